Source: an optimization exercise on an open RTL-to-GDS flow (aim: small area and a short achievable clock period). Production flows keep margins and buffers that such runs may drop. At most, simulation tests tie the RTL to the original design; equivalence was not proved. Runs are listed by start time; runs that overlapped did not see each other's results, and the first one shown may already differ from the original design. Some runs may be left out. An edit can pass the tests and still lose a function that they never use. For runs 2 to 5, 7, 24 and 25, only the layout was checked, not whether the RTL still works. Power figures rest on the tool's default switching activity, not on a simulated workload.

==> flow/design.v <==
module clock_generator(f_clk,rst,f_adc_clock,f_dac_clock,f_sw,f_sw_rise);
input f_clk,rst;
output reg f_adc_clock,f_dac_clock,f_sw;
output f_sw_rise;                                   
parameter N_sw=499;                                 
parameter N_adc=3;                                  
reg [9:0]counter1,counter2;
wire f_sw_next;
assign f_sw_next=(counter1<=10)||(counter1==N_sw);
assign f_sw_rise=f_sw_next&~f_sw;
always@(posedge f_clk)
begin
if(rst)
begin
f_sw<=0;
counter1<=0;
end
else if(counter1<=10)
begin
f_sw<=1;
counter1<=counter1+1;
end
else if (counter1==N_sw)
begin
f_sw<=1;
counter1<=0;
end
else
begin
f_sw<=0;
counter1<=counter1+1;
end
end
always@(posedge f_clk)
begin
if(rst)
begin
f_adc_clock<=0;
f_dac_clock<=0;
counter2<=0;
end
else if(counter2<=0)
begin
f_adc_clock<=0;
f_dac_clock<=0;
counter2<=counter2+1;
end
else if(counter2==N_adc)
begin
f_adc_clock<=1;
f_dac_clock<=1;
counter2<=0;
end
else 
begin
f_adc_clock<=0;
f_dac_clock<=0;
counter2<=counter2+1;
end
end
endmodule
module digital_PID_controller(clk,rst,f_pwm,N_er,N_con,K_p,K_i,K_d);
input signed[9:0]N_er,K_p,K_i,K_d;
input clk,rst;
input f_pwm;                              
output signed [18:0]N_con;
wire signed [19:0]N_prop_temp,N_int_temp1;
reg signed [19:0]N_der_temp;
wire signed [18:0]N_prop,N_int_temp2,N_int_inst,N_der;  
reg signed [18:0]N_int,N_int_temp3,N_int_temp4;
reg signed [9:0]N_er_prev;
parameter u_int_max=19'sb0_111111111111111110;
assign N_prop_temp=K_p*N_er;
assign N_int_temp1=K_i*N_er;
always@(posedge clk)
begin
if(rst)
begin
N_der_temp<=0;
N_er_prev<=0;
end
else if(f_pwm)
begin
N_der_temp<=K_d*(N_er-N_er_prev);
N_er_prev<=N_er;
end
end
assign N_prop={N_prop_temp[18:0]};        
assign N_int_temp2={N_int_temp1[18:0]};
assign N_der={N_der_temp[18:0]};
always@(posedge clk)
begin
if(rst)
begin
N_int_temp4<=0;
N_int_temp3<=0;
end
else if(f_pwm)
begin
N_int_temp4<=N_int_temp2+N_int_temp3;
N_int_temp3<=N_int_temp2+N_int_temp3;
end
end
assign N_int_inst={N_int_temp4[18],N_int_temp4[18],N_int_temp4[18],{N_int_temp4[18:3]}};
always@(posedge clk)
begin
if(rst)
N_int<=0;
else if(f_pwm)
begin
if(N_int_inst>u_int_max)
N_int<=u_int_max;
else
N_int<=N_int_inst;
end
end
assign N_con=N_prop+N_int+N_der;
endmodule
module DPWM_dead_time_circuit(clk,rst,f_pwm,cont_out,Q_H,Q_L);
input clk,rst,f_pwm;
input signed [18:0]cont_out;     
output Q_H,Q_L;
reg q_pwm;
reg[7:0]shift;
reg pwm_delay;
wire signed [11:0]controller_output;
reg signed [11:0]counter;        
assign controller_output={cont_out[18:7]};
always@(posedge clk)
begin
if(rst)
begin
q_pwm<=0;
counter<=0;
end
else if(counter<=1)
begin
q_pwm<=1;
counter<=counter+1;
end
else if(counter<=controller_output)
begin
q_pwm<=1;
counter<=counter+1;
end
else if(counter==499)
begin
q_pwm<=0;
counter<=0;
end
else 
begin
q_pwm<=0;
counter<=counter+1;
end
end
always@(posedge clk)
begin
if(rst)
begin
shift<=0;
pwm_delay<=0;
end
else
begin
shift[0]<=q_pwm;
shift[1]<=shift[0];
shift[2]<=shift[1];
shift[3]<=shift[2];
shift[4]<=shift[3];
pwm_delay<=shift[4];
end
end
assign Q_H=q_pwm & pwm_delay;
assign Q_L=~(q_pwm | pwm_delay);
endmodule
  module PID_CONTROLLER(clk,rst,clk_adc,clk_dac,pwm_high,pwm_low,adc_data,dac_data,Q_load,Q_L_R_tran);
input clk,rst,Q_L_R_tran;                             
output clk_adc,clk_dac,pwm_high,pwm_low,Q_load;       
input signed [9:0]adc_data;                           
output [11:0]dac_data;                                
reg signed [9:0]N_out;
wire signed [9:0] N_e;
wire signed [18:0] N_con;
wire f_sw;                                            
wire f_pwm;                                           
parameter K_p=10'sb0001_010000;                       
parameter K_i=10'sb0_001100011;                       
parameter K_d=10'sb0111_111111;                       
parameter N_ref_nom=10'sb0_010001010;                 
parameter delta_N_ref=10'sb0_000001110;               
wire signed [9:0]N_ref;
reg signed [9:0]N_ref_temp;
always@(posedge clk)
begin                                                 
if(rst)
N_out<=0;
else if(f_pwm)
N_out<={adc_data[9:1],1'b0};                          
end
assign N_e=N_ref-N_out;
clock_generator u1(.f_clk(clk),.rst(rst),.f_adc_clock(clk_adc),.f_dac_clock(clk_dac),.f_sw(f_sw),.f_sw_rise(f_pwm));
digital_PID_controller u2(.clk(clk),.rst(rst),.f_pwm(f_pwm),.N_er(N_e),.N_con(N_con),.K_p(K_p),.K_i(K_i),.K_d(K_d));
DPWM_dead_time_circuit u6(.clk(clk),.rst(rst),.f_pwm(f_pwm),.cont_out(N_con),.Q_H(pwm_high),.Q_L(pwm_low));
parameter N_tran=100;
reg[9:0]counter1;
reg Q_tran;
wire Q_tran_type;
assign Q_tran_type=Q_L_R_tran;                       
always@(posedge clk)
begin
if(rst)
begin
Q_tran<=0;
N_ref_temp<=0;
counter1<=0;
end
else if(f_pwm)
begin
if(counter1<=N_tran/2)
begin
Q_tran<=0;
N_ref_temp<=N_ref_nom;
counter1<=counter1+1;
end
else if(counter1==N_tran)
begin
Q_tran<=0;
N_ref_temp<=N_ref_nom;
counter1<=0;
end
else 
begin
Q_tran<=1;
N_ref_temp<=N_ref_nom+delta_N_ref;
counter1<=counter1+1;
end
end
end
assign Q_load=Q_tran_type?0:Q_tran;
assign N_ref=Q_tran_type?N_ref_temp:N_ref_nom;
assign dac_data=12'b0;
endmodule
==> flow/run.sh <==
#!/bin/bash
# synth_recipe.tcl (not shown) runs the flow's synth.tcl, then flattens the netlist and writes it again
# the make line also repeats each setting of config.mk as NAME=value (left out here)
make -C /OpenROAD-flow-scripts/flow DESIGN_CONFIG=/design/flow/config.mk WORK_HOME=/design/flow/orfs CLKGATE_MAP_FILE= SYNTH_SCRIPT=/design/flow/synth_recipe.tcl finish
==> flow/config.mk <==
export PLATFORM = sky130hd
export DESIGN_NAME = PID_CONTROLLER
export DESIGN_NICKNAME = PID_CONTROLLER
export VERILOG_FILES = /design/flow/design.v
export SDC_FILE = /design/flow/constraint.sdc
export NUM_CORES = 4
export LEC_CHECK = 0
export CAP_MARGIN = 20
export CORE_MARGIN = 2
export CORE_UTILIZATION = 40
export SLEW_MARGIN = 20
==> flow/constraint.sdc <==
create_clock -name core_clock -period 10.0 [get_ports {clk}]
set_input_delay 2.0000 -clock core_clock [delete_from_list [all_inputs] [get_ports {clk}]]
set_output_delay 2.0000 -clock core_clock [all_outputs]
set_load 0.01 [all_outputs]
==> results of run 1 <==
-- cells by family after synthesis --
family,after synthesis,share of synthesized area
other,1,0.000334
adder cells (fa/ha/maj),254,0.346
buffers and inverters,267,0.0964
AND/OR/NAND/NOR,362,0.146
multiplexers,1,0.000891
flip-flops,124,0.221
AO/OA/AOI/OAI,208,0.114
XOR/XNOR,95,0.0747
-- flip-flops by register name (all words and copies together), names as in the netlist --
| signal | flops |
|---|---|
| u1.counter1 | 10 |
| u2.N_int_temp3 | 18 |
| u1.f_adc_clock | 1 |
| counter1 | 10 |
| u6.counter | 12 |
| u2.N_der_temp | 18 |
| u6.shift | 5 |
| u1.f_sw | 1 |
| u6.pwm_delay | 1 |
| N_ref_temp | 3 |
| u2.N_er_prev | 9 |
| N_out | 9 |
| u2.N_int | 16 |
| u1.counter2 | 10 |
| u6.q_pwm | 1 |
-- metrics by stage --
stage          instance area, µm²  hold slack [ns]  setup TNS, ns  instances   util
2_1_floorplan               11300            0.414              0       1323      -
3_3_place_gp                11800            0.416              0       1695  0.427
3_5_place_dp                11800            0.424       -0.00918       1695  0.427
4_1_cts                     12400            0.439              0       1727  0.447
5_1_grt                     12400            0.453              0       1727  0.447
6_report                    12400            0.438              0       1727  0.447
-- layout by cell type (no fill, tap or decap), types with 8 or more instances in the layout --
cell / synthesis / routed
nand3_1: 26 / 26
o21bai_1: 8 / 8
inv_1: 223 / 223
conb_1: 1 / 12
clkbuf_16: 0 / 17
a21oi_1: 100 / 100
nand2_1: 151 / 151
a21o_1: 12 / 12
nand4_1: 15 / 15
nand2b_1: 8 / 8
or3_1: 9 / 9
a211oi_1: 11 / 11
nor2b_1: 18 / 16
o21ai_0: 28 / 26
ha_1: 159 / 159
buf_4: 13 / 22
clkdlybuf4s50_1: 0 / 15
dfxtp_1: 124 / 124
xor2_1: 39 / 39
fa_1: 95 / 95
nor2_1: 82 / 82
nor3_1: 18 / 18
xnor2_1: 55 / 55
-- worst min path at each step --
stage | startpoint | end | slack (ns) | cells past startpoint
floorplan | u6.shift[4] | u6.pwm_delay | 0.41 | 1
global placement | u6.shift[1] | u6.shift[2] | 0.42 | 1
detailed placement | u6.shift[0] | u6.shift[1] | 0.42 | 1
CTS | u6.shift[0] | u6.shift[1] | 0.44 | 1
finish | u6.shift[0] | u6.shift[1] | 0.44 | 1
global route | u6.shift[0] | u6.shift[1] | 0.45 | 1
-- repair_timing --
item | in CTS | in global routing
endpoints found under the setup margin | 0 | 1
gates resized for setup | 0 | 6
setup buffers | 0 | 0
-- layout make-up --
cell class	count	area, µm²	area share
multi-input cells	932	7740	0.624
flip-flops and latches	124	2480	0.200
inverters	224	841	0.0679
well taps	378	473	0.0382
clock buffers	17	425	0.0343
repair buffers	37	315	0.0254
clock inverters	15	118	0.00949
-- per-layer routing --
layer | up-vias | global-route usage | routed length (µm)
met2 | 90 | 0.287 | 10700
met3 | 22 | 0.0269 | 602
li1 | 4286 | - | -
met4 | 0 | 0.0405 | 289
met5 | - | 0 | 0
met1 | 3941 | 0.232 | 11400
==> run summary, run 1 <==
total CTS buffers - 17
Post-synth EDFFs - 0
reg2reg end - u2.N_der_temp[18]
IO Pins - 30
clk_skew - 0.0114 ns
Critical Path Slowest Stage Cell - fa_1
sequential-to-total area share from yosys stat - 0.221
post-synth top area cell - dfxtp_1
DR iter-0 viols - 340
Place WS - -0.00918 ns
Clk pin slew, worst setup/hold paths - 0.06 ns
clock root buffer - clkbuf_16
Final ANT Viol Nets - 0
Yosys warnings - 4
gpl congestion - 0.819
worst slew pin tran - 0.836 ns
RSZ-0062 raised after global routing - false
Synth top cells by count - inv_1 (223), ha_1 (159), nand2_1 (151)
cts hold-fix bufs - 0
# diodes - 0
htree depth - 4
DRT Wirelength - 23.0 mm
Worst EP arrival - 9.76 ns
Post-synth top flop - dfxtp_1
gr ovfl total - 0
Total GRT Usage - 0.171
later-pin clock latency in the skew report - 0.42 ns
Syn-to-layout area delta - 10.2%
Slew HR - 0.443
core area - 27700 µm²
outcome - finished clean
Die X - 172 µm
Setup WS post-layout - 0.553 ns
Avg Cell Area, Syn - 8.57 µm²
Starting Density - 0.406
crit path capture type - flip-flop
final hold violations - 0
max-slew violation count - 0
initial antenna violation count - 0
WP depth - 28
Detail Placement HPWL - 17.9 mm
vias in the first global route - 8449
crit-path leading delay family - adder cells
#FFs+latches synth - 124
top-count cell post-synth - inv_1
Synth area leaders - dfxtp_1 (22%), ha_1 (18%), fa_1 (17%), inv_1 (7.4%), nand2_1 (5.0%)
reg-to-reg startpoint - N_ref_temp[3]
mapped cell area - 11200 µm²
largest net degree at the start of global routing - 74
crit-path max FO - 6
first-pass GRT wire length - 40.5 mm
Cell variety after synth - 67
CP endpoint - u2.N_der_temp[18]
post-synth top area share - 0.221
die area - 29500 µm²
slowest cell delay on critical path - 0.56 ns
worst setup path class - input port to flip-flop
Startpoint Class - input port
min Tclk post-route - 9.45 ns
most frequent CP cell - fa_1
CTS tree - yes
Rows - 61
drc violations - 0
I/O Buffers - 16
Critical Path RT - 10.31 ns
total vias in the final route - 8339
max_cap viols - 0
critical path startpoint - Q_L_R_tran
routed vias/inst - 4.83
r2r setup slk - 2.33 ns
Setup Viol. Count Final - 0
CP Buf/Inv Count - 4
Final period util - 0.945
Clock Sink Count - 124
clk buf depth - 2
Reg2Reg Depth - 28
Die Ht - 172 µm
Gate Count Post-Synth - 1312
Fillers - 2716
share of layout cells above drive strength 1 - 0.0563
Pre-antenna DRT Iters - 5
f_max - 0.106 GHz
HP Class - flip-flop to flip-flop
final net count - 1603
ys async rst share - 0
drt wl/cell - 13.3 µm
Power of run 1 is left out: the tool's default activity adds up to more than one toggle a clock period on the data nets, which glitch-free logic cannot reach.
==> inputs of run 2 (changes only) <==
==> flow/design.v (replaced) <==
module clock_generator(f_clk,rst,f_adc_clock,f_dac_clock,f_sw,f_sw_rise);
input f_clk,rst;
output f_adc_clock,f_dac_clock,f_sw;
output f_sw_rise;
reg [8:0] t;
wire en = (&t[8:4]) & t[1] & t[0];       
assign f_sw_rise = en;
assign f_sw = en & t[2];                 
assign f_adc_clock = ~t[1] & ~t[0];
assign f_dac_clock = f_adc_clock;
always @(posedge f_clk)
  if (rst) t <= 9'd503;
  else if (en) t <= {8'd0, t[2]};
  else t <= t + 9'd1;
endmodule
module digital_PID_controller(clk,rst,en,sel,a,r1,y0,y1);
input clk,rst,en,sel;
input signed [8:0] a;           
input [6:0] r1;                 
output signed [11:0] y0,y1;     
reg signed [8:0] fp;
reg signed [17:0] acc;
reg [13:0] kh;
wire signed [8:0] f0 = 9'sd69 - a;
wire signed [8:0] f1 = $signed({2'b00, r1}) - a;
wire signed [8:0] fe = sel ? f1 : f0;
wire signed [18:0] ai = {{3{acc[17]}}, acc[17:2]};
wire signed [9:0] d = fe - fp;
wire [18:0] k = ai + ({{9{d[9]}}, d} <<< 10) - ({{9{d[9]}}, d} <<< 1);
wire [13:0] s0 = kh + {{3{f0[8]}}, f0, 2'b00} + {{5{f0[8]}}, f0};
wire [13:0] s1 = kh + {{3{f1[8]}}, f1, 2'b00} + {{5{f1[8]}}, f1};
assign y0 = s0[13:2];
assign y1 = s1[13:2];
always @(posedge clk)
  if (en) kh <= k[18:5];
always @(posedge clk)
  if (rst) begin
    fp <= 9'sd0;
    acc <= 18'sd0;
  end else if (en) begin
    fp <= fe;
    acc <= acc + fe * 18'sd99;
  end
endmodule
module DPWM_dead_time_circuit(clk,rst,sel,y0,y1,Q_H,Q_L);
input clk,rst,sel;
input signed [11:0] y0,y1;
output Q_H,Q_L;
reg q_pwm;
reg [5:0] shift;
reg signed [11:0] counter;
wire low = counter <= 12'sd1;
wire cmp0 = counter <= y0;
wire cmp1 = counter <= y1;
wire on = low | (sel ? cmp1 : cmp0);
wire wrap = (counter == 12'sd499) & ~on;
always @(posedge clk)
  if (rst) begin
    q_pwm <= 1'b0;
    counter <= 12'sd0;
    shift <= 6'd0;
  end else begin
    q_pwm <= on;
    counter <= wrap ? 12'sd0 : counter + 12'sd1;
    shift <= {shift[4:0], q_pwm};
  end
assign Q_H = q_pwm & shift[5];
assign Q_L = ~(q_pwm | shift[5]);
endmodule
module PID_CONTROLLER(clk,rst,clk_adc,clk_dac,pwm_high,pwm_low,adc_data,dac_data,Q_load,Q_L_R_tran);
input clk,rst,Q_L_R_tran;
output clk_adc,clk_dac,pwm_high,pwm_low,Q_load;
input signed [9:0] adc_data;
output [11:0] dac_data;
wire en, init;
reg signed [8:0] a;             
reg [6:0] s;                    
wire q_tran = s[6];             
wire [6:0] r1 = init ? 7'd0 : (q_tran ? 7'd76 : 7'd69);
wire signed [11:0] y0, y1;
clock_generator u1(.f_clk(clk),.rst(rst),.f_adc_clock(clk_adc),.f_dac_clock(clk_dac),.f_sw(init),.f_sw_rise(en));
always @(posedge clk)
  if (rst) begin
    a <= 9'sd0;
    s <= 7'd12;
  end else if (en) begin
    a <= adc_data[9:1];
    s <= (s == 7'd112) ? 7'd12 : s + 7'd1;
  end
digital_PID_controller u2(.clk(clk),.rst(rst),.en(en),.sel(Q_L_R_tran),.a(a),.r1(r1),.y0(y0),.y1(y1));
DPWM_dead_time_circuit u6(.clk(clk),.rst(rst),.sel(Q_L_R_tran),.y0(y0),.y1(y1),.Q_H(pwm_high),.Q_L(pwm_low));
assign Q_load = ~Q_L_R_tran & q_tran;
assign dac_data = 12'b0;
endmodule
==> run summary, run 2 <==
outcome - finished clean
Avg Cell Area, Syn - 8.53 µm²
Reg2Reg Depth - 31
DR iter-0 viols - 350
multi-input logic area - 6500 µm²
max reg flops - 18
gpl congestion - 0.832
initial antenna violation count - 0
sequential-to-total area share from yosys stat - 0.206
Total GRT Usage - 0.161
Cell variety after synth - 72
min Tclk post-route - 7.83 ns
slowest cell delay on critical path - 0.64 ns
Slew HR - 0.467
first-pass GRT wire length - 31.1 mm
Detail Placement HPWL - 14.6 mm
IO Pins - 30
total vias in the final route - 6771
Startpoint Class - input port
crit path cell chain - clkdlybuf4s50_1 > buf_4 > inv_1 > a21oi_1 > ha_1 > ha_1 > fa_1 > inv_1 > fa_1 > inv_1 > ha_1 > a21oi_1 > nor2b_1 > o21bai_1 > nand2_1 > xor2_1 > ha_1 > a21oi_1 > or4b_2 > a41oi_1 > xnor2_1 > nand2_1 > a21oi_1
Rows - 54
final hold violations - 0
Starting Density - 0.408
top-count cell post-synth - ha_1
# diodes - 0
hold depth - 1
largest net degree at the start of global routing - 68
Yosys warnings - 4
core area - 21900 µm²
gr ovfl total - 0
most frequent cells in the layout - ha_1 (152), inv_1 (113), nand2_1 (105)
Die X - 153 µm
most common cell after layout, fill and taps aside - ha_1
Final period util - 0.783
Final ANT Viol Nets - 0
#FFs+latches synth - 85
clk_skew - 0.00822 ns
Post-synth top flop - dfxtp_1
crit path capture type - flip-flop
Clk pin slew, worst setup/hold paths - 0.07 ns
Setup Viol. Count Final - 0
drc violations - 0
worst slew pin tran - 0.778 ns
FF+latch area - 1840 µm²
Synth area leaders - ha_1 (21%), dfxtp_1 (16%), fa_1 (8.1%), xnor2_1 (6.4%), inv_1 (4.7%)
final net count - 1259
later-pin clock latency in the skew report - 0.35 ns
htree depth - 3
post-synth top area cell - ha_1
I/O Buffers - 16
mapped cell area - 8930 µm²
Worst EP arrival - 8.10 ns
Placed Cells - 1327
Pre-antenna DRT Iters - 4
Fillers - 2207
Layout Cells excl Fill - 1343
HP Class - flip-flop to flip-flop
Largest Register - u2.acc
Critical Path RT - 10.28 ns
worst setup path class - input port to flip-flop
drt wl/cell - 13.6 µm
Syn-to-layout area delta - 7.95%
post-CTS sizing - 0
DRT Wirelength - 18.2 mm
routed vias/inst - 5.04
Gate Count Post-Synth - 1047
total CTS buffers - 9
Clock Sink Count - 85
Die Ht - 153 µm
ys async rst share - 0
die area - 23500 µm²
cts hold-fix bufs - 0
Critical Path Slowest Stage Cell - or4b_2
Post-synth EDFFs - 14
RSZ-0062 raised after global routing - false
share of layout cells above drive strength 1 - 0.0405
clock root buffer - clkbuf_16
vias in the first global route - 6652
max-slew violation count - 0
Synth top cells by count - ha_1 (152), inv_1 (113), nand2_1 (105)
clk buf depth - 2
setup tns final - 0 ns
post-synth top area share - 0.213
f_max - 0.128 GHz
crit-path max FO - 17
CTS tree - yes
top flop regs - u2.acc (18), u2.kh (14), u6.counter (12)
setup bufs post-CTS - 0
max_cap viols - 0
==> run 2: changes by cell type after synthesis, sizes merged, moves of 10 or more <==
cell    change
nand2      -46
xnor2      +10
fa         -59
nor2       -16
edfxtp     +14
dfxtp      -53
a21oi      -32
a21o       +14
inv       -110
==> run 2: cell families (layout without fill, tap and decap cells) <==
group | Yosys count | count (layout) | synth area share
buffers and inverters | 148 | 153 | 0.0707
AND/OR/NAND/NOR | 309 | 309 | 0.167
adder cells (fa/ha/maj) | 190 | 190 | 0.296
AO/OA/AOI/OAI | 206 | 206 | 0.151
XOR/XNOR | 104 | 104 | 0.103
flip-flops | 85 | 85 | 0.206
multiplexers | 4 | 4 | 0.00476
other | 1 | 12 | 0.000420
==> run 2: stage by stage <==
stage	setup slack, ns	cell area (µm²)	hold WS (ns)	util
2_1_floorplan	2.82	8980	0.414	-
3_3_place_gp	1.86	9330	0.418	0.426
3_5_place_dp	1.83	9330	0.427	0.426
4_1_cts	2.21	9650	0.444	0.441
5_1_grt	1.73	9650	0.456	0.441
6_report	2.17	9650	0.440	0.441
==> run 2: final timing paths <==
path / end / slack [ns] / from
worst min register to register: u6.shift[5] / 0.44 / u6.shift[4]
worst max-delay path: u2.acc[16] / 2.17 / Q_L_R_tran
worst max register to register: u2.acc[16] / 2.50 / u1.t[0]
worst min-delay path: u6.shift[5] / 0.44 / u6.shift[4]
==> run 2: cell type report <==
type / instances / area share
Multi-Input combinational cell: 825 / 0.674
Clock buffer: 10 / 0.0237
Clock inverter: 6 / 0.00895
Inverter: 114 / 0.0444
Sequential cell: 85 / 0.191
Tap cell: 280 / 0.0363
Timing Repair Buffer: 23 / 0.0215
==> run 2: routing by layer <==
layer	part of all wire	GRT usage	up-vias
met3	0.020	0.0250	19
met1	0.47	0.203	3096
li1	-	-	3595
met5	0	0	-
met4	0.019	0.0502	0
met2	0.49	0.283	61
==> run 2: critical path, delay by kind of cell <==
kind | cells | cell delay [ns]
AOI/OAI and AO/OA | 6 | 1.54
adders and majority gates | 6 | 2.35
xor gates and xnor gates | 2 | 0.30
buffers and inverters | 5 | 1.00
and+or+nand+nor | 4 | 0.89
Power of run 2 is left out for the same reason.
==> inputs of run 3 (changes only) <==
==> flow/design.v (replaced) <==
module clock_generator(f_clk,rst,f_adc_clock,f_dac_clock,f_sw,f_sw_rise,upd);
input f_clk,rst;
output f_adc_clock,f_dac_clock,f_sw;
output f_sw_rise;
output upd;
reg [8:0] t;
wire en = (&t[8:4]) & t[1] & t[0];       
assign f_sw_rise = en;
assign f_sw = en & t[2];                 
assign upd = (t == 9'd1);                
assign f_adc_clock = ~t[1] & ~t[0];
assign f_dac_clock = f_adc_clock;
always @(posedge f_clk)
  if (rst) t <= 9'd503;
  else if (en) t <= {8'd0, t[2]};
  else t <= t + 9'd1;
endmodule
module digital_PID_controller(clk,rst,en,upd,init,qt,sel,adc,y0,y1);
input clk,rst;
input en;                       
input upd;                      
input init;                     
input qt;                       
input sel;                      
input [8:0] adc;                
output [11:0] y0,y1;            
reg [8:0] f0;
reg [8:0] fp;
reg [17:0] acc;
reg [13:0] kh;
wire band = ~f0[8] & (&f0[7:3]) & (|f0[2:0]);    
wire [8:0] f76 = f0 + 9'd7;
wire hi = sel & qt;
wire zero = sel & init;
wire [8:0] fe = zero ? 9'd0 : hi ? f76 : f0;
wire [9:0] d = {f0[8], f0} - {fp[8], fp};
wire [18:0] k0 = {{3{acc[17]}}, acc[17:2]} + {d[8:0], 10'd0} - {{8{d[9]}}, d, 1'b0};
wire [13:0] k1 = k0[18:5] + (band ? 14'd255 : 14'd223) + (k0[4:0] >= 5'd14);
wire [13:0] s0 = kh + {{3{f0[8]}}, f0, 2'b00} + {{5{f0[8]}}, f0};
wire [13:0] s1 = s0 + (band ? 14'h3623 : 14'h0023);
assign y0 = s0[13:2];
assign y1 = s1[13:2];
always @(posedge clk)
  if (en) kh <= zero ? 14'd0 : hi ? k1 : k0[18:5];
always @(posedge clk)
  if (rst) begin
    f0 <= 9'd69;
    fp <= 9'd0;
    acc <= 18'd0;
  end else begin
    if (en) begin
      f0 <= 9'd69 - adc;
      fp <= fe;
    end
    if (upd) acc <= acc + {{9{fp[8]}}, fp} * 18'd99;
  end
endmodule
module DPWM_dead_time_circuit(clk,rst,sel,y0,y1,Q_H,Q_L);
input clk,rst,sel;
input signed [11:0] y0,y1;
output Q_H,Q_L;
reg q_pwm;
reg [5:0] shift;
reg signed [11:0] counter;
wire low = counter <= 12'sd1;
wire cmp0 = counter <= y0;
wire cmp1 = counter <= y1;
wire on = low | (sel ? cmp1 : cmp0);
wire wrap = (counter == 12'sd499) & ~on;
always @(posedge clk)
  if (rst) begin
    q_pwm <= 1'b0;
    counter <= 12'sd0;
    shift <= 6'd0;
  end else begin
    q_pwm <= on;
    counter <= wrap ? 12'sd0 : counter + 12'sd1;
    shift <= {shift[4:0], q_pwm};
  end
assign Q_H = q_pwm & shift[5];
assign Q_L = ~(q_pwm | shift[5]);
endmodule
module PID_CONTROLLER(clk,rst,clk_adc,clk_dac,pwm_high,pwm_low,adc_data,dac_data,Q_load,Q_L_R_tran);
input clk,rst,Q_L_R_tran;
output clk_adc,clk_dac,pwm_high,pwm_low,Q_load;
input signed [9:0] adc_data;
output [11:0] dac_data;
wire en, init, upd;
reg [6:0] s;                    
wire q_tran = s[6];             
wire [11:0] y0, y1;
clock_generator u1(.f_clk(clk),.rst(rst),.f_adc_clock(clk_adc),.f_dac_clock(clk_dac),.f_sw(init),.f_sw_rise(en),.upd(upd));
always @(posedge clk)
  if (rst) s <= 7'd12;
  else if (en) s <= (s == 7'd112) ? 7'd12 : s + 7'd1;
digital_PID_controller u2(.clk(clk),.rst(rst),.en(en),.upd(upd),.init(init),.qt(q_tran),.sel(Q_L_R_tran),
  .adc(adc_data[9:1]),.y0(y0),.y1(y1));
DPWM_dead_time_circuit u6(.clk(clk),.rst(rst),.sel(Q_L_R_tran & q_tran),.y0(y0),.y1(y1),.Q_H(pwm_high),.Q_L(pwm_low));
assign Q_load = ~Q_L_R_tran & q_tran;
assign dac_data = 12'b0;
endmodule
==> run summary, run 3 <==
initial antenna violation count - 0
Setup Viol. Count Final - 0
vias in the first global route - 6798
outcome - finished clean
Total GRT Usage - 0.173
Pre-antenna DRT Iters - 5
drt wl/cell - 14.2 µm
top flop regs - u2.acc (18), u2.kh (14), u6.counter (12)
Post-synth EDFFs - 14
later-pin clock latency in the skew report - 0.36 ns
setup bufs post-CTS - 0
#FFs+latches synth - 85
post-synth top area cell - ha_1
Rows - 54
post-synthesis adder-cell area fraction - 0.280
Die Ht - 153 µm
Gate Count Post-Synth - 1051
Clock Sink Count - 85
min Tclk post-route - 5.83 ns
placed inst area - 9340 µm²
share of layout cells above drive strength 1 - 0.0336
Finished Cell Area - 9640 µm²
Yosys warnings - 4
crit path cell chain - fa_1 > ha_1 > a21o_1 > a21oi_1 > nor2b_1 > o31a_1 > o311a_1 > o21a_1 > o21a_1 > nor2_1 > ha_1 > a21o_1 > a41o_1 > xnor2_1 > ha_1 > nand4_1 > nor3_1 > a311oi_1 > o311a_1 > o21ai_0 > a21oi_1 > a211oi_1
worst setup path class - flip-flop to flip-flop
Core Util, Final - 0.442
WL met3 - 347 µm
crit-path max FO - 9
slowest cell delay on critical path - 0.58 ns
Final ANT Viol Nets - 0
drc violations - 0
post-synth top area share - 0.208
htree depth - 3
die area - 23500 µm²
ys async rst share - 0
XOR/XNOR share of the synthesized area - 0.106
most common cell after layout, fill and taps aside - ha_1
mux share of post-synthesis cell area - 0.00562
RSZ-0062 raised after global routing - false
r2r setup slk - 4.17 ns
most frequent cells in the layout - ha_1 (148), nor2_1 (109), inv_1 (109)
post-CTS sizing - 0
Clk pin slew, worst setup/hold paths - 0.07 ns
gr ovfl total - 0
I/O Buffers - 16
DR iter-0 viols - 336
met2 WL post-DR - 8.66 mm
Largest Register - u2.acc
Avg Cell Area, Syn - 8.47 µm²
Startpoint Class - flip-flop
total vias in the final route - 7007
mapped cell area - 8900 µm²
IO Pins - 30
# diodes - 0
cts hold-fix bufs - 0
Die X - 153 µm
Synth top cells by count - ha_1 (148), inv_1 (109), nor2_1 (109)
DRT Wirelength - 19.1 mm
first-pass GRT wire length - 33.2 mm
Critical Path RT - 10.21 ns
Synth area leaders - ha_1 (21%), dfxtp_1 (16%), fa_1 (7.2%), xnor2_1 (6.8%), edfxtp_1 (4.7%)
HP Class - flip-flop to flip-flop
max layer used - met4
final net count - 1260
clk buf depth - 2
Syn-to-layout area delta - 8.22%
setup tns final - 0 ns
core area - 21800 µm²
Starting Density - 0.408
wl on met1 - 9.88 mm
Worst EP arrival - 6.04 ns
Cell variety after synth - 69
CTS tree - yes
max-slew violation count - 0
total CTS buffers - 9
gpl congestion - 0.829
Detail Placement HPWL - 15.4 mm
max_cap viols - 0
Final period util - 0.583
largest family of logic cells by synthesized area - adder cells
clk_skew - 0.00955 ns
compound-gate portion of the synthesized area - 0.183
top-count cell post-synth - ha_1
largest net degree at the start of global routing - 50
Critical Path Slowest Stage Cell - a21oi_1
most frequent CP cell - ha_1
crit path capture type - flip-flop
final hold violations - 0
worst slew pin tran - 0.853 ns
Post-synth top flop - dfxtp_1
max reg flops - 18
Slew HR - 0.424
f_max - 0.171 GHz
routed vias/inst - 5.18
sequential-to-total area share from yosys stat - 0.207
clock root buffer - clkbuf_16
post-synthesis simple-gate area fraction - 0.155
==> run 3: cell types whose count changed in the layout (fill, tap and decap cells not counted), sizes merged, moves of 9 or more <==
cell	previous run	this run
a21o	26	17
nand3	23	14
nand2	105	67
o21a	8	18
o21ai	36	53
a211oi	11	21
nor2	68	109
==> run 3: routing by layer <==
layer	up-vias	global-route usage
met2	52	0.283
li1	3682	-
met5	-	0
met4	0	0.0459
met3	14	0.0196
met1	3259	0.241
==> run 3: worst paths after layout <==
check	start	endpoint	cells after the start
max	u2.f0[2]	u6.counter[2]	22
min	u6.shift[1]	u6.shift[2]	1
max reg2reg	u2.f0[2]	u6.counter[2]	22
min reg2reg	u6.shift[1]	u6.shift[2]	1
==> run 3: cell families after synthesis <==
logic type | Yosys count
xor gates and xnor gates | 106
muxes | 5
buffers and inverters | 138
adders and majority gates | 180
and+or+nand+nor | 292
other | 1
DFF | 85
AOI/OAI and AO/OA | 244
==> run 3: worst max-delay path: cells and delay by family, from the launching register on <==
kind	cells	cell delay, ns
and+or+nand+nor	4	0.52
adders and majority gates	4	1.43
DFF	1	0.49
AOI/OAI and AO/OA	13	3.01
xor gates and xnor gates	1	0.22
==> run 3: cell type report <==
cell class,instances,area [µm²]
multi-input cells,839,6540
inverters,110,413
well taps,280,350
fillers,2170,12200
clock buffers,10,250
clock inverters,6,43.8
flip-flops and latches,85,1840
repair buffers,22,200
==> run 3: stage by stage <==
step	hold slack, ns	instances	setup slack (ns)
after floorplan	0.414	1062	4.71
after global placement	0.421	1336	4.21
after detailed placement	0.429	1336	4.18
after CTS	0.445	1352	4.16
after global routing	0.466	1352	3.65
final	0.441	1352	4.17
Power of run 3 is not shown: the default activity estimate is doubtful for this run.
==> inputs of run 4 (changes only) <==
--- a/flow/config.mk
+++ b/flow/config.mk
@@ -8,4 +8,5 @@
 export CAP_MARGIN = 20
 export CORE_MARGIN = 2
 export CORE_UTILIZATION = 40
+export SETUP_SLACK_MARGIN = 5
 export SLEW_MARGIN = 20
==> run summary, run 4 <==
core area - 21800 µm²
max_cap viols - 0
die area - 23500 µm²
final net count - 1283
#FFs+latches synth - 85
ys async rst share - 0
Detail Placement HPWL - 15.5 mm
top flop regs - u2.acc (18), u2.kh (14), u6.counter (12)
worst hold start - u6.shift[2]
final hold violations - 0
crit path capture type - flip-flop
largest net degree at the start of global routing - 50
most frequent cells in the layout - ha_1 (139), inv_1 (107), nor2_1 (104)
gpl congestion - 0.855
share of layout cells above drive strength 1 - 0.129
Die Ht - 153 µm
Critical Path Slowest Stage Cell - fa_1
Die X - 153 µm
CP Buf/Inv Count - 3
clk_skew - 0.0108 ns
top-count cell post-synth - ha_1
gr ovfl total - 0
slowest cell delay on critical path - 0.50 ns
Gate Count Post-Synth - 1051
outcome - finished clean
Clock Sink Count - 85
Worst EP arrival - 5.44 ns
Slew HR - 0.473
Yosys warnings - 4
total vias in the final route - 7081
most common cell after layout, fill and taps aside - ha_1
r2r setup slk - 4.83 ns
Cell variety after synth - 69
max-slew violation count - 0
DRT Wirelength - 20.1 mm
clock root buffer - clkbuf_16
Startpoint Class - flip-flop
later-pin clock latency in the skew report - 0.36 ns
vias in the first global route - 7031
post-synth top area cell - ha_1
Synth area leaders - ha_1 (21%), dfxtp_1 (16%), fa_1 (7.2%), xnor2_1 (6.8%), edfxtp_1 (4.7%)
htree depth - 3
CTS tree - yes
most frequent CP cell - ha_1
drc violations - 0
DR iter-0 viols - 249
Rows - 54
crit-path max FO - 8
routed vias/inst - 5.15
worst setup path class - flip-flop to flip-flop
Synth top cells by count - ha_1 (148), inv_1 (109), nor2_1 (109)
Post-synth top flop - dfxtp_1
hold path endpoint - u6.shift[3]
first-pass GRT wire length - 34.3 mm
cts hold-fix bufs - 0
Post-synth EDFFs - 14
initial antenna violation count - 0
min Tclk post-route - 5.17 ns
Largest Register - u2.acc
Final period util - 0.517
max reg flops - 18
Placed Cells - 1334
crit-path leading delay family - compound AO/OA/AOI/OAI gates
Final ANT Viol Nets - 0
RSZ-0062 raised after global routing - true
Critical Path RT - 10.27 ns
Syn-to-layout area delta - 15.6%
IO Pins - 30
worst slew pin tran - 0.788 ns
post-synth top area share - 0.208
Pre-antenna DRT Iters - 4
mapped cell area - 8900 µm²
Total GRT Usage - 0.176
Avg Cell Area, Syn - 8.47 µm²
setup tns final - 0 ns
HP Class - flip-flop to flip-flop
sequential-to-total area share from yosys stat - 0.207
Layout Cells excl Fill - 1375
Starting Density - 0.408
f_max - 0.193 GHz
hold depth - 1
# diodes - 0
reg2reg end - u6.counter[0]
Clk pin slew, worst setup/hold paths - 0.07 ns
I/O Buffers - 16
clk buf depth - 2
Reg2Reg Depth - 25
total CTS buffers - 9
drt wl/cell - 14.6 µm
reg-to-reg startpoint - u2.kh[2]
Setup Viol. Count Final - 0
Fillers - 2097
==> run 4: cell counts after synthesis <==
Identical to the previous run, type by type.
==> run 4: cells by family (layout without fill, tap and decap cells) <==
family,Yosys count,in the layout,synth area share
buf+inv,138,171,0.0636
other cells,1,12,0.000421
fa+ha+maj,180,180,0.280
compound gates,244,244,0.183
mux,5,5,0.00562
simple gates,292,292,0.155
xor+xnor,106,106,0.106
flops,85,85,0.207
==> run 4: through the flow <==
step / worst slack, ns / hold WS [ns] / util / instance area (µm²)
floorplan: 5.02 / 0.414 / - / 8960
global placement: 4.35 / 0.417 / 0.428 / 9340
detailed placement: 4.27 / 0.429 / 0.428 / 9340
CTS: 4.86 / 0.446 / 0.454 / 9920
global route: 4.53 / 0.464 / 0.472 / 10300
finish: 4.83 / 0.442 / 0.472 / 10300
==> run 4: layout make-up <==
cell class | count | area (µm²) | area share
clock buffers | 9 | 225 | 0.0219
flip-flops and latches | 85 | 1860 | 0.181
clock inverters | 7 | 55.1 | 0.00535
inverters | 110 | 417 | 0.0405
repair buffers | 45 | 388 | 0.0377
multi-input cells | 839 | 7000 | 0.680
well taps | 280 | 350 | 0.0340
==> run 4: worst max-delay path by stage <==
stage	cells past startpoint	to	start
2_1_floorplan	22	u6.counter[8]	u2.kh[2]
3_3_place_gp	19	u2.kh[13]	u2.f0[1]
3_5_place_dp	19	u2.kh[13]	u2.f0[1]
4_1_cts	23	u6.counter[6]	u2.kh[2]
5_1_grt	25	u6.counter[8]	u2.kh[2]
6_report	25	u6.counter[0]	u2.kh[2]
==> run 4: timing repair <==
action / 4_1_cts / 5_1_grt
resized for setup: 45 / 65
buffers inserted: 15 / 10
setup endpoints to repair: 20 / 19
pin swaps: 23 / 31
==> run 4: routing by layer <==
layer | track usage | routed length, µm | vias to the layer above
li1 | - | - | 3726
met1 | 0.245 | 10200 | 3298
met2 | 0.293 | 9360 | 44
met3 | 0.0204 | 264 | 13
met4 | 0.0437 | 232 | 0
met5 | 0 | 0 | -
Power of run 4 is left out: the tool's default activity adds up to more than one toggle a clock period on the data nets, which glitch-free logic cannot reach.
==> inputs of run 5 (changes only) <==
--- a/flow/design.v
+++ b/flow/design.v
@@ -33,13 +33,28 @@
 wire hi = sel & qt;
 wire zero = sel & init;
 wire [8:0] fe = zero ? 9'd0 : hi ? f76 : f0;
-wire [9:0] d = {f0[8], f0} - {fp[8], fp};
-wire [18:0] k0 = {{3{acc[17]}}, acc[17:2]} + {d[8:0], 10'd0} - {{8{d[9]}}, d, 1'b0};
-wire [13:0] k1 = k0[18:5] + (band ? 14'd255 : 14'd223) + (k0[4:0] >= 5'd14);
-wire [13:0] s0 = kh + {{3{f0[8]}}, f0, 2'b00} + {{5{f0[8]}}, f0};
-wire [13:0] s1 = s0 + (band ? 14'h3623 : 14'h0023);
+wire [9:0] d;
+rca #(10) ad(.a({f0[8], f0}), .b(~{fp[8], fp}), .ci(1'b1), .s(d), .co());
+wire [18:0] ka = {{3{acc[17]}}, acc[17:2]};
+wire [18:0] kb = {d[8:0], 10'd0};
+wire [18:0] kc = ~{{8{d[9]}}, d, 1'b0};
+wire [18:0] ks, kk;
+csa #(19) kcs(.a(ka), .b(kb), .c(kc), .s(ks), .k(kk));
+wire [18:0] k0;
+rca #(19) ka0(.a(ks), .b(kk), .ci(1'b1), .s(k0), .co());
+wire [13:0] k1;
+rca #(14) ka1(.a(k0[18:5]), .b(band ? 14'd255 : 14'd223), .ci(k0[4:0] >= 5'd14), .s(k1), .co());
+wire [13:0] ss, sk, s0, s1;
+csa #(14) scs(.a(kh), .b({{3{f0[8]}}, f0, 2'b00}), .c({{5{f0[8]}}, f0}), .s(ss), .k(sk));
+rca #(14) sa0(.a(ss), .b(sk), .ci(1'b0), .s(s0), .co());
+rca #(14) sa1(.a(s0), .b(band ? 14'h3623 : 14'h0023), .ci(1'b0), .s(s1), .co());
 assign y0 = s0[13:2];
 assign y1 = s1[13:2];
+wire [10:0] f3;
+rca #(11) af3(.a({{2{fp[8]}}, fp}), .b({fp[8], fp, 1'b0}), .ci(1'b0), .s(f3), .co());
+wire [17:0] as, ak, accn;
+csa #(18) acs(.a(acc), .b({{7{f3[10]}}, f3}), .c({{2{f3[10]}}, f3, 5'd0}), .s(as), .k(ak));
+rca #(18) aa(.a(as), .b(ak), .ci(1'b0), .s(accn), .co());
 always @(posedge clk)
   if (en) kh <= zero ? 14'd0 : hi ? k1 : k0[18:5];
 always @(posedge clk)
@@ -52,8 +67,22 @@
       f0 <= 9'd69 - adc;
       fp <= fe;
     end
-    if (upd) acc <= acc + {{9{fp[8]}}, fp} * 18'd99;
+    if (upd) acc <= accn;
   end
+endmodule
+module rca #(parameter N = 8) (input [N-1:0] a, input [N-1:0] b, input ci, output [N-1:0] s, output co);
+wire [N:0] c;
+assign c[0] = ci;
+genvar i;
+generate for (i = 0; i < N; i = i + 1) begin : g
+  assign s[i] = a[i] ^ b[i] ^ c[i];
+  assign c[i+1] = (a[i] & b[i]) | (c[i] & (a[i] ^ b[i]));
+end endgenerate
+assign co = c[N];
+endmodule
+module csa #(parameter N = 8) (input [N-1:0] a, input [N-1:0] b, input [N-1:0] c, output [N-1:0] s, output [N-1:0] k);
+assign s = a ^ b ^ c;
+assign k = {(a[N-2:0] & b[N-2:0]) | (c[N-2:0] & (a[N-2:0] ^ b[N-2:0])), 1'b0};
 endmodule
 module DPWM_dead_time_circuit(clk,rst,sel,y0,y1,Q_H,Q_L);
 input clk,rst,sel;
==> run summary, run 5 <==
vias in the first global route - 5174
drt wl/cell - 15.4 µm
ys async rst share - 0
Synth area leaders - fa_1 (24%), dfxtp_1 (19%), ha_1 (14%), inv_1 (7.1%), edfxtp_1 (5.7%)
Pre-antenna DRT Iters - 4
clk buf depth - 2
r2r setup slk - 1.78 ns
Synth top cells by count - inv_1 (139), fa_1 (87), ha_1 (81)
Reg2Reg Depth - 27
Gate Count Post-Synth - 743
worst slew pin tran - 1.02 ns
#FFs+latches synth - 85
max_cap viols - 0
final net count - 948
Setup Viol. Count Final - 0
hold depth - 1
Cell variety after synth - 53
top flop regs - u2.acc (18), u2.kh (14), u6.counter (12)
total vias in the final route - 5002
top-count cell post-synth - inv_1
largest net degree at the start of global routing - 60
Die X - 139 µm
clock root buffer - clkbuf_16
post-synth top area share - 0.238
sequential-to-total area share from yosys stat - 0.251
Post-synth top flop - dfxtp_1
routed vias/inst - 5.00
cts hold-fix bufs - 0
Yosys warnings - 4
Worst EP arrival - 8.30 ns
RSZ-0062 raised after global routing - true
worst hold start - u6.shift[0]
first-pass GRT wire length - 25.5 mm
core area - 18000 µm²
Detail Placement HPWL - 12.0 mm
min Tclk post-route - 8.22 ns
Die Ht - 139 µm
Avg Cell Area, Syn - 9.87 µm²
Slew HR - 0.315
gr ovfl total - 0
htree depth - 3
reg-to-reg startpoint - u2.f0[0]
crit-path max FO - 2
drc violations - 0
HP Class - flip-flop to flip-flop
outcome - finished clean
Syn-to-layout area delta - 15.1%
critical path startpoint - u2.f0[0]
max-slew violation count - 0
initial antenna violation count - 0
hold path endpoint - u6.shift[1]
f_max - 0.122 GHz
CTS tree - yes
Total GRT Usage - 0.165
die area - 19400 µm²
Final period util - 0.822
setup tns final - 0 ns
later-pin clock latency in the skew report - 0.36 ns
Rows - 49
clk_skew - 0.00924 ns
most common cell after layout, fill and taps aside - inv_1
DR iter-0 viols - 142
worst setup path class - flip-flop to flip-flop
Starting Density - 0.408
IO Pins - 30
I/O Buffers - 16
reg2reg end - u2.kh[13]
final hold violations - 0
Final ANT Viol Nets - 0
mapped cell area - 7330 µm²
max reg flops - 18
share of layout cells above drive strength 1 - 0.185
Clk pin slew, worst setup/hold paths - 0.07 ns
# diodes - 0
gpl congestion - 0.848
total CTS buffers - 9
crit path capture type - flip-flop
DRT Wirelength - 15.4 mm
Critical Path RT - 10.08 ns
Startpoint Class - flip-flop
Largest Register - u2.acc
Clock Sink Count - 85
post-synth top area cell - fa_1
most frequent cells in the layout - inv_1 (123), ha_1 (72), dfxtp_1 (65)
Post-synth EDFFs - 14
==> run 5: cell count changes after synthesis, sizes merged, moves of 10 or more <==
cell   delta
o21a     -18
ha       -67
o21ai    -38
xnor2    -39
xor2     -21
inv      +30
fa       +55
nor3     -17
a21oi    -48
nor2     -55
nand2    -24
mux2i    +10
==> run 5: area by class of cell <==
| class | instances | area (µm²) |
|---|---|---|
| clock buffers | 10 | 250 |
| clock inverters | 6 | 58.8 |
| fillers | 1649 | 9530 |
| inverters | 139 | 524 |
| multi-input cells | 498 | 5160 |
| flip-flops and latches | 85 | 1850 |
| well taps | 229 | 287 |
| repair buffers | 34 | 299 |
==> run 5: how the worst max path moves through the flow <==
| stage | end | slack, ns | cells past startpoint |
|---|---|---|---|
| floorplan | u2.kh[13] | 2.06 | 27 |
| global placement | u2.kh[13] | 1.75 | 27 |
| detailed placement | u2.kh[13] | 1.70 | 27 |
| CTS | u2.kh[13] | 1.82 | 27 |
| global route | u2.kh[13] | 1.57 | 27 |
| finish | u2.kh[13] | 1.78 | 27 |
==> run 5: cells by family after synthesis <==
group | count (synthesis) | share of synthesized area
AND/OR/NAND/NOR | 177 | 0.122
buffers and inverters | 171 | 0.0942
adder cells (fa/ha/maj) | 168 | 0.376
flip-flops | 85 | 0.251
AO/OA/AOI/OAI | 81 | 0.0826
XOR/XNOR | 45 | 0.0538
multiplexers | 15 | 0.0205
other | 1 | 0.000511
==> run 5: per-stage QoR <==
stage | hold slack [ns] | util | worst slack [ns] | std cells | instance area (µm²)
floorplan | 0.414 | - | 2.06 | 754 | 7610
global placement | 0.419 | 0.440 | 1.75 | 970 | 7900
detailed placement | 0.428 | 0.440 | 1.70 | 970 | 7900
CTS | 0.446 | 0.463 | 1.82 | 994 | 8320
global route | 0.465 | 0.470 | 1.57 | 1001 | 8440
finish | 0.440 | 0.470 | 1.78 | 1001 | 8440
==> run 5: layer usage <==
| layer | vias to the layer above | track usage | part of all wire |
|---|---|---|---|
| met3 | 23 | 0.0323 | 0.026 |
| li1 | 2435 | - | - |
| met5 | - | 0 | 0 |
| met1 | 2482 | 0.212 | 0.46 |
| met4 | 0 | 0.0420 | 0.017 |
| met2 | 62 | 0.285 | 0.50 |
==> run 5: repair_timing <==
action / CTS / global route
resized for setup: 12 / 20
setup endpoints to repair: 30 / 30
setup buffers: 8 / 7
pin swaps: 7 / 34
==> run 5: critical path, stage by stage, from the launching register on <==
cell and delay (ns):
dfxtp_4 0.36, inv_4 0.06, ha_4 0.12, inv_2 0.03
fa_2 0.39, fa_2 0.40, fa_2 0.36, fa_2 0.38
fa_2 0.59, inv_2 0.05, ha_4 0.21, fa_2 0.38
fa_2 0.36, fa_2 0.36, fa_2 0.35, fa_2 0.35
fa_2 0.35, fa_2 0.35, fa_2 0.34, fa_2 0.35
fa_2 0.35, fa_2 0.34, fa_1 0.51, ha_1 0.15
nand2_1 0.08, xnor2_2 0.14, xnor2_1 0.17, nor2_1 0.06
Power of run 5 is not shown: the default activity estimate is doubtful for this run.
==> inputs of run 6 (changes only) <==
==> flow/design.v (replaced) <==
module clock_generator(f_clk,rst,f_adc_clock,f_dac_clock,f_sw,f_sw_rise,t);
input f_clk,rst;
output f_adc_clock,f_dac_clock,f_sw;
output f_sw_rise;
output reg [8:0] t;
wire en = (&t[8:4]) & t[1] & t[0];       
assign f_sw_rise = en;
assign f_sw = en & t[2];                 
assign f_adc_clock = ~t[1] & ~t[0];
assign f_dac_clock = f_adc_clock;
always @(posedge f_clk)
  if (rst) t <= 9'd503;
  else if (en) t <= {8'd0, t[2]};
  else t <= t + 9'd1;
endmodule
module digital_PID_controller(clk,rst,en,init,qt,sel,adc,t,y0,y1);
input clk,rst;
input en;                       
input init;                     
input qt;                       
input sel;                      
input [8:0] adc;                
input [8:0] t;                  
output [11:0] y0,y1;            
reg [8:0] f0;
reg [8:0] fp;                   
reg fs;                         
reg [17:0] acc;                 
reg [13:0] k0;                  
reg kap;                        
reg [13:0] kh;
reg c1, c2, ca, cb, cx, cy, ck1, ck2;
wire band = ~f0[8] & (&f0[7:3]) & (|f0[2:0]);    
wire hi = sel & qt;
wire pass = (t[8:5] == 4'd1);
wire [4:0] s = t[4:0];
wire tp0 = (s <= 5'd8) ? fp[0] : fs;                                  
wire tp8 = (s == 5'd0) ? 1'b0 : (s <= 5'd9) ? fp[8] : fs;             
wire tp4 = (s < 5'd5) ? 1'b0 : (s <= 5'd13) ? fp[4] : fs;             
wire tp3 = (s < 5'd6) ? 1'b0 : (s <= 5'd14) ? fp[3] : fs;             
wire tpx = (s <= 5'd11) ? fp[6] : fs;                                 
wire tpy = (s < 5'd12) ? 1'b0 : fp[6];                                
reg f0m;                                                              
always @(*)
  case (s)
    5'd3,  5'd12: f0m = f0[0];
    5'd4,  5'd13: f0m = f0[1];
    5'd5,  5'd14: f0m = f0[2];
    5'd6,  5'd15: f0m = f0[3];
    5'd7,  5'd16: f0m = f0[4];
    5'd8,  5'd17: f0m = f0[5];
    5'd9,  5'd18: f0m = f0[6];
    5'd10, 5'd19: f0m = f0[7];
    default:      f0m = f0[8];
  endcase
wire f0x = (s <= 5'd11) ? f0m : f0[8];
wire f0y = (s < 5'd12) ? 1'b0 : f0m;
wire h1 = tp0 ^ tp8 ^ c1;
wire h1c = (tp0 & tp8) | (c1 & (tp0 ^ tp8));
wire h2 = tp4 ^ tp3 ^ c2;
wire h2c = (tp4 & tp3) | (c2 & (tp4 ^ tp3));
wire sa = acc[0] ^ h1 ^ ca;
wire sac = (acc[0] & h1) | (ca & (acc[0] ^ h1));
wire ab = sa ^ h2 ^ cb;                                               
wire abc = (sa & h2) | (cb & (sa ^ h2));
wire x = f0x ^ ~tpx ^ cx;
wire xc = (f0x & ~tpx) | (cx & (f0x ^ ~tpx));
wire y = f0y ^ ~tpy ^ cy;
wire yc = (f0y & ~tpy) | (cy & (f0y ^ ~tpy));
wire dy = (s < 5'd12) ? 1'b0 : y;                                     
wire nx = (s < 5'd3) ? 1'b1 : ~x;                                     
wire ak = (s <= 5'd17) ? ab : acc[17];
wire sk = ak ^ dy ^ ck1;
wire skc = (ak & dy) | (ck1 & (ak ^ dy));
wire kb = sk ^ nx ^ ck2;
wire kbc = (sk & nx) | (ck2 & (sk ^ nx));
always @(posedge clk) begin
  c1 <= pass & h1c;
  c2 <= pass & h2c;
  ca <= pass & sac;
  cb <= pass & abc;
  cx <= ~(pass & (s >= 5'd3)) | xc;
  cy <= ~(pass & (s >= 5'd12)) | yc;
  ck1 <= pass & (s >= 5'd2) & skc;
  ck2 <= ~(pass & (s >= 5'd2)) | kbc;
  if (pass & (s >= 5'd7) & (s <= 5'd20)) k0 <= {kb, k0[13:1]};
  if (pass & (s == 5'd3)) kap <= kb;
  if (pass & ((s == 5'd4) | (s == 5'd5))) kap <= kap & kb;
  if (pass & (s == 5'd6)) kap <= kap | kb;
end
wire [13:0] k1 = k0 + (band ? 14'd255 : 14'd223) + kap;
wire [8:0] fe = init ? (sel ? 9'd0 : 9'd69) : hi ? f0 + 9'd7 : f0;
always @(posedge clk) begin
  if (en) begin
    kh <= init ? (sel ? 14'd0 : 14'd2203) : hi ? k1 : k0;
    f0 <= 9'd69 - adc;
  end
  if (en) begin
    fp <= fe;
    fs <= fe[8];
  end else if (pass & (s <= 5'd20))
    fp <= {fp[0], fp[8:1]};
end
always @(posedge clk)
  if (rst) acc <= 18'd0;
  else if (pass & (s <= 5'd17)) acc <= {ab, acc[17:1]};
wire [13:0] s0 = kh + {{3{f0[8]}}, f0, 2'b00} + {{5{f0[8]}}, f0};
wire [13:0] s1 = kh + {{3{f0[8]}}, f0, 2'b00} + {{5{f0[8]}}, f0} + (band ? 14'h3623 : 14'h0023);
assign y0 = s0[13:2];
assign y1 = s1[13:2];
endmodule
module DPWM_dead_time_circuit(clk,rst,sel,y0,y1,Q_H,Q_L);
input clk,rst,sel;
input signed [11:0] y0,y1;
output Q_H,Q_L;
reg q_pwm;
reg [5:0] shift;
reg signed [11:0] counter;
wire low = counter <= 12'sd1;
wire cmp0 = counter <= y0;
wire cmp1 = counter <= y1;
wire on = low | (sel ? cmp1 : cmp0);
wire wrap = (counter == 12'sd499) & ~on;
always @(posedge clk)
  if (rst) begin
    q_pwm <= 1'b0;
    counter <= 12'sd0;
    shift <= 6'd0;
  end else begin
    q_pwm <= on;
    counter <= wrap ? 12'sd0 : counter + 12'sd1;
    shift <= {shift[4:0], q_pwm};
  end
assign Q_H = q_pwm & shift[5];
assign Q_L = ~(q_pwm | shift[5]);
endmodule
module PID_CONTROLLER(clk,rst,clk_adc,clk_dac,pwm_high,pwm_low,adc_data,dac_data,Q_load,Q_L_R_tran);
input clk,rst,Q_L_R_tran;
output clk_adc,clk_dac,pwm_high,pwm_low,Q_load;
input signed [9:0] adc_data;
output [11:0] dac_data;
wire en, init;
wire [8:0] t;
reg [6:0] s;                    
wire q_tran = s[6];             
wire [11:0] y0, y1;
clock_generator u1(.f_clk(clk),.rst(rst),.f_adc_clock(clk_adc),.f_dac_clock(clk_dac),.f_sw(init),.f_sw_rise(en),.t(t));
always @(posedge clk)
  if (rst) s <= 7'd12;
  else if (en) s <= (s == 7'd112) ? 7'd12 : s + 7'd1;
digital_PID_controller u2(.clk(clk),.rst(rst),.en(en),.init(init),.qt(q_tran),.sel(Q_L_R_tran),
  .adc(adc_data[9:1]),.t(t),.y0(y0),.y1(y1));
DPWM_dead_time_circuit u6(.clk(clk),.rst(rst),.sel(Q_L_R_tran & q_tran),.y0(y0),.y1(y1),.Q_H(pwm_high),.Q_L(pwm_low));
assign Q_load = ~Q_L_R_tran & q_tran;
assign dac_data = 12'b0;
endmodule
==> run summary, run 6 <==
Cell variety after synth - 73
final net count - 867
HP Class - flip-flop to flip-flop
Clk pin slew, worst setup/hold paths - 0.07 ns
Synth top cells by count - nand2_1 (85), dfxtp_1 (61), ha_1 (59)
Die X - 137 µm
vias in the first global route - 5047
total CTS buffers - 9
DRT Wirelength - 15.4 mm
Synth area leaders - edfxtp_1 (20%), dfxtp_1 (17%), ha_1 (10%), fa_1 (4.8%), nand2_1 (4.5%)
Setup Viol. Count Final - 0
mapped cell area - 7040 µm²
IO Pins - 30
total vias in the final route - 5368
max-slew violation count - 0
Gate Count Post-Synth - 745
#FFs+latches synth - 109
gpl congestion - 0.863
Die Ht - 137 µm
worst setup path class - flip-flop to flip-flop
Starting Density - 0.409
Largest Register - u2.acc
# diodes - 0
core area - 17200 µm²
outcome - finished clean
Total GRT Usage - 0.168
Worst EP arrival - 5.14 ns
die area - 18700 µm²
later-pin clock latency in the skew report - 0.36 ns
Startpoint Class - flip-flop
Post-synth top flop - dfxtp_1
Final period util - 0.491
htree depth - 3
Rows - 48
max_cap viols - 0
drt wl/cell - 15.2 µm
Yosys warnings - 4
most frequent cells in the layout - nand2_1 (85), dfxtp_1 (56), ha_1 (54)
most common cell after layout, fill and taps aside - nand2_1
min Tclk post-route - 4.91 ns
post-synth top area cell - edfxtp_1
share of layout cells above drive strength 1 - 0.124
routed vias/inst - 5.33
crit path capture type - flip-flop
initial antenna violation count - 0
I/O Buffers - 16
f_max - 0.204 GHz
cts hold-fix bufs - 0
DR iter-0 viols - 300
max reg flops - 18
clock root buffer - clkbuf_16
Syn-to-layout area delta - 14.3%
worst slew pin tran - 0.861 ns
final hold violations - 0
Critical Path RT - 10.23 ns
Final ANT Viol Nets - 0
clk_skew - 0.0105 ns
gr ovfl total - 0
Post-synth EDFFs - 48
crit-path max FO - 8
RSZ-0062 raised after global routing - true
CTS tree - yes
setup tns final - 0 ns
Avg Cell Area, Syn - 9.45 µm²
first-pass GRT wire length - 24.5 mm
Detail Placement HPWL - 11.1 mm
Slew HR - 0.420
top-count cell post-synth - nand2_1
largest net degree at the start of global routing - 42
Clock Sink Count - 109
post-synth top area share - 0.205
sequential-to-total area share from yosys stat - 0.378
ys async rst share - 0
clk buf depth - 2
top flop regs - u2.acc (18), u2.k0 (14), u2.kh (14)
drc violations - 0
Pre-antenna DRT Iters - 5
## run 6: cell types whose count changed after synthesis, sizes merged, moves of 13 or more
cell,before,now
fa,87,17
ha,81,59
o21ai,15,32
nor3,6,19
nand2,43,86
xor2,15,29
edfxtp,14,48
inv,139,44
a21oi,21,56
## run 6: through the flow
step / setup WS, ns / area (µm²) / hold WS, ns / instances / utilization
final: 5.09 / 8050 / 0.447 / 1008 / 0.467
after global routing: 4.87 / 8050 / 0.461 / 1008 / 0.467
after CTS: 5.01 / 7810 / 0.453 / 992 / 0.453
after detailed placement: 4.39 / 7370 / 0.431 / 966 / 0.428
after global placement: 4.59 / 7370 / 0.421 / 966 / 0.428
after floorplan: 5.07 / 7080 / 0.414 / 756 / -
## run 6: logic make-up after synthesis
| family | after synthesis | share of synthesized area |
|---|---|---|
| adders and majority gates | 76 | 0.153 |
| and+or+nand+nor | 242 | 0.163 |
| other | 1 | 0.000532 |
| xor gates and xnor gates | 65 | 0.0849 |
| muxes | 8 | 0.0121 |
| AOI/OAI and AO/OA | 165 | 0.159 |
| DFF | 109 | 0.378 |
| buffers and inverters | 79 | 0.0496 |
## run 6: final timing paths
kind / start / end / slack [ns] / cells after the start
worst max register to register: u2.f0[2] / u6.counter[2] / 5.09 / 24
worst max-delay path: u2.f0[2] / u6.counter[2] / 5.09 / 24
worst min-delay path: u6.shift[3] / u6.shift[4] / 0.45 / 1
worst min register to register: u6.shift[3] / u6.shift[4] / 0.45 / 1
## run 6: layout make-up
type                       count  area, µm²
tap                          225        282
multi-input combinational    568       4250
clock inverter                 7       48.8
timing repair buffer          46        399
inverter                      44        168
sequential                   109       2680
clock buffer                   9        225
fill                        1595       9190
## run 6: what timing repair did
item                       4_1_cts  5_1_grt
pin swaps                       11       26
buffers inserted                10       16
setup endpoints to repair       12       11
resized for setup               24       20
cloned                           0        0
## run 6: worst max-delay path: stages, from the launching register on
cell      delay, ns
edfxtp_1       0.49
buf_6          0.17
fa_1           0.51
ha_4           0.32
nand2_4        0.06
o31ai_4        0.29
a21oi_2        0.11
nor2b_2        0.15
o21a_1         0.18
nor2_4         0.06
xnor2_2        0.18
ha_1           0.29
a21oi_2        0.20
o31ai_4        0.10
a31oi_2        0.21
xnor2_1        0.10
ha_1           0.31
nand4_1        0.08
nor2_1         0.11
nand2_1        0.07
o21bai_4       0.17
a31o_4         0.25
a31oi_4        0.15
buf_12         0.15
nor3_2         0.05
## run 6: routing by layer
metal / up-vias / global-route usage / share of wire
li1: 2655 / - / -
met2: 111 / 0.285 / 0.49
met3: 26 / 0.0341 / 0.038
met1: 2576 / 0.213 / 0.45
met5: - / 0 / 0
met4: 0 / 0.0550 / 0.015
Power of run 6 is left out: the tool's default activity adds up to more than one toggle a clock period on the data nets, which glitch-free logic cannot reach.
==> inputs of run 7 (changes only) <==
--- a/flow/design.v
+++ b/flow/design.v
@@ -25,21 +25,22 @@
 reg [8:0] f0;
 reg [8:0] fp;                   
 reg fs;                         
-reg [17:0] acc;                 
+reg [19:0] acc;                 
 reg [13:0] k0;                  
 reg kap;                        
-reg [13:0] kh;
+reg [11:0] y0r;                 
+reg y0e;                        
 reg c1, c2, ca, cb, cx, cy, ck1, ck2;
 wire band = ~f0[8] & (&f0[7:3]) & (|f0[2:0]);    
 wire hi = sel & qt;
 wire pass = (t[8:5] == 4'd1);
 wire [4:0] s = t[4:0];
-wire tp0 = (s <= 5'd8) ? fp[0] : fs;                                  
-wire tp8 = (s == 5'd0) ? 1'b0 : (s <= 5'd9) ? fp[8] : fs;             
-wire tp4 = (s < 5'd5) ? 1'b0 : (s <= 5'd13) ? fp[4] : fs;             
-wire tp3 = (s < 5'd6) ? 1'b0 : (s <= 5'd14) ? fp[3] : fs;             
-wire tpx = (s <= 5'd11) ? fp[6] : fs;                                 
-wire tpy = (s < 5'd12) ? 1'b0 : fp[6];                                
+wire tp0 = (s <= 5'd8) ? fp[4] : fs;                                  
+wire tp8 = (s == 5'd0) ? 1'b0 : (s <= 5'd9) ? fp[3] : fs;             
+wire tp4 = (s < 5'd5) ? 1'b0 : (s <= 5'd13) ? fp[8] : fs;             
+wire tp3 = (s < 5'd6) ? 1'b0 : (s <= 5'd14) ? fp[7] : fs;             
+wire tpx = (s <= 5'd11) ? fp[1] : fs;                                 
+wire tpy = (s < 5'd12) ? 1'b0 : fp[1];                                
 reg f0m;                                                              
 always @(*)
   case (s)
@@ -69,7 +70,7 @@
 wire yc = (f0y & ~tpy) | (cy & (f0y ^ ~tpy));
 wire dy = (s < 5'd12) ? 1'b0 : y;                                     
 wire nx = (s < 5'd3) ? 1'b1 : ~x;                                     
-wire ak = (s <= 5'd17) ? ab : acc[17];
+wire ak = (s <= 5'd17) ? ab : acc[19];
 wire sk = ak ^ dy ^ ck1;
 wire skc = (ak & dy) | (ck1 & (ak ^ dy));
 wire kb = sk ^ nx ^ ck2;
@@ -83,52 +84,83 @@
   cy <= ~(pass & (s >= 5'd12)) | yc;
   ck1 <= pass & (s >= 5'd2) & skc;
   ck2 <= ~(pass & (s >= 5'd2)) | kbc;
-  if (pass & (s >= 5'd7) & (s <= 5'd20)) k0 <= {kb, k0[13:1]};
+  k0 <= {(pass & (s >= 5'd7) & (s <= 5'd20)) ? kb : k0[0], k0[13:1]};
   if (pass & (s == 5'd3)) kap <= kb;
   if (pass & ((s == 5'd4) | (s == 5'd5))) kap <= kap & kb;
   if (pass & (s == 5'd6)) kap <= kap | kb;
 end
-wire [13:0] k1 = k0 + (band ? 14'd255 : 14'd223) + kap;
-wire [8:0] fe = init ? (sel ? 9'd0 : 9'd69) : hi ? f0 + 9'd7 : f0;
+wire [8:0] na = ~adc;
+wire w = ~na[8] & (na[7:0] >= 8'd186);
+wire hn = hi & ~init;
+wire [13:0] kbase = init ? (sel ? 14'd0 : 14'd2203) : {k0[1:0], k0[13:2]};
+wire [8:0] ko = hn ? (band ? 9'd255 : 9'd223) + {8'd0, kap} : 9'd0;
+wire [13:0] kc = (w ? 14'd350 - 14'd2560 : 14'd350) + {5'd0, ko};
+wire [13:0] o2 = {{3{na[8]}}, na, 2'b00};
+wire [13:0] o3 = {{5{na[8]}}, na};
+wire [13:0] p1 = kbase ^ o2 ^ o3;
+wire [13:0] g1 = {(kbase[12:0] & o2[12:0]) | (kbase[12:0] & o3[12:0]) | (o2[12:0] & o3[12:0]), 1'b0};
+wire [13:0] p2 = p1 ^ g1 ^ kc;
+wire [13:0] g2 = {(p1[12:0] & g1[12:0]) | (p1[12:0] & kc[12:0]) | (g1[12:0] & kc[12:0]), 1'b0};
+wire [13:0] y0n = p2 + g2;
+wire [8:0] fe = init ? (sel ? 9'd0 : 9'b100100010) : hi ? f0 + 9'd7 : f0;
 always @(posedge clk) begin
   if (en) begin
-    kh <= init ? (sel ? 14'd0 : 14'd2203) : hi ? k1 : k0;
+    y0r <= y0n[13:2];
+    y0e <= y0n[1] | y0n[0];
     f0 <= 9'd69 - adc;
   end
-  if (en) begin
-    fp <= fe;
-    fs <= fe[8];
-  end else if (pass & (s <= 5'd20))
-    fp <= {fp[0], fp[8:1]};
+  fp <= en ? fe : {fp[0], fp[8:1]};
+  if (en) fs <= ~init & fe[8];
 end
 always @(posedge clk)
-  if (rst) acc <= 18'd0;
-  else if (pass & (s <= 5'd17)) acc <= {ab, acc[17:1]};
-wire [13:0] s0 = kh + {{3{f0[8]}}, f0, 2'b00} + {{5{f0[8]}}, f0};
-wire [13:0] s1 = kh + {{3{f0[8]}}, f0, 2'b00} + {{5{f0[8]}}, f0} + (band ? 14'h3623 : 14'h0023);
-assign y0 = s0[13:2];
-assign y1 = s1[13:2];
+  if (rst) acc <= 20'd0;
+  else acc <= {(pass & (s <= 5'd17)) ? ab : (pass & (s <= 5'd19) & s[4]) ? acc[19] : acc[0], acc[19:1]};
+wire [11:0] d0 = y0r;
+wire [11:0] ad = {band, band, 1'b0, band, band, 3'b000, 1'b1, 2'b00, y0e};
+wire [12:0] rc;
+assign rc[0] = 1'b0;
+genvar i;
+generate for (i = 0; i < 12; i = i + 1) begin : r1
+  assign rc[i+1] = (d0[i] & ad[i]) | (rc[i] & (d0[i] ^ ad[i]));
+end endgenerate
+assign y0 = d0;
+assign y1 = d0 ^ ad ^ rc[11:0];
 endmodule
 module DPWM_dead_time_circuit(clk,rst,sel,y0,y1,Q_H,Q_L);
 input clk,rst,sel;
-input signed [11:0] y0,y1;
+input [11:0] y0,y1;
 output Q_H,Q_L;
 reg q_pwm;
 reg [5:0] shift;
-reg signed [11:0] counter;
-wire low = counter <= 12'sd1;
-wire cmp0 = counter <= y0;
-wire cmp1 = counter <= y1;
-wire on = low | (sel ? cmp1 : cmp0);
-wire wrap = (counter == 12'sd499) & ~on;
+reg [11:0] counter;
+function le12;
+  input [11:0] a, b;
+  reg [11:0] g, p;
+  reg [2:0] gg, pp;
+  integer k;
+  begin
+    g = b & ~a;                          
+    p = ~(a ^ b);
+    g[11] = a[11] & ~b[11];              
+    for (k = 0; k < 3; k = k + 1) begin
+      gg[k] = g[4*k+3] | (p[4*k+3] & g[4*k+2]) | (p[4*k+3] & p[4*k+2] & g[4*k+1]) |
+              (p[4*k+3] & p[4*k+2] & p[4*k+1] & g[4*k]);
+      pp[k] = &p[4*k +: 4];
+    end
+    le12 = gg[2] | (pp[2] & (gg[1] | (pp[1] & (gg[0] | pp[0]))));
+  end
+endfunction
+wire low = counter[11] | (counter[10:1] == 10'd0);    
+wire on = low | le12(counter, sel ? y1 : y0);
+wire wrap = (counter == 12'd499) & ~on;
 always @(posedge clk)
   if (rst) begin
     q_pwm <= 1'b0;
-    counter <= 12'sd0;
+    counter <= 12'd0;
     shift <= 6'd0;
   end else begin
     q_pwm <= on;
-    counter <= wrap ? 12'sd0 : counter + 12'sd1;
+    counter <= wrap ? 12'd0 : counter + 12'd1;
     shift <= {shift[4:0], q_pwm};
   end
 assign Q_H = q_pwm & shift[5];
==> run summary, run 7 <==
outcome - finished clean
IO Pins - 30
CTS tree - yes
crit-path leading delay family - compound AO/OA/AOI/OAI gates
Critical Path RT - 10.09 ns
reg-to-reg startpoint - u2.y0r[0]
Synth area leaders - dfxtp_1 (25%), edfxtp_1 (10%), ha_1 (10%), fa_1 (8.0%), inv_1 (4.5%)
Worst EP arrival - 4.97 ns
#FFs+latches synth - 110
clk buf depth - 2
gr ovfl total - 0
Post-synth EDFFs - 24
FF+latch area - 2450 µm²
Final ANT Viol Nets - 0
most frequent cells in the layout - dfxtp_1 (84), inv_1 (81), nand2_1 (76)
final net count - 878
Setup Viol. Count Final - 0
CP endpoint - u2.y0r[11]
setup tns final - 0 ns
wl on met1 - 7.28 mm
Final period util - 0.487
htree depth - 3
initial antenna violation count - 0
mapped cell area - 6970 µm²
# diodes - 0
post-synth top area share - 0.247
crit-path max FO - 6
total CTS buffers - 9
Starting Density - 0.406
min Tclk post-route - 4.87 ns
WL met3 - 440 µm
core area - 17200 µm²
Clk pin slew, worst setup/hold paths - 0.07 ns
RSZ-0062 raised after global routing - false
Yosys warnings - 4
Largest Register - u2.acc
worst setup path class - input port to flip-flop
die area - 18500 µm²
WP depth - 11
Critical Path Slowest Stage Cell - fa_1
Cell variety after synth - 64
post-synth top area cell - dfxtp_1
critical path startpoint - adc_data[3]
final hold violations - 0
share of layout cells above drive strength 1 - 0.115
max_cap viols - 0
HP Class - flip-flop to flip-flop
Reg2Reg Depth - 23
drt wl/cell - 14.3 µm
routed vias/inst - 5.04
met2 WL post-DR - 6.57 mm
Die X - 136 µm
first-pass GRT wire length - 24.1 mm
max reg flops - 20
total vias in the final route - 5091
Slew HR - 0.522
Startpoint Class - input port
reg2reg end - u6.counter[5]
slowest cell delay on critical path - 0.56 ns
I/O Buffers - 16
ys async rst share - 0
Post-synth top flop - dfxtp_1
Detail Placement HPWL - 10.4 mm
Syn-to-layout area delta - 12.4%
most common cell after layout, fill and taps aside - dfxtp_1
gpl congestion - 0.811
worst slew pin tran - 0.709 ns
DRT Wirelength - 14.5 mm
CP Buf/Inv Count - 1
vias in the first global route - 4757
crit path cell chain - dlygate4sd2_1 > a2111o_1 > a211oi_4 > ha_4 > fa_1 > ha_4 > a21o_1 > a31o_2 > a21oi_1 > o31ai_1 > xor2_1
Synth top cells by count - dfxtp_1 (86), inv_1 (83), nand2_1 (77)
clk_skew - 0.0143 ns
Total GRT Usage - 0.166
Rows - 48
sequential-to-total area share from yosys stat - 0.350
multi-input logic area - 4190 µm²
most frequent CP cell - ha_4
later-pin clock latency in the skew report - 0.36 ns
top-count cell post-synth - dfxtp_1
clock root buffer - clkbuf_16
Avg Cell Area, Syn - 9.11 µm²
max layer used - met4
crit path capture type - flip-flop
top flop regs - u2.acc (20), u2.k0 (14)
Gate Count Post-Synth - 765
Die Ht - 136 µm
DR iter-0 viols - 278
drc violations - 0
Fillers - 1706
max-slew violation count - 0
largest net degree at the start of global routing - 43
Clock Sink Count - 110
r2r setup slk - 5.20 ns
f_max - 0.205 GHz
cts hold-fix bufs - 0
Pre-antenna DRT Iters - 5
## run 7: area by class of cell
cell class,instances,area share
Clock buffer,9,0.0288
Timing Repair Buffer,34,0.0343
Tap cell,225,0.0359
Multi-Input combinational cell,539,0.535
Clock inverter,7,0.0115
Sequential cell,110,0.313
Inverter,86,0.0422
## run 7: through the flow
step                std cells   util  cell area, µm²  hold WS [ns]  worst slack (ns)
floorplan                 776      -            7010         0.323              5.01
global route             1010  0.456            7830         0.357              5.00
global placement          981  0.423            7270         0.327              4.03
finish                   1010  0.456            7830         0.353              5.13
detailed placement        981  0.423            7270         0.329              4.06
CTS                      1000  0.446            7670         0.354              5.01
## run 7: kinds of logic (layout without fill, tap and decap cells)
kind of cell / after synthesis / after routing / share of synthesized area
AOI/OAI and AO/OA: 131 / 132 / 0.123
xor gates and xnor gates: 49 / 49 / 0.0636
adders and majority gates: 85 / 85 / 0.183
buffers and inverters: 128 / 136 / 0.0790
DFF: 110 / 110 / 0.350
muxes: 9 / 9 / 0.0135
other: 1 / 12 / 0.000538
and+or+nand+nor: 252 / 252 / 0.187
## run 7: worst min path at each step
stage	start	endpoint	slack, ns	cells past startpoint
after floorplan	u2.k0[11]	u2.k0[10]	0.32	0
after global routing	u2.k0[2]	u2.k0[1]	0.36	0
after global placement	u2.k0[7]	u2.k0[6]	0.33	0
after CTS	u2.k0[2]	u2.k0[1]	0.35	0
after detailed placement	u2.k0[4]	u2.k0[3]	0.33	0
final	u2.k0[11]	u2.k0[10]	0.35	0
## run 7: what timing repair did
| item | CTS | global route |
|---|---|---|
| resized for setup | 24 | 42 |
| setup endpoints to repair | 20 | 14 |
| gates cloned | 0 | 1 |
| pin swaps | 2 | 16 |
| buffers inserted | 3 | 9 |
## run 7: per-layer routing
metal  track usage  vias to the layer above
met5             0                        -
met4        0.0527                        0
met3        0.0321                       10
met2         0.261                       70
met1         0.232                     2416
li1              -                     2595
Power of run 7 is not shown: the default activity estimate is doubtful for this run.
==> inputs of run 8 (changes only) <==
--- a/flow/design.v
+++ b/flow/design.v
@@ -93,8 +93,20 @@
 wire w = ~na[8] & (na[7:0] >= 8'd186);
 wire hn = hi & ~init;
 wire [13:0] kbase = init ? (sel ? 14'd0 : 14'd2203) : {k0[1:0], k0[13:2]};
-wire [8:0] ko = hn ? (band ? 9'd255 : 9'd223) + {8'd0, kap} : 9'd0;
-wire [13:0] kc = (w ? 14'd350 - 14'd2560 : 14'd350) + {5'd0, ko};
+wire [13:0] kc0 = w ? 14'd350 - 14'd2560 : 14'd350;
+reg [13:0] kc1;
+always @(*)
+  case ({band, kap, w})
+    3'b000: kc1 = 14'd350 + 14'd223;
+    3'b001: kc1 = 14'd350 + 14'd223 - 14'd2560;
+    3'b010: kc1 = 14'd350 + 14'd224;
+    3'b011: kc1 = 14'd350 + 14'd224 - 14'd2560;
+    3'b100: kc1 = 14'd350 + 14'd255;
+    3'b101: kc1 = 14'd350 + 14'd255 - 14'd2560;
+    3'b110: kc1 = 14'd350 + 14'd256;
+    default: kc1 = 14'd350 + 14'd256 - 14'd2560;
+  endcase
+wire [13:0] kc = hn ? kc1 : kc0;
 wire [13:0] o2 = {{3{na[8]}}, na, 2'b00};
 wire [13:0] o3 = {{5{na[8]}}, na};
 wire [13:0] p1 = kbase ^ o2 ^ o3;
@@ -135,23 +147,17 @@
 reg [11:0] counter;
 function le12;
   input [11:0] a, b;
-  reg [11:0] g, p;
-  reg [2:0] gg, pp;
+  reg c;
   integer k;
   begin
-    g = b & ~a;                          
-    p = ~(a ^ b);
-    g[11] = a[11] & ~b[11];              
-    for (k = 0; k < 3; k = k + 1) begin
-      gg[k] = g[4*k+3] | (p[4*k+3] & g[4*k+2]) | (p[4*k+3] & p[4*k+2] & g[4*k+1]) |
-              (p[4*k+3] & p[4*k+2] & p[4*k+1] & g[4*k]);
-      pp[k] = &p[4*k +: 4];
-    end
-    le12 = gg[2] | (pp[2] & (gg[1] | (pp[1] & (gg[0] | pp[0]))));
+    c = 1'b1;
+    for (k = 0; k < 11; k = k + 1)
+      c = (b[k] & ~a[k]) | (b[k] & c) | (~a[k] & c);
+    le12 = (~b[11] & a[11]) | (~b[11] & c) | (a[11] & c);
   end
 endfunction
 wire low = counter[11] | (counter[10:1] == 10'd0);    
-wire on = low | le12(counter, sel ? y1 : y0);
+wire on = low | (sel ? le12(counter, y1) : le12(counter, y0));
 wire wrap = (counter == 12'd499) & ~on;
 always @(posedge clk)
   if (rst) begin
==> run summary, run 8 <==
Starting Density - 0.410
Total GRT Usage - 0.156
top flop regs - u2.acc (20), u2.k0 (14)
CTS tree - yes
Synth top cells by count - dfxtp_1 (86), inv_1 (75), nand2_1 (53)
crit path capture type - flip-flop
Critical Path RT - 10.10 ns
most common cell after layout, fill and taps aside - dfxtp_1
drc violations - 0
ys async rst share - 0
final net count - 799
worst slew pin tran - 0.910 ns
cts hold-fix bufs - 0
Max VDD drop - 0.119 mV
clock root buffer - clkbuf_16
slowest cell delay on critical path - 0.50 ns
Cell variety after synth - 66
Largest Register - u2.acc
Rows - 46
drt wl/cell - 14.0 µm
Pre-antenna DRT Iters - 5
max-slew violation count - 0
Clock Sink Count - 110
die area - 17300 µm²
placed inst area - 6830 µm²
post-synth top area share - 0.264
routed vias/inst - 5.07
Synth area leaders - dfxtp_1 (26%), edfxtp_1 (11%), fa_1 (8.6%), ha_1 (7.9%), inv_1 (4.3%)
DR iter-0 viols - 273
Final period util - 0.486
Avg Cell Area, Syn - 9.36 µm²
f_max - 0.206 GHz
P_leak - 3.10 nW
Fillers - 1540
max reg flops - 20
clk_skew - 0.00660 ns
multi-input logic area - 3790 µm²
Critical Path Slowest Stage Cell - fa_1
core area - 15900 µm²
first-pass GRT wire length - 22.3 mm
initial antenna violation count - 0
Yosys warnings - 4
final hold violations - 0
share of layout cells above drive strength 1 - 0.118
most frequent cells in the layout - dfxtp_1 (83), inv_1 (70), nand2_1 (52)
r2r setup slk - 5.23 ns
setup tns final - 0 ns
RSZ-0062 raised after global routing - false
Power Dens Cells - 267 nW/µm²
Place WS - 3.84 ns
sequential-to-total area share from yosys stat - 0.375
vias in the first global route - 4610
Finished Cell Area - 7350 µm²
Die X - 132 µm
total CTS buffers - 9
Post-synth top flop - dfxtp_1
clk buf depth - 2
Gate Count Post-Synth - 696
Clk pin slew, worst setup/hold paths - 0.07 ns
# diodes - 0
worst setup path class - input port to flip-flop
htree depth - 3
DRT Wirelength - 13.1 mm
Die Ht - 132 µm
post-synth top area cell - dfxtp_1
Worst EP arrival - 4.96 ns
total vias in the final route - 4760
largest net degree at the start of global routing - 36
max_cap viols - 0
mapped cell area - 6520 µm²
Detail Placement HPWL - 9.71 mm
Setup Viol. Count Final - 0
HP Class - flip-flop to flip-flop
Setup WS post-layout - 5.14 ns
Slew HR - 0.388
gpl congestion - 0.884
I/O Buffers - 16
gr ovfl total - 0
later-pin clock latency in the skew report - 0.35 ns
min Tclk post-route - 4.86 ns
outcome - finished clean
#FFs+latches synth - 110
top-count cell post-synth - dfxtp_1
crit-path max FO - 5
IO Pins - 30
Syn-to-layout area delta - 12.9%
Final ANT Viol Nets - 0
crit path cell chain - clkdlybuf4s50_1 > inv_2 > fa_1 > inv_1 > fa_1 > inv_1 > ha_1 > or2_2 > a21oi_1 > a21oi_2 > a21o_1 > a21oi_2 > xnor2_1
Startpoint Class - input port
FF+latch area - 2450 µm²
Post-synth EDFFs - 24
==> run 8: logic make-up (layout without fill, tap and decap cells) <==
logic type      count (synthesis)  in the layout  share of synthesized area
simple gates                  220            220                      0.173
fa+ha+maj                      73             73                      0.172
mux                             7              7                     0.0111
buf+inv                       108            123                     0.0714
xor+xnor                       49             49                     0.0659
compound gates                128            128                      0.132
other cells                     1             12                   0.000575
flops                         110            110                      0.375
==> run 8: critical path, delay by kind of cell <==
family,cells,cell delay [ns]
AO/OA/AOI/OAI,4,0.71
buffers and inverters,4,0.67
AND/OR/NAND/NOR,1,0.33
XOR/XNOR,1,0.08
adder cells (fa/ha/maj),3,1.16
==> run 8: worst paths after layout <==
check,startpoint,endpoint,depth (start not counted)
max,adc_data[7],u2.y0r[9],13
min,u2.k0[4],u2.k0[3],0
max reg2reg,u1.t[2],u2.y0r[8],17
min reg2reg,u2.k0[4],u2.k0[3],0
==> run 8: per-stage QoR <==
| stage | power, mW | hold slack, ns | util | instances |
|---|---|---|---|---|
| 2_1_floorplan | 1.33 | 0.323 | - | 707 |
| 3_3_place_gp | 1.51 | 0.330 | 0.430 | 910 |
| 3_5_place_dp | 1.54 | 0.333 | 0.430 | 910 |
| 4_1_cts | 1.92 | 0.350 | 0.452 | 927 |
| 5_1_grt | 2.14 | 0.358 | 0.463 | 938 |
| 6_report | 1.96 | 0.349 | 0.463 | 938 |
==> run 8: repair_timing <==
| item | CTS | global route |
|---|---|---|
| endpoints found under the setup margin | 9 | 6 |
| pin swaps | 2 | 13 |
| setup buffers | 1 | 11 |
| resized for setup | 26 | 34 |
==> run 8: report_power, final <==
| part | switching, mW | total (mW) | internal [mW] | leakage, nW |
|---|---|---|---|---|
| Clock | 0.155 | 0.353 | 0.198 | 0.145 |
| Combinational | 0.546 | 0.947 | 0.401 | 2.03 |
| Sequential | 0.0836 | 0.663 | 0.579 | 0.922 |
==> run 8: metal layers <==
layer | GRT usage | vias to the layer above | routed length, µm
li1 | - | 2363 | -
met5 | 0 | - | 0
met3 | 0.0285 | 19 | 574
met2 | 0.253 | 98 | 6120
met4 | 0.0525 | 0 | 242
met1 | 0.211 | 2280 | 6190
==> run 8: area by class of cell <==
type                       count  area share
tap                          216      0.0367
sequential                   110       0.334
timing repair buffer          32      0.0367
clock inverter                 6     0.00698
multi-input combinational    489       0.515
clock buffer                  10      0.0325
inverter                      75      0.0383
==> inputs of run 9 (changes only) <==
--- a/flow/design.v
+++ b/flow/design.v
@@ -31,6 +31,7 @@
 reg [11:0] y0r;                 
 reg y0e;                        
 reg c1, c2, ca, cb, cx, cy, ck1, ck2;
+reg fw;                         
 wire band = ~f0[8] & (&f0[7:3]) & (|f0[2:0]);    
 wire hi = sel & qt;
 wire pass = (t[8:5] == 4'd1);
@@ -60,8 +61,9 @@
 wire h1c = (tp0 & tp8) | (c1 & (tp0 ^ tp8));
 wire h2 = tp4 ^ tp3 ^ c2;
 wire h2c = (tp4 & tp3) | (c2 & (tp4 ^ tp3));
-wire sa = acc[0] ^ h1 ^ ca;
-wire sac = (acc[0] & h1) | (ca & (acc[0] ^ h1));
+wire a0 = acc[0] & ~fw;
+wire sa = a0 ^ h1 ^ ca;
+wire sac = (a0 & h1) | (ca & (a0 ^ h1));
 wire ab = sa ^ h2 ^ cb;                                               
 wire abc = (sa & h2) | (cb & (sa ^ h2));
 wire x = f0x ^ ~tpx ^ cx;
@@ -93,22 +95,22 @@
 wire w = ~na[8] & (na[7:0] >= 8'd186);
 wire hn = hi & ~init;
 wire [13:0] kbase = init ? (sel ? 14'd0 : 14'd2203) : {k0[1:0], k0[13:2]};
-wire [13:0] kc0 = w ? 14'd350 - 14'd2560 : 14'd350;
+wire [13:0] kc0 = w ? 14'd350 - 14'd1280 - 14'd2560 : 14'd350 - 14'd1280;
 reg [13:0] kc1;
 always @(*)
   case ({band, kap, w})
-    3'b000: kc1 = 14'd350 + 14'd223;
-    3'b001: kc1 = 14'd350 + 14'd223 - 14'd2560;
-    3'b010: kc1 = 14'd350 + 14'd224;
-    3'b011: kc1 = 14'd350 + 14'd224 - 14'd2560;
-    3'b100: kc1 = 14'd350 + 14'd255;
-    3'b101: kc1 = 14'd350 + 14'd255 - 14'd2560;
-    3'b110: kc1 = 14'd350 + 14'd256;
-    default: kc1 = 14'd350 + 14'd256 - 14'd2560;
+    3'b000: kc1 = 14'd350 - 14'd1280 + 14'd223;
+    3'b001: kc1 = 14'd350 - 14'd1280 + 14'd223 - 14'd2560;
+    3'b010: kc1 = 14'd350 - 14'd1280 + 14'd224;
+    3'b011: kc1 = 14'd350 - 14'd1280 + 14'd224 - 14'd2560;
+    3'b100: kc1 = 14'd350 - 14'd1280 + 14'd255;
+    3'b101: kc1 = 14'd350 - 14'd1280 + 14'd255 - 14'd2560;
+    3'b110: kc1 = 14'd350 - 14'd1280 + 14'd256;
+    default: kc1 = 14'd350 - 14'd1280 + 14'd256 - 14'd2560;
   endcase
 wire [13:0] kc = hn ? kc1 : kc0;
-wire [13:0] o2 = {{3{na[8]}}, na, 2'b00};
-wire [13:0] o3 = {{5{na[8]}}, na};
+wire [13:0] o2 = {3'b000, adc[8], na[7:0], 2'b00};
+wire [13:0] o3 = {5'b00000, adc[8], na[7:0]};
 wire [13:0] p1 = kbase ^ o2 ^ o3;
 wire [13:0] g1 = {(kbase[12:0] & o2[12:0]) | (kbase[12:0] & o3[12:0]) | (o2[12:0] & o3[12:0]), 1'b0};
 wire [13:0] p2 = p1 ^ g1 ^ kc;
@@ -125,8 +127,10 @@
   if (en) fs <= ~init & fe[8];
 end
 always @(posedge clk)
-  if (rst) acc <= 20'd0;
-  else acc <= {(pass & (s <= 5'd17)) ? ab : (pass & (s <= 5'd19) & s[4]) ? acc[19] : acc[0], acc[19:1]};
+  if (rst) fw <= 1'b1;
+  else if (en & ~init) fw <= 1'b0;
+always @(posedge clk)
+  acc <= {(pass & (s <= 5'd17)) ? ab : (pass & (s <= 5'd19) & s[4]) ? acc[19] : acc[0], acc[19:1]};
 wire [11:0] d0 = y0r;
 wire [11:0] ad = {band, band, 1'b0, band, band, 3'b000, 1'b1, 2'b00, y0e};
 wire [12:0] rc;
==> run summary, run 9 <==
worst slew pin tran - 0.696 ns
clk_skew - 0.00971 ns
top-count cell post-synth - dfxtp_1
clk buf depth - 2
Synth area leaders - dfxtp_1 (27%), edfxtp_1 (12%), fa_1 (8.1%), ha_1 (7.8%), inv_1 (4.4%)
hold depth - 0
Syn-to-layout area delta - 11.3%
worst setup path class - input port to flip-flop
Finished Cell Area - 7180 µm²
slowest cell delay on critical path - 0.58 ns
largest net degree at the start of global routing - 36
Gate Count Post-Synth - 685
M3 GR Usage - 0.0366
met2 usage - 0.252
CTS tree - yes
vias in the first global route - 4537
Power Dens Cells - 267 nW/µm²
Final period util - 0.486
Worst EP arrival - 4.97 ns
mapped cell area - 6450 µm²
#FFs+latches synth - 111
Avg Cell Area, Syn - 9.42 µm²
hold path endpoint - u2.acc[4]
gr ovfl total - 0
Startpoint Class - input port
max-slew violation count - 0
crit-path max FO - 4
HP Class - flip-flop to flip-flop
P_leak - 2.96 nW
drc violations - 0
multi-input logic area - 3610 µm²
sequential-to-total area share from yosys stat - 0.383
Yosys warnings - 4
DR iter-0 viols - 298
htree depth - 3
Fillers - 1488
Synth top cells by count - dfxtp_1 (86), inv_1 (76), nand2_1 (47)
Critical Path Slowest Stage Cell - clkdlybuf4s50_1
gpl congestion - 0.847
reg-to-reg startpoint - u1.t[1]
top flop regs - u2.acc (20), u2.k0 (14)
Clk pin slew, worst setup/hold paths - 0.07 ns
Die Ht - 131 µm
Setup Viol. Count Final - 0
final net count - 775
first-pass GRT wire length - 21.6 mm
Starting Density - 0.408
# diodes - 0
GR peak layer - met2
FF+latch area - 2480 µm²
crit path cell chain - clkdlybuf4s50_1 > inv_1 > fa_1 > inv_1 > fa_1 > ha_1 > a21oi_1 > o21ai_0 > a211o_1 > a21oi_1 > xnor2_1
most common cell after layout, fill and taps aside - dfxtp_1
cts hold-fix bufs - 0
critical path startpoint - adc_data[9]
most frequent cells in the layout - dfxtp_1 (82), inv_1 (75), nand2_1 (46)
total vias in the final route - 4745
post-synth top area cell - dfxtp_1
die area - 17200 µm²
Total GRT Usage - 0.160
outcome - finished clean
routed vias/inst - 5.17
clock root buffer - clkbuf_16
Pre-antenna DRT Iters - 8
Critical Path RT - 10.11 ns
crit path capture type - flip-flop
later-pin clock latency in the skew report - 0.36 ns
Detail Placement HPWL - 9.74 mm
met1 usage - 0.215
max_cap viols - 0
f_max - 0.206 GHz
Max VDD drop - 0.112 mV
Rows - 46
placed inst area - 6750 µm²
reg2reg end - u2.kap
Slew HR - 0.535
max reg flops - 20
share of layout cells above drive strength 1 - 0.0827
IO Pins - 30
Final ANT Viol Nets - 0
Post-synth EDFFs - 25
Cell variety after synth - 74
post-synth top area share - 0.267
initial antenna violation count - 0
Reg2Reg Depth - 18
Clock Sink Count - 111
DRT Wirelength - 13.1 mm
I/O Buffers - 16
total CTS buffers - 9
r2r setup slk - 5.22 ns
drt wl/cell - 14.3 µm
Die X - 131 µm
min Tclk post-route - 4.86 ns
ys async rst share - 0
worst hold start - u2.acc[5]
setup tns final - 0 ns
final hold violations - 0
RSZ-0062 raised after global routing - false
Post-synth top flop - dfxtp_1
Largest Register - u2.acc
core area - 15800 µm²
## run 9: cell types whose count changed after synthesis, moves of 4 or more
cell	delta
nand2_1	-6
nor3_1	+10
clkbuf_1	-4
a21o_1	+5
nor2b_1	-11
nor2_1	-6
o21ai_0	-4
buf_2	+6
nand4_1	+9
xor2_1	-4
## run 9: logic make-up (layout without fill, tap and decap cells)
| kind of cell | Yosys count | count (layout) | share of synthesized area |
|---|---|---|---|
| compound gates | 129 | 129 | 0.136 |
| buf+inv | 114 | 119 | 0.0774 |
| fa+ha+maj | 69 | 69 | 0.163 |
| simple gates | 212 | 212 | 0.172 |
| mux | 5 | 5 | 0.00834 |
| flops | 111 | 111 | 0.383 |
| xor+xnor | 44 | 44 | 0.0597 |
| other cells | 1 | 12 | 0.000581 |
## run 9: per-stage QoR
stage	std cells	utilization	power [mW]	setup slack, ns	hold WS [ns]
finish	917	0.454	1.92	5.14	0.329
global route	917	0.454	2.08	5.00	0.335
CTS	911	0.447	1.89	4.99	0.332
detailed placement	895	0.426	1.52	4.13	0.314
global placement	895	0.426	1.50	4.15	0.315
floorplan	696	-	1.33	5.03	0.310
## run 9: worst max path at each step
stage	end	slack, ns	depth (start not counted)
after global routing	u2.kap	5.00	18
after floorplan	u2.kap	5.03	20
final	u2.y0r[11]	5.14	11
after detailed placement	u2.y0r[11]	4.13	12
after global placement	u2.y0r[11]	4.15	12
after CTS	u2.kap	4.99	18
## run 9: per-layer routing
metal / up-vias / routed length (µm) / share of wire
met5: - / 0 / 0
met4: 0 / 253 / 0.019
met3: 21 / 470 / 0.036
met2: 94 / 6060 / 0.46
met1: 2282 / 6320 / 0.48
li1: 2348 / - / -
## run 9: area by class of cell
type,count,share of cell area
Inverter,78,0.0408
Timing Repair Buffer,25,0.0336
Clock buffer,10,0.0319
Clock inverter,6,0.00766
Sequential cell,111,0.346
Tap cell,216,0.0376
Multi-Input combinational cell,471,0.503
## run 9: worst max-delay path: cells and delay by family
family / cells / cell delay [ns]
xor gates and xnor gates: 1 / 0.07
adders and majority gates: 3 / 1.27
AOI/OAI and AO/OA: 4 / 0.87
buffers and inverters: 3 / 0.75
## run 9: timing repair
action | in CTS | in global routing
gates resized for setup | 19 | 22
setup endpoints to repair | 10 | 6
pin swaps | 0 | 2
setup buffers | 0 | 6
## run 9: power by group
part / leakage, nW / internal (mW) / switching, mW / total [mW]
Combinational: 1.88 / 0.391 / 0.497 / 0.888
Sequential: 0.934 / 0.585 / 0.0960 / 0.681
Clock: 0.139 / 0.174 / 0.173 / 0.347
Total: 2.96 / 1.15 / 0.766 / 1.92
==> inputs of run 10 (changes only) <==
--- a/flow/config.mk
+++ b/flow/config.mk
@@ -7,6 +7,6 @@
 export LEC_CHECK = 0
 export CAP_MARGIN = 20
 export CORE_MARGIN = 2
-export CORE_UTILIZATION = 40
+export CORE_UTILIZATION = 60
 export SETUP_SLACK_MARGIN = 5
 export SLEW_MARGIN = 20
==> run summary, run 10 <==
sw power - 0.777 mW
mapped cell area - 6450 µm²
core area - 10400 µm²
Critical Path Slowest Stage Cell - fa_1
Gate Count Post-Synth - 685
Core Util, Final - 0.671
share of layout cells above drive strength 1 - 0.0801
Sw Ratio - 0.421
Tot Pwr - 1.85 mW
gpl congestion - 0.892
min Tclk post-route - 4.89 ns
clk_skew - 0.0134 ns
HP Class - flip-flop to flip-flop
drt wl/cell - 15.4 µm
Pre-antenna DRT Iters - 5
Rows - 37
Synth area leaders - dfxtp_1 (27%), edfxtp_1 (12%), fa_1 (8.1%), ha_1 (7.8%), inv_1 (4.4%)
worst hold start - u2.acc[9]
# diodes - 0
DRT Wirelength - 12.9 mm
power share of the sequential group - 0.367
Synth top cells by count - dfxtp_1 (86), inv_1 (76), nand2_1 (47)
crit path capture type - flip-flop
sequential-to-total area share from yosys stat - 0.383
worst slew pin tran - 0.701 ns
Avg Cell Area, Syn - 9.42 µm²
Comb power frac - 0.488
clock power share - 0.145
final net count - 773
worst setup path class - input port to flip-flop
post-synth top area cell - dfxtp_1
CTS tree - yes
Total GRT Usage - 0.240
most frequent cells in the layout - dfxtp_1 (82), inv_1 (75), nand2_1 (46)
outcome - finished clean
Pint - 1.07 mW
#FFs+latches synth - 111
Final ANT Viol Nets - 0
routed vias/inst - 5.66
slowest cell delay on critical path - 0.48 ns
htree depth - 3
top flop regs - u2.acc (20), u2.k0 (14)
post-synth top area share - 0.267
Power Dens Cells - 266 nW/µm²
r2r setup slk - 5.13 ns
f_max - 0.204 GHz
Die X - 108 µm
Startpoint Class - input port
first-pass GRT wire length - 21.7 mm
reg2reg end - u2.kap
most common cell after layout, fill and taps aside - dfxtp_1
DR iter-0 viols - 262
Post-synth top flop - dfxtp_1
later-pin clock latency in the skew report - 0.40 ns
Setup Viol. Count Final - 0
final hold violations - 0
die area - 11600 µm²
gr ovfl total - 0
cts hold-fix bufs - 0
max-slew violation count - 0
Largest Register - u2.acc
Setup WS post-layout - 5.11 ns
Die Ht - 108 µm
Yosys warnings - 4
crit-path max FO - 7
hold depth - 0
Starting Density - 0.622
Clock Sink Count - 111
vias in the first global route - 4579
Detail Placement HPWL - 9.72 mm
hold path endpoint - u2.acc[8]
ys async rst share - 0
Reg2Reg Depth - 18
max_cap viols - 0
Final period util - 0.489
total CTS buffers - 9
max reg flops - 20
Syn-to-layout area delta - 7.85%
Final Hold Slack - 0.337 ns
RSZ-0062 raised after global routing - true
initial antenna violation count - 0
I/O Buffers - 16
clock root buffer - clkbuf_8
Post-synth EDFFs - 25
Clk pin slew, worst setup/hold paths - 0.11 ns
clk buf depth - 2
reg-to-reg startpoint - u1.t[1]
P_leak - 2.90 nW
Critical Path RT - 10.17 ns
IO Pins - 30
Place WS - 4.13 ns
total vias in the final route - 4724
drc violations - 0
largest net degree at the start of global routing - 36
crit path cell chain - clkdlybuf4s18_2 > nor2_4 > a21o_1 > ha_1 > fa_1 > ha_1 > fa_1 > a211oi_2 > o21a_1 > nor2_1 > a211o_1 > a21oi_2 > xnor2_1
top-count cell post-synth - dfxtp_1
setup tns final - 0 ns
Worst EP arrival - 5.06 ns
Max VDD drop - 0.165 mV
Fillers - 869
Cell variety after synth - 74
Slew HR - 0.531
## run 10: cell counts after synthesis
Identical to the previous run, type by type.
## run 10: metal layers
layer | GRT usage | vias up | routed length (µm)
li1 | - | 2337 | -
met1 | 0.317 | 2259 | 5870
met2 | 0.398 | 110 | 6200
met3 | 0.0593 | 18 | 628
met4 | 0.0586 | 0 | 153
met5 | 0 | - | 0
## run 10: timing repair
item | 4_1_cts | 5_1_grt
pin swaps | 0 | 2
endpoints found under the setup margin | 8 | 5
resized for setup | 17 | 20
setup buffers | 2 | 0
## run 10: worst max-delay path: cells and delay by family
| kind | cells | cell delay (ns) |
|---|---|---|
| AOI/OAI and AO/OA | 5 | 1.09 |
| buffers and inverters | 1 | 0.30 |
| and+or+nand+nor | 2 | 0.15 |
| adders and majority gates | 4 | 1.45 |
| xor gates and xnor gates | 1 | 0.08 |
## run 10: final cells by class
type | count | area (µm²) | area share
Sequential cell | 111 | 2480 | 0.357
Inverter | 78 | 297 | 0.0426
Tap cell | 136 | 170 | 0.0245
Timing Repair Buffer | 23 | 220 | 0.0316
Clock inverter | 7 | 71.3 | 0.0102
Multi-Input combinational cell | 471 | 3590 | 0.516
Clock buffer | 9 | 124 | 0.0178
## run 10: power groups by stage
stage / Combinational (mW) / Clock [mW] / Sequential [mW]
after CTS: 0.884 / 0.278 / 0.672
final: 0.903 / 0.268 / 0.678
after floorplan: 0.690 / 0 / 0.637
after global placement: 0.828 / 0 / 0.681
after global routing: 1.02 / 0.294 / 0.692
after detailed placement: 0.859 / 0 / 0.684
## run 10: cell families after synthesis
logic type                 after synthesis  synth area share
buffers and inverters                  114            0.0774
AOI/OAI and AO/OA                      129             0.136
xor gates and xnor gates                44            0.0597
DFF                                    111             0.383
and+or+nand+nor                        212             0.172
other                                    1          0.000581
adders and majority gates               69             0.163
muxes                                    5           0.00834
## run 10: per-stage QoR
stage                     cell area (µm²)  std cells
after floorplan                      6490        696
after global placement               6660        817
after detailed placement             6660        817
after CTS                            6900        835
after global routing                 6960        835
final                                6960        835
## run 10: worst max path at each step
stage                      end  slack, ns  depth (start not counted)  startpoint
floorplan               u2.kap       5.03                         20     u1.t[1]
global placement    u2.y0r[11]       4.16                         12  Q_L_R_tran
detailed placement  u2.y0r[11]       4.13                         12  Q_L_R_tran
CTS                     u2.kap       4.99                         18     u1.t[1]
global route            u2.kap       4.95                         18     u1.t[1]
finish              u2.y0r[11]       5.11                         13  Q_L_R_tran
==> inputs of run 11 (changes only) <==
==> flow/flow/run.sh (new file) <==
#!/bin/bash
set -euo pipefail
export SETUP_SLACK_MARGIN=5.5
bash standard.sh > standard.log 2>&1
==> flow/standard.sh (new file) <==
#!/bin/bash
# synth_recipe.tcl (not shown) runs the flow's synth.tcl, then flattens the netlist and writes it again
# the make line also repeats each setting of config.mk as NAME=value (left out here)
make -C /OpenROAD-flow-scripts/flow DESIGN_CONFIG=/design/flow/config.mk WORK_HOME=/design/flow/orfs CLKGATE_MAP_FILE= SYNTH_SCRIPT=/design/flow/synth_recipe.tcl "${@:-finish}"
--- a/flow/config.mk
+++ b/flow/config.mk
@@ -7,6 +7,5 @@
 export LEC_CHECK = 0
 export CAP_MARGIN = 20
 export CORE_MARGIN = 2
-export CORE_UTILIZATION = 60
-export SETUP_SLACK_MARGIN = 5
+export CORE_UTILIZATION = 40
 export SLEW_MARGIN = 20
removed: flow/run.sh
==> run summary, run 11 <==
sequential-to-total area share from yosys stat - 0.383
DRT Wirelength - 13.6 mm
initial antenna violation count - 0
largest net degree at the start of global routing - 36
Yosys warnings - 4
post-synth top area share - 0.267
clk buf depth - 2
max reg flops - 20
Critical Path Slowest Stage Cell - fa_1
Setup Viol. Count Final - 0
max_cap viols - 0
Synth area leaders - dfxtp_1 (27%), edfxtp_1 (12%), fa_1 (8.1%), ha_1 (7.8%), inv_1 (4.4%)
Post-synth EDFFs - 25
clock root buffer - clkbuf_16
RSZ-0062 raised after global routing - true
gr ovfl total - 0
slowest cell delay on critical path - 0.49 ns
Clk pin slew, worst setup/hold paths - 0.07 ns
Rows - 46
Syn-to-layout area delta - 14.6%
top flop regs - u2.acc (20), u2.k0 (14)
hold depth - 0
Pre-antenna DRT Iters - 4
Largest Register - u2.acc
crit-path max FO - 7
worst slew pin tran - 0.747 ns
Post-synth top flop - dfxtp_1
first-pass GRT wire length - 23.0 mm
htree depth - 3
# diodes - 0
max-slew violation count - 0
Startpoint Class - input port
cts hold-fix bufs - 0
min Tclk post-route - 4.55 ns
outcome - finished clean
Gate Count Post-Synth - 685
vias in the first global route - 4776
most common cell after layout, fill and taps aside - dfxtp_1
Layout Cells excl Fill - 925
HP Class - flip-flop to flip-flop
die area - 17200 µm²
Max VDD drop - 0.140 mV
worst setup path class - input port to flip-flop
Synth top cells by count - dfxtp_1 (86), inv_1 (76), nand2_1 (47)
Cell variety after synth - 74
Reg2Reg Depth - 17
clk_skew - 0.0102 ns
#FFs+latches synth - 111
crit path capture type - flip-flop
setup tns final - 0 ns
Final period util - 0.455
I/O Buffers - 16
post-synth top area cell - dfxtp_1
crit path cell chain - buf_12 > nand2_8 > or3_4 > fa_1 > ha_2 > fa_2 > a211oi_2 > o21a_1 > nor2_2 > a211o_1 > a21oi_2 > xnor2_1
f_max - 0.220 GHz
Worst EP arrival - 4.65 ns
gpl congestion - 0.858
core area - 15800 µm²
later-pin clock latency in the skew report - 0.36 ns
IO Pins - 30
Core Util, Final - 0.467
Avg Cell Area, Syn - 9.42 µm²
share of layout cells above drive strength 1 - 0.140
total CTS buffers - 9
P_leak - 2.96 nW
Slew HR - 0.501
final net count - 783
total vias in the final route - 4770
mapped cell area - 6450 µm²
ys async rst share - 0
routed vias/inst - 5.16
top-count cell post-synth - dfxtp_1
Total GRT Usage - 0.171
Starting Density - 0.408
final hold violations - 0
Clock Sink Count - 111
most frequent cells in the layout - dfxtp_1 (81), inv_1 (70), nand2_1 (45)
CTS tree - yes
drt wl/cell - 14.7 µm
Die X - 131 µm
Power Dens Cells - 278 nW/µm²
drc violations - 0
Die Ht - 131 µm
Critical Path RT - 10.11 ns
Detail Placement HPWL - 10.1 mm
DR iter-0 viols - 285
Final ANT Viol Nets - 0
Placed Cells - 894
-- run 11: timing repair --
| item | 4_1_cts | 5_1_grt |
|---|---|---|
| gates cloned | 0 | 0 |
| endpoints found under the setup margin | 15 | 11 |
| gates resized for setup | 70 | 13 |
| buffers inserted | 13 | 2 |
| pin swaps | 25 | 14 |
-- run 11: metrics by stage --
step	total power [mW]	instance area (µm²)	setup WS (ns)	hold slack, ns
after global placement	1.54	6810	4.45	0.315
after CTS	2.04	7350	5.43	0.335
after global routing	2.22	7390	5.35	0.336
after floorplan	1.35	6590	5.42	0.310
final	2.05	7390	5.45	0.331
after detailed placement	1.57	6810	4.43	0.312
-- run 11: logic make-up after synthesis --
kind of cell | count (synthesis) | share of synthesized area
adders and majority gates | 69 | 0.163
buffers and inverters | 114 | 0.0774
muxes | 5 | 0.00834
and+or+nand+nor | 212 | 0.172
xor gates and xnor gates | 44 | 0.0597
DFF | 111 | 0.383
other | 1 | 0.000581
AOI/OAI and AO/OA | 129 | 0.136
-- run 11: cell type report --
cell class | instances | area [µm²]
clock inverter | 6 | 62.6
inverter | 78 | 297
multi-input combinational | 471 | 3760
fill | 1499 | 8440
sequential | 111 | 2490
timing repair buffer | 33 | 282
tap | 216 | 270
clock buffer | 10 | 229
-- run 11: critical path, delay by kind of cell --
family,cells,cell delay (ns)
XOR/XNOR,1,0.08
AO/OA/AOI/OAI,4,0.91
buffers and inverters,1,0.11
adder cells (fa/ha/maj),3,1.04
AND/OR/NAND/NOR,3,0.52
-- run 11: worst paths after layout --
kind | from | endpoint | slack (ns)
setup reg to reg | u1.t[0] | u2.kap | 5.55
hold / removal | u2.acc[9] | u2.acc[8] | 0.33
hold reg to reg | u2.acc[9] | u2.acc[8] | 0.33
setup / recovery | Q_L_R_tran | u2.y0r[11] | 5.45
-- run 11: layer usage --
metal | wire (µm) | up-vias | global-route usage
li1 | - | 2362 | -
met1 | 6280 | 2334 | 0.222
met2 | 6710 | 65 | 0.287
met3 | 401 | 9 | 0.0309
met4 | 180 | 0 | 0.0601
met5 | 0 | - | 0
-- run 11: where the power goes --
part	switching, mW	internal (mW)
Sequential	0.107	0.586
Clock	0.175	0.176
Combinational	0.540	0.468
==> inputs of run 12 (changes only) <==
==> flow/run.sh (new file) <==
#!/bin/bash
# synth_recipe.tcl (not shown) runs the flow's synth.tcl, then flattens the netlist and writes it again
# the make line also repeats each setting of config.mk as NAME=value (left out here)
make -C /OpenROAD-flow-scripts/flow DESIGN_CONFIG=/design/flow/config.mk WORK_HOME=/design/flow/orfs CLKGATE_MAP_FILE= SYNTH_SCRIPT=/design/flow/synth_recipe.tcl finish
--- a/flow/config.mk
+++ b/flow/config.mk
@@ -8,4 +8,6 @@
 export CAP_MARGIN = 20
 export CORE_MARGIN = 2
 export CORE_UTILIZATION = 40
+export CTS_BUF_LIST = sky130_fd_sc_hd__clkbuf_8
+export SETUP_SLACK_MARGIN = 5
 export SLEW_MARGIN = 20
removed: flow/flow/run.sh
removed: flow/standard.sh
==> run summary, run 12 <==
outcome - finished clean
Slew HR - 0.544
gpl congestion - 0.847
Comb power frac - 0.485
worst slew pin tran - 0.682 ns
Die X - 131 µm
post-synth top area cell - dfxtp_1
routed vias/inst - 5.16
Clk pin slew, worst setup/hold paths - 0.10 ns
RSZ-0062 raised after global routing - false
Pre-antenna DRT Iters - 8
# diodes - 0
Synth top cells by count - dfxtp_1 (86), inv_1 (76), nand2_1 (47)
worst setup path class - input port to flip-flop
Post-synth top flop - dfxtp_1
Cell variety after synth - 74
clk buf depth - 2
Critical Path RT - 10.15 ns
mapped cell area - 6450 µm²
later-pin clock latency in the skew report - 0.39 ns
Total GRT Usage - 0.159
Largest Register - u2.acc
die area - 17200 µm²
Rows - 46
gr ovfl total - 0
Critical Path Slowest Stage Cell - clkdlybuf4s50_1
Post-synth EDFFs - 25
vias in the first global route - 4537
clock root buffer - clkbuf_8
Tot Pwr - 1.82 mW
clk_skew - 0.0125 ns
max_cap viols - 0
drt wl/cell - 14.3 µm
crit path capture type - flip-flop
initial antenna violation count - 0
Power Dens Cells - 258 nW/µm²
Max VDD drop - 0.0813 mV
clock power share - 0.143
P_leak - 2.89 nW
CTS tree - yes
Final ANT Viol Nets - 0
HP Class - flip-flop to flip-flop
htree depth - 3
Sw Ratio - 0.415
Starting Density - 0.408
DRT Wirelength - 13.1 mm
CP Buf/Inv Count - 2
cts hold-fix bufs - 0
Setup Viol. Count Final - 0
Die Ht - 131 µm
first-pass GRT wire length - 21.5 mm
Clock Sink Count - 111
top-count cell post-synth - dfxtp_1
core area - 15800 µm²
Worst EP arrival - 5.04 ns
final net count - 774
power share of the sequential group - 0.372
ys async rst share - 0
I/O Buffers - 16
#FFs+latches synth - 111
Pint - 1.06 mW
Layout Cells excl Fill - 916
Detail Placement HPWL - 9.74 mm
drc violations - 0
Placed Cells - 895
total CTS buffers - 9
total vias in the final route - 4729
IO Pins - 30
Synth area leaders - dfxtp_1 (27%), edfxtp_1 (12%), fa_1 (8.1%), ha_1 (7.8%), inv_1 (4.4%)
largest net degree at the start of global routing - 36
max-slew violation count - 0
sw power - 0.755 mW
Startpoint Class - input port
top flop regs - u2.acc (20), u2.k0 (14)
Yosys warnings - 4
most frequent cells in the layout - dfxtp_1 (82), inv_1 (76), nand2_1 (46)
crit-path max FO - 5
setup tns final - 0 ns
f_max - 0.205 GHz
final hold violations - 0
DR iter-0 viols - 288
sequential-to-total area share from yosys stat - 0.383
crit path cell chain - clkdlybuf4s50_1 > inv_1 > fa_1 > fa_1 > ha_1 > and3_1 > a221o_1 > nand4_1 > nand4_1 > o211ai_1 > xnor2_1
Avg Cell Area, Syn - 9.42 µm²
max reg flops - 20
min Tclk post-route - 4.89 ns
slowest cell delay on critical path - 0.58 ns
post-synth top area share - 0.267
share of layout cells above drive strength 1 - 0.0800
Syn-to-layout area delta - 9.33%
Final period util - 0.489
crit-path leading delay family - adder cells
Gate Count Post-Synth - 685
most common cell after layout, fill and taps aside - dfxtp_1
-- run 12: cell counts after synthesis --
Identical to the previous run, type by type.
-- run 12: logic make-up (layout without fill, tap and decap cells) --
kind of cell,after synthesis,after routing,synth area share
other cells,1,12,0.000581
mux,5,5,0.00834
fa+ha+maj,69,69,0.163
xor+xnor,44,44,0.0597
simple gates,212,212,0.172
buf+inv,114,118,0.0774
compound gates,129,129,0.136
flops,111,111,0.383
-- run 12: timing repair --
item,4_1_cts,5_1_grt
hold endpoints to repair,0,0
gates resized for setup,18,16
buffers inserted,2,3
pin swaps,0,2
setup endpoints to repair,10,6
-- run 12: cell type report --
type,instances,area [µm²]
multi-input cells,471,3600
clock buffers,9,124
flip-flops and latches,111,2480
well taps,216,270
fillers,1502,8770
inverters,78,293
clock inverters,7,58.8
repair buffers,24,226
-- run 12: power groups by stage --
stage / clock, mW / combinational (mW) / sequential, mW
global route: 0.287 / 1.00 / 0.689
global placement: 0 / 0.824 / 0.680
CTS: 0.268 / 0.869 / 0.673
finish: 0.259 / 0.882 / 0.677
floorplan: 0 / 0.690 / 0.637
detailed placement: 0 / 0.838 / 0.684
-- run 12: worst register-to-register path: stages (launching register included) --
cell     delay (ns)
dfxtp_4        0.46
ha_4           0.21
nor2_4         0.06
o21ai_1        0.15
mux2i_1        0.20
a21oi_1        0.07
a21oi_2        0.13
fa_1           0.46
fa_1           0.52
inv_1          0.05
fa_1           0.48
mux2_2         0.29
fa_1           0.53
inv_1          0.06
fa_2           0.62
a41oi_1        0.06
nor2_1         0.14
a21oi_1        0.04
-- run 12: worst paths after layout --
path          startpoint  slack [ns]          to  cells after the start
min reg2reg   u2.acc[11]        0.34  u2.acc[10]                      0
max reg2reg      u1.t[0]        5.24      u2.kap                     17
min           u2.acc[11]        0.34  u2.acc[10]                      0
max          adc_data[6]        5.11  u2.y0r[10]                     11
-- run 12: metal layers --
| metal | vias up | track usage | routed length (µm) | share of wire |
|---|---|---|---|---|
| met4 | 0 | 0.0426 | 174 | 0.013 |
| met5 | - | 0 | 0 | 0 |
| met2 | 104 | 0.252 | 5950 | 0.46 |
| met1 | 2267 | 0.215 | 6350 | 0.49 |
| li1 | 2342 | - | - | - |
| met3 | 16 | 0.0464 | 576 | 0.044 |
-- run 12: stage by stage --
| stage | util | instance area [µm²] | hold WS (ns) | worst slack (ns) |
|---|---|---|---|---|
| floorplan | - | 6490 | 0.310 | 5.03 |
| global placement | 0.426 | 6740 | 0.315 | 4.15 |
| detailed placement | 0.426 | 6750 | 0.314 | 4.13 |
| CTS | 0.441 | 6990 | 0.339 | 5.00 |
| global route | 0.446 | 7050 | 0.344 | 5.00 |
| finish | 0.446 | 7050 | 0.336 | 5.11 |
==> inputs of run 13 (changes only) <==
--- a/flow/config.mk
+++ b/flow/config.mk
@@ -8,6 +8,6 @@
 export CAP_MARGIN = 20
 export CORE_MARGIN = 2
 export CORE_UTILIZATION = 40
-export CTS_BUF_LIST = sky130_fd_sc_hd__clkbuf_8
+export CTS_BUF_LIST = sky130_fd_sc_hd__clkbuf_4 sky130_fd_sc_hd__clkbuf_8
 export SETUP_SLACK_MARGIN = 5
 export SLEW_MARGIN = 20
==> run summary, run 13 <==
Final ANT Viol Nets - 0
htree depth - 3
Reg2Reg Depth - 17
Gate Count Post-Synth - 685
Slew HR - 0.544
Syn-to-layout area delta - 9.39%
critical path startpoint - adc_data[6]
share of layout cells above drive strength 1 - 0.0814
top flop regs - u2.acc (20), u2.k0 (14)
most common cell after layout, fill and taps aside - dfxtp_1
sw power - 0.755 mW
post-synth top area share - 0.267
CTS tree - yes
IO Pins - 30
Finished Cell Area - 7060 µm²
DR iter-0 viols - 288
clock power share - 0.144
#FFs+latches synth - 111
reg-to-reg startpoint - u1.t[0]
Pint - 1.07 mW
Clk pin slew, worst setup/hold paths - 0.10 ns
vias in the first global route - 4537
crit-path max FO - 5
min Tclk post-route - 4.89 ns
clock root buffer - clkbuf_8
mapped cell area - 6450 µm²
max reg flops - 20
ys async rst share - 0
sequential-to-total area share from yosys stat - 0.383
Yosys warnings - 4
max-slew violation count - 0
Worst EP arrival - 5.04 ns
top-count cell post-synth - dfxtp_1
Placed Cells - 895
final hold violations - 0
Detail Placement HPWL - 9.74 mm
Layout Cells excl Fill - 916
Synth top cells by count - dfxtp_1 (86), inv_1 (76), nand2_1 (47)
total CTS buffers - 9
Core Util, Final - 0.446
Rows - 46
Post-synth top flop - dfxtp_1
power share of the sequential group - 0.372
# diodes - 0
gr ovfl total - 0
Clock Sink Count - 111
final net count - 774
clk buf depth - 2
Cell variety after synth - 74
Comb power frac - 0.484
Avg Cell Area, Syn - 9.42 µm²
Sw Ratio - 0.414
f_max - 0.205 GHz
initial antenna violation count - 0
core area - 15800 µm²
Power Dens Cells - 258 nW/µm²
post-synth top area cell - dfxtp_1
Pre-antenna DRT Iters - 8
Starting Density - 0.408
largest net degree at the start of global routing - 36
worst setup path class - input port to flip-flop
placed inst area - 6750 µm²
Setup Viol. Count Final - 0
Tot Pwr - 1.82 mW
Synth area leaders - dfxtp_1 (27%), edfxtp_1 (12%), fa_1 (8.1%), ha_1 (7.8%), inv_1 (4.4%)
worst slew pin tran - 0.682 ns
setup tns final - 0 ns
outcome - finished clean
later-pin clock latency in the skew report - 0.39 ns
max_cap viols - 0
CP endpoint - u2.y0r[10]
Critical Path RT - 10.15 ns
drt wl/cell - 14.2 µm
die area - 17200 µm²
Startpoint Class - input port
most frequent cells in the layout - dfxtp_1 (82), inv_1 (75), nand2_1 (46)
I/O Buffers - 16
HP Class - flip-flop to flip-flop
Largest Register - u2.acc
gpl congestion - 0.847
Max VDD drop - 0.0813 mV
P_leak - 2.89 nW
Post-synth EDFFs - 25
Total GRT Usage - 0.159
routed vias/inst - 5.16
Die X - 131 µm
first-pass GRT wire length - 21.5 mm
total vias in the final route - 4724
clk_skew - 0.0125 ns
r2r setup slk - 5.24 ns
Final period util - 0.489
crit path capture type - flip-flop
Die Ht - 131 µm
reg2reg end - u2.kap
drc violations - 0
Fillers - 1501
DRT Wirelength - 13.0 mm
RSZ-0062 raised after global routing - false
-- run 13: how the worst min path moves through the flow --
stage,endpoint,depth (start not counted),from,slack [ns]
detailed placement,u2.acc[12],0,u2.acc[13],0.31
global placement,u2.acc[10],0,u2.acc[11],0.31
finish,u2.acc[10],0,u2.acc[11],0.34
global route,u2.acc[4],0,u2.acc[5],0.34
floorplan,u2.acc[0],0,u2.acc[1],0.31
CTS,u2.acc[10],0,u2.acc[11],0.34
-- run 13: area by class of cell --
cell class	count	area, µm²	share of cell area
Multi-Input combinational cell	471	3600	0.510
Sequential cell	111	2480	0.352
Inverter	78	293	0.0415
Tap cell	216	270	0.0383
Timing Repair Buffer	24	226	0.0321
Clock buffer	10	131	0.0186
Clock inverter	6	55.1	0.00780
-- run 13: repair_timing --
action / in CTS / in global routing
gates resized for setup: 18 / 16
endpoints found under the setup margin: 10 / 6
setup buffers: 2 / 3
hold buffers: 0 / 0
pin swaps: 0 / 2
-- run 13: routing by layer --
metal / GRT usage / part of all wire / routed length (µm)
met1: 0.215 / 0.48 / 6330
met2: 0.252 / 0.46 / 5950
met3: 0.0464 / 0.045 / 591
met4: 0.0426 / 0.013 / 174
met5: 0 / 0 / 0
-- run 13: cells by family (layout without fill, tap and decap cells) --
group | Yosys count | in the layout | synth area share
buffers and inverters | 114 | 118 | 0.0774
adders and majority gates | 69 | 69 | 0.163
and+or+nand+nor | 212 | 212 | 0.172
xor gates and xnor gates | 44 | 44 | 0.0597
AOI/OAI and AO/OA | 129 | 129 | 0.136
other | 1 | 12 | 0.000581
DFF | 111 | 111 | 0.383
muxes | 5 | 5 | 0.00834
-- run 13: stage by stage --
stage / hold WS, ns / setup WS, ns
floorplan: 0.310 / 5.03
global placement: 0.315 / 4.15
detailed placement: 0.314 / 4.13
CTS: 0.339 / 5.00
global route: 0.344 / 5.00
finish: 0.336 / 5.11
-- run 13: power by group through the flow --
stage / clock network [mW] / registers, mW / logic, mW
5_1_grt: 0.290 / 0.689 / 1.00
4_1_cts: 0.271 / 0.673 / 0.869
3_5_place_dp: 0 / 0.684 / 0.838
6_report: 0.263 / 0.677 / 0.882
2_1_floorplan: 0 / 0.637 / 0.690
3_3_place_gp: 0 / 0.680 / 0.824
-- run 13: worst max-delay path: stages --
cell and delay [ns]:
clkdlybuf4s50_1 0.58, inv_1 0.13, fa_1 0.50, fa_1 0.49
ha_1 0.35, and3_1 0.16, a221o_1 0.35, nand4_1 0.13
nand4_1 0.11, o211ai_1 0.13, xnor2_1 0.09
==> inputs of run 14 (changes only) <==
==> flow/flow/run.sh (new file) <==
#!/bin/bash
set -euo pipefail
export SETUP_SLACK_MARGIN=5.5
bash standard.sh > standard.log 2>&1
==> flow/standard.sh (new file) <==
#!/bin/bash
# synth_recipe.tcl (not shown) runs the flow's synth.tcl, then flattens the netlist and writes it again
# the make line also repeats each setting of config.mk as NAME=value (left out here)
make -C /OpenROAD-flow-scripts/flow DESIGN_CONFIG=/design/flow/config.mk WORK_HOME=/design/flow/orfs CLKGATE_MAP_FILE= SYNTH_SCRIPT=/design/flow/synth_recipe.tcl "${@:-finish}"
--- a/flow/config.mk
+++ b/flow/config.mk
@@ -8,6 +8,5 @@
 export CAP_MARGIN = 20
 export CORE_MARGIN = 2
 export CORE_UTILIZATION = 40
-export CTS_BUF_LIST = sky130_fd_sc_hd__clkbuf_4 sky130_fd_sc_hd__clkbuf_8
-export SETUP_SLACK_MARGIN = 5
+export CTS_BUF_LIST = sky130_fd_sc_hd__clkbuf_8
 export SLEW_MARGIN = 20
removed: flow/run.sh
==> run summary, run 14 <==
HP Class - flip-flop to flip-flop
post-synth top area cell - dfxtp_1
Max VDD drop - 0.139 mV
Syn-to-layout area delta - 13.5%
share of layout cells above drive strength 1 - 0.145
Clk pin slew, worst setup/hold paths - 0.10 ns
CTS tree - yes
top-count cell post-synth - dfxtp_1
final net count - 784
f_max - 0.223 GHz
Critical Path RT - 10.15 ns
most common cell after layout, fill and taps aside - dfxtp_1
max_cap viols - 0
drc violations - 0
Detail Placement HPWL - 10.1 mm
DR iter-0 viols - 259
routed vias/inst - 5.16
Synth area leaders - dfxtp_1 (27%), edfxtp_1 (12%), fa_1 (8.1%), ha_1 (7.8%), inv_1 (4.4%)
total vias in the final route - 4777
I/O Buffers - 16
ys async rst share - 0
mapped cell area - 6450 µm²
max-slew violation count - 0
sequential-to-total area share from yosys stat - 0.383
vias in the first global route - 4782
P_leak - 2.93 nW
later-pin clock latency in the skew report - 0.40 ns
crit path cell chain - inv_4 > ha_4 > nor2_4 > o21ai_2 > mux2i_1 > a21oi_1 > a21oi_2 > fa_1 > fa_1 > inv_1 > fa_1 > mux2_4 > fa_1 > inv_2 > fa_2 > a41oi_2 > nor2_1 > a21oi_1
Setup Viol. Count Final - 0
Gate Count Post-Synth - 685
Cell variety after synth - 74
Startpoint Class - flip-flop
max reg flops - 20
clk buf depth - 2
outcome - finished clean
cts hold-fix bufs - 0
#FFs+latches synth - 111
Slew HR - 0.469
# diodes - 0
Yosys warnings - 4
most frequent cells in the layout - dfxtp_1 (81), inv_1 (70), nand2_1 (45)
first-pass GRT wire length - 22.9 mm
Largest Register - u2.acc
Final period util - 0.448
most frequent CP cell - fa_1
clk_skew - 0.0154 ns
drt wl/cell - 14.9 µm
IO Pins - 30
setup tns final - 0 ns
worst slew pin tran - 0.795 ns
RSZ-0062 raised after global routing - true
Die X - 131 µm
Critical Path Slowest Stage Cell - fa_2
Starting Density - 0.408
worst setup path class - flip-flop to flip-flop
clock root buffer - clkbuf_8
htree depth - 3
Clock Sink Count - 111
core area - 15800 µm²
top flop regs - u2.acc (20), u2.k0 (14)
die area - 17200 µm²
final hold violations - 0
Tot Pwr - 1.99 mW
initial antenna violation count - 0
min Tclk post-route - 4.48 ns
Avg Cell Area, Syn - 9.42 µm²
Total GRT Usage - 0.169
Post-synth top flop - dfxtp_1
DRT Wirelength - 13.8 mm
total CTS buffers - 9
crit-path max FO - 6
Pre-antenna DRT Iters - 4
gr ovfl total - 0
Final ANT Viol Nets - 0
Worst EP arrival - 4.63 ns
Rows - 46
slowest cell delay on critical path - 0.56 ns
Power Dens Cells - 272 nW/µm²
Die Ht - 131 µm
largest net degree at the start of global routing - 36
Synth top cells by count - dfxtp_1 (86), inv_1 (76), nand2_1 (47)
post-synth top area share - 0.267
Post-synth EDFFs - 25
crit path capture type - flip-flop
gpl congestion - 0.858
## run 14: worst paths after layout
kind,startpoint,to,slack (ns),depth (start not counted)
setup / recovery,u1.t[1],u2.kap,5.52,18
hold / removal,u2.acc[9],u2.acc[8],0.34,0
setup reg to reg,u1.t[1],u2.kap,5.52,18
hold reg to reg,u2.acc[9],u2.acc[8],0.34,0
## run 14: kinds of logic after synthesis
| family | Yosys count | share of synthesized area |
|---|---|---|
| AO/OA/AOI/OAI | 129 | 0.136 |
| XOR/XNOR | 44 | 0.0597 |
| adder cells (fa/ha/maj) | 69 | 0.163 |
| buffers and inverters | 114 | 0.0774 |
| flip-flops | 111 | 0.383 |
| multiplexers | 5 | 0.00834 |
| other | 1 | 0.000581 |
| AND/OR/NAND/NOR | 212 | 0.172 |
## run 14: area by class of cell
class                   instances  area (µm²)
clock inverters                 7        66.3
multi-input cells             472        3800
clock buffers                   9         124
repair buffers                 33         270
inverters                      78         297
well taps                     216         270
fillers                      1518        8510
flip-flops and latches        111        2490
## run 14: routing by layer
layer	global-route usage	vias up	share of wire
met1	0.220	2315	0.46
met2	0.283	83	0.49
li1	-	2360	-
met4	0.0507	0	0.017
met3	0.0375	19	0.041
met5	0	-	0
## run 14: critical path, delay by kind of cell, from the launching register on
kind	cells	cell delay (ns)
AOI/OAI and AO/OA	5	0.36
adders and majority gates	6	2.64
buffers and inverters	3	0.14
DFF	1	0.42
muxes	2	0.41
and+or+nand+nor	2	0.27
## run 14: what timing repair did
| item | 4_1_cts | 5_1_grt |
|---|---|---|
| setup buffers | 12 | 3 |
| gates cloned | 0 | 1 |
| setup endpoints to repair | 15 | 12 |
| resized for setup | 65 | 27 |
| pin swaps | 21 | 24 |
## run 14: through the flow
stage	worst slack (ns)	instance area, µm²	std cells	util	hold slack, ns
floorplan	5.42	6590	696	-	0.310
global placement	4.45	6810	894	0.430	0.315
detailed placement	4.43	6810	894	0.431	0.312
CTS	5.44	7210	922	0.456	0.342
global route	5.34	7320	926	0.463	0.346
finish	5.52	7320	926	0.463	0.338
## run 14: where the power goes
group	switching (mW)	internal (mW)	total, mW
clock network	0.166	0.0964	0.263
logic	0.555	0.476	1.03
registers	0.109	0.586	0.695
total	0.830	1.16	1.99
==> inputs of run 15 (changes only) <==
--- a/flow/config.mk
+++ b/flow/config.mk
@@ -7,6 +7,6 @@
 export LEC_CHECK = 0
 export CAP_MARGIN = 20
 export CORE_MARGIN = 2
-export CORE_UTILIZATION = 40
+export CORE_UTILIZATION = 60
 export CTS_BUF_LIST = sky130_fd_sc_hd__clkbuf_8
 export SLEW_MARGIN = 20
==> run summary, run 15 <==
outcome - finished clean
Post-synth EDFFs - 25
met2 usage - 0.427
post-synth top area cell - dfxtp_1
Starting Density - 0.622
Rows - 37
share of layout cells above drive strength 1 - 0.156
die area - 11600 µm²
Clock Sink Count - 111
Final period util - 0.452
Sw Ratio - 0.418
Total GRT Usage - 0.255
most common cell after layout, fill and taps aside - dfxtp_1
Syn-to-layout area delta - 12.7%
most frequent cells in the layout - dfxtp_1 (82), inv_1 (69), nand2_1 (45)
HP Class - flip-flop to flip-flop
Synth area leaders - dfxtp_1 (27%), edfxtp_1 (12%), fa_1 (8.1%), ha_1 (7.8%), inv_1 (4.4%)
power share of the sequential group - 0.338
Power Dens Cells - 276 nW/µm²
max reg flops - 20
Critical Path RT - 10.16 ns
min Tclk post-route - 4.52 ns
Layout Cells excl Fill - 854
Placed Cells - 816
crit-path max FO - 8
initial antenna violation count - 0
drt wl/cell - 16.1 µm
Slew HR - 0.473
clock power share - 0.140
post-synth top area share - 0.267
sequential-to-total area share from yosys stat - 0.383
ys async rst share - 0
total CTS buffers - 9
total vias in the final route - 4910
Detail Placement HPWL - 9.88 mm
cts hold-fix bufs - 0
Fillers - 805
Gate Count Post-Synth - 685
largest net degree at the start of global routing - 36
Post-synth top flop - dfxtp_1
f_max - 0.221 GHz
drc violations - 0
worst setup path class - input port to flip-flop
max_cap viols - 0
placed inst area - 6720 µm²
Avg Cell Area, Syn - 9.42 µm²
sw power - 0.837 mW
# diodes - 0
clock root buffer - clkbuf_8
Pre-antenna DRT Iters - 5
final hold violations - 0
max-slew violation count - 0
Setup Viol. Count Final - 0
top flop regs - u2.acc (20), u2.k0 (14)
gr ovfl total - 0
Clk pin slew, worst setup/hold paths - 0.12 ns
Final ANT Viol Nets - 0
DR iter-0 viols - 426
P_leak - 2.98 nW
Cell variety after synth - 74
final net count - 792
DRT Wirelength - 13.7 mm
Core Util, Final - 0.701
#FFs+latches synth - 111
crit path capture type - flip-flop
later-pin clock latency in the skew report - 0.40 ns
Comb power frac - 0.522
core area - 10400 µm²
Startpoint Class - input port
Largest Register - u2.acc
IO Pins - 30
I/O Buffers - 16
gpl congestion - 0.940
clk buf depth - 2
top-count cell post-synth - dfxtp_1
Pint - 1.17 mW
htree depth - 3
met1 usage - 0.333
Max VDD drop - 0.148 mV
FF+latch area - 2480 µm²
first-pass GRT wire length - 23.1 mm
routed vias/inst - 5.75
RSZ-0062 raised after global routing - true
Finished Cell Area - 7270 µm²
CTS tree - yes
worst slew pin tran - 0.788 ns
Worst EP arrival - 4.68 ns
Synth top cells by count - dfxtp_1 (86), inv_1 (76), nand2_1 (47)
Die Ht - 108 µm
vias in the first global route - 4822
clk_skew - 0.0155 ns
Tot Pwr - 2.01 mW
setup tns final - 0 ns
Die X - 108 µm
mapped cell area - 6450 µm²
Yosys warnings - 4
GR peak layer - met2
multi-input logic area - 3770 µm²
M3 GR Usage - 0.0527
[run 15: cell counts after synthesis]
No cell type changed its count.
[run 15: power by group through the flow]
stage / logic [mW] / registers [mW] / clock network, mW
after floorplan: 0.716 / 0.638 / 0
after global placement: 0.854 / 0.680 / 0
after detailed placement: 0.882 / 0.683 / 0
after CTS: 1.00 / 0.674 / 0.288
after global routing: 1.16 / 0.690 / 0.305
final: 1.05 / 0.678 / 0.281
[run 15: metrics by stage]
step | worst slack [ns] | hold slack, ns
final | 5.48 | 0.340
after global routing | 5.36 | 0.347
after CTS | 5.43 | 0.341
after detailed placement | 4.42 | 0.312
after global placement | 4.46 | 0.313
after floorplan | 5.42 | 0.310
[run 15: logic make-up after synthesis]
group | count (synthesis) | synth area share
simple gates | 212 | 0.172
mux | 5 | 0.00834
other cells | 1 | 0.000581
buf+inv | 114 | 0.0774
fa+ha+maj | 69 | 0.163
flops | 111 | 0.383
xor+xnor | 44 | 0.0597
compound gates | 129 | 0.136
[run 15: final cells by class]
cell class	instances	share of cell area
repair buffers	42	0.0449
clock inverters	7	0.0139
clock buffers	9	0.0170
flip-flops and latches	111	0.342
multi-input cells	471	0.518
well taps	136	0.0234
inverters	78	0.0411
[run 15: what timing repair did]
| item | CTS | global route |
|---|---|---|
| pin swaps | 26 | 21 |
| setup buffers | 17 | 5 |
| gates cloned | 0 | 0 |
| gates resized for setup | 69 | 14 |
| endpoints found under the setup margin | 13 | 8 |
[run 15: routing by layer]
layer	share of wire	up-vias	wire length [µm]
met3	0.051	18	704
met2	0.49	148	6680
met4	0.014	0	199
met5	0	-	0
li1	-	2376	-
met1	0.45	2368	6170
[run 15: path summary, 6_finish.rpt]
path	startpoint	end	slack, ns	cells past startpoint
worst max-delay path	Q_L_R_tran	u2.y0r[11]	5.48	12
worst min register to register	u2.acc[14]	u2.acc[13]	0.34	0
worst min-delay path	u2.acc[14]	u2.acc[13]	0.34	0
worst max register to register	u1.t[1]	u2.kap	5.49	16
[run 15: critical path, stage by stage]
cell and delay [ns]:
buf_6 0.12, nand2_4 0.09, or3_4 0.43, fa_1 0.47, ha_2 0.20, fa_2 0.35
a211oi_2 0.23, o21a_1 0.19, nor2_2 0.05, a211o_1 0.31, a21oi_2 0.16, xnor2_1 0.08
==> inputs of run 16 (changes only) <==
==> flow/flow/run.sh (replaced) <==
#!/bin/bash
set -euo pipefail
export SETUP_SLACK_MARGIN=5.65
bash standard.sh > standard.log 2>&1
--- a/flow/config.mk
+++ b/flow/config.mk
@@ -7,6 +7,6 @@
 export LEC_CHECK = 0
 export CAP_MARGIN = 20
 export CORE_MARGIN = 2
-export CORE_UTILIZATION = 60
+export CORE_UTILIZATION = 40
 export CTS_BUF_LIST = sky130_fd_sc_hd__clkbuf_8
 export SLEW_MARGIN = 20
==> run summary, run 16 <==
outcome - finished clean
RSZ-0062 raised after global routing - true
clk_skew - 0.0228 ns
worst setup path class - input port to flip-flop
#FFs+latches synth - 111
Yosys warnings - 4
Setup WS post-layout - 5.47 ns
largest net degree at the start of global routing - 36
hold depth - 0
CTS tree - yes
Avg Cell Area, Syn - 9.42 µm²
DR iter-0 viols - 268
Finished Cell Area - 7420 µm²
max reg flops - 20
Cell variety after synth - 74
Total GRT Usage - 0.164
setup tns final - 0 ns
min Tclk post-route - 4.53 ns
Final period util - 0.453
most common cell after layout, fill and taps aside - dfxtp_1
power share of the sequential group - 0.346
cts hold-fix bufs - 0
max_cap viols - 0
final hold violations - 0
worst slew pin tran - 0.672 ns
crit path capture type - flip-flop
Post-synth EDFFs - 25
top flop regs - u2.acc (20), u2.k0 (14)
mapped cell area - 6450 µm²
I/O Buffers - 16
Sw Ratio - 0.416
Slew HR - 0.551
Post-synth top flop - dfxtp_1
Reg2Reg Depth - 18
DRT Wirelength - 13.8 mm
Layout Cells excl Fill - 930
vias in the first global route - 4591
Max VDD drop - 0.110 mV
Largest Register - u2.acc
WL met3 - 589 µm
clock power share - 0.130
post-synth top area share - 0.267
later-pin clock latency in the skew report - 0.40 ns
sw power - 0.834 mW
Fillers - 1471
ys async rst share - 0
die area - 17200 µm²
Rows - 46
HP Class - flip-flop to flip-flop
crit-path max FO - 6
gpl congestion - 0.859
reg2reg end - u2.kap
Pre-antenna DRT Iters - 5
first-pass GRT wire length - 22.2 mm
worst hold start - u2.acc[11]
wl on met1 - 6.34 mm
Pint - 1.17 mW
met2 WL post-DR - 6.64 mm
most frequent cells in the layout - dfxtp_1 (81), inv_1 (68), nand2_1 (45)
hold path endpoint - u2.acc[10]
Gate Count Post-Synth - 685
Synth area leaders - dfxtp_1 (27%), edfxtp_1 (12%), fa_1 (8.1%), ha_1 (7.8%), inv_1 (4.4%)
# diodes - 0
Setup Viol. Count Final - 0
max layer used - met4
Startpoint Class - input port
Clk pin slew, worst setup/hold paths - 0.10 ns
post-synth top area cell - dfxtp_1
share of layout cells above drive strength 1 - 0.168
drt wl/cell - 14.8 µm
Syn-to-layout area delta - 15.0%
core area - 15800 µm²
total CTS buffers - 9
sequential-to-total area share from yosys stat - 0.383
initial antenna violation count - 0
drc violations - 0
Synth top cells by count - dfxtp_1 (86), inv_1 (76), nand2_1 (47)
Placed Cells - 894
routed vias/inst - 5.15
reg-to-reg startpoint - u1.t[1]
top-count cell post-synth - dfxtp_1
Detail Placement HPWL - 10.0 mm
multi-input logic area - 3860 µm²
Clock Sink Count - 111
clock root buffer - clkbuf_8
IO Pins - 30
Power Dens Cells - 270 nW/µm²
htree depth - 3
Worst EP arrival - 4.68 ns
f_max - 0.221 GHz
Die X - 131 µm
Die Ht - 131 µm
max-slew violation count - 0
gr ovfl total - 0
Final ANT Viol Nets - 0
r2r setup slk - 5.57 ns
clk buf depth - 2
Place WS - 4.42 ns
Critical Path RT - 10.15 ns
P_leak - 2.96 nW
placed inst area - 6840 µm²
final net count - 788
FF+latch area - 2490 µm²
Starting Density - 0.408
total vias in the final route - 4787
Comb power frac - 0.524
## run 16: per-stage QoR
| step | power, mW | utilization | hold slack [ns] |
|---|---|---|---|
| 2_1_floorplan | 1.36 | - | 0.310 |
| 3_3_place_gp | 1.54 | 0.432 | 0.314 |
| 3_5_place_dp | 1.57 | 0.432 | 0.312 |
| 4_1_cts | 1.93 | 0.459 | 0.337 |
| 5_1_grt | 2.16 | 0.469 | 0.339 |
| 6_report | 2.00 | 0.469 | 0.336 |
## run 16: logic make-up after synthesis
logic type / share of synthesized area
buffers and inverters: 0.0774
xor gates and xnor gates: 0.0597
DFF: 0.383
other: 0.000581
muxes: 0.00834
AOI/OAI and AO/OA: 0.136
and+or+nand+nor: 0.172
adders and majority gates: 0.163
## run 16: power groups by stage
stage / Sequential, mW / Combinational (mW) / Clock [mW]
after floorplan: 0.638 / 0.724 / 0
after global placement: 0.695 / 0.849 / 0
after detailed placement: 0.696 / 0.875 / 0
after CTS: 0.689 / 0.975 / 0.269
after global routing: 0.709 / 1.17 / 0.284
final: 0.693 / 1.05 / 0.261
## run 16: what timing repair did
item | in CTS | in global routing
gates resized for setup | 73 | 29
pin swaps | 24 | 19
endpoints found under the setup margin | 16 | 19
gates cloned | 0 | 1
endpoints found under the hold margin | 0 | 0
setup buffers | 13 | 6
## run 16: worst max path at each step
stage,startpoint,end,slack [ns]
global route,adc_data[5],u2.y0r[11],5.39
floorplan,u1.t[1],u2.kap,5.42
detailed placement,Q_L_R_tran,u2.y0r[11],4.42
global placement,Q_L_R_tran,u2.y0r[11],4.45
CTS,Q_L_R_tran,u2.y0r[11],5.46
finish,adc_data[5],u2.y0r[11],5.47
## run 16: per-layer routing
metal	vias up	global-route usage
met1	2304	0.217
met2	100	0.271
met3	17	0.0371
li1	2366	-
met4	0	0.0482
met5	-	0
## run 16: worst max-delay path: stages
cell and delay, ns:
buf_2 0.14, inv_1 0.10, fa_1 0.54, inv_1 0.06, fa_1 0.53, inv_1 0.06, ha_4 0.26, o21a_1 0.18
nor2_2 0.16, nor2_2 0.07, a211o_1 0.31, a21oi_2 0.16, xnor2_1 0.08
## run 16: area by class of cell
| cell class | count | area share |
|---|---|---|
| clock buffers | 9 | 0.0167 |
| clock inverters | 7 | 0.00877 |
| inverters | 78 | 0.0410 |
| multi-input cells | 472 | 0.520 |
| flip-flops and latches | 111 | 0.335 |
| well taps | 216 | 0.0364 |
| repair buffers | 37 | 0.0415 |
==> inputs of run 17 (changes only) <==
==> flow/flow/run.sh (replaced) <==
#!/bin/bash
set -euo pipefail
export SETUP_SLACK_MARGIN=5.4
bash standard.sh > standard.log 2>&1
==> run summary, run 17 <==
Core Util, Final - 0.457
slowest cell delay on critical path - 0.44 ns
worst slew pin tran - 0.781 ns
RSZ-0062 raised after global routing - true
HP Class - flip-flop to flip-flop
Yosys warnings - 4
crit path cell chain - buf_4 > nand2_4 > or3_4 > fa_1 > ha_2 > fa_2 > a211oi_2 > o21a_1 > nor2_1 > a211o_1 > a21oi_2 > xnor2_1
max reg flops - 20
Final period util - 0.452
Synth top cells by count - dfxtp_1 (86), inv_1 (76), nand2_1 (47)
Clk pin slew, worst setup/hold paths - 0.10 ns
Gate Count Post-Synth - 685
Avg Cell Area, Syn - 9.42 µm²
Final ANT Viol Nets - 0
Die Ht - 131 µm
Critical Path RT - 10.15 ns
most frequent cells in the layout - dfxtp_1 (81), inv_1 (74), nand2_1 (45)
worst hold start - u2.acc[17]
Post-synth top flop - dfxtp_1
Rows - 46
drt wl/cell - 14.5 µm
clock root buffer - clkbuf_8
Slew HR - 0.478
top-count cell post-synth - dfxtp_1
drc violations - 0
final hold violations - 0
Tot Pwr - 1.92 mW
# diodes - 0
later-pin clock latency in the skew report - 0.40 ns
max_cap viols - 0
total CTS buffers - 9
vias in the first global route - 4466
worst setup path class - input port to flip-flop
I/O Buffers - 16
Pre-antenna DRT Iters - 5
Post-synth EDFFs - 25
largest net degree at the start of global routing - 36
post-synth top area share - 0.267
crit path capture type - flip-flop
DRT Wirelength - 13.3 mm
mapped cell area - 6450 µm²
post-synth top area cell - dfxtp_1
top flop regs - u2.acc (20), u2.k0 (14)
share of layout cells above drive strength 1 - 0.125
min Tclk post-route - 4.52 ns
Detail Placement HPWL - 9.94 mm
f_max - 0.221 GHz
sequential-to-total area share from yosys stat - 0.383
clk buf depth - 2
total vias in the final route - 4780
Worst EP arrival - 4.67 ns
Setup Viol. Count Final - 0
Max VDD drop - 0.111 mV
first-pass GRT wire length - 21.8 mm
CTS tree - yes
gr ovfl total - 0
ys async rst share - 0
core area - 15800 µm²
Synth area leaders - dfxtp_1 (27%), edfxtp_1 (12%), fa_1 (8.1%), ha_1 (7.8%), inv_1 (4.4%)
initial antenna violation count - 0
most common cell after layout, fill and taps aside - dfxtp_1
setup tns final - 0 ns
Total GRT Usage - 0.163
IO Pins - 30
die area - 17200 µm²
routed vias/inst - 5.19
Die X - 131 µm
Starting Density - 0.408
final net count - 779
P_leak - 2.93 nW
Final Hold Slack - 0.334 ns
gpl congestion - 0.864
DR iter-0 viols - 268
htree depth - 3
Power Dens Cells - 266 nW/µm²
max-slew violation count - 0
Cell variety after synth - 74
Clock Sink Count - 111
Largest Register - u2.acc
Finished Cell Area - 7230 µm²
#FFs+latches synth - 111
reg-to-reg startpoint - u1.t[1]
Syn-to-layout area delta - 12.0%
Critical Path Slowest Stage Cell - fa_1
Startpoint Class - input port
critical path startpoint - Q_L_R_tran
placed inst area - 6800 µm²
Fillers - 1484
outcome - finished clean
clk_skew - 0.0149 ns
crit-path max FO - 8
-- run 17: cell count changes in the layout (fill, tap and decap cells not counted), sizes merged --
cell,delta
bufinv,+1
nand3,-1
clkdlybuf4s18,+1
dlymetal6s2s,+1
clkdlybuf4s15,-1
clkinv,-1
buf,-10
clkbuf,+1
-- run 17: stage by stage --
stage	std cells	setup WS [ns]
final	921	5.48
after global routing	921	5.37
after CTS	921	5.41
after detailed placement	894	4.40
after global placement	894	4.42
after floorplan	696	5.41
-- run 17: path summary, 6_finish.rpt --
path,to,slack (ns),depth (start not counted)
max,u2.y0r[11],5.48,12
min,u2.acc[16],0.33,0
max reg2reg,u2.kap,5.55,16
min reg2reg,u2.acc[16],0.33,0
-- run 17: final cells by class --
class	instances	area (µm²)	area share
inverter	78	299	0.0414
timing repair buffer	29	235	0.0326
clock inverter	7	71.3	0.00987
clock buffer	9	124	0.0171
multi-input combinational	471	3740	0.517
sequential	111	2490	0.344
tap	216	270	0.0374
-- run 17: cells by family after synthesis --
kind of cell	Yosys count	synth area share
buffers and inverters	114	0.0774
adders and majority gates	69	0.163
AOI/OAI and AO/OA	129	0.136
xor gates and xnor gates	44	0.0597
other	1	0.000581
DFF	111	0.383
muxes	5	0.00834
and+or+nand+nor	212	0.172
-- run 17: routing by layer --
metal / up-vias / share of wire / wire length [µm] / track usage
met3: 21 / 0.042 / 557 / 0.0273
li1: 2350 / - / - / -
met4: 0 / 0.023 / 304 / 0.0763
met5: - / 0 / 0 / 0
met1: 2312 / 0.46 / 6130 / 0.217
met2: 97 / 0.48 / 6320 / 0.260
-- run 17: worst max-delay path: cells and delay by family --
| family | cells | cell delay [ns] |
|---|---|---|
| compound gates | 4 | 0.88 |
| xor+xnor | 1 | 0.07 |
| fa+ha+maj | 3 | 1.01 |
| buf+inv | 1 | 0.15 |
| simple gates | 3 | 0.57 |
-- run 17: where the power goes --
group	internal, mW	switching [mW]	leakage, nW
registers	0.586	0.107	0.934
clock network	0.116	0.152	0.103
logic	0.439	0.523	1.89
total	1.14	0.783	2.93
-- run 17: repair_timing --
| action | in CTS | in global routing |
|---|---|---|
| resized for setup | 56 | 19 |
| setup buffers | 11 | 0 |
| endpoints found under the hold margin | 0 | 0 |
| pin swaps | 15 | 12 |
| endpoints found under the setup margin | 12 | 8 |
| hold buffers | 0 | 0 |
==> inputs of run 18 (changes only) <==
==> flow/flow/run.sh (replaced) <==
#!/bin/bash
set -euo pipefail
export SETUP_SLACK_MARGIN=5.5
bash standard.sh > standard.log 2>&1
--- a/flow/config.mk
+++ b/flow/config.mk
@@ -9,4 +9,5 @@
 export CORE_MARGIN = 2
 export CORE_UTILIZATION = 40
 export CTS_BUF_LIST = sky130_fd_sc_hd__clkbuf_8
+export PLACE_DENSITY = 0.6
 export SLEW_MARGIN = 20
==> run summary, run 18 <==
outcome - finished clean
Rows - 46
top-count cell post-synth - dfxtp_1
Clk pin slew, worst setup/hold paths - 0.10 ns
core area - 15800 µm²
Startpoint Class - flip-flop
cts hold-fix bufs - 0
sequential-to-total area share from yosys stat - 0.383
Syn-to-layout area delta - 13.5%
crit path capture type - flip-flop
worst slew pin tran - 0.795 ns
mapped cell area - 6450 µm²
post-synth top area share - 0.267
largest net degree at the start of global routing - 36
mux share of post-synthesis cell area - 0.00834
crit-path max FO - 6
most common cell after layout, fill and taps aside - dfxtp_1
CTS tree - yes
Final period util - 0.448
Setup Viol. Count Final - 0
HP Class - flip-flop to flip-flop
Starting Density - 0.408
post-synthesis adder-cell area fraction - 0.163
Die Ht - 131 µm
IO Pins - 30
DR iter-0 viols - 259
Max VDD drop - 0.139 mV
Post-synth top flop - dfxtp_1
Fillers - 1518
compound-gate portion of the synthesized area - 0.136
clock root buffer - clkbuf_8
drt wl/cell - 14.9 µm
Pre-antenna DRT Iters - 4
multi-input logic area - 3800 µm²
max-slew violation count - 0
I/O Buffers - 16
Worst EP arrival - 4.63 ns
gpl congestion - 0.858
die area - 17200 µm²
setup tns final - 0 ns
vias in the first global route - 4782
min Tclk post-route - 4.48 ns
Largest Register - u2.acc
Power Dens Cells - 272 nW/µm²
RSZ-0062 raised after global routing - true
final hold violations - 0
Synth area leaders - dfxtp_1 (27%), edfxtp_1 (12%), fa_1 (8.1%), ha_1 (7.8%), inv_1 (4.4%)
drc violations - 0
Die X - 131 µm
most frequent cells in the layout - dfxtp_1 (81), inv_1 (70), nand2_1 (45)
initial antenna violation count - 0
Core Util, Final - 0.463
Final ANT Viol Nets - 0
DRT Wirelength - 13.8 mm
routed vias/inst - 5.16
Cell variety after synth - 74
Critical Path RT - 10.15 ns
clk_skew - 0.0154 ns
post-synthesis simple-gate area fraction - 0.172
top flop regs - u2.acc (20), u2.k0 (14)
gr ovfl total - 0
XOR/XNOR share of the synthesized area - 0.0597
# diodes - 0
Setup WS post-layout - 5.52 ns
total CTS buffers - 9
Slew HR - 0.469
post-synth top area cell - dfxtp_1
htree depth - 3
Avg Cell Area, Syn - 9.42 µm²
#FFs+latches synth - 111
Clock Sink Count - 111
final net count - 784
total vias in the final route - 4777
clk buf depth - 2
Place WS - 4.43 ns
Total GRT Usage - 0.169
max_cap viols - 0
Yosys warnings - 4
Detail Placement HPWL - 10.1 mm
Post-synth EDFFs - 25
P_leak - 2.93 nW
largest family of logic cells by synthesized area - simple AND/OR/NAND/NOR gates
later-pin clock latency in the skew report - 0.40 ns
f_max - 0.223 GHz
Synth top cells by count - dfxtp_1 (86), inv_1 (76), nand2_1 (47)
FF+latch area - 2490 µm²
first-pass GRT wire length - 22.9 mm
share of layout cells above drive strength 1 - 0.145
Gate Count Post-Synth - 685
worst setup path class - flip-flop to flip-flop
ys async rst share - 0
max reg flops - 20
==> run 18: kinds of logic after synthesis <==
family                     Yosys count
adders and majority gates           69
other                                1
muxes                                5
AOI/OAI and AO/OA                  129
and+or+nand+nor                    212
buffers and inverters              114
DFF                                111
xor gates and xnor gates            44
==> run 18: critical path, cell delays in order (launching register included) <==
cell and delay (ns):
dfxtp_4 0.42, inv_4 0.05, ha_4 0.17, nor2_4 0.11, o21ai_2 0.06, mux2i_1 0.13
a21oi_1 0.16, a21oi_2 0.05, fa_1 0.46, fa_1 0.49, inv_1 0.05, fa_1 0.46
mux2_4 0.28, fa_1 0.50, inv_2 0.04, fa_2 0.56, a41oi_2 0.04, nor2_1 0.16
a21oi_1 0.05
==> run 18: worst paths after layout <==
| kind | start | end | slack [ns] | cells after the start |
|---|---|---|---|---|
| worst min register to register | u2.acc[9] | u2.acc[8] | 0.34 | 0 |
| worst max-delay path | u1.t[1] | u2.kap | 5.52 | 18 |
| worst min-delay path | u2.acc[9] | u2.acc[8] | 0.34 | 0 |
| worst max register to register | u1.t[1] | u2.kap | 5.52 | 18 |
==> run 18: cell type report <==
type | count | area share
Multi-Input combinational cell | 472 | 0.520
Sequential cell | 111 | 0.340
Inverter | 78 | 0.0405
Timing Repair Buffer | 33 | 0.0369
Tap cell | 216 | 0.0369
Clock buffer | 9 | 0.0169
Clock inverter | 7 | 0.00906
==> run 18: power breakdown <==
group          total, mW  switching (mW)  internal (mW)
sequential         0.695           0.109          0.586
combinational       1.03           0.555          0.476
clock              0.263           0.166         0.0964
==> run 18: repair_timing <==
action	CTS	global route
gates cloned	0	1
gates resized for setup	65	27
setup buffers	12	3
endpoints found under the setup margin	15	12
pin swaps	21	24
==> run 18: routing by layer <==
layer | vias up | share of wire | global-route usage
met5 | - | 0 | 0
met3 | 19 | 0.041 | 0.0375
li1 | 2360 | - | -
met2 | 83 | 0.49 | 0.283
met4 | 0 | 0.017 | 0.0507
met1 | 2315 | 0.46 | 0.220
==> run 18: through the flow <==
step / std cells / cell area (µm²) / hold slack (ns) / total power, mW
4_1_cts: 922 / 7210 / 0.342 / 1.93
3_3_place_gp: 894 / 6810 / 0.315 / 1.54
2_1_floorplan: 696 / 6590 / 0.310 / 1.35
3_5_place_dp: 894 / 6810 / 0.312 / 1.57
6_report: 926 / 7320 / 0.338 / 1.99
5_1_grt: 926 / 7320 / 0.346 / 2.16
==> inputs of run 19 (changes only) <==
--- a/flow/config.mk
+++ b/flow/config.mk
@@ -9,5 +9,5 @@
 export CORE_MARGIN = 2
 export CORE_UTILIZATION = 40
 export CTS_BUF_LIST = sky130_fd_sc_hd__clkbuf_8
-export PLACE_DENSITY = 0.6
+export GPL_TIMING_DRIVEN = 0
 export SLEW_MARGIN = 20
==> run summary, run 19 <==
Layout Cells excl Fill - 960
Post-synth EDFFs - 25
drt wl/cell - 15.0 µm
RSZ-0062 raised after global routing - true
Pre-antenna DRT Iters - 5
Fillers - 1475
Synth area leaders - dfxtp_1 (27%), edfxtp_1 (12%), fa_1 (8.1%), ha_1 (7.8%), inv_1 (4.4%)
slowest cell delay on critical path - 0.54 ns
Gate Count Post-Synth - 685
top-count cell post-synth - dfxtp_1
Critical Path Slowest Stage Cell - fa_2
outcome - finished clean
most frequent CP cell - fa_1
ys async rst share - 0
Starting Density - 0.408
hold depth - 0
sequential-to-total area share from yosys stat - 0.383
I/O Buffers - 16
reg2reg end - u2.kap
Power Dens Cells - 266 nW/µm²
vias in the first global route - 4823
setup tns final - 0 ns
Critical Path RT - 10.16 ns
Pint - 1.18 mW
r2r setup slk - 5.43 ns
DRT Wirelength - 14.4 mm
routed vias/inst - 5.16
Sw Ratio - 0.415
post-synth top area cell - dfxtp_1
f_max - 0.219 GHz
gr ovfl total - 0
#FFs+latches synth - 111
min Tclk post-route - 4.57 ns
power share of the sequential group - 0.327
P_leak - 3.07 nW
crit path capture type - flip-flop
Syn-to-layout area delta - 17.2%
most frequent cells in the layout - dfxtp_1 (84), inv_1 (69), nand2_1 (46)
clk_skew - 0.0223 ns
Clock Sink Count - 111
Startpoint Class - flip-flop
crit-path leading delay family - adder cells
later-pin clock latency in the skew report - 0.40 ns
largest net degree at the start of global routing - 33
worst slew pin tran - 0.765 ns
Worst EP arrival - 4.72 ns
drc violations - 0
Final ANT Viol Nets - 0
reg-to-reg startpoint - u1.t[1]
core area - 15800 µm²
Yosys warnings - 4
HP Class - flip-flop to flip-flop
initial antenna violation count - 0
IO Pins - 30
# diodes - 0
DR iter-0 viols - 266
Total GRT Usage - 0.177
Slew HR - 0.485
worst hold start - u2.acc[14]
Final period util - 0.457
Cell variety after synth - 74
post-synth top area share - 0.267
sw power - 0.834 mW
Rows - 46
Clk pin slew, worst setup/hold paths - 0.11 ns
gpl congestion - 0.884
Die Ht - 131 µm
Die X - 131 µm
Largest Register - u2.acc
worst setup path class - flip-flop to flip-flop
top flop regs - u2.acc (20), u2.k0 (14)
final hold violations - 0
crit-path max FO - 2
Max VDD drop - 0.113 mV
mapped cell area - 6450 µm²
hold path endpoint - u2.acc[13]
Comb power frac - 0.545
htree depth - 3
max-slew violation count - 0
CTS tree - yes
Reg2Reg Depth - 20
share of layout cells above drive strength 1 - 0.175
max reg flops - 20
Placed Cells - 928
most common cell after layout, fill and taps aside - dfxtp_1
total CTS buffers - 9
CP Buf/Inv Count - 5
clk buf depth - 2
die area - 17200 µm²
Detail Placement HPWL - 11.0 mm
crit path cell chain - buf_6 > clkinv_4 > ha_4 > buf_8 > nor2_4 > o21ai_2 > mux2i_1 > a21oi_1 > a21oi_2 > fa_1 > fa_1 > inv_1 > fa_1 > mux2_4 > fa_1 > inv_2 > fa_2 > a41oi_2 > nor2_1 > a21oi_1
Post-synth top flop - dfxtp_1
clock power share - 0.128
max_cap viols - 0
first-pass GRT wire length - 23.7 mm
total vias in the final route - 4950
final net count - 818
Synth top cells by count - dfxtp_1 (86), inv_1 (76), nand2_1 (47)
Setup Viol. Count Final - 0
clock root buffer - clkbuf_8
Avg Cell Area, Syn - 9.42 µm²
## run 19: what timing repair did
action	in CTS	in global routing
setup buffers	12	4
gates cloned	0	0
endpoints found under the setup margin	12	12
pin swaps	22	14
hold buffers	0	0
gates resized for setup	66	40
## run 19: routing by layer
metal	up-vias	GRT usage	share of wire
li1	2422	-	-
met2	115	0.296	0.48
met3	26	0.0342	0.048
met1	2387	0.229	0.45
met4	0	0.0607	0.025
met5	-	0	0
## run 19: cell families after synthesis
logic type / after synthesis / synth area share
muxes: 5 / 0.00834
DFF: 111 / 0.383
xor gates and xnor gates: 44 / 0.0597
AOI/OAI and AO/OA: 129 / 0.136
and+or+nand+nor: 212 / 0.172
other: 1 / 0.000581
adders and majority gates: 69 / 0.163
buffers and inverters: 114 / 0.0774
## run 19: how the worst max path moves through the flow
stage / start / end / slack [ns] / cells past startpoint
2_1_floorplan: u1.t[1] / u2.kap / 5.42 / 20
3_5_place_dp: Q_L_R_tran / u2.y0r[11] / 4.39 / 12
6_report: u1.t[1] / u2.kap / 5.43 / 20
5_1_grt: u1.t[1] / u2.kap / 5.25 / 20
3_3_place_gp: Q_L_R_tran / u2.y0r[11] / 4.43 / 12
4_1_cts: u1.t[1] / u2.kap / 5.29 / 20
## run 19: metrics by stage
stage / setup WS [ns] / cell area, µm² / util / power, mW / hold slack, ns
after floorplan: 5.42 / 6590 / - / 1.35 / 0.310
after global placement: 4.43 / 7020 / 0.443 / 1.58 / 0.314
after detailed placement: 4.39 / 7020 / 0.443 / 1.60 / 0.312
after CTS: 5.29 / 7410 / 0.468 / 1.95 / 0.333
after global routing: 5.25 / 7560 / 0.478 / 2.18 / 0.348
final: 5.43 / 7560 / 0.478 / 2.01 / 0.337
## run 19: power by group through the flow
stage               Combinational [mW]  Clock, mW  Sequential (mW)
finish                            1.10      0.258            0.657
floorplan                        0.716          0            0.638
detailed placement               0.932          0            0.665
global route                      1.23      0.286            0.670
global placement                 0.914          0            0.661
CTS                               1.03      0.266            0.656
## run 19: cell type report
type                    instances  area [µm²]  share of cell area
multi-input cells             471        3810               0.503
plain buffers                  36         251              0.0333
well taps                     216         270              0.0357
inverters                      78         302              0.0399
clock inverters                 7        60.1             0.00794
flip-flops and latches        111        2480               0.328
clock buffers                   9         124              0.0164
repair buffers                 32         270              0.0357
==> inputs of run 20 (changes only) <==
--- a/flow/design.v
+++ b/flow/design.v
@@ -23,10 +23,9 @@
 input [8:0] t;                  
 output [11:0] y0,y1;            
 reg [8:0] f0;
-reg [8:0] fp;                   
+reg [14:0] fk;                  
 reg fs;                         
 reg [19:0] acc;                 
-reg [13:0] k0;                  
 reg kap;                        
 reg [11:0] y0r;                 
 reg y0e;                        
@@ -36,12 +35,12 @@
 wire hi = sel & qt;
 wire pass = (t[8:5] == 4'd1);
 wire [4:0] s = t[4:0];
-wire tp0 = (s <= 5'd8) ? fp[4] : fs;                                  
-wire tp8 = (s == 5'd0) ? 1'b0 : (s <= 5'd9) ? fp[3] : fs;             
-wire tp4 = (s < 5'd5) ? 1'b0 : (s <= 5'd13) ? fp[8] : fs;             
-wire tp3 = (s < 5'd6) ? 1'b0 : (s <= 5'd14) ? fp[7] : fs;             
-wire tpx = (s <= 5'd11) ? fp[1] : fs;                                 
-wire tpy = (s < 5'd12) ? 1'b0 : fp[1];                                
+wire tp0 = (s <= 5'd8) ? fk[13] : fs;                                  
+wire tp8 = (s == 5'd0) ? 1'b0 : (s <= 5'd9) ? fk[12] : fs;             
+wire tp4 = (s < 5'd5) ? 1'b0 : (s <= 5'd13) ? fk[8] : fs;              
+wire tp3 = (s < 5'd6) ? 1'b0 : (s <= 5'd14) ? fk[7] : fs;              
+wire tpx = (s <= 5'd11) ? fk[10] : fs;                                 
+wire tpy = (s < 5'd12) ? 1'b0 : fk[1];                                 
 reg f0m;                                                              
 always @(*)
   case (s)
@@ -86,7 +85,6 @@
   cy <= ~(pass & (s >= 5'd12)) | yc;
   ck1 <= pass & (s >= 5'd2) & skc;
   ck2 <= ~(pass & (s >= 5'd2)) | kbc;
-  k0 <= {(pass & (s >= 5'd7) & (s <= 5'd20)) ? kb : k0[0], k0[13:1]};
   if (pass & (s == 5'd3)) kap <= kb;
   if (pass & ((s == 5'd4) | (s == 5'd5))) kap <= kap & kb;
   if (pass & (s == 5'd6)) kap <= kap | kb;
@@ -94,7 +92,7 @@
 wire [8:0] na = ~adc;
 wire w = ~na[8] & (na[7:0] >= 8'd186);
 wire hn = hi & ~init;
-wire [13:0] kbase = init ? (sel ? 14'd0 : 14'd2203) : {k0[1:0], k0[13:2]};
+wire [13:0] kbase = init ? (sel ? 14'd0 : 14'd2203) : {fk[3:0], fk[14:5]};
 wire [13:0] kc0 = w ? 14'd350 - 14'd1280 - 14'd2560 : 14'd350 - 14'd1280;
 reg [13:0] kc1;
 always @(*)
@@ -116,14 +114,16 @@
 wire [13:0] p2 = p1 ^ g1 ^ kc;
 wire [13:0] g2 = {(p1[12:0] & g1[12:0]) | (p1[12:0] & kc[12:0]) | (g1[12:0] & kc[12:0]), 1'b0};
 wire [13:0] y0n = p2 + g2;
-wire [8:0] fe = init ? (sel ? 9'd0 : 9'b100100010) : hi ? f0 + 9'd7 : f0;
+wire [8:0] fe = init ? (sel ? 9'd0 : 9'b000100010) : hi ? f0 + 9'd7 : f0;
 always @(posedge clk) begin
   if (en) begin
     y0r <= y0n[13:2];
     y0e <= y0n[1] | y0n[0];
     f0 <= 9'd69 - adc;
   end
-  fp <= en ? fe : {fp[0], fp[8:1]};
+  fk[14] <= en ? init & ~sel : (pass & (s >= 5'd7) & (s <= 5'd20)) ? kb : fk[0];
+  fk[13:9] <= fk[14:10];
+  fk[8:0] <= en ? fe : fk[9:1];
   if (en) fs <= ~init & fe[8];
 end
 always @(posedge clk)
==> flow/flow/run.sh (replaced) <==
#!/bin/bash
set -euo pipefail
export SETUP_SLACK_MARGIN=5.4
bash standard.sh > standard.log 2>&1
--- a/flow/config.mk
+++ b/flow/config.mk
@@ -9,5 +9,4 @@
 export CORE_MARGIN = 2
 export CORE_UTILIZATION = 40
 export CTS_BUF_LIST = sky130_fd_sc_hd__clkbuf_8
-export GPL_TIMING_DRIVEN = 0
 export SLEW_MARGIN = 20
==> run summary, run 20 <==
outcome - finished clean
Cell variety after synth - 65
Starting Density - 0.408
gr ovfl total - 0
Clk pin slew, worst setup/hold paths - 0.11 ns
clock power share - 0.121
top flop regs - u2.acc (20), u2.fk (15)
Largest Register - u2.acc
#FFs+latches synth - 103
drt wl/cell - 16.0 µm
Rows - 45
reg-to-reg startpoint - u1.t[1]
Gate Count Post-Synth - 660
Startpoint Class - input port
Sw Ratio - 0.431
sw power - 1.00 mW
post-synth top area cell - dfxtp_1
gpl congestion - 0.864
DRT Wirelength - 14.1 mm
Power Dens Cells - 319 nW/µm²
post-synth top area share - 0.252
mapped cell area - 6200 µm²
IO Pins - 30
Syn-to-layout area delta - 17.2%
Synth area leaders - dfxtp_1 (25%), edfxtp_1 (12%), fa_1 (8.4%), ha_1 (8.1%), inv_1 (4.7%)
Reg2Reg Depth - 17
Critical Path Slowest Stage Cell - fa_1
Critical Path RT - 10.14 ns
Slew HR - 0.457
crit-path leading delay family - adder cells
P_leak - 2.93 nW
HP Class - flip-flop to flip-flop
Die X - 129 µm
hold depth - 0
slowest cell delay on critical path - 0.52 ns
Max VDD drop - 0.121 mV
Final ANT Viol Nets - 0
htree depth - 3
clk_skew - 0.0164 ns
worst slew pin tran - 0.805 ns
r2r setup slk - 5.45 ns
power share of the sequential group - 0.294
max-slew violation count - 0
final hold violations - 0
Pre-antenna DRT Iters - 5
Clock Sink Count - 103
setup tns final - 0 ns
placed inst area - 6550 µm²
top-count cell post-synth - dfxtp_1
CTS tree - yes
worst setup path class - input port to flip-flop
later-pin clock latency in the skew report - 0.39 ns
Detail Placement HPWL - 9.90 mm
sequential-to-total area share from yosys stat - 0.373
Avg Cell Area, Syn - 9.40 µm²
Post-synth EDFFs - 25
Comb power frac - 0.585
routed vias/inst - 5.32
max_cap viols - 0
I/O Buffers - 16
first-pass GRT wire length - 23.4 mm
Yosys warnings - 4
largest net degree at the start of global routing - 37
CP Buf/Inv Count - 1
min Tclk post-route - 4.57 ns
core area - 15200 µm²
# diodes - 0
worst hold start - u2.acc[13]
drc violations - 0
Total GRT Usage - 0.179
clk buf depth - 2
most frequent cells in the layout - dfxtp_1 (74), inv_1 (67), nor2_1 (39), nand2_1 (39), xnor2_1 (28)
crit path cell chain - buf_12 > nor2_4 > a21o_1 > ha_4 > fa_1 > ha_4 > fa_2 > a211oi_4 > o21ai_2 > nand4_1 > o2111ai_2 > o31ai_2 > xnor2_1
vias in the first global route - 4686
most frequent CP cell - ha_4
reg2reg end - u2.kap
Worst EP arrival - 4.70 ns
die area - 16500 µm²
Finished Cell Area - 7260 µm²
Synth top cells by count - dfxtp_1 (78), inv_1 (77), nor2_1 (42)
crit-path max FO - 6
Setup Viol. Count Final - 0
max reg flops - 20
total CTS buffers - 9
Pint - 1.32 mW
Post-synth top flop - dfxtp_1
clock root buffer - clkbuf_8
initial antenna violation count - 0
f_max - 0.219 GHz
total vias in the final route - 4688
most common cell after layout, fill and taps aside - dfxtp_1
DR iter-0 viols - 356
RSZ-0062 raised after global routing - true
share of layout cells above drive strength 1 - 0.170
final net count - 767
crit path capture type - flip-flop
ys async rst share - 0
Final period util - 0.457
hold path endpoint - u2.acc[12]
Die Ht - 129 µm
-- run 20: cell count changes after synthesis, sizes merged, moves of 4 or more --
cell    delta
nand2      -6
a21oi      -4
nand4      -4
clkbuf     +5
nor3       -6
nor2       -5
buf        -8
nor2b      -4
dfxtp      -8
a211oi     +8
-- run 20: logic make-up after synthesis --
family	Yosys count	share of synthesized area
flops	103	0.373
fa+ha+maj	69	0.169
compound gates	134	0.147
simple gates	190	0.160
buf+inv	113	0.0765
mux	6	0.0105
xor+xnor	44	0.0621
other cells	1	0.000605
-- run 20: area by class of cell --
| cell class | instances | area [µm²] |
|---|---|---|
| sequential | 103 | 2320 |
| clock inverter | 7 | 87.6 |
| fill | 1425 | 7940 |
| multi-input combinational | 456 | 3850 |
| clock buffer | 9 | 124 |
| timing repair buffer | 38 | 345 |
| tap | 188 | 235 |
| inverter | 80 | 300 |
-- run 20: power by group through the flow --
stage / Sequential (mW) / Clock (mW) / Combinational (mW)
floorplan: 0.635 / 0 / 0.918
global placement: 0.680 / 0 / 1.10
detailed placement: 0.684 / 0 / 1.13
CTS: 0.672 / 0.288 / 1.23
global route: 0.695 / 0.304 / 1.53
finish: 0.682 / 0.282 / 1.36
-- run 20: layer usage --
metal / vias up / part of all wire / GRT usage
met5: - / 0 / 0
met4: 0 / 0.021 / 0.0716
met3: 23 / 0.041 / 0.0254
met2: 125 / 0.47 / 0.292
met1: 2228 / 0.47 / 0.240
li1: 2312 / - / -
-- run 20: timing repair --
action / in CTS / in global routing
endpoints found under the setup margin: 22 / 17
endpoints found under the hold margin: 0 / 0
setup buffers: 12 / 7
gates cloned: 1 / 0
pin swaps: 17 / 28
gates resized for setup: 55 / 48
hold buffers: 0 / 0
-- run 20: worst max-delay path by stage --
stage / slack (ns) / depth (start not counted) / end / from
after floorplan: 5.35 / 12 / u2.y0r[11] / Q_L_R_tran
after global placement: 4.29 / 12 / u2.y0r[11] / Q_L_R_tran
after detailed placement: 4.24 / 12 / u2.y0r[11] / Q_L_R_tran
after CTS: 5.40 / 13 / u2.y0r[11] / Q_L_R_tran
after global routing: 5.27 / 17 / u2.kap / u1.t[1]
final: 5.43 / 13 / u2.y0r[11] / Q_L_R_tran
-- run 20: metrics by stage --
stage / worst slack (ns) / std cells / power (mW) / util / hold slack, ns
global route: 5.27 / 881 / 2.53 / 0.478 / 0.346
global placement: 4.29 / 845 / 1.78 / 0.431 / 0.311
CTS: 5.40 / 874 / 2.19 / 0.462 / 0.339
floorplan: 5.35 / 671 / 1.55 / - / 0.310
finish: 5.43 / 881 / 2.32 / 0.478 / 0.331
detailed placement: 4.24 / 845 / 1.82 / 0.431 / 0.312
==> inputs of run 21 (changes only) <==
==> flow/flow/run.sh (replaced) <==
#!/bin/bash
set -euo pipefail
export SETUP_SLACK_MARGIN=5.5
bash standard.sh > standard.log 2>&1
==> run summary, run 21 <==
outcome - finished clean
reg-to-reg startpoint - u1.t[0]
Slew HR - 0.398
final hold violations - 0
later-pin clock latency in the skew report - 0.40 ns
worst slew pin tran - 0.890 ns
vias in the first global route - 4658
post-synth top area cell - dfxtp_1
post-synth top area share - 0.252
Yosys warnings - 4
IO Pins - 30
most common cell after layout, fill and taps aside - dfxtp_1
P_leak - 2.89 nW
routed vias/inst - 5.36
drt wl/cell - 15.8 µm
I/O Buffers - 16
die area - 16500 µm²
#FFs+latches synth - 103
CP Buf/Inv Count - 1
clk buf depth - 2
core area - 15200 µm²
# diodes - 0
WP depth - 12
Critical Path RT - 10.16 ns
Die Ht - 129 µm
final net count - 764
Avg Cell Area, Syn - 9.40 µm²
first-pass GRT wire length - 23.1 mm
Critical Path Slowest Stage Cell - fa_1
crit path cell chain - buf_8 > nand2_8 > or3_4 > fa_1 > ha_2 > fa_2 > a211oi_4 > o21ai_2 > nand4_1 > o2111ai_2 > o31ai_2 > xnor2_1
max_cap viols - 0
Gate Count Post-Synth - 660
top-count cell post-synth - dfxtp_1
crit-path leading delay family - adder cells
max reg flops - 20
Final period util - 0.451
drc violations - 0
total vias in the final route - 4710
total CTS buffers - 9
Startpoint Class - input port
RSZ-0062 raised after global routing - true
CTS tree - yes
critical path startpoint - Q_L_R_tran
clock root buffer - clkbuf_8
Starting Density - 0.408
crit-path max FO - 9
Rows - 45
Setup Viol. Count Final - 0
Clk pin slew, worst setup/hold paths - 0.11 ns
setup tns final - 0 ns
top flop regs - u2.acc (20), u2.fk (15)
gpl congestion - 0.854
most frequent cells in the layout - dfxtp_1 (74), inv_1 (68), nor2_1 (39), nand2_1 (39), xnor2_1 (28)
Cell variety after synth - 65
worst setup path class - input port to flip-flop
f_max - 0.222 GHz
Final ANT Viol Nets - 0
gr ovfl total - 0
Detail Placement HPWL - 9.85 mm
Post-synth EDFFs - 25
Syn-to-layout area delta - 17.1%
clk_skew - 0.0117 ns
share of layout cells above drive strength 1 - 0.174
Synth top cells by count - dfxtp_1 (78), inv_1 (77), nor2_1 (42)
min Tclk post-route - 4.51 ns
HP Class - flip-flop to flip-flop
CP endpoint - u2.y0r[11]
initial antenna violation count - 0
max-slew violation count - 0
Power Dens Cells - 321 nW/µm²
Total GRT Usage - 0.176
DRT Wirelength - 13.9 mm
Pre-antenna DRT Iters - 5
largest net degree at the start of global routing - 37
reg2reg end - u2.kap
htree depth - 3
DR iter-0 viols - 452
Clock Sink Count - 103
Synth area leaders - dfxtp_1 (25%), edfxtp_1 (12%), fa_1 (8.4%), ha_1 (8.1%), inv_1 (4.7%)
Tot Pwr - 2.33 mW
r2r setup slk - 5.54 ns
ys async rst share - 0
mapped cell area - 6200 µm²
Post-synth top flop - dfxtp_1
slowest cell delay on critical path - 0.49 ns
Die X - 129 µm
Worst EP arrival - 4.67 ns
Max VDD drop - 0.140 mV
sequential-to-total area share from yosys stat - 0.373
cts hold-fix bufs - 0
Largest Register - u2.acc
Reg2Reg Depth - 16
crit path capture type - flip-flop
[run 21: cell type report]
type,count,area (µm²)
Clock buffer,9,124
Clock inverter,7,100
Fill cell,1424,7940
Inverter,80,303
Multi-Input combinational cell,456,3880
Sequential cell,103,2320
Tap cell,188,235
Timing Repair Buffer,35,292
[run 21: cells by family (layout without fill, tap and decap cells)]
group,Yosys count,in the layout,synth area share
flops,103,103,0.373
xor+xnor,44,44,0.0621
compound gates,134,135,0.147
other cells,1,12,0.000605
fa+ha+maj,69,69,0.169
mux,6,6,0.0105
buf+inv,113,131,0.0765
simple gates,190,190,0.160
[run 21: worst min path at each step]
| stage | end | startpoint | cells after the start | slack, ns |
|---|---|---|---|---|
| after global routing | u2.acc[13] | u2.acc[14] | 0 | 0.34 |
| after global placement | u2.acc[17] | u2.acc[18] | 0 | 0.31 |
| after floorplan | u2.acc[0] | u2.acc[1] | 0 | 0.31 |
| after CTS | u2.acc[4] | u2.acc[5] | 0 | 0.34 |
| final | u2.acc[7] | u2.acc[8] | 0 | 0.34 |
| after detailed placement | u2.acc[12] | u2.acc[13] | 0 | 0.31 |
[run 21: stage by stage]
step	hold slack (ns)	cells	utilization	cell area, µm²	setup slack, ns
floorplan	0.310	671	-	6330	5.35
global placement	0.311	845	0.431	6550	4.29
detailed placement	0.314	845	0.431	6550	4.27
CTS	0.339	876	0.470	7150	5.49
global route	0.340	878	0.477	7260	5.32
finish	0.337	878	0.477	7260	5.49
[run 21: timing repair]
| action | CTS | global route |
|---|---|---|
| hold endpoints to repair | 0 | 0 |
| gates cloned | 1 | 0 |
| setup buffers | 14 | 2 |
| resized for setup | 82 | 31 |
| setup endpoints to repair | 22 | 18 |
| pin swaps | 25 | 20 |
[run 21: layer usage]
layer | routed length [µm] | track usage | vias to the layer above
met4 | 294 | 0.0710 | 0
met1 | 6500 | 0.238 | 2249
met5 | 0 | 0 | -
met3 | 626 | 0.0241 | 25
met2 | 6440 | 0.288 | 124
li1 | - | - | 2312
[run 21: where the power goes]
| part | internal, mW | leakage, nW | switching (mW) |
|---|---|---|---|
| sequential | 0.578 | 0.871 | 0.104 |
| combinational | 0.624 | 1.91 | 0.732 |
| clock | 0.124 | 0.112 | 0.167 |
| total | 1.33 | 2.89 | 1.00 |
==> inputs of run 22 (changes only) <==
==> flow/run.sh (new file) <==
#!/bin/bash
# synth_recipe.tcl (not shown) runs the flow's synth.tcl, then flattens the netlist and writes it again
# the make line also repeats each setting of config.mk as NAME=value (left out here)
make -C /OpenROAD-flow-scripts/flow DESIGN_CONFIG=/design/flow/config.mk WORK_HOME=/design/flow/orfs CLKGATE_MAP_FILE= SYNTH_SCRIPT=/design/flow/synth_recipe.tcl finish
--- a/flow/config.mk
+++ b/flow/config.mk
@@ -9,4 +9,5 @@
 export CORE_MARGIN = 2
 export CORE_UTILIZATION = 40
 export CTS_BUF_LIST = sky130_fd_sc_hd__clkbuf_8
+export SETUP_SLACK_MARGIN = 5
 export SLEW_MARGIN = 20
removed: flow/flow/run.sh
removed: flow/standard.sh
==> run summary, run 22 <==
outcome - finished clean
worst setup path class - input port to flip-flop
max-slew violation count - 0
Max VDD drop - 0.105 mV
Final ANT Viol Nets - 0
worst slew pin tran - 0.846 ns
IO Pins - 30
Detail Placement HPWL - 9.79 mm
drc violations - 0
first-pass GRT wire length - 21.7 mm
clk buf depth - 2
ys async rst share - 0
Finished Cell Area - 6830 µm²
HP Class - flip-flop to flip-flop
Placed Cells - 844
Largest Register - u2.acc
Post-synth EDFFs - 25
FF+latch area - 2330 µm²
Clk pin slew, worst setup/hold paths - 0.11 ns
P_leak - 2.84 nW
gr ovfl total - 0
#FFs+latches synth - 103
max_cap viols - 0
drt wl/cell - 15.3 µm
power share of the sequential group - 0.324
largest net degree at the start of global routing - 37
most frequent cells in the layout - inv_1 (76), dfxtp_1 (73), nand2_1 (40)
final net count - 751
total CTS buffers - 9
reg2reg end - u2.kap
# diodes - 0
Synth area leaders - dfxtp_1 (25%), edfxtp_1 (12%), fa_1 (8.4%), ha_1 (8.1%), inv_1 (4.7%)
Sw Ratio - 0.435
placed inst area - 6480 µm²
DR iter-0 viols - 403
sw power - 0.924 mW
Synth top cells by count - dfxtp_1 (78), inv_1 (77), nor2_1 (42)
post-synth top area cell - dfxtp_1
critical path startpoint - adc_data[7]
I/O Buffers - 16
clock power share - 0.132
Post-synth top flop - dfxtp_1
total vias in the final route - 4621
Slew HR - 0.428
Fillers - 1448
min Tclk post-route - 4.87 ns
Pre-antenna DRT Iters - 5
Avg Cell Area, Syn - 9.40 µm²
Clock Sink Count - 103
Cell variety after synth - 65
Yosys warnings - 4
Critical Path RT - 10.16 ns
Die X - 129 µm
die area - 16500 µm²
Setup Viol. Count Final - 0
Setup WS post-layout - 5.13 ns
multi-input logic area - 3550 µm²
Power Dens Cells - 311 nW/µm²
CTS tree - yes
Startpoint Class - input port
clk_skew - 0.0154 ns
Gate Count Post-Synth - 660
post-synth top area share - 0.252
crit path capture type - flip-flop
sequential-to-total area share from yosys stat - 0.373
routed vias/inst - 5.34
CP endpoint - u2.y0r[11]
top-count cell post-synth - dfxtp_1
top flop regs - u2.acc (20), u2.fk (15)
mapped cell area - 6200 µm²
Starting Density - 0.408
clock root buffer - clkbuf_8
htree depth - 3
DRT Wirelength - 13.2 mm
Final period util - 0.487
setup tns final - 0 ns
Comb power frac - 0.545
final hold violations - 0
RSZ-0062 raised after global routing - true
gpl congestion - 0.861
max reg flops - 20
later-pin clock latency in the skew report - 0.39 ns
f_max - 0.205 GHz
crit-path max FO - 6
most common cell after layout, fill and taps aside - inv_1
Layout Cells excl Fill - 865
Pint - 1.20 mW
Die Ht - 129 µm
r2r setup slk - 5.18 ns
reg-to-reg startpoint - u1.t[1]
share of layout cells above drive strength 1 - 0.0812
initial antenna violation count - 0
Total GRT Usage - 0.166
core area - 15200 µm²
vias in the first global route - 4382
Place WS - 3.96 ns
Reg2Reg Depth - 16
Syn-to-layout area delta - 10.1%
Rows - 45
Worst EP arrival - 5.02 ns
run 22: cell count changes in the layout (fill, tap and decap cells not counted), sizes merged:
| cell | previous run | this run |
|---|---|---|
| a2bb2oi | 3 | 2 |
| buf | 22 | 8 |
| clkbuf | 10 | 9 |
| clkdlybuf4s15 | 4 | 0 |
| clkdlybuf4s50 | 5 | 10 |
| dlygate4sd2 | 3 | 2 |
| dlymetal6s2s | 0 | 3 |
run 22: repair_timing:
action	CTS	global route
endpoints found under the setup margin	12	14
buffers inserted	2	3
pin swaps	2	3
resized for setup	23	17
hold buffers	0	0
run 22: metrics by stage:
stage / hold slack (ns) / util / power (mW)
2_1_floorplan: 0.310 / - / 1.53
3_3_place_gp: 0.312 / 0.426 / 1.75
6_report: 0.330 / 0.449 / 2.12
3_5_place_dp: 0.314 / 0.426 / 1.79
4_1_cts: 0.334 / 0.444 / 2.10
5_1_grt: 0.341 / 0.449 / 2.32
run 22: logic make-up after synthesis:
| logic type | Yosys count | synth area share |
|---|---|---|
| other | 1 | 0.000605 |
| AO/OA/AOI/OAI | 134 | 0.147 |
| flip-flops | 103 | 0.373 |
| multiplexers | 6 | 0.0105 |
| adder cells (fa/ha/maj) | 69 | 0.169 |
| buffers and inverters | 113 | 0.0765 |
| AND/OR/NAND/NOR | 190 | 0.160 |
| XOR/XNOR | 44 | 0.0621 |
run 22: area by class of cell:
cell class | instances | area share
multi-input combinational | 455 | 0.519
inverter | 80 | 0.0440
timing repair buffer | 23 | 0.0311
sequential | 103 | 0.341
tap | 188 | 0.0344
clock buffer | 9 | 0.0181
clock inverter | 7 | 0.0126
run 22: power by group through the flow:
stage	registers (mW)	clock network [mW]	logic [mW]
CTS	0.683	0.289	1.13
detailed placement	0.693	0	1.10
finish	0.688	0.279	1.16
global route	0.701	0.303	1.32
floorplan	0.634	0	0.891
global placement	0.691	0	1.06
run 22: worst min path at each step:
stage	from	to	depth (start not counted)
final	u2.acc[9]	u2.acc[8]	0
after global routing	u2.acc[9]	u2.acc[8]	0
after CTS	u2.acc[9]	u2.acc[8]	0
after detailed placement	u2.acc[7]	u2.acc[6]	0
after global placement	u2.acc[12]	u2.acc[11]	0
after floorplan	u2.acc[1]	u2.acc[0]	0
run 22: metal layers:
metal | share of wire | up-vias | GRT usage
li1 | - | 2277 | -
met3 | 0.037 | 14 | 0.0237
met2 | 0.46 | 99 | 0.270
met1 | 0.48 | 2231 | 0.226
met5 | 0 | - | 0
met4 | 0.016 | 0 | 0.0633
run 22: worst max-delay path, stage by stage:
cell,delay (ns)
clkdlybuf4s50_1,0.53
inv_1,0.12
fa_1,0.52
inv_1,0.06
fa_1,0.53
inv_1,0.04
ha_1,0.37
o21a_1,0.24
nand4_1,0.10
o2111ai_1,0.19
o31ai_2,0.25
xnor2_1,0.08
==> inputs of run 23 (changes only) <==
==> flow/flow/run.sh (new file) <==
#!/bin/bash
set -euo pipefail
export SETUP_SLACK_MARGIN=5.25
bash standard.sh > standard.log 2>&1
==> flow/standard.sh (new file) <==
#!/bin/bash
# synth_recipe.tcl (not shown) runs the flow's synth.tcl, then flattens the netlist and writes it again
# the make line also repeats each setting of config.mk as NAME=value (left out here)
make -C /OpenROAD-flow-scripts/flow DESIGN_CONFIG=/design/flow/config.mk WORK_HOME=/design/flow/orfs CLKGATE_MAP_FILE= SYNTH_SCRIPT=/design/flow/synth_recipe.tcl "${@:-finish}"
--- a/flow/config.mk
+++ b/flow/config.mk
@@ -9,5 +9,4 @@
 export CORE_MARGIN = 2
 export CORE_UTILIZATION = 40
 export CTS_BUF_LIST = sky130_fd_sc_hd__clkbuf_8
-export SETUP_SLACK_MARGIN = 5
 export SLEW_MARGIN = 20
removed: flow/run.sh
==> run summary, run 23 <==
outcome - finished clean
Fillers - 1440
power share of the sequential group - 0.302
Die X - 129 µm
Comb power frac - 0.574
RSZ-0062 raised after global routing - true
top flop regs - u2.acc (20), u2.fk (15)
Final ANT Viol Nets - 0
Yosys warnings - 4
#FFs+latches synth - 103
clock root buffer - clkbuf_8
total CTS buffers - 9
IO Pins - 30
Rows - 45
Sw Ratio - 0.433
worst slew pin tran - 0.808 ns
Pint - 1.25 mW
f_max - 0.215 GHz
ys async rst share - 0
Critical Path RT - 10.15 ns
total vias in the final route - 4690
critical path startpoint - Q_L_R_tran
drc violations - 0
share of layout cells above drive strength 1 - 0.137
slowest cell delay on critical path - 0.49 ns
Gate Count Post-Synth - 660
Power Dens Cells - 312 nW/µm²
Post-synth top flop - dfxtp_1
die area - 16500 µm²
post-synth top area cell - dfxtp_1
clock power share - 0.124
Finished Cell Area - 7060 µm²
max-slew violation count - 0
top-count cell post-synth - dfxtp_1
htree depth - 3
crit-path max FO - 6
Pre-antenna DRT Iters - 8
sequential-to-total area share from yosys stat - 0.373
Detail Placement HPWL - 9.97 mm
# diodes - 0
final net count - 759
mapped cell area - 6200 µm²
I/O Buffers - 16
Cell variety after synth - 65
routed vias/inst - 5.37
core area - 15200 µm²
Post-synth EDFFs - 25
first-pass GRT wire length - 22.1 mm
later-pin clock latency in the skew report - 0.39 ns
vias in the first global route - 4555
DR iter-0 viols - 376
final hold violations - 0
initial antenna violation count - 0
Largest Register - u2.acc
Starting Density - 0.408
gr ovfl total - 0
Final period util - 0.466
Setup Viol. Count Final - 0
HP Class - flip-flop to flip-flop
Clk pin slew, worst setup/hold paths - 0.10 ns
crit path capture type - flip-flop
Worst EP arrival - 4.81 ns
Startpoint Class - input port
Critical Path Slowest Stage Cell - fa_1
crit path cell chain - clkbuf_4 > nor2_4 > a21o_1 > ha_1 > fa_1 > ha_2 > fa_2 > a211oi_2 > o21ai_2 > nand4_1 > o2111ai_2 > o31ai_2 > xnor2_1
setup tns final - 0 ns
worst setup path class - input port to flip-flop
Synth top cells by count - dfxtp_1 (78), inv_1 (77), nor2_1 (42)
P_leak - 2.88 nW
CTS tree - yes
clk buf depth - 2
Die Ht - 129 µm
Synth area leaders - dfxtp_1 (25%), edfxtp_1 (12%), fa_1 (8.4%), ha_1 (8.1%), inv_1 (4.7%)
reg-to-reg startpoint - u2.y0e
most common cell after layout, fill and taps aside - dfxtp_1
Clock Sink Count - 103
largest net degree at the start of global routing - 37
Max VDD drop - 0.105 mV
placed inst area - 6530 µm²
sw power - 0.956 mW
cts hold-fix bufs - 0
Total GRT Usage - 0.169
max reg flops - 20
Avg Cell Area, Syn - 9.40 µm²
Slew HR - 0.453
max_cap viols - 0
DRT Wirelength - 13.6 mm
Syn-to-layout area delta - 13.9%
drt wl/cell - 15.5 µm
post-synth top area share - 0.252
most frequent cells in the layout - dfxtp_1 (75), inv_1 (73), nor2_1 (39), nand2_1 (39), xnor2_1 (28)
gpl congestion - 0.847
worst hold start - u2.acc[3]
min Tclk post-route - 4.66 ns
clk_skew - 0.00909 ns
run 23: changes by cell type in the layout (fill, tap and decap cells not counted), sizes merged:
cell,previous run,this run
buf,8,14
clkbuf,9,12
clkdlybuf4s50,10,7
clkinv,3,5
inv,83,81
a2bb2oi,2,3
clkdlybuf4s15,0,1
run 23: cell type report:
type                    instances  area, µm²  share of cell area
multi-input cells             456       3740               0.529
flip-flops and latches        103       2320               0.329
inverters                      80        300              0.0425
repair buffers                 30        265              0.0375
well taps                     188        235              0.0333
clock buffers                   9        124              0.0175
clock inverters                 7       81.3              0.0115
run 23: per-stage QoR:
stage | utilization | hold slack (ns) | setup WS (ns) | power, mW | std cells
floorplan | - | 0.310 | 5.26 | 1.54 | 671
global placement | 0.430 | 0.312 | 4.23 | 1.77 | 846
detailed placement | 0.430 | 0.312 | 4.15 | 1.81 | 846
CTS | 0.447 | 0.336 | 5.11 | 2.13 | 866
global route | 0.465 | 0.339 | 5.22 | 2.40 | 873
finish | 0.465 | 0.337 | 5.34 | 2.21 | 873
run 23: critical path: cells and delay by family:
| kind | cells | cell delay (ns) |
|---|---|---|
| AO/OA/AOI/OAI | 5 | 0.96 |
| XOR/XNOR | 1 | 0.10 |
| adder cells (fa/ha/maj) | 4 | 1.39 |
| buffers and inverters | 1 | 0.18 |
| AND/OR/NAND/NOR | 2 | 0.17 |
run 23: path summary, 6_finish.rpt:
kind	to	slack (ns)	cells past startpoint
setup / recovery	u2.y0r[11]	5.34	13
hold reg to reg	u2.acc[2]	0.34	0
hold / removal	u2.acc[2]	0.34	0
setup reg to reg	u6.counter[4]	5.39	20
run 23: repair_timing:
action                     in CTS  in global routing
pin swaps                       5                 24
buffers inserted                4                  6
setup endpoints to repair      11                 17
gates cloned                    0                  1
gates resized for setup        22                 54
run 23: power groups by stage:
stage               Sequential, mW  Combinational [mW]  Clock (mW)
finish                       0.668                1.27       0.273
global route                 0.682                1.42       0.293
CTS                          0.662                1.19       0.278
detailed placement           0.675                1.14           0
global placement             0.672                1.09           0
floorplan                    0.635               0.906           0
run 23: routing by layer:
layer | GRT usage | share of wire
met2 | 0.267 | 0.47
met1 | 0.229 | 0.47
met3 | 0.0245 | 0.038
met4 | 0.0812 | 0.023
met5 | 0 | 0
run 23: kinds of logic (layout without fill, tap and decap cells):
| logic type | count (synthesis) | in the layout | share of synthesized area |
|---|---|---|---|
| AO/OA/AOI/OAI | 134 | 135 | 0.147 |
| AND/OR/NAND/NOR | 190 | 190 | 0.160 |
| other | 1 | 12 | 0.000605 |
| buffers and inverters | 113 | 126 | 0.0765 |
| multiplexers | 6 | 6 | 0.0105 |
| XOR/XNOR | 44 | 44 | 0.0621 |
| flip-flops | 103 | 103 | 0.373 |
| adder cells (fa/ha/maj) | 69 | 69 | 0.169 |
==> inputs of run 24 (changes only) <==
--- a/flow/design.v
+++ b/flow/design.v
@@ -31,6 +31,7 @@
 reg y0e;                        
 reg c1, c2, ca, cb, cx, cy, ck1, ck2;
 reg fw;                         
+reg abr;                        
 wire band = ~f0[8] & (&f0[7:3]) & (|f0[2:0]);    
 wire hi = sel & qt;
 wire pass = (t[8:5] == 4'd1);
@@ -39,23 +40,23 @@
 wire tp8 = (s == 5'd0) ? 1'b0 : (s <= 5'd9) ? fk[12] : fs;             
 wire tp4 = (s < 5'd5) ? 1'b0 : (s <= 5'd13) ? fk[8] : fs;              
 wire tp3 = (s < 5'd6) ? 1'b0 : (s <= 5'd14) ? fk[7] : fs;              
-wire tpx = (s <= 5'd11) ? fk[10] : fs;                                 
-wire tpy = (s < 5'd12) ? 1'b0 : fk[1];                                 
+wire tpx = (s <= 5'd12) ? fk[9] : fs;                                  
+wire tpy = (s < 5'd13) ? 1'b0 : fk[0];                                 
 reg f0m;                                                              
 always @(*)
   case (s)
-    5'd3,  5'd12: f0m = f0[0];
-    5'd4,  5'd13: f0m = f0[1];
-    5'd5,  5'd14: f0m = f0[2];
-    5'd6,  5'd15: f0m = f0[3];
-    5'd7,  5'd16: f0m = f0[4];
-    5'd8,  5'd17: f0m = f0[5];
-    5'd9,  5'd18: f0m = f0[6];
-    5'd10, 5'd19: f0m = f0[7];
+    5'd4,  5'd13: f0m = f0[0];
+    5'd5,  5'd14: f0m = f0[1];
+    5'd6,  5'd15: f0m = f0[2];
+    5'd7,  5'd16: f0m = f0[3];
+    5'd8,  5'd17: f0m = f0[4];
+    5'd9,  5'd18: f0m = f0[5];
+    5'd10, 5'd19: f0m = f0[6];
+    5'd11, 5'd20: f0m = f0[7];
     default:      f0m = f0[8];
   endcase
-wire f0x = (s <= 5'd11) ? f0m : f0[8];
-wire f0y = (s < 5'd12) ? 1'b0 : f0m;
+wire f0x = (s <= 5'd12) ? f0m : f0[8];
+wire f0y = (s < 5'd13) ? 1'b0 : f0m;
 wire h1 = tp0 ^ tp8 ^ c1;
 wire h1c = (tp0 & tp8) | (c1 & (tp0 ^ tp8));
 wire h2 = tp4 ^ tp3 ^ c2;
@@ -69,9 +70,9 @@
 wire xc = (f0x & ~tpx) | (cx & (f0x ^ ~tpx));
 wire y = f0y ^ ~tpy ^ cy;
 wire yc = (f0y & ~tpy) | (cy & (f0y ^ ~tpy));
-wire dy = (s < 5'd12) ? 1'b0 : y;                                     
-wire nx = (s < 5'd3) ? 1'b1 : ~x;                                     
-wire ak = (s <= 5'd17) ? ab : acc[19];
+wire dy = (s < 5'd13) ? 1'b0 : y;                                     
+wire nx = (s < 5'd4) ? 1'b1 : ~x;                                     
+wire ak = (s <= 5'd18) ? abr : (s <= 5'd20) ? acc[19] : acc[18];
 wire sk = ak ^ dy ^ ck1;
 wire skc = (ak & dy) | (ck1 & (ak ^ dy));
 wire kb = sk ^ nx ^ ck2;
@@ -81,18 +82,19 @@
   c2 <= pass & h2c;
   ca <= pass & sac;
   cb <= pass & abc;
-  cx <= ~(pass & (s >= 5'd3)) | xc;
-  cy <= ~(pass & (s >= 5'd12)) | yc;
-  ck1 <= pass & (s >= 5'd2) & skc;
-  ck2 <= ~(pass & (s >= 5'd2)) | kbc;
-  if (pass & (s == 5'd3)) kap <= kb;
-  if (pass & ((s == 5'd4) | (s == 5'd5))) kap <= kap & kb;
-  if (pass & (s == 5'd6)) kap <= kap | kb;
+  abr <= ab;
+  cx <= ~(pass & (s >= 5'd4)) | xc;
+  cy <= ~(pass & (s >= 5'd13)) | yc;
+  ck1 <= pass & (s >= 5'd3) & skc;
+  ck2 <= ~(pass & (s >= 5'd3)) | kbc;
+  if (pass & (s == 5'd4)) kap <= kb;
+  if (pass & ((s == 5'd5) | (s == 5'd6))) kap <= kap & kb;
+  if (pass & (s == 5'd7)) kap <= kap | kb;
 end
 wire [8:0] na = ~adc;
 wire w = ~na[8] & (na[7:0] >= 8'd186);
 wire hn = hi & ~init;
-wire [13:0] kbase = init ? (sel ? 14'd0 : 14'd2203) : {fk[3:0], fk[14:5]};
+wire [13:0] kbase = init ? (sel ? 14'd0 : 14'd2203) : {fk[4:0], fk[14:6]};
 wire [13:0] kc0 = w ? 14'd350 - 14'd1280 - 14'd2560 : 14'd350 - 14'd1280;
 reg [13:0] kc1;
 always @(*)
@@ -121,7 +123,7 @@
     y0e <= y0n[1] | y0n[0];
     f0 <= 9'd69 - adc;
   end
-  fk[14] <= en ? init & ~sel : (pass & (s >= 5'd7) & (s <= 5'd20)) ? kb : fk[0];
+  fk[14] <= en ? init & ~sel : (pass & (s >= 5'd8) & (s <= 5'd21)) ? kb : fk[0];
   fk[13:9] <= fk[14:10];
   fk[8:0] <= en ? fe : fk[9:1];
   if (en) fs <= ~init & fe[8];
==> flow/flow/run.sh (replaced) <==
#!/bin/bash
set -euo pipefail
export SETUP_SLACK_MARGIN=5.5
bash standard.sh > standard.log 2>&1
==> run summary, run 24 <==
most common cell after layout, fill and taps aside - dfxtp_1
Clock Sink Count - 104
sequential-to-total area share from yosys stat - 0.364
Power Dens Cells - 324 nW/µm²
HP Class - flip-flop to flip-flop
Rows - 46
cts hold-fix bufs - 0
Starting Density - 0.406
Clk pin slew, worst setup/hold paths - 0.11 ns
initial antenna violation count - 0
share of layout cells above drive strength 1 - 0.170
Cell variety after synth - 78
Synth top cells by count - dfxtp_1 (79), inv_1 (79), nand2_1 (47)
CTS tree - yes
post-synthesis simple-gate area fraction - 0.162
Pint - 1.32 mW
Post-synth top flop - dfxtp_1
Yosys warnings - 4
clk_skew - 0.0193 ns
wl on met1 - 6.50 mm
Post-synth EDFFs - 25
Core Util, Final - 0.456
IO Pins - 30
outcome - finished clean
post-synthesis adder-cell area fraction - 0.169
Detail Placement HPWL - 10.2 mm
Slew HR - 0.622
later-pin clock latency in the skew report - 0.39 ns
#FFs+latches synth - 104
Die X - 131 µm
crit path capture type - flip-flop
Critical Path RT - 10.15 ns
Final ANT Viol Nets - 0
Final Hold Slack - 0.327 ns
most frequent cells in the layout - dfxtp_1 (74), inv_1 (70), nand2_1 (46)
Final period util - 0.461
Syn-to-layout area delta - 12.3%
Sw Ratio - 0.432
power share of the sequential group - 0.305
final net count - 776
DRT Wirelength - 13.8 mm
drc violations - 0
top flop regs - u2.acc (20), u2.fk (15)
post-synth top area share - 0.247
worst slew pin tran - 0.566 ns
total CTS buffers - 9
Synth area leaders - dfxtp_1 (25%), edfxtp_1 (12%), fa_1 (8.1%), ha_1 (7.8%), inv_1 (4.6%)
gr ovfl total - 0
max reg flops - 20
Comb power frac - 0.579
mux share of post-synthesis cell area - 0.00801
final hold violations - 0
Total GRT Usage - 0.170
Die Ht - 131 µm
min Tclk post-route - 4.61 ns
Layout Cells excl Fill - 918
clock power share - 0.116
Worst EP arrival - 4.76 ns
f_max - 0.217 GHz
die area - 17000 µm²
crit-path max FO - 6
post-synth top area cell - dfxtp_1
drt wl/cell - 15.0 µm
vias in the first global route - 4576
Largest Register - u2.acc
P_leak - 2.95 nW
largest family of logic cells by synthesized area - adder cells
RSZ-0062 raised after global routing - true
Startpoint Class - input port
I/O Buffers - 16
Avg Cell Area, Syn - 9.45 µm²
Reg2Reg Depth - 13
WL met3 - 499 µm
mapped cell area - 6400 µm²
max-slew violation count - 0
setup tns final - 0 ns
sw power - 1.01 mW
largest net degree at the start of global routing - 32
total vias in the final route - 4756
first-pass GRT wire length - 22.7 mm
worst setup path class - input port to flip-flop
Tot Pwr - 2.33 mW
clock root buffer - clkbuf_8
hold depth - 0
clk buf depth - 2
htree depth - 3
core area - 15800 µm²
met2 WL post-DR - 6.59 mm
gpl congestion - 0.926
max layer used - met4
compound-gate portion of the synthesized area - 0.159
Placed Cells - 887
Setup Viol. Count Final - 0
# diodes - 0
Max VDD drop - 0.205 mV
max_cap viols - 0
XOR/XNOR share of the synthesized area - 0.0561
routed vias/inst - 5.18
Gate Count Post-Synth - 678
ys async rst share - 0
Pre-antenna DRT Iters - 5
DR iter-0 viols - 314
[run 24: cells by family after synthesis]
logic type,after synthesis
AOI/OAI and AO/OA,140
xor gates and xnor gates,41
adders and majority gates,72
buffers and inverters,120
DFF,104
muxes,5
other,1
and+or+nand+nor,195
[run 24: path summary, 6_finish.rpt]
| path | start | endpoint | slack [ns] |
|---|---|---|---|
| min | u2.acc[5] | u2.acc[4] | 0.33 |
| max reg2reg | u1.t[2] | u2.fk[14] | 5.49 |
| max | Q_L_R_tran | u2.y0r[11] | 5.39 |
| min reg2reg | u2.acc[5] | u2.acc[4] | 0.33 |
[run 24: area by class of cell]
cell class | count | area [µm²]
clock buffers | 9 | 124
clock inverters | 7 | 78.8
fillers | 1501 | 8580
inverters | 83 | 313
multi-input cells | 465 | 3760
flip-flops and latches | 104 | 2340
well taps | 216 | 270
repair buffers | 34 | 300
[run 24: per-layer routing]
layer | vias up | track usage
li1 | 2340 | -
met2 | 95 | 0.280
met4 | 0 | 0.0551
met1 | 2305 | 0.228
met3 | 16 | 0.0305
met5 | - | 0
[run 24: power groups by stage]
stage               combinational, mW  clock [mW]  sequential, mW
detailed placement               1.21           0           0.714
global route                     1.51       0.298           0.725
finish                           1.35       0.271           0.711
global placement                 1.17           0           0.709
floorplan                       0.982           0           0.645
CTS                              1.28       0.281           0.709
[run 24: timing repair]
action / in CTS / in global routing
setup endpoints to repair: 12 / 16
pin swaps: 14 / 9
buffers inserted: 10 / 5
gates resized for setup: 58 / 23
[run 24: critical path, stage by stage]
cell and delay (ns):
buf_8 0.11, nor2_4 0.21, a21o_1 0.18, ha_4 0.22
fa_1 0.44, ha_2 0.20, fa_2 0.35, a211o_1 0.31
a21oi_2 0.15, a21oi_2 0.06, a211o_1 0.29, a21oi_2 0.16
xnor2_1 0.08
[run 24: metrics by stage]
stage               cell area [µm²]  setup slack (ns)
detailed placement             6750              4.32
global route                   7190              5.29
CTS                            7080              5.37
floorplan                      6500              5.24
global placement               6750              4.37
finish                         7190              5.39
==> inputs of run 25 (changes only) <==
==> flow/run.sh (new file) <==
#!/bin/bash
# synth_recipe.tcl (not shown) runs the flow's synth.tcl, then flattens the netlist and writes it again
# the make line also repeats each setting of config.mk as NAME=value (left out here)
make -C /OpenROAD-flow-scripts/flow DESIGN_CONFIG=/design/flow/config.mk WORK_HOME=/design/flow/orfs CLKGATE_MAP_FILE= SYNTH_SCRIPT=/design/flow/synth_recipe.tcl finish
--- a/flow/config.mk
+++ b/flow/config.mk
@@ -9,4 +9,5 @@
 export CORE_MARGIN = 2
 export CORE_UTILIZATION = 40
 export CTS_BUF_LIST = sky130_fd_sc_hd__clkbuf_8
+export SETUP_SLACK_MARGIN = 5
 export SLEW_MARGIN = 20
removed: flow/flow/run.sh
removed: flow/standard.sh
==> run summary, run 25 <==
core area - 15800 µm²
initial antenna violation count - 0
Placed Cells - 888
Final Hold Slack - 0.321 ns
P_leak - 2.89 nW
Clock Sink Count - 104
DR iter-0 viols - 309
Avg Cell Area, Syn - 9.45 µm²
Total GRT Usage - 0.171
first-pass GRT wire length - 22.8 mm
most common cell after layout, fill and taps aside - inv_1
RSZ-0062 raised after global routing - true
# diodes - 0
Worst EP arrival - 2.91 ns
top flop regs - u2.acc (20), u2.fk (15)
Cell variety after synth - 78
Syn-to-layout area delta - 8.36%
f_max - 0.203 GHz
CTS tree - yes
most frequent cells in the layout - inv_1 (79), dfxtp_1 (76), nand2_1 (47)
outcome - finished clean
DRT Wirelength - 13.5 mm
max reg flops - 20
Synth area leaders - dfxtp_1 (25%), edfxtp_1 (12%), fa_1 (8.1%), ha_1 (7.8%), inv_1 (4.6%)
clk buf depth - 2
Gate Count Post-Synth - 678
post-synth top area cell - dfxtp_1
total vias in the final route - 4682
Setup Viol. Count Final - 0
Fillers - 1568
worst setup path class - input port to output port
max_cap viols - 0
total CTS buffers - 9
crit path capture type - output port
htree depth - 3
Largest Register - u2.acc
HP Class - flip-flop to flip-flop
crit-path max FO - 5
sequential-to-total area share from yosys stat - 0.364
setup tns final - 0 ns
Die X - 131 µm
final net count - 767
Final ANT Viol Nets - 0
share of layout cells above drive strength 1 - 0.102
IO Pins - 30
Power Dens Cells - 308 nW/µm²
Critical Path Slowest Stage Cell - clkdlybuf4s50_1
Final period util - 0.491
routed vias/inst - 5.15
vias in the first global route - 4537
Layout Cells excl Fill - 909
Starting Density - 0.406
Detail Placement HPWL - 10.2 mm
crit path cell chain - clkdlybuf4s15_2 > nor2b_1 > clkdlybuf4s50_1
final hold violations - 0
drc violations - 0
Post-synth top flop - dfxtp_1
Clk pin slew, worst setup/hold paths - 0.11 ns
Die Ht - 131 µm
gpl congestion - 0.934
Synth top cells by count - dfxtp_1 (79), inv_1 (79), nand2_1 (47)
max-slew violation count - 0
gr ovfl total - 0
post-synth top area share - 0.247
worst slew pin tran - 0.596 ns
I/O Buffers - 16
Slew HR - 0.603
#FFs+latches synth - 104
min Tclk post-route - 4.91 ns
later-pin clock latency in the skew report - 0.39 ns
Critical Path RT - 8.00 ns
Rows - 46
slowest cell delay on critical path - 0.55 ns
mapped cell area - 6400 µm²
die area - 17000 µm²
Pre-antenna DRT Iters - 4
cts hold-fix bufs - 0
ys async rst share - 0
drt wl/cell - 14.9 µm
Post-synth EDFFs - 25
Max VDD drop - 0.128 mV
Yosys warnings - 4
clk_skew - 0.0152 ns
largest net degree at the start of global routing - 32
Startpoint Class - input port
clock root buffer - clkbuf_8
==> run 25: layout make-up <==
type | count | area, µm² | share of cell area
Timing Repair Buffer | 25 | 218 | 0.0314
Sequential cell | 104 | 2340 | 0.337
Multi-Input combinational cell | 465 | 3630 | 0.523
Inverter | 83 | 313 | 0.0451
Clock inverter | 7 | 52.6 | 0.00757
Tap cell | 216 | 270 | 0.0389
Clock buffer | 9 | 124 | 0.0178
==> run 25: metrics by stage <==
stage / utilization / power (mW) / setup slack [ns] / cell area (µm²)
global placement: 0.425 / 1.84 / 3.97 / 6700
global route: 0.440 / 2.36 / 4.99 / 6940
floorplan: - / 1.60 / 5.00 / 6450
CTS: 0.439 / 2.14 / 5.01 / 6920
finish: 0.440 / 2.14 / 5.09 / 6940
detailed placement: 0.425 / 1.88 / 3.93 / 6700
==> run 25: final timing paths <==
path / startpoint / to / slack (ns) / depth (start not counted)
worst min register to register: u2.acc[6] / u2.acc[5] / 0.32 / 0
worst min-delay path: u2.acc[6] / u2.acc[5] / 0.32 / 0
worst max-delay path: Q_L_R_tran / Q_load / 5.09 / 3
worst max register to register: u1.t[0] / u2.fk[14] / 5.23 / 14
==> run 25: critical path: cells and delay by family <==
kind	cells	cell delay, ns
buffers and inverters	2	0.79
and+or+nand+nor	1	0.13
==> run 25: logic make-up after synthesis <==
logic type | Yosys count | synth area share
compound gates | 140 | 0.159
buf+inv | 120 | 0.0809
mux | 5 | 0.00801
flops | 104 | 0.364
other cells | 1 | 0.000585
xor+xnor | 41 | 0.0561
simple gates | 195 | 0.162
fa+ha+maj | 72 | 0.169
==> run 25: routing by layer <==
layer | wire (µm) | global-route usage | vias to the layer above
met5 | 0 | 0 | -
met4 | 221 | 0.0670 | 0
met3 | 566 | 0.0224 | 12
met2 | 6550 | 0.278 | 101
met1 | 6210 | 0.231 | 2253
li1 | - | - | 2316
==> run 25: power by group <==
part	switching [mW]	internal [mW]	total (mW)
combinational	0.682	0.519	1.20
clock	0.154	0.0931	0.247
sequential	0.108	0.585	0.692
total	0.944	1.20	2.14
==> run 25: timing repair <==
| item | CTS | global route |
|---|---|---|
| endpoints found under the setup margin | 8 | 4 |
| gates cloned | 0 | 0 |
| setup buffers | 5 | 0 |
| resized for setup | 15 | 12 |
| pin swaps | 2 | 0 |

separate check: timing with driven ports:
No port has a modelled driver above. Below, the same layouts with a new extraction and two added sets of constraints.
Step 1 sets driving cells, clkbuf_16 on the clock port and buf_2 on the other inputs (assumed; they add their load-dependent delay and slew).
Step 2 moves the port delays by t, midway between the first and last clock arrival at a register: inputs arrive t later, outputs are due t later. That takes back most of the time a late clock gives input paths.
Slacks: ideal / step 1 / step 2; pairs: ideal / step 1.
| run | t, ns | slack for setup (ns) | worst setup path at the end | latest minus earliest clock arrival (ns) |
|---|---|---|---|---|
| run 1 | 0.466 | 0.553 / 0.577 / 0.112 | input to register | 0.011 / 0.011 |
| run 2 | 0.394 | 2.174 / 2.192 / 1.798 | input to register | 0.010 / 0.009 |
| run 3 | 0.397 | 4.167 / 4.167 / 4.167 | register to register | 0.010 / 0.010 |
| run 4 | 0.395 | 4.828 / 4.828 / 4.828 | register to register | 0.011 / 0.011 |
| run 5 | 0.397 | 1.784 / 1.784 / 1.784 | register to register | 0.010 / 0.010 |
| run 6 | 0.397 | 5.090 / 5.090 / 5.090 | register to register | 0.013 / 0.013 |
| run 7 | 0.398 | 5.127 / 5.151 / 4.754 | input to register | 0.014 / 0.015 |
| run 8 | 0.388 | 5.138 / 5.152 / 4.764 | input to register | 0.007 / 0.007 |
| run 9 | 0.396 | 5.142 / 5.161 / 4.765 | input to register | 0.010 / 0.010 |
| run 10 | 0.430 | 5.105 / 5.116 / 4.685 | input to register | 0.015 / 0.015 |
| run 11 | 0.393 | 5.454 / 5.433 / 5.040 | input to register | 0.010 / 0.010 |
| run 12 | 0.422 | 5.111 / 5.114 / 4.692 | input to register | 0.013 / 0.013 |
| run 13 | 0.422 | 5.111 / 5.114 / 4.692 | input to register | 0.013 / 0.014 |
| run 14 | 0.427 | 5.524 / 5.487 / 5.113 | input to register | 0.016 / 0.017 |
| run 15 | 0.426 | 5.478 / 5.476 / 5.050 | input to register | 0.016 / 0.016 |
| run 16 | 0.427 | 5.474 / 5.470 / 5.042 | input to register | 0.023 / 0.023 |
| run 17 | 0.427 | 5.481 / 5.453 / 5.057 | input to register | 0.015 / 0.015 |
| run 18 | 0.427 | 5.524 / 5.487 / 5.113 | input to register | 0.016 / 0.017 |
| run 19 | 0.424 | 5.432 / 5.430 / 5.005 | input to register | 0.022 / 0.023 |
| run 20 | 0.413 | 5.435 / 5.422 / 5.009 | input to register | 0.016 / 0.017 |
| run 21 | 0.424 | 5.488 / 5.468 / 5.044 | input to register | 0.012 / 0.012 |
| run 22 | 0.420 | 5.131 / 5.142 / 4.722 | input to register | 0.016 / 0.016 |
| run 23 | 0.413 | 5.342 / 5.348 / 4.934 | input to register | 0.009 / 0.009 |
| run 24 | 0.419 | 5.393 / 5.388 / 4.969 | input to register | 0.020 / 0.021 |
| run 25 | 0.419 | 5.085 / 5.065 / 4.728 | input to register | 0.016 / 0.016 |
After both steps setup and hold are still met in every run listed. For run 21, which loses most, drivers alone change the setup slack by -0.020 ns; drivers and shift together by -0.444 ns.
